From an optimization exercise on the open Yosys and OpenROAD flow, aimed at small area; shortcuts taken in it are not production practice.
Where RTL was checked, it was by simulation tests only, not by an equivalence proof against the original.
Order is by start time. A run may have started before the one above it ended, and the first run may already hold edits.
The series may have gaps, and a smaller design here may also do less where the tests do not look.
The RTL of runs 6, 7, 9 to 12, 14 and 16 was laid out without a check of its function.
Power is estimated from default activity; no workload was simulated.

## config.mk

```make
export PLATFORM = sky130hd
export DESIGN_NAME = rst_cipher
export DESIGN_NICKNAME = rst_cipher
export VERILOG_FILES = /design/flow/design.v
export SDC_FILE = /design/flow/constraint.sdc
export NUM_CORES = 4
export LEC_CHECK = 0
export CAP_MARGIN = 20
export CORE_MARGIN = 2
export CORE_UTILIZATION = 40
export SLEW_MARGIN = 20
```

## constraint.sdc

```tcl
create_clock -name core_clock -period 6.0 [get_ports {clk}]
set_input_delay 1.2000 -clock core_clock [delete_from_list [all_inputs] [get_ports {clk}]]
set_output_delay 1.2000 -clock core_clock [all_outputs]
set_load 0.01 [all_outputs]
```

## design.v

```verilog
module rst_cipher(
   input clk
  ,input rst_n
  ,input ptxt_valid
  ,input [11:0][7:0] key
  ,input [7:0] ptxt_char
  ,output reg [15:0] ctxt_str
  ,output reg ctxt_ready
  ,output reg err_invalid_ptxt_char
  ,output reg err_invalid_key
  ,output reg key_not_installed  
);
  wire [11:0][7:0] rot_table;
  wire key_valid;
  wire is_key_installed;
  wire ptxt_invalid;
  reg ctxt_ready_reg;
  reg [15:0] ctxt_str_reg;
  check_key check(
    .c0(key[0]),
    .c1(key[1]),
    .c2(key[2]),
    .c3(key[3]),
    .c4(key[4]),
    .c5(key[5]),
    .c6(key[6]),
    .c7(key[7]),
    .c8(key[8]),
    .c9(key[9]),
    .c10(key[10]),
    .c11(key[11]),
    .is_valid(key_valid)
  );
  always @ (posedge clk or negedge rst_n)
    if(!rst_n) begin
      ctxt_str <= {2{8'h00}};
      ctxt_ready <= 0;
      err_invalid_key <= 0;
      err_invalid_ptxt_char <= 0;
      key_not_installed <= 1;
    end else begin
      err_invalid_key <= !key_valid;
      ctxt_str <= ctxt_str_reg;
      ctxt_ready <= ctxt_ready_reg;
      key_not_installed <= !is_key_installed;
      err_invalid_ptxt_char <= ptxt_invalid;
    end
  rot_table ROT_TABLE(
    .clk(clk),
    .rst_n(rst_n),
    .key_valid(key_valid),
    .ctxt_valid(ctxt_ready_reg),  
    .key(key),
    .rot_table(rot_table),
    .is_table_initialized(is_key_installed)
  );
  substitution_law SUB_LAW(
    .ptxt_char(ptxt_char),
    .ptxt_valid(ptxt_valid),
    .rot_table(rot_table),
    .is_key_installed(is_key_installed),
    .ctxt_str(ctxt_str_reg),
    .ctxt_valid(ctxt_ready_reg),
    .err_invalid_ptxt_char(ptxt_invalid)
  );
endmodule
module rot_table (
   input clk
  ,input rst_n
  ,input key_valid
  ,input ctxt_valid
  ,input [11:0][7:0] key
  ,output reg [11:0][7:0] rot_table
  ,output reg is_table_initialized
);
  reg [7:0] temp_row;
  reg [7:0] temp_column;
  always @ (posedge clk or negedge rst_n) 
    if(!rst_n) begin
      rot_table <= {12{8'd0}};
      temp_row <= 8'd0;
      temp_column <= 8'd0;
      is_table_initialized <= 0;
    end else if(key_valid && !is_table_initialized) begin
      rot_table[0] <= key[11];
      rot_table[1] <= key[1];
      rot_table[2] <= key[9];
      rot_table[3] <= key[3];
      rot_table[4] <= key[7];
      rot_table[5] <= key[5];
      rot_table[6] <= key[10];
      rot_table[7] <= key[0]; 
      rot_table[8] <= key[8]; 
      rot_table[9] <= key[2]; 
      rot_table[10] <= key[6]; 
      rot_table[11] <= key[4];
      temp_row <= key[5];
      temp_column <= key[4];
      is_table_initialized <= 1;
    end else if(ctxt_valid) begin
      rot_table[0] <= temp_row;
      rot_table[1] <= rot_table[0];
      rot_table[2] <= rot_table[1];
      rot_table[3] <= rot_table[2];
      rot_table[4] <= rot_table[3];
      rot_table[5] <= rot_table[4];
      rot_table[6] <=  temp_column;
      rot_table[7] <=  rot_table[6]; 
      rot_table[8] <=  rot_table[7]; 
      rot_table[9] <=  rot_table[8]; 
      rot_table[10] <= rot_table[9]; 
      rot_table[11] <= rot_table[10];
      temp_row <= rot_table[4];
      temp_column <= rot_table[10];
    end
endmodule
module check_key (c0,c1,c2,c3,c4,c5,c6,c7,c8,c9,c10,c11,is_valid);
  input [7:0] c0,c1,c2,c3,c4,c5,c6,c7,c8,c9,c10,c11;
  output is_valid;
  wire check_all,check0,check1,check2,check3,check4,check5,check6,check7,check8,check9,check10,check11;
  wire  [7:0] key [11:0];
  localparam NUL_CHAR = 8'h00;
  localparam UPPERCASE_A_CHAR = 8'h41;
  localparam UPPERCASE_Z_CHAR = 8'h5A;
  localparam LOWERCASE_A_CHAR = 8'h61;
  localparam LOWERCASE_Z_CHAR = 8'h7A;
  localparam DIGIT_0_CHAR = 8'h30;
  localparam DIGIT_9_CHAR = 8'h39;
  wire       	c0_char_is_uppercase_letter;
  wire       	c0_char_is_lowercase_letter;
  wire 		  	c0_char_is_digit;
  wire       	c0_char_is_valid;
  wire       	c1_char_is_uppercase_letter;
  wire       	c1_char_is_lowercase_letter;
  wire 		  	c1_char_is_digit;
  wire       	c1_char_is_valid;
  wire       	c2_char_is_uppercase_letter;
  wire       	c2_char_is_lowercase_letter;
  wire 		  	c2_char_is_digit;
  wire       	c2_char_is_valid;
  wire       	c3_char_is_uppercase_letter;
  wire       	c3_char_is_lowercase_letter;
  wire 		  	c3_char_is_digit;
  wire       	c3_char_is_valid;
  wire       	c4_char_is_uppercase_letter;
  wire       	c4_char_is_lowercase_letter;
  wire 		  	c4_char_is_digit;
  wire       	c4_char_is_valid;
  wire       	c5_char_is_uppercase_letter;
  wire       	c5_char_is_lowercase_letter;
  wire 		  	c5_char_is_digit;
  wire       	c5_char_is_valid;
  wire       	c6_char_is_uppercase_letter;
  wire       	c6_char_is_lowercase_letter;
  wire 		  	c6_char_is_digit;
  wire       	c6_char_is_valid;
  wire       	c7_char_is_uppercase_letter;
  wire       	c7_char_is_lowercase_letter;
  wire 		  	c7_char_is_digit;
  wire       	c7_char_is_valid;
  wire       	c8_char_is_uppercase_letter;
  wire       	c8_char_is_lowercase_letter;
  wire 		  	c8_char_is_digit;
  wire       	c8_char_is_valid;
  wire       	c9_char_is_uppercase_letter;
  wire       	c9_char_is_lowercase_letter;
  wire 		  	c9_char_is_digit;
  wire       	c9_char_is_valid;
  wire       	c10_char_is_uppercase_letter;
  wire       	c10_char_is_lowercase_letter;
  wire 		  	c10_char_is_digit;
  wire       	c10_char_is_valid;
  wire       	c11_char_is_uppercase_letter;
  wire       	c11_char_is_lowercase_letter;
  wire 		  	c11_char_is_digit;
  wire       	c11_char_is_valid;
  wire 			  keyformalvalid;
  assign c0_char_is_uppercase_letter = (c0 >= UPPERCASE_A_CHAR) && (c0 <= UPPERCASE_Z_CHAR);                                  
  assign c0_char_is_lowercase_letter = (c0 >= LOWERCASE_A_CHAR) && (c0 <= LOWERCASE_Z_CHAR);                                        											  
  assign c0_char_is_digit = (c0 >= DIGIT_0_CHAR) && (c0 <= DIGIT_9_CHAR);                                                                              
  assign c0_char_is_valid = c0_char_is_uppercase_letter || c0_char_is_lowercase_letter || c0_char_is_digit; 
  assign c1_char_is_uppercase_letter = (c1 >= UPPERCASE_A_CHAR) && (c1 <= UPPERCASE_Z_CHAR);                                  
  assign c1_char_is_lowercase_letter = (c1 >= LOWERCASE_A_CHAR) && (c1 <= LOWERCASE_Z_CHAR);                                        											  
  assign c1_char_is_digit = (c1 >= DIGIT_0_CHAR) && (c1 <= DIGIT_9_CHAR);                                                                              
  assign c1_char_is_valid = c1_char_is_uppercase_letter || c1_char_is_lowercase_letter || c1_char_is_digit; 
  assign c2_char_is_uppercase_letter = (c2 >= UPPERCASE_A_CHAR) && (c2 <= UPPERCASE_Z_CHAR);                                  
  assign c2_char_is_lowercase_letter = (c2 >= LOWERCASE_A_CHAR) && (c2 <= LOWERCASE_Z_CHAR);                                        											  
  assign c2_char_is_digit = (c2 >= DIGIT_0_CHAR) && (c2 <= DIGIT_9_CHAR);                                                                              
  assign c2_char_is_valid = c2_char_is_uppercase_letter || c2_char_is_lowercase_letter || c2_char_is_digit; 
  assign c3_char_is_uppercase_letter = (c3 >= UPPERCASE_A_CHAR) && (c3 <= UPPERCASE_Z_CHAR);                                  
  assign c3_char_is_lowercase_letter = (c3 >= LOWERCASE_A_CHAR) && (c3 <= LOWERCASE_Z_CHAR);                                        											  
  assign c3_char_is_digit = (c3 >= DIGIT_0_CHAR) && (c3 <= DIGIT_9_CHAR);                                                                              
  assign c3_char_is_valid = c3_char_is_uppercase_letter || c3_char_is_lowercase_letter || c3_char_is_digit; 
  assign c4_char_is_uppercase_letter = (c4 >= UPPERCASE_A_CHAR) && (c4 <= UPPERCASE_Z_CHAR);                                  
  assign c4_char_is_lowercase_letter = (c4 >= LOWERCASE_A_CHAR) && (c4 <= LOWERCASE_Z_CHAR);                                        											  
  assign c4_char_is_digit = (c4 >= DIGIT_0_CHAR) && (c4 <= DIGIT_9_CHAR);                                                                              
  assign c4_char_is_valid = c4_char_is_uppercase_letter || c4_char_is_lowercase_letter || c4_char_is_digit; 
  assign c5_char_is_uppercase_letter = (c5 >= UPPERCASE_A_CHAR) && (c5 <= UPPERCASE_Z_CHAR);                                  
  assign c5_char_is_lowercase_letter = (c5 >= LOWERCASE_A_CHAR) && (c5 <= LOWERCASE_Z_CHAR);                                        											  
  assign c5_char_is_digit = (c5 >= DIGIT_0_CHAR) && (c5 <= DIGIT_9_CHAR);                                                                              
  assign c5_char_is_valid = c5_char_is_uppercase_letter || c5_char_is_lowercase_letter || c5_char_is_digit; 
  assign c6_char_is_uppercase_letter = (c6 >= UPPERCASE_A_CHAR) && (c6 <= UPPERCASE_Z_CHAR);                                  
  assign c6_char_is_lowercase_letter = (c6 >= LOWERCASE_A_CHAR) && (c6 <= LOWERCASE_Z_CHAR);                                        											  
  assign c6_char_is_digit = (c6 >= DIGIT_0_CHAR) && (c6 <= DIGIT_9_CHAR);                                                                              
  assign c6_char_is_valid = c6_char_is_uppercase_letter || c6_char_is_lowercase_letter || c6_char_is_digit; 
  assign c7_char_is_uppercase_letter = (c7 >= UPPERCASE_A_CHAR) && (c7 <= UPPERCASE_Z_CHAR);                                  
  assign c7_char_is_lowercase_letter = (c7 >= LOWERCASE_A_CHAR) && (c7 <= LOWERCASE_Z_CHAR);                                        											  
  assign c7_char_is_digit = (c7 >= DIGIT_0_CHAR) && (c7 <= DIGIT_9_CHAR);                                                                              
  assign c7_char_is_valid = c7_char_is_uppercase_letter || c7_char_is_lowercase_letter || c7_char_is_digit; 
  assign c8_char_is_uppercase_letter = (c8 >= UPPERCASE_A_CHAR) && (c8 <= UPPERCASE_Z_CHAR);                                  
  assign c8_char_is_lowercase_letter = (c8 >= LOWERCASE_A_CHAR) && (c8 <= LOWERCASE_Z_CHAR);                                        											  
  assign c8_char_is_digit = (c8 >= DIGIT_0_CHAR) && (c8 <= DIGIT_9_CHAR);                                                                              
  assign c8_char_is_valid = c8_char_is_uppercase_letter || c8_char_is_lowercase_letter || c8_char_is_digit; 
  assign c9_char_is_uppercase_letter = (c9 >= UPPERCASE_A_CHAR) && (c9 <= UPPERCASE_Z_CHAR);                                  
  assign c9_char_is_lowercase_letter = (c9 >= LOWERCASE_A_CHAR) && (c9 <= LOWERCASE_Z_CHAR);                                        											  
  assign c9_char_is_digit = (c9 >= DIGIT_0_CHAR) && (c9 <= DIGIT_9_CHAR);                                                                              
  assign c9_char_is_valid = c9_char_is_uppercase_letter || c9_char_is_lowercase_letter || c9_char_is_digit; 
  assign c10_char_is_uppercase_letter = (c10 >= UPPERCASE_A_CHAR) && (c10 <= UPPERCASE_Z_CHAR);                                  
  assign c10_char_is_lowercase_letter = (c10 >= LOWERCASE_A_CHAR) && (c10 <= LOWERCASE_Z_CHAR);                                        											  
  assign c10_char_is_digit = (c10 >= DIGIT_0_CHAR) && (c10 <= DIGIT_9_CHAR);                                                                              
  assign c10_char_is_valid = c10_char_is_uppercase_letter || c10_char_is_lowercase_letter || c10_char_is_digit; 
  assign c11_char_is_uppercase_letter = (c11 >= UPPERCASE_A_CHAR) && (c11 <= UPPERCASE_Z_CHAR);                                  
  assign c11_char_is_lowercase_letter = (c11 >= LOWERCASE_A_CHAR) && (c11 <= LOWERCASE_Z_CHAR);                                        											  
  assign c11_char_is_digit = (c11 >= DIGIT_0_CHAR) && (c11 <= DIGIT_9_CHAR);                                                                              
  assign c11_char_is_valid = c11_char_is_uppercase_letter || c11_char_is_lowercase_letter || c11_char_is_digit;
  assign keyformalvalid = c0_char_is_valid &&
              c1_char_is_valid && 
              c2_char_is_valid && 
              c3_char_is_valid && 
              c4_char_is_valid && 
              c5_char_is_valid && 
              c6_char_is_valid && 
              c7_char_is_valid && 
              c8_char_is_valid && 
              c9_char_is_valid && 
              c10_char_is_valid && 
              c11_char_is_valid;
  assign check0  = (c0==c1)||(c0==c2)||(c0==c3)||(c0==c4)||(c0==c5)||(c0==c6)||(c0==c7)||(c0==c8)||(c0==c9)||(c0==c10)||(c0==c11);						
  assign check1  = (c1==c2)||(c1==c3)||(c1==c4)||(c1==c5)||(c1==c6)||(c1==c7)||(c1==c8)||(c1==c9)||(c1==c10)||(c1==c11);	
  assign check2  = (c2==c3)||(c2==c4)||(c2==c5)||(c2==c6)||(c2==c7)||(c2==c8)||(c2==c9)||(c2==c10)||(c2==c11);	
  assign check3  = (c3==c4)||(c3==c5)||(c3==c6)||(c3==c7)||(c3==c8)||(c3==c9)||(c3==c10)||(c3==c11);	
  assign check4  = (c4==c5)||(c4==c6)||(c4==c7)||(c4==c8)||(c4==c9)||(c4==c10)||(c4==c11);	
  assign check5  = (c5==c6)||(c5==c7)||(c5==c8)||(c5==c9)||(c5==c10)||(c5==c11);	
  assign check6  = (c6==c7)||(c6==c8)||(c6==c9)||(c6==c10)||(c6==c11);	
  assign check7  = (c7==c8)||(c7==c9)||(c7==c10)||(c7==c11);	
  assign check8  = (c8==c9)||(c8==c10)||(c8==c11);	
  assign check9  = (c9==c10)||(c9==c11);	
  assign check10 = (c10==c11);	
  assign check_all = check0||check1||check2||check3||check4||check5||check6||check7||check8||check9||check10;						
  assign is_valid = (keyformalvalid===1'b1) && (check_all===1'b0) ? 1'b1:1'b0;
endmodule
module substitution_law(
  input [7:0] ptxt_char,
  input [11:0][7:0] rot_table,
  input ptxt_valid,
  input is_key_installed,
  output reg [15:0] ctxt_str, 
  output reg ctxt_valid,
  output err_invalid_ptxt_char
);
  localparam NUL_CHAR = 8'h00;
  localparam UPPERCASE_A_CHAR = 8'h41;
  localparam UPPERCASE_Z_CHAR = 8'h5A;
  localparam LOWERCASE_A_CHAR = 8'h61;
  localparam LOWERCASE_Z_CHAR = 8'h7A;
  localparam DIGIT_0_CHAR = 8'h30;
  localparam DIGIT_9_CHAR = 8'h39;
  wire is_uppercase_char;
  wire is_lowercase_char;
  wire is_digit_char;
  assign is_uppercase_char =  (ptxt_char >= UPPERCASE_A_CHAR) &&
                              (ptxt_char <= UPPERCASE_Z_CHAR);
  assign is_lowercase_char =  (ptxt_char >= LOWERCASE_A_CHAR) &&
                              (ptxt_char <= LOWERCASE_Z_CHAR);
  assign is_digit_char =  (ptxt_char >= DIGIT_0_CHAR) &&
                              (ptxt_char <= DIGIT_9_CHAR);
  assign err_invalid_ptxt_char = !(is_digit_char || is_uppercase_char || is_lowercase_char);
  always @(*) begin
    ctxt_valid = 0;
    if(!err_invalid_ptxt_char && ptxt_valid && is_key_installed) begin
      ctxt_valid = 1;
      case(ptxt_char)
        (8'd97) : ctxt_str = {rot_table[0],rot_table[6]}; 
        (8'd98) : ctxt_str = {rot_table[0],rot_table[7]}; 
        (8'd99) : ctxt_str = {rot_table[0],rot_table[8]}; 
        (8'd100) : ctxt_str = {rot_table[0],rot_table[9]}; 
        (8'd101) : ctxt_str = {rot_table[0],rot_table[10]}; 
        (8'd102) : ctxt_str = {rot_table[0],rot_table[11]}; 
        (8'd103) : ctxt_str = {rot_table[1],rot_table[6]}; 
        (8'd104) : ctxt_str = {rot_table[1],rot_table[7]}; 
        (8'd105) : ctxt_str = {rot_table[1],rot_table[8]}; 
        (8'd106) : ctxt_str = {rot_table[1],rot_table[9]}; 
        (8'd107) : ctxt_str = {rot_table[1],rot_table[10]}; 
        (8'd108) : ctxt_str = {rot_table[1],rot_table[11]}; 
        (8'd109) : ctxt_str = {rot_table[2],rot_table[6]}; 
        (8'd110) : ctxt_str = {rot_table[2],rot_table[7]}; 
        (8'd111) : ctxt_str = {rot_table[2],rot_table[8]}; 
        (8'd112) : ctxt_str = {rot_table[2],rot_table[9]}; 
        (8'd113) : ctxt_str = {rot_table[2],rot_table[10]}; 
        (8'd114) : ctxt_str = {rot_table[2],rot_table[11]}; 
        (8'd115) : ctxt_str = {rot_table[3],rot_table[6]}; 
        (8'd116) : ctxt_str = {rot_table[3],rot_table[7]}; 
        (8'd117) : ctxt_str = {rot_table[3],rot_table[8]}; 
        (8'd118) : ctxt_str = {rot_table[3],rot_table[9]}; 
        (8'd119) : ctxt_str = {rot_table[3],rot_table[10]}; 
        (8'd120) : ctxt_str = {rot_table[3],rot_table[11]}; 
        (8'd121) : ctxt_str = {rot_table[4],rot_table[6]}; 
        (8'd122) : ctxt_str = {rot_table[4],rot_table[7]};
        (8'd65) : ctxt_str = {rot_table[0],rot_table[6]}; 
        (8'd66) : ctxt_str = {rot_table[0],rot_table[7]}; 
        (8'd67) : ctxt_str = {rot_table[0],rot_table[8]}; 
        (8'd68) : ctxt_str = {rot_table[0],rot_table[9]}; 
        (8'd69) : ctxt_str = {rot_table[0],rot_table[10]}; 
        (8'd70) : ctxt_str = {rot_table[0],rot_table[11]}; 
        (8'd71) : ctxt_str = {rot_table[1],rot_table[6]}; 
        (8'd72) : ctxt_str = {rot_table[1],rot_table[7]}; 
        (8'd73) : ctxt_str = {rot_table[1],rot_table[8]}; 
        (8'd74) : ctxt_str = {rot_table[1],rot_table[9]}; 
        (8'd75) : ctxt_str = {rot_table[1],rot_table[10]}; 
        (8'd76) : ctxt_str = {rot_table[1],rot_table[11]}; 
        (8'd77) : ctxt_str = {rot_table[2],rot_table[6]}; 
        (8'd78) : ctxt_str = {rot_table[2],rot_table[7]}; 
        (8'd79) : ctxt_str = {rot_table[2],rot_table[8]}; 
        (8'd80) : ctxt_str = {rot_table[2],rot_table[9]}; 
        (8'd81) : ctxt_str = {rot_table[2],rot_table[10]}; 
        (8'd82) : ctxt_str = {rot_table[2],rot_table[11]}; 
        (8'd83) : ctxt_str = {rot_table[3],rot_table[6]}; 
        (8'd84) : ctxt_str = {rot_table[3],rot_table[7]}; 
        (8'd85) : ctxt_str = {rot_table[3],rot_table[8]}; 
        (8'd86) : ctxt_str = {rot_table[3],rot_table[9]}; 
        (8'd87) : ctxt_str = {rot_table[3],rot_table[10]}; 
        (8'd88) : ctxt_str = {rot_table[3],rot_table[11]}; 
        (8'd89) : ctxt_str = {rot_table[4],rot_table[6]}; 
        (8'd90) : ctxt_str = {rot_table[4],rot_table[7]};
        (8'd48) : ctxt_str = {rot_table[4],rot_table[8]}; 
        (8'd49) : ctxt_str = {rot_table[4],rot_table[9]}; 
        (8'd50) : ctxt_str = {rot_table[4],rot_table[10]}; 
        (8'd51) : ctxt_str = {rot_table[4],rot_table[11]}; 
        (8'd52) : ctxt_str = {rot_table[5],rot_table[6]}; 
        (8'd53) : ctxt_str = {rot_table[5],rot_table[7]}; 
        (8'd54) : ctxt_str = {rot_table[5],rot_table[8]}; 
        (8'd55) : ctxt_str = {rot_table[5],rot_table[9]}; 
        (8'd56) : ctxt_str = {rot_table[5],rot_table[10]}; 
        (8'd57) : ctxt_str = {rot_table[5],rot_table[11]};
        default: begin
          ctxt_str = {2{8'h00}};
          ctxt_valid = 0;
        end
      endcase
    end else begin
      ctxt_valid = 0;
      ctxt_str = {2{8'h00}};
    end
  end
endmodule
```

## run.sh

```bash
#!/bin/bash
# synth_recipe.tcl (not shown) runs the flow's synth.tcl, then flattens the netlist and writes it again
# the make line also repeats each setting of config.mk as NAME=value (left out here)
make -C /OpenROAD-flow-scripts/flow DESIGN_CONFIG=/design/flow/config.mk WORK_HOME=/design/flow/orfs CLKGATE_MAP_FILE= SYNTH_SCRIPT=/design/flow/synth_recipe.tcl finish
```

==> metrics.md, run 1 <==
| Metric | Value |
|---|---|
| Largest register FFs | 88 |
| Die ar. | 0.0355 mm^2 |
| Distinct cells, synth | 52 |
| Sequential power share | 28.8% |
| Sw frac | 32.4% |
| Cell mode on critical path | nor4_1 |
| DRT iter0 DRCs | 1539 |
| Final hold violations | 0 |
| LEAKAGE | 6.29 nW |
| Final Setup Violations | 0 |
| Num ports | 127 |
| Cell taking the most area after synthesis | xor2_1 |
| Worst slew margin | 21.6% |
| Root Driver | clkbuf_16 |
| Sequential-to-total area share from yosys stat | 21.5% |
| FF+latch count, synth | 117 |
| Crit-path max cell delay | 1.17 ns |
| Family with the most delay on the worst path | buffers and inverters |
| Cell area after layout | 0.0157 mm^2 |
| Resized Gates After CTS | 0 |
| Clk sinks | 117 |
| Clock Path Buffers | 2 |
| Core area | 0.0335 mm^2 |
| Crit Path Category | primary input to register |
| Diodes inserted | 0 |
| CP Max Fanout | 96 |
| # rows | 67 |
| Pins Over Slew Limit | 0 |
| Cell Pwr Density | 175 mW/mm^2 |
| Routability-driven placement congestion ratio | 1.09 |
| Ys flop type | dfrtp_1 |
| CTS tree | built |
| Clock power share | 40.0% |
| Async SR Flop Fraction | 100% |
| Vias in the first global route | 12700 |
| Combinational share of power | 31.2% |
| Synth cell count leaders | xor2_1 (340), xnor2_1 (192), buf_2 (145), mux2_2 (129) |
| Avg Cell Area, Syn | 8.62 um^2 |
| DR DRC count | 0 |
| Total negative slack | 0 ns |
| Layout cell share with drive strength beyond 1 | 16.4% |
| Arr. time, crit path | 5.13 ns |
| Input/output buffers | 126 |
| Top-count cell post-synth | xor2_1 |
| Total gr overflow | 0 |
| Initial core utilization | 40.6% |
| Initial antenna violation count | 0 |
| Maximum clock rate | 207 MHz |
| Power Total | 2.74 mW |
| VDD IR max | 180 uV |
| Synth Instances | 1578 |
| All-layer global routing usage | 31.2% |
| Syn-to-layout area delta | 15.3% |
| Number of post-CTS setup repair buffers | 0 |
| Routed met2 length | 24000 um |
| Global-route wire length before repair | 83000 um |
| Synth top area share | 21.9% |
| Vias per cell | 6.16 |
| ANT nets after route | 0 |
| Max layer used | met4 |
| DIE WIDTH | 188 um |
| Layout Utilization | 46.8% |
| Hold WC Path Type | register to register |
| Final Skew | 0.00725 ns |
| Top cells by area, synth | xor2_1 (22%), dfrtp_1 (21%), xnor2_1 (12%) |
| Post-placement cell area | 0.0150 mm^2 |
| Synth warn | 3 |
| Critical Path End Type | register |
| Post-synth EDFFs | 0 |
| DRT Pass-1 Iters | 9 |
| CTS Hold Bufs | 0 |
| Fin crit share | 80.5% |
| CP required | 6.30 ns |
| Max Cap Violations | 0 |
| Via count | 12700 |
| Final min period | 4.83 ns |
| Die Height | 188 um |
| Clock Latency Late Sink | 0.42 ns |
| Critical-path cell list | clkdlybuf4s50_1 -> buf_4 -> xor2_1 -> nor4_1 -> nand2_1 -> o21ai_0 -> nor4_1 -> nand3_1 -> nor3_4 -> buf_12 -> mux2_2 |
| Clk slew on worst S/H paths | 0.05 ns |
| CP Launch Type | primary input |
| Slowest CP cell | clkdlybuf4s50_1 |
| Final non-filler cell total | 2058 |
| Number of H-tree levels | 4 |
| Internal | 1.85 mW |
| Nets | 1704 |
| Inserted Clock Buffers | 17 |
| Placed cells | 2025 |
| WP buf/inv | 3 |
| Dpl hpwl | 39000 um |
| Net Sw Power | 889 uW |
| WL met3 | 6000 um |
| Met1 WL | 23100 um |
| Routed WL | 56100 um |
| RSZ-0062 raised after global routing | no |
| Largest net degree at the start of global routing | 97 |
| Avg WL per Cell | 27.3 um |
| Status | timing/DRC/antenna clean |
| Worst Max-Slew Pin Slew | 1.17 ns |
| Synthesized cell area | 0.0136 mm^2 |
==> area by class of cell <==
class | instances | area [um^2]
tap | 448 | 561
timing repair buffer | 216 | 1930
fill | 3254 | 17900
sequential | 117 | 2930
multi-input combinational | 1216 | 9510
inverter | 29 | 110
clock buffer | 24 | 492
clock inverter | 8 | 145
==> cell families after synthesis <==
family                 count (synthesis)  synth area share, %
buffers and inverters                245                 8.76
AO/OA/AOI/OAI                        134                 6.76
multiplexers                         171                 13.9
XOR/XNOR                             532                 34.3
flip-flops                           117                 21.5
AND/OR/NAND/NOR                      379                 14.8
==> cells in the final DEF (no fill, tap or decap), types with 11 or more instances in the layout <==
cell and count:
a21oi_1 30, clkbuf_16 17, a222oi_1 16, a22oi_1 11, mux2_2 129, inv_1 28
clkdlybuf4s50_1 120, mux2i_1 30, mux2_1 12, buf_4 89, o21ai_0 21, nand2_1 116
nand4_1 65, xnor2_1 192, xor2_1 340, dfrtp_1 116, nor2_1 43, o22ai_1 14
or4_1 18, nor4_1 106
==> worst paths after layout <==
path	from	endpoint	slack, ns	cells after the start
max	key[66]	ROT_TABLE.temp_column[2]	1.17	11
min	ROT_TABLE.rot_table[15]	ROT_TABLE.rot_table[23]	0.51	2
max reg2reg	ROT_TABLE.is_table_initialized	ROT_TABLE.temp_column[2]	3.66	4
min reg2reg	ROT_TABLE.rot_table[15]	ROT_TABLE.rot_table[23]	0.51	2
max in group asynchronous	rst_n	ROT_TABLE.rot_table[10]	3.90	2
min in group asynchronous	rst_n	ROT_TABLE.rot_table[53]	0.90	1
==> tightest hold or removal path: cells and delay by family (launching register included) <==
family / cells / cell delay (ns)
simple gates: 1 / 0.05
flops: 1 / 0.36
compound gates: 1 / 0.06
==> per-layer routing <==
metal / up-vias / track usage (%)
met5: - / 0
met2: 856 / 46.4
met3: 203 / 5.49
met4: 0 / 16.4
met1: 6203 / 43.2
li1: 5416 / -
==> power by group through the flow <==
stage	Clock, mW	Sequential, mW	Combinational, mW
floorplan	0	0.805	0.543
global placement	0	0.805	0.822
detailed placement	0	0.805	0.828
CTS	1.11	0.791	0.831
global route	1.15	0.790	0.897
finish	1.10	0.791	0.856
==> per-stage QoR <==
| step | worst slack [ns] | hold slack, ns |
|---|---|---|
| 2_1_floorplan | 2.34 | 0.397 |
| 3_3_place_gp | 0.954 | 0.491 |
| 3_5_place_dp | 0.915 | 0.504 |
| 4_1_cts | 1.34 | 0.515 |
| 5_1_grt | 1.11 | 0.551 |
| 6_report | 1.17 | 0.513 |
==> run 2: changes to the inputs <==
==> design.v (replaced) <==
module rst_cipher(
   input clk
  ,input rst_n
  ,input ptxt_valid
  ,input [11:0][7:0] key
  ,input [7:0] ptxt_char
  ,output [15:0] ctxt_str
  ,output reg ctxt_ready
  ,output reg err_invalid_ptxt_char
  ,output reg err_invalid_key
  ,output reg key_not_installed
);
  function automatic valid_char(input [7:0] c);
    valid_char = !c[7] && (c[6] ? (c[4:0] != 5'd0 && c[4:0] <= 5'd26)
                                : (c[5] && c[4] && c[3:0] <= 4'd9));
  endfunction
  function automatic [5:0] enc(input [7:0] c);
    enc[5] = c[6] ? c[5] : (c[3] ? c[0] : c[2]);
    enc[4] = c[4];
    enc[3] = c[3] | !c[6];
    enc[2] = c[6] ? c[2] : !c[3];
    enc[1] = c[1] | (!c[6] & c[3]);
    enc[0] = c[0] | (!c[6] & c[3]);
  endfunction
  function automatic [7:0] dec(input [5:0] e);
    reg dig, dig8;
    dig  = e[4] & e[3] & (e[2] | (e[1] & e[0]));
    dig8 = dig & !e[2];
    dec[7] = 1'b0;
    dec[6] = !dig;
    dec[5] = dig | e[5];
    dec[4] = e[4];
    dec[3] = dig ? !e[2] : e[3];
    dec[2] = e[2] & (!dig | e[5]);
    dec[1] = e[1] & !dig8;
    dec[0] = dig8 ? e[5] : e[0];
  endfunction
  function automatic [5:0] rowcol(input [5:0] k);
    case (k)
      6'd16: rowcol = 6'b001010;
      6'd17: rowcol = 6'b001100;
      6'd18: rowcol = 6'b001001;
      6'd19: rowcol = 6'b001110;
      6'd20: rowcol = 6'b110000;
      6'd21: rowcol = 6'b110101;
      6'd22: rowcol = 6'b110010;
      6'd23: rowcol = 6'b110100;
      6'd24: rowcol = 6'b110001;
      6'd25: rowcol = 6'b110110;
      6'd33: rowcol = 6'b000000;
      6'd34: rowcol = 6'b000101;
      6'd35: rowcol = 6'b000010;
      6'd36: rowcol = 6'b000100;
      6'd37: rowcol = 6'b000001;
      6'd38: rowcol = 6'b000110;
      6'd39: rowcol = 6'b101000;
      6'd40: rowcol = 6'b101101;
      6'd41: rowcol = 6'b101010;
      6'd42: rowcol = 6'b101100;
      6'd43: rowcol = 6'b101001;
      6'd44: rowcol = 6'b101110;
      6'd45: rowcol = 6'b010000;
      6'd46: rowcol = 6'b010101;
      6'd47: rowcol = 6'b010010;
      6'd48: rowcol = 6'b010100;
      6'd49: rowcol = 6'b010001;
      6'd50: rowcol = 6'b010110;
      6'd51: rowcol = 6'b100000;
      6'd52: rowcol = 6'b100101;
      6'd53: rowcol = 6'b100010;
      6'd54: rowcol = 6'b100100;
      6'd55: rowcol = 6'b100001;
      6'd56: rowcol = 6'b100110;
      6'd57: rowcol = 6'b001000;
      6'd58: rowcol = 6'b001101;
      default: rowcol = 6'd0;
    endcase
  endfunction
  function automatic [1:0] sub3(input [1:0] a, input [1:0] b);
    case ({a, b})
      4'b0000, 4'b0101, 4'b1010: sub3 = 2'd0;
      4'b0100, 4'b1001, 4'b0010: sub3 = 2'd1;
      default:                   sub3 = 2'd2;
    endcase
  endfunction
  function automatic [5:0] pick(input [5:0][5:0] t, input [2:0] a);
    case (a)
      3'b000:  pick = t[0];
      3'b101:  pick = t[1];
      3'b010:  pick = t[2];
      3'b100:  pick = t[3];
      3'b001:  pick = t[4];
      default: pick = t[5];
    endcase
  endfunction
  wire [11:0][5:0] kc;
  wire [11:0] kval;
  wire [65:0] same;
  genvar gi, gj;
  generate
    for (gi = 0; gi < 12; gi = gi + 1) begin : g_enc
      assign kc[gi] = enc(key[gi]);
      assign kval[gi] = valid_char(key[gi]);
    end
    for (gi = 0; gi < 12; gi = gi + 1) begin : g_a
      for (gj = gi + 1; gj < 12; gj = gj + 1) begin : g_b
        code_eq u_eq (
          .a(kc[gi]), .an(~kc[gi]), .b(kc[gj]), .bn(~kc[gj]),
          .eq(same[gi * (23 - gi) / 2 + gj - gi - 1])
        );
      end
    end
  endgenerate
  wire kv = (&kval) & !(|same);
  wire pv = valid_char(ptxt_char);
  reg installed;
  reg rot2;                
  reg [1:0] rot3;          
  reg [5:0][5:0] trow;     
  reg [5:0][5:0] tcol;     
  reg [2:0] arow, acol;    
  wire sub = pv & ptxt_valid & installed;
  wire [5:0] rc = rowcol({ptxt_char[6], ptxt_char[4:0]});
  always @(posedge clk or negedge rst_n)
    if (!rst_n) begin
      ctxt_ready <= 1'b0;
      err_invalid_key <= 1'b0;
      err_invalid_ptxt_char <= 1'b0;
      key_not_installed <= 1'b1;
      installed <= 1'b0;
      rot2 <= 1'b0;
      rot3 <= 2'd0;
    end else begin
      ctxt_ready <= sub;
      err_invalid_key <= !kv;
      err_invalid_ptxt_char <= !pv;
      key_not_installed <= !installed;
      if (kv) installed <= 1'b1;
      if (sub) begin
        rot2 <= !rot2;
        rot3 <= {rot3[0], !rot3[0] & !rot3[1]};
      end
    end
  always @(posedge clk) begin
    if (!installed) begin
      trow <= {kc[5], kc[7], kc[3], kc[9], kc[1], kc[11]};
      tcol <= {kc[4], kc[6], kc[2], kc[8], kc[0], kc[10]};
    end
    arow <= {rc[5] ^ rot2, sub3(rc[4:3], rot3)};
    acol <= {rc[2] ^ rot2, sub3(rc[1:0], rot3)};
  end
  assign ctxt_str = ctxt_ready ? {dec(pick(trow, arow)), dec(pick(tcol, acol))}
                               : 16'd0;
endmodule
module code_eq (
   input [5:0] a
  ,input [5:0] an
  ,input [5:0] b
  ,input [5:0] bn
  ,output eq
);
  assign eq = &(~((a | b) & (an | bn)));
endmodule
--- a/config.mk
+++ b/config.mk
@@ -10,2 +10,4 @@
 export CORE_UTILIZATION = 40
 export SLEW_MARGIN = 20
+export SYNTH_HIERARCHICAL = 1
+export SYNTH_MINIMUM_KEEP_SIZE = 0
==> run 2 against run 1 <==
Net effect: still clean on timing, DRC and antenna; area after synthesis down 30%; critical path depth up 1; worst hold slack better by 0.015 ns; non-clock buffer count fell by 42; largest power group is now combinational cells.
==> metrics.md, run 2 <==
| Metric | Value |
|---|---|
| VDD IR max | 122 uV |
| Resized Gates After CTS | 0 |
| Synth warn | 7 |
| Maximum clock rate | 215 MHz |
| CTS Hold Bufs | 0 |
| RSZ-0062 raised after global routing | no |
| Number of H-tree levels | 3 |
| Final hold violations | 0 |
| Pins Over Slew Limit | 0 |
| Top-count cell post-synth | o22ai_1 |
| Initial core utilization | 40.5% |
| CP required | 6.16 ns |
| DRT iter0 DRCs | 2033 |
| Complex-gate fraction of the synthesized area | 41.8% |
| Main combinational cell family by area after synthesis | compound AO/OA/AOI/OAI gates |
| CTS tree | built |
| Final WS setup | 1.35 ns |
| Largest net degree at the start of global routing | 61 |
| Sequential-to-total area share from yosys stat | 26.2% |
| Simple-Gate Fraction of Synth Area | 21.2% |
| Critical-path cell list | clkdlybuf4s50_1 -> nand2b_1 -> nand2b_1 -> inv_1 -> o22ai_1 -> nand4_1 -> nor2_1 -> nor4_1 -> nand4_1 -> or4_1 -> a2111oi_2 -> nand3_1 |
| Final Setup Violations | 0 |
| Initial antenna violation count | 1 |
| Dpl hpwl | 33300 um |
| Crit Path Category | primary input to register |
| Most common cell after layout, fill and taps aside | o22ai_1 |
| Power Total | 2.26 mW |
| Synth Area in Adders | 0.897% |
| Status | timing/DRC/antenna clean |
| ANT nets after route | 0 |
| Hold WC Path Type | register to register |
| Avg WL per Cell | 28.3 um |
| Clock Latency Late Sink | 0.35 ns |
| Placed cells | 1678 |
| Die ar. | 0.0250 mm^2 |
| CP Max Fanout | 13 |
| Synth top area share | 22.8% |
| Global-route wire length before repair | 71100 um |
| Root Driver | clkbuf_16 |
| FF+latch count, synth | 86 |
| Post-synth EDFFs | 72 |
| Synth Instances | 1206 |
| Worst Max-Slew Pin Slew | 0.983 ns |
| Routability-driven placement congestion ratio | 1.11 |
| # rows | 56 |
| Final non-filler cell total | 1696 |
| Fin Hold WS | 0.528 ns |
| Filler instances | 2359 |
| Routed WL | 48000 um |
| Critical Path End Type | register |
| Layout cell share with drive strength beyond 1 | 11.5% |
| Async SR Flop Fraction | 9.30% |
| Seq. cell area | 0.00248 mm^2 |
| Fin crit share | 77.6% |
| Via count | 12100 |
| CP Launch Type | primary input |
| Synthesized cell area | 0.00948 mm^2 |
| Top cells by area, synth | edfxtp_1 (23%), o22ai_1 (22%), o22ai_2 (8.7%) |
| Total negative slack | 0 ns |
| Vias in the first global route | 11300 |
| Xor/xnor cell area share of the yosys netlist | 0.462% |
| Crit-path max cell delay | 0.62 ns |
| Arr. time, crit path | 4.81 ns |
| Cell area after layout | 0.0118 mm^2 |
| Post-synthesis mux area share | 4.99% |
| Number of post-CTS setup repair buffers | 0 |
| Post-placement cell area | 0.0114 mm^2 |
| Layout Utilization | 50.2% |
| Core area | 0.0234 mm^2 |
| Total gr overflow | 0 |
| Clk sinks | 86 |
| Nets | 1483 |
| Area of the multi-input gates | 0.00659 mm^2 |
| Ys flop type | edfxtp_1 |
| Final Skew | 0.0113 ns |
| DR DRC count | 0 |
| DIE WIDTH | 158 um |
| Synth cell count leaders | o22ai_1 (333), nand2_1 (114), nor2_1 (111), inv_1 (84) |
| Max Cap Violations | 0 |
| Cell Pwr Density | 192 mW/mm^2 |
| Slowest CP cell | clkdlybuf4s50_1 |
| Num ports | 127 |
| Clock Path Buffers | 2 |
| Final min period | 4.65 ns |
| Syn-to-layout area delta | 23.9% |
| LEAKAGE | 4.22 nW |
| Top Registers | tcol: 36 flops, trow: 36 flops |
| All-layer global routing usage | 38.2% |
| Distinct cells, synth | 73 |
| Cell taking the most area after synthesis | edfxtp_1 |
| Most frequent cells in the layout | o22ai_1 (333), clkdlybuf4s50_1 (124), nand2_1 (114) |
| Avg Cell Area, Syn | 7.86 um^2 |
| Input/output buffers | 124 |
| Clk slew on worst S/H paths | 0.06 ns |
| Vias per cell | 7.16 |
| DP Worst Slack | 1.05 ns |
| Inserted Clock Buffers | 9 |
| Die Height | 158 um |
| Worst slew margin | 34.5% |
| DRT Pass-1 Iters | 8 |
==> run 2: changes by cell type after synthesis, sizes merged, moves of 23 or more <==
| cell | delta |
|---|---|
| buf | -156 |
| clkbuf | -38 |
| dfrtp | -109 |
| edfxtp | +72 |
| inv | +55 |
| mux2 | -134 |
| nand2b | +49 |
| nor2 | +69 |
| nor4 | -84 |
| o21ai | +23 |
| o22ai | +385 |
| xnor2 | -190 |
| xor2 | -337 |
==> run 2: final timing paths <==
check | slack, ns | startpoint | to | depth (start not counted)
min in group asynchronous | 1.22 | rst_n | err_invalid_ptxt_char | 1
hold / removal | 0.53 | rot2 | rot2 | 1
setup / recovery | 1.35 | key[78] | err_invalid_key | 12
setup reg to reg | 4.15 | installed | tcol[29] | 2
hold reg to reg | 0.53 | rot2 | rot2 | 1
max in group asynchronous | 4.41 | rst_n | ctxt_ready | 1
==> run 2: logic make-up (layout without fill, tap and decap cells) <==
group,Yosys count,in the layout
xor+xnor,5,5
buf+inv,107,275
compound gates,556,556
mux,36,36
flops,86,86
fa+ha+maj,7,7
simple gates,408,408
other cells,1,4
==> run 2: area by class of cell <==
cell class / count / share of cell area (%)
antenna: 2 / 0.0426
clock buffer: 9 / 1.92
clock inverter: 7 / 0.894
inverter: 85 / 2.71
multi-input combinational: 1014 / 56.1
sequential: 86 / 21.1
tap: 319 / 3.40
timing repair buffer: 174 / 13.8
==> run 2: per-module statistics from Yosys (local to each module, per instance) <==
module	cell area (um^2)	times used	flip-flops and latches
code_eq	57.6	66	0
rst_cipher	5690	1	86
==> run 2: where the power goes <==
part	switching [mW]	internal, mW	leakage (nW)
Combinational	0.596	0.337	3.17
Clock	0.244	0.371	0.158
Sequential	0.0275	0.686	0.890
==> run 2: critical path, delay by kind of cell <==
family          cells  cell delay (ns)
compound gates      2             0.55
buf+inv             2             1.12
simple gates        8             1.95
==> run 2: layer usage <==
layer	up-vias	global-route usage (%)	wire, um
met5	-	0	0
met4	0	26.0	4030
met3	253	8.43	6240
met2	1035	55.2	19800
met1	5584	50.8	18000
li1	5266	-	-
==> run 3: changes to the inputs <==
--- a/design.v
+++ b/design.v
@@ -14,25 +14,4 @@
     valid_char = !c[7] && (c[6] ? (c[4:0] != 5'd0 && c[4:0] <= 5'd26)
                                 : (c[5] && c[4] && c[3:0] <= 4'd9));
-  endfunction
-  function automatic [5:0] enc(input [7:0] c);
-    enc[5] = c[6] ? c[5] : (c[3] ? c[0] : c[2]);
-    enc[4] = c[4];
-    enc[3] = c[3] | !c[6];
-    enc[2] = c[6] ? c[2] : !c[3];
-    enc[1] = c[1] | (!c[6] & c[3]);
-    enc[0] = c[0] | (!c[6] & c[3]);
-  endfunction
-  function automatic [7:0] dec(input [5:0] e);
-    reg dig, dig8;
-    dig  = e[4] & e[3] & (e[2] | (e[1] & e[0]));
-    dig8 = dig & !e[2];
-    dec[7] = 1'b0;
-    dec[6] = !dig;
-    dec[5] = dig | e[5];
-    dec[4] = e[4];
-    dec[3] = dig ? !e[2] : e[3];
-    dec[2] = e[2] & (!dig | e[5]);
-    dec[1] = e[1] & !dig8;
-    dec[0] = dig8 ? e[5] : e[0];
   endfunction
   function automatic [5:0] rowcol(input [5:0] k);
@@ -84,39 +63,35 @@
     endcase
   endfunction
-  function automatic [5:0] pick(input [5:0][5:0] t, input [2:0] a);
-    case (a)
-      3'b000:  pick = t[0];
-      3'b101:  pick = t[1];
-      3'b010:  pick = t[2];
-      3'b100:  pick = t[3];
-      3'b001:  pick = t[4];
-      default: pick = t[5];
-    endcase
-  endfunction
-  wire [11:0][5:0] kc;
   wire [11:0] kval;
-  wire [65:0] same;
+  wire [65:0][1:0] differ;
   genvar gi, gj;
   generate
-    for (gi = 0; gi < 12; gi = gi + 1) begin : g_enc
-      assign kc[gi] = enc(key[gi]);
+    for (gi = 0; gi < 12; gi = gi + 1) begin : g_val
       assign kval[gi] = valid_char(key[gi]);
     end
     for (gi = 0; gi < 12; gi = gi + 1) begin : g_a
       for (gj = gi + 1; gj < 12; gj = gj + 1) begin : g_b
-        code_eq u_eq (
-          .a(kc[gi]), .an(~kc[gi]), .b(kc[gj]), .bn(~kc[gj]),
-          .eq(same[gi * (23 - gi) / 2 + gj - gi - 1])
+        char_eq u_eq (
+          .a(key[gi][6:0]), .an(~key[gi][6:0]),
+          .b(key[gj][6:0]), .bn(~key[gj][6:0]),
+          .ne(differ[gi * (23 - gi) / 2 + gj - gi - 1])
         );
       end
     end
   endgenerate
-  wire kv = (&kval) & !(|same);
+  reg distinct;
+  integer p;
+  always @(*) begin
+    distinct = 1'b1;
+    for (p = 0; p < 66; p = p + 1)
+      distinct = distinct & (|differ[p]);
+  end
+  wire kv = (&kval) & distinct;
   wire pv = valid_char(ptxt_char);
   reg installed;
   reg rot2;                
   reg [1:0] rot3;          
-  reg [5:0][5:0] trow;     
-  reg [5:0][5:0] tcol;     
+  reg [5:0][6:0] trow;     
+  reg [5:0][6:0] tcol;     
   reg [2:0] arow, acol;    
   wire sub = pv & ptxt_valid & installed;
@@ -144,20 +119,47 @@
   always @(posedge clk) begin
     if (!installed) begin
-      trow <= {kc[5], kc[7], kc[3], kc[9], kc[1], kc[11]};
-      tcol <= {kc[4], kc[6], kc[2], kc[8], kc[0], kc[10]};
+      trow <= {key[5][6:0], key[7][6:0], key[3][6:0], key[9][6:0], key[1][6:0], key[11][6:0]};
+      tcol <= {key[4][6:0], key[6][6:0], key[2][6:0], key[8][6:0], key[0][6:0], key[10][6:0]};
     end
     arow <= {rc[5] ^ rot2, sub3(rc[4:3], rot3)};
     acol <= {rc[2] ^ rot2, sub3(rc[1:0], rot3)};
   end
-  assign ctxt_str = ctxt_ready ? {dec(pick(trow, arow)), dec(pick(tcol, acol))}
-                               : 16'd0;
+  ctxt_out u_out (
+    .trow(trow), .tcol(tcol), .arow(arow), .acol(acol), .rdy(ctxt_ready),
+    .ctxt_str(ctxt_str)
+  );
 endmodule
-module code_eq (
-   input [5:0] a
-  ,input [5:0] an
-  ,input [5:0] b
-  ,input [5:0] bn
-  ,output eq
+module char_eq (
+   input [6:0] a
+  ,input [6:0] an
+  ,input [6:0] b
+  ,input [6:0] bn
+  ,output [1:0] ne
 );
-  assign eq = &(~((a | b) & (an | bn)));
+  wire [6:0] same = ~((a | b) & (an | bn));
+  assign ne = {~&same[6:4], ~&same[3:0]};
 endmodule
+module ctxt_out (
+   input [5:0][6:0] trow
+  ,input [5:0][6:0] tcol
+  ,input [2:0] arow
+  ,input [2:0] acol
+  ,input rdy
+  ,output [15:0] ctxt_str
+);
+  function automatic [5:0] lines(input [2:0] a, input en);
+    lines[0] = en & !a[2] & (a[1:0] == 2'd0);
+    lines[1] = en &  a[2] & (a[1:0] == 2'd1);
+    lines[2] = en & !a[2] & (a[1:0] == 2'd2);
+    lines[3] = en &  a[2] & (a[1:0] == 2'd0);
+    lines[4] = en & !a[2] & (a[1:0] == 2'd1);
+    lines[5] = en &  a[2] & (a[1:0] == 2'd2);
+  endfunction
+  function automatic [6:0] sel(input [5:0][6:0] t, input [5:0] l);
+    integer i;
+    sel = 7'd0;
+    for (i = 0; i < 6; i = i + 1)
+      sel = sel | (t[i] & {7{l[i]}});
+  endfunction
+  assign ctxt_str = {1'b0, sel(trow, lines(arow, rdy)), 1'b0, sel(tcol, lines(acol, rdy))};
+endmodule
==> flow/run.sh (new file) <==
#!/bin/bash
# Layout flow: the standard ORFS flow with two changes:
#  - synthesis maps with an area-oriented ABC script (flow/abc.script)
#  - port buffers are sky130_fd_sc_hd__buf_1 cells
#  - clock tree: small clock buffers, no dummy loads
set -uo pipefail
W=$(pwd)
export MY_ABC_SCRIPT=$W/flow/abc.script
export CTS_ARGS="-sink_clustering_enable -repair_clock_nets -dont_use_dummy_load -buf_list sky130_fd_sc_hd__clkbuf_4 -root_buf sky130_fd_sc_hd__clkbuf_8"
make -C "$FLOW_HOME" DESIGN_CONFIG="$FLOW_CONFIG" WORK_HOME="$W/orfs" \
  CLKGATE_MAP_FILE= SYNTH_SCRIPT="$W/flow/synth.tcl" \
  BUFFER_PORTS_ARGS="-buffer_cell sky130_fd_sc_hd__buf_1" \
  finish > "$W/make.log" 2>&1
status=$?
R=$W/orfs/results/$FLOW_PLATFORM/rst_cipher/base
if [[ -f $R/6_final.odb ]]; then
  : # left out here: write the final layout as DEF
fi
exit $status
==> flow/abc.script (new file) <==
&get -n
&st
&dch -f
&nf -a -R 1000
&put
topo
==> flow/synth.tcl (new file) <==
# The standard flow's synthesis (synth_recipe.tcl), except that technology mapping runs
# the ABC script in MY_ABC_SCRIPT (area-oriented, no buffering or sizing)
proc synth {args} { yosys synth -nofsm -noshare {*}$args }
proc abc {args} {
  set i [lsearch -exact $args -script]
  if {$i >= 0 && [info exists ::env(MY_ABC_SCRIPT)]} {
    lset args [expr {$i + 1}] $::env(MY_ABC_SCRIPT)
  }
  puts "abc with: $args"
  yosys abc {*}$args
}
source $::env(SCRIPTS_DIR)/synth.tcl
# left out here: clear keep_hierarchy, flatten, clean up, hide names made inside functions, write 1_2_yosys.v
==> standard.sh (new file) <==
#!/bin/bash
# synth_recipe.tcl (not shown) runs the flow's synth.tcl, then flattens the netlist and writes it again
# the make line also repeats each setting of config.mk as NAME=value (left out here)
make -C /OpenROAD-flow-scripts/flow DESIGN_CONFIG=/design/flow/config.mk WORK_HOME=/design/flow/orfs CLKGATE_MAP_FILE= SYNTH_SCRIPT=/design/flow/synth_recipe.tcl "${@:-finish}"
--- a/config.mk
+++ b/config.mk
@@ -8,5 +8,6 @@
 export CAP_MARGIN = 20
 export CORE_MARGIN = 2
-export CORE_UTILIZATION = 40
+export CORE_UTILIZATION = 35
+export PLACE_DENSITY = 0.45
 export SLEW_MARGIN = 20
 export SYNTH_HIERARCHICAL = 1
removed: run.sh
==> run 3 against run 2 <==
Net effect: via count increased by 4.0%; core utilization shrank 9.6 points; combinational power down 17%; first-iteration DRC count up 28%; sequential cell count is 12 higher; cell count fell by 6.5%; power shrank 14%; worst hold slack worse by 0.0073 ns; cell area shrank 17%; fmax is 7.4% higher; area after synthesis down 9.6%; sequential power up 13%; critical endpoint is now installed.
==> metrics.md, run 3 <==
| Metric | Value |
|---|---|
| Worst Setup EP | installed |
| Largest net degree at the start of global routing | 86 |
| Most frequent cells in the layout | o22ai_1 (504), buf_1 (124), clkinv_1 (90) |
| Root Driver | clkbuf_8 |
| Total negative slack | 0 ns |
| Number of post-CTS setup repair buffers | 0 |
| Synth Instances | 1096 |
| Layout cell share with drive strength beyond 1 | 3.49% |
| Most common cell after layout, fill and taps aside | o22ai_1 |
| Critical-path cell list | buf_1 -> clkinv_1 -> nand4_1 -> o21ai_0 -> a2111oi_0 -> and4_1 -> nand4_1 -> nand2_1 |
| VDD IR max | 100 uV |
| Met2 usage | 61.6% |
| FF+latch count, synth | 98 |
| Maximum clock rate | 231 MHz |
| Nets | 1374 |
| Avg Cell Area, Syn | 7.83 um^2 |
| Worst r2r dst | trow[3] |
| Synth warn | 8 |
| Net Sw Power | 799 uW |
| R2R Setup Slk | 4.43 ns |
| DRT Pass-1 Iters | 10 |
| Number of H-tree levels | 3 |
| Clk sinks | 98 |
| LEAKAGE | 2.59 nW |
| Clock Path Buffers | 2 |
| Input/output buffers | 124 |
| Layout Utilization | 40.6% |
| ANT nets after route | 0 |
| Combinational share of power | 39.9% |
| DRT iter0 DRCs | 2594 |
| Dpl hpwl | 36300 um |
| Die Height | 161 um |
| Inserted Clock Buffers | 9 |
| Cell taking the most area after synthesis | o22ai_1 |
| CTS tree | built |
| Clk slew on worst S/H paths | 0.09 ns |
| Worst Setup SP | key[35] |
| All-layer global routing usage | 42.0% |
| Worst slew margin | 23.5% |
| Initial antenna violation count | 0 |
| Diodes inserted | 0 |
| Sequential-to-total area share from yosys stat | 33.2% |
| Routability-driven placement congestion ratio | 1.06 |
| Final Setup Violations | 0 |
| Final min period | 4.33 ns |
| CP Launch Type | primary input |
| Met3 usage | 11.5% |
| Clock power share | 18.6% |
| Hold WC Path Type | register to register |
| Sequential power share | 41.5% |
| Synth cell count leaders | o22ai_1 (504), clkinv_1 (91), nand4_1 (89), edfxtp_1 (84), nand3_1 (78) |
| Max Cap Violations | 0 |
| Top-count cell post-synth | o22ai_1 |
| DIE WIDTH | 161 um |
| Via count | 12600 |
| Critical Path End Type | register |
| Pins Over Slew Limit | 0 |
| Final hold violations | 0 |
| WP buf/inv | 2 |
| Initial core utilization | 35.5% |
| Synthesized cell area | 0.00858 mm^2 |
| Crit-path max cell delay | 0.81 ns |
| Global-route wire length before repair | 80500 um |
| Sw frac | 41.3% |
| Routed WL | 56000 um |
| Resized Gates After CTS | 0 |
| DR DRC count | 0 |
| Vias in the first global route | 11600 |
| Top cells by area, synth | o22ai_1 (37%), edfxtp_1 (29%), nand4_1 (6.5%) |
| Core area | 0.0242 mm^2 |
| Status | timing/DRC/antenna clean |
| Num ports | 127 |
| Top Registers | tcol: 42 flops, trow: 42 flops |
| Cell Pwr Density | 197 mW/mm^2 |
| RR Startpoint | installed |
| Distinct cells, synth | 41 |
| # rows | 57 |
| Clock Latency Late Sink | 0.38 ns |
| Family with the most delay on the worst path | buffers and inverters |
| RSZ-0062 raised after global routing | no |
| Avg WL per Cell | 35.3 um |
| Synth top area share | 36.8% |
| Total gr overflow | 0 |
| CP required | 6.32 ns |
| Die ar. | 0.0258 mm^2 |
| Internal | 1.14 mW |
| Met1 usage | 55.7% |
| Arr. time, crit path | 4.65 ns |
| CP Max Fanout | 14 |
| Worst reg-to-reg path cell count | 2 |
| Async SR Flop Fraction | 8.16% |
| Grt peak-use layer | met2 |
| Fin crit share | 72.2% |
| CTS Hold Bufs | 0 |
| Vias per cell | 7.97 |
| Syn-to-layout area delta | 14.4% |
| Final Skew | 0.0295 ns |
| Slowest CP cell | clkinv_1 |
| Crit Path Category | primary input to register |
| Cell mode on critical path | nand4_1 |
| Post-synth EDFFs | 84 |
| CP Depth | 8 |
| Worst Max-Slew Pin Slew | 1.15 ns |
| Ys flop type | edfxtp_1 |
run 3: area by class of cell:
type | instances | area, um^2
clock buffer | 9 | 124
fill | 2588 | 14400
inverter | 91 | 343
multi-input combinational | 906 | 5380
sequential | 98 | 2840
tap | 324 | 405
timing repair buffer | 157 | 717
run 3: how the worst min path moves through the flow:
stage	from	cells after the start	to	slack [ns]
finish	installed	1	key_not_installed	0.52
global route	installed	1	key_not_installed	0.54
CTS	installed	1	key_not_installed	0.51
detailed placement	installed	1	key_not_installed	0.48
global placement	installed	1	key_not_installed	0.47
floorplan	rot2	1	rot2	0.50
run 3: stage by stage:
step           setup slack [ns]  hold WS, ns  std cells  total power [mW]  area [um^2]
6_report                   1.67        0.521       1585              1.93         9810
5_1_grt                    1.89        0.536       1585              2.00         9810
4_1_cts                    2.18        0.511       1585              1.89         9810
3_5_place_dp               1.76        0.477       1576              1.54         9690
3_3_place_gp               1.72        0.473       1576              1.55         9690
2_1_floorplan              3.05        0.498       1097              1.19         8580
run 3: metal layers:
metal  part of all wire, %  vias to the layer above
li1                      -                     5116
met1                    37                     5943
met2                    42                     1250
met3                    14                      316
met4                   7.4                        0
met5                     0                        -
run 3: worst reg2reg max path, delay by kind of cell, from the launching register on:
family,cells,cell delay [ns]
buffers and inverters,2,0.70
flip-flops,1,0.43
run 3: per-module statistics from Yosys (local to each module, per instance):
module	flops+latches	copies in the design	area [um^2]
ctxt_out	0	1	499
rst_cipher	98	1	4440
char_eq	0	66	55.1
run 3: kinds of logic after synthesis:
logic type	after synthesis	synth area share (%)
compound gates	583	43.0
simple gates	312	18.5
flops	98	33.2
buf+inv	93	4.16
fa+ha+maj	4	0.584
xor+xnor	3	0.306
mux	2	0.263
other cells	1	0.0437
run 3: power groups by stage:
stage          Sequential, mW  Combinational [mW]  Clock (mW)
2_1_floorplan           0.811               0.378           0
3_3_place_gp            0.817               0.728           0
3_5_place_dp            0.819               0.725           0
4_1_cts                 0.803               0.727       0.364
5_1_grt                 0.809               0.802       0.394
6_report                0.804               0.771       0.360
==> run 4: changes to the inputs <==
--- a/flow/run.sh
+++ b/flow/run.sh
@@ -3,9 +3,7 @@
 #  - synthesis maps with an area-oriented ABC script (flow/abc.script)
 #  - port buffers are sky130_fd_sc_hd__buf_1 cells
-#  - clock tree: small clock buffers, no dummy loads
 set -uo pipefail
 W=$(pwd)
 export MY_ABC_SCRIPT=$W/flow/abc.script
-export CTS_ARGS="-sink_clustering_enable -repair_clock_nets -dont_use_dummy_load -buf_list sky130_fd_sc_hd__clkbuf_4 -root_buf sky130_fd_sc_hd__clkbuf_8"
 make -C "$FLOW_HOME" DESIGN_CONFIG="$FLOW_CONFIG" WORK_HOME="$W/orfs" \
   CLKGATE_MAP_FILE= SYNTH_SCRIPT="$W/flow/synth.tcl" \
--- a/config.mk
+++ b/config.mk
@@ -9,5 +9,4 @@
 export CORE_MARGIN = 2
 export CORE_UTILIZATION = 35
-export PLACE_DENSITY = 0.45
 export SLEW_MARGIN = 20
 export SYNTH_HIERARCHICAL = 1
==> run 4 against run 3 <==
Net effect: critical path type unchanged; register-to-register slack better by 0.05 ns; still clean; cell count is 0.19% lower; setup slack better by 0.24 ns; critical path depth is 3 higher; cell area is 0.75% higher; combinational power is 2% lower; wire length is 5.7% lower.
==> metrics.md, run 4 <==
| Metric | Value |
|---|---|
| Synth warn | 8 |
| CP Launch Type | primary input |
| FF+latch count, synth | 98 |
| DP Worst Slack | 1.91 ns |
| Final hold violations | 0 |
| Resized Gates After CTS | 0 |
| RSZ-0062 raised after global routing | no |
| Routed WL | 52800 um |
| CP Max Fanout | 14 |
| DR DRC count | 0 |
| Most common cell after layout, fill and taps aside | o22ai_1 |
| WP buf/inv | 2 |
| Clock Path Buffers | 2 |
| Worst Max-Slew Pin Slew | 1.12 ns |
| Post-synthesis mux area share | 0.263% |
| Vias in the first global route | 11400 |
| Synthesized cell area | 0.00858 mm^2 |
| Pins Over Slew Limit | 0 |
| Fin Hold WS | 0.572 ns |
| Hold WC Path Type | register to register |
| Synth top area share | 36.8% |
| Clock Latency Late Sink | 0.35 ns |
| Family with the most delay on the worst path | buffers and inverters |
| Top Registers | tcol: 42 flops, trow: 42 flops |
| Final min period | 4.09 ns |
| Crit-path max cell delay | 0.81 ns |
| Total gr overflow | 0 |
| Max Cap Violations | 0 |
| Async SR Flop Fraction | 8.16% |
| Cell mode on critical path | nand4_1 |
| Slowest CP cell | clkinv_1 |
| Clk slew on worst S/H paths | 0.07 ns |
| Filler instances | 2532 |
| Maximum clock rate | 244 MHz |
| Power Total | 2.13 mW |
| Critical Path End Type | register |
| Synth Instances | 1096 |
| Worst slew margin | 24.9% |
| CTS Hold Bufs | 0 |
| Simple-Gate Fraction of Synth Area | 18.5% |
| Top-count cell post-synth | o22ai_1 |
| Status | timing/DRC/antenna clean |
| Layout cell share with drive strength beyond 1 | 3.03% |
| Die ar. | 0.0258 mm^2 |
| Cell Pwr Density | 215 mW/mm^2 |
| Fin crit share | 68.2% |
| CTS tree | built |
| Avg WL per Cell | 33.4 um |
| Clk sinks | 98 |
| LEAKAGE | 2.60 nW |
| Input/output buffers | 124 |
| ANT nets after route | 0 |
| Post-placement cell area | 0.00959 mm^2 |
| Xor/xnor cell area share of the yosys netlist | 0.306% |
| Distinct cells, synth | 41 |
| VDD IR max | 119 uV |
| Top cells by area, synth | o22ai_1 (37%), edfxtp_1 (29%), nand4_1 (6.5%) |
| Complex-gate fraction of the synthesized area | 43.0% |
| Main combinational cell family by area after synthesis | compound AO/OA/AOI/OAI gates |
| DRT iter0 DRCs | 3284 |
| Inserted Clock Buffers | 9 |
| Crit Path Category | primary input to register |
| DIE WIDTH | 161 um |
| Root Driver | clkbuf_16 |
| # rows | 57 |
| Cell area after layout | 0.00989 mm^2 |
| Global-route wire length before repair | 78100 um |
| Final Skew | 0.00708 ns |
| Initial core utilization | 35.5% |
| Die Height | 161 um |
| Number of H-tree levels | 3 |
| Via count | 12600 |
| Nets | 1362 |
| Total negative slack | 0 ns |
| CP required | 6.20 ns |
| Syn-to-layout area delta | 15.3% |
| DRT Pass-1 Iters | 7 |
| Synth cell count leaders | o22ai_1 (504), clkinv_1 (91), nand4_1 (89), edfxtp_1 (84), nand3_1 (78) |
| Area of the multi-input gates | 0.00538 mm^2 |
| Dpl hpwl | 34600 um |
| Core area | 0.0242 mm^2 |
| Final WS setup | 1.91 ns |
| Post-synth EDFFs | 84 |
| Num ports | 127 |
| Avg Cell Area, Syn | 7.83 um^2 |
| Most frequent cells in the layout | o22ai_1 (504), buf_1 (124), clkinv_1 (91) |
| Cell taking the most area after synthesis | o22ai_1 |
| Initial antenna violation count | 2 |
| Critical-path cell list | buf_1 -> clkinv_1 -> o22ai_1 -> nand4_1 -> o22a_1 -> o221ai_1 -> nor3_1 -> nand4_1 -> nor4_1 -> nand4_1 -> nand2_1 |
| Synth Area in Adders | 0.584% |
| Largest net degree at the start of global routing | 87 |
| Routability-driven placement congestion ratio | 1.14 |
| Final Setup Violations | 0 |
| Arr. time, crit path | 4.29 ns |
| Sequential-to-total area share from yosys stat | 33.2% |
| Vias per cell | 7.94 |
| Seq. cell area | 0.00284 mm^2 |
| All-layer global routing usage | 40.0% |
| Ys flop type | edfxtp_1 |
| Number of post-CTS setup repair buffers | 0 |
run 4: cell types whose count changed in the layout (fill, tap and decap cells not counted), sizes merged:
cell | before | now
buf | 157 | 145
diode | 0 | 2
clkinvlp | 0 | 1
clkinv | 91 | 93
inv | 0 | 4
run 4: power by group:
group / switching [mW] / internal, mW / leakage [nW]
Combinational: 0.529 / 0.224 / 1.57
Sequential: 0.0361 / 0.771 / 0.893
Clock: 0.279 / 0.290 / 0.138
Total: 0.844 / 1.28 / 2.60
run 4: logic make-up (layout without fill, tap and decap cells):
family,after synthesis,after routing
AO/OA/AOI/OAI,583,583
AND/OR/NAND/NOR,312,312
flip-flops,98,98
buffers and inverters,93,252
adder cells (fa/ha/maj),4,4
XOR/XNOR,3,3
multiplexers,2,2
other,1,4
run 4: path summary, 6_finish.rpt:
| kind | slack, ns | to | start | depth (start not counted) |
|---|---|---|---|---|
| max | 1.91 | installed | key[27] | 11 |
| min | 0.57 | rot2 | rot2 | 1 |
| max reg2reg | 4.48 | acol[1] | rot3[0] | 4 |
| min reg2reg | 0.57 | rot2 | rot2 | 1 |
| max in group asynchronous | 4.90 | key_not_installed | rst_n | 1 |
| min in group asynchronous | 0.76 | err_invalid_ptxt_char | rst_n | 1 |
run 4: layout make-up:
class                   count  share of cell area (%)
diodes                      2                  0.0506
flip-flops and latches     98                    28.8
multi-input cells         906                    54.4
inverters                  91                    3.47
clock inverters             7                   0.607
repair buffers            145                    6.31
clock buffers               9                    2.28
well taps                 324                    4.10
run 4: stage by stage:
stage                     util [%]  instances
after detailed placement      39.7       1563
after global placement        39.7       1563
after global routing          40.9       1582
final                         40.9       1582
after floorplan                  -       1097
after CTS                     40.8       1579
run 4: per-module statistics from Yosys (local to each module, per instance):
module,copies in the design,flops+latches
char_eq,66,0
ctxt_out,1,0
rst_cipher,1,98
run 4: per-layer routing:
| layer | global-route usage [%] | part of all wire [%] | vias to the layer above |
|---|---|---|---|
| met5 | 0.189 | 0 | - |
| met3 | 10.7 | 15 | 292 |
| met1 | 54.6 | 37 | 5816 |
| li1 | - | - | 5129 |
| met4 | 18.9 | 6.4 | 0 |
| met2 | 58.8 | 41 | 1325 |
==> run 5: changes to the inputs <==
--- a/design.v
+++ b/design.v
@@ -14,4 +14,12 @@
     valid_char = !c[7] && (c[6] ? (c[4:0] != 5'd0 && c[4:0] <= 5'd26)
                                 : (c[5] && c[4] && c[3:0] <= 4'd9));
+  endfunction
+  function automatic [5:0] enc(input [7:0] c);
+    enc[5] = c[6] ? c[5] : (c[3] ? c[0] : c[2]);
+    enc[4] = c[4];
+    enc[3] = c[3] | !c[6];
+    enc[2] = c[6] ? c[2] : !c[3];
+    enc[1] = c[1] | (!c[6] & c[3]);
+    enc[0] = c[0] | (!c[6] & c[3]);
   endfunction
   function automatic [5:0] rowcol(input [5:0] k);
@@ -56,12 +64,6 @@
     endcase
   endfunction
-  function automatic [1:0] sub3(input [1:0] a, input [1:0] b);
-    case ({a, b})
-      4'b0000, 4'b0101, 4'b1010: sub3 = 2'd0;
-      4'b0100, 4'b1001, 4'b0010: sub3 = 2'd1;
-      default:                   sub3 = 2'd2;
-    endcase
-  endfunction
   wire [11:0] kval;
+  wire [11:0][5:0] kc;
   wire [65:0][1:0] differ;
   genvar gi, gj;
@@ -69,10 +71,10 @@
     for (gi = 0; gi < 12; gi = gi + 1) begin : g_val
       assign kval[gi] = valid_char(key[gi]);
+      assign kc[gi] = enc(key[gi]);
     end
     for (gi = 0; gi < 12; gi = gi + 1) begin : g_a
       for (gj = gi + 1; gj < 12; gj = gj + 1) begin : g_b
         char_eq u_eq (
-          .a(key[gi][6:0]), .an(~key[gi][6:0]),
-          .b(key[gj][6:0]), .bn(~key[gj][6:0]),
+          .a(kc[gi]), .an(~kc[gi]), .b(kc[gj]), .bn(~kc[gj]),
           .ne(differ[gi * (23 - gi) / 2 + gj - gi - 1])
         );
@@ -92,7 +94,7 @@
   reg rot2;                
   reg [1:0] rot3;          
-  reg [5:0][6:0] trow;     
-  reg [5:0][6:0] tcol;     
-  reg [2:0] arow, acol;    
+  reg [5:0][5:0] trow;     
+  reg [5:0][5:0] tcol;     
+  reg [2:0] crow, ccol;    
   wire sub = pv & ptxt_valid & installed;
   wire [5:0] rc = rowcol({ptxt_char[6], ptxt_char[4:0]});
@@ -119,47 +121,72 @@
   always @(posedge clk) begin
     if (!installed) begin
-      trow <= {key[5][6:0], key[7][6:0], key[3][6:0], key[9][6:0], key[1][6:0], key[11][6:0]};
-      tcol <= {key[4][6:0], key[6][6:0], key[2][6:0], key[8][6:0], key[0][6:0], key[10][6:0]};
+      trow <= {kc[5], kc[7], kc[3], kc[9], kc[1], kc[11]};
+      tcol <= {kc[4], kc[6], kc[2], kc[8], kc[0], kc[10]};
     end
-    arow <= {rc[5] ^ rot2, sub3(rc[4:3], rot3)};
-    acol <= {rc[2] ^ rot2, sub3(rc[1:0], rot3)};
+    crow <= rc[5:3];
+    ccol <= rc[2:0];
   end
   ctxt_out u_out (
-    .trow(trow), .tcol(tcol), .arow(arow), .acol(acol), .rdy(ctxt_ready),
+    .trow(trow), .tcol(tcol), .crow(crow), .ccol(ccol), .rot2(rot2), .rot3(rot3),
+    .rdy(ctxt_ready),
     .ctxt_str(ctxt_str)
   );
 endmodule
 module char_eq (
-   input [6:0] a
-  ,input [6:0] an
-  ,input [6:0] b
-  ,input [6:0] bn
+   input [5:0] a
+  ,input [5:0] an
+  ,input [5:0] b
+  ,input [5:0] bn
   ,output [1:0] ne
 );
-  wire [6:0] same = ~((a | b) & (an | bn));
-  assign ne = {~&same[6:4], ~&same[3:0]};
+  wire [5:0] same = ~((a | b) & (an | bn));
+  assign ne = {~&same[5:3], ~&same[2:0]};
 endmodule
 module ctxt_out (
-   input [5:0][6:0] trow
-  ,input [5:0][6:0] tcol
-  ,input [2:0] arow
-  ,input [2:0] acol
+   input [5:0][5:0] trow
+  ,input [5:0][5:0] tcol
+  ,input [2:0] crow
+  ,input [2:0] ccol
+  ,input rot2
+  ,input [1:0] rot3
   ,input rdy
   ,output [15:0] ctxt_str
 );
-  function automatic [5:0] lines(input [2:0] a, input en);
-    lines[0] = en & !a[2] & (a[1:0] == 2'd0);
-    lines[1] = en &  a[2] & (a[1:0] == 2'd1);
-    lines[2] = en & !a[2] & (a[1:0] == 2'd2);
-    lines[3] = en &  a[2] & (a[1:0] == 2'd0);
-    lines[4] = en & !a[2] & (a[1:0] == 2'd1);
-    lines[5] = en &  a[2] & (a[1:0] == 2'd2);
+  function automatic [1:0] sub3(input [1:0] a, input [1:0] b);
+    case ({a, b})
+      4'b0000, 4'b0101, 4'b1010: sub3 = 2'd0;
+      4'b0100, 4'b1001, 4'b0010: sub3 = 2'd1;
+      default:                   sub3 = 2'd2;
+    endcase
   endfunction
-  function automatic [6:0] sel(input [5:0][6:0] t, input [5:0] l);
+  function automatic [5:0] lines(input [2:0] a, input k2, input [1:0] k3,
+                                 input en);
+    reg e;
+    reg [1:0] s;
+    integer p;
+    e = a[2] ^ k2;
+    s = sub3(a[1:0], k3);
+    for (p = 0; p < 6; p = p + 1)
+      lines[p] = en & (e != p[0]) & (s == (p % 3 + 2) % 3);
+  endfunction
+  function automatic [5:0] sel(input [5:0][5:0] t, input [5:0] l);
     integer i;
-    sel = 7'd0;
+    sel = 6'd0;
     for (i = 0; i < 6; i = i + 1)
-      sel = sel | (t[i] & {7{l[i]}});
+      sel = sel | (t[i] & {6{l[i]}});
   endfunction
-  assign ctxt_str = {1'b0, sel(trow, lines(arow, rdy)), 1'b0, sel(tcol, lines(acol, rdy))};
+  function automatic [7:0] dec(input [5:0] e);
+    reg dig, dig8;
+    dig  = e[4] & e[3] & (e[2] | (e[1] & e[0]));
+    dig8 = dig & !e[2];
+    dec[7] = 1'b0;
+    dec[6] = !dig & (e != 6'd0);
+    dec[5] = dig | e[5];
+    dec[4] = e[4];
+    dec[3] = dig ? !e[2] : e[3];
+    dec[2] = e[2] & (!dig | e[5]);
+    dec[1] = e[1] & !dig8;
+    dec[0] = dig8 ? e[5] : e[0];
+  endfunction
+  assign ctxt_str = {dec(sel(trow, lines(crow, rot2, rot3, rdy))), dec(sel(tcol, lines(ccol, rot2, rot3, rdy)))};
 endmodule
--- a/flow/run.sh
+++ b/flow/run.sh
@@ -3,7 +3,9 @@
 #  - synthesis maps with an area-oriented ABC script (flow/abc.script)
 #  - port buffers are sky130_fd_sc_hd__buf_1 cells
+#  - clock tree: small clock buffers, no dummy loads
 set -uo pipefail
 W=$(pwd)
 export MY_ABC_SCRIPT=$W/flow/abc.script
+export CTS_ARGS="-sink_clustering_enable -repair_clock_nets -dont_use_dummy_load -buf_list sky130_fd_sc_hd__clkbuf_4 -root_buf sky130_fd_sc_hd__clkbuf_8"
 make -C "$FLOW_HOME" DESIGN_CONFIG="$FLOW_CONFIG" WORK_HOME="$W/orfs" \
   CLKGATE_MAP_FILE= SYNTH_SCRIPT="$W/flow/synth.tcl" \
==> run 5 against run 4 <==
Net effect: sequential power decreased by 15%; synthesized cell count increased by 3.7%; area after synthesis decreased by 1.2%; wire length decreased by 16%; worst hold slack got worse by 0.016 ns; setup slack got worse by 0.48 ns; count of clock-buffer cells in the layout unchanged; still clean; critical path type is now register to output port; fmax decreased by 10%; register-to-register slack got worse by 0.40 ns; cell count increased by 3.6%; highest routed layer is now met5; die area decreased by 1.1%; sequential share of layout area decreased by 3.5 points.
==> metrics.md, run 5 <==
| Metric | Value |
|---|---|
| Inserted Clock Buffers | 9 |
| Syn-to-layout area delta | 15.9% |
| CP required | 4.80 ns |
| Clk slew on worst S/H paths | 0.08 ns |
| Initial antenna violation count | 1 |
| Post-synth EDFFs | 72 |
| Initial core utilization | 35.9% |
| CTS tree | built |
| Root Driver | clkbuf_8 |
| All-layer global routing usage | 33.1% |
| Synth top area share | 31.7% |
| Layout cell share with drive strength beyond 1 | 4.48% |
| Worst slew margin | 23.8% |
| Arr. time, crit path | 3.37 ns |
| Synth Instances | 1137 |
| Number of H-tree levels | 3 |
| CP Launch Type | register |
| Final Skew | 0.0243 ns |
| Worst Max-Slew Pin Slew | 1.14 ns |
| Largest net degree at the start of global routing | 39 |
| Die Height | 160 um |
| DRT Pass-1 Iters | 10 |
| Total gr overflow | 0 |
| Hold Path Depth | 1 |
| Maximum clock rate | 219 MHz |
| CP Max Fanout | 7 |
| Number of post-CTS setup repair buffers | 0 |
| Via count | 12000 |
| Clk sinks | 86 |
| DRT iter0 DRCs | 2396 |
| Num ports | 127 |
| ANT nets after route | 0 |
| Vias per cell | 7.34 |
| Final hold violations | 0 |
| Avg WL per Cell | 27.0 um |
| Slowest CP cell | dfrtp_1 |
| Top cells by area, synth | o22ai_1 (32%), edfxtp_1 (26%), nand3_1 (8.0%) |
| Clock Latency Late Sink | 0.37 ns |
| Hold WC Path Type | register to register |
| Synth cell count leaders | o22ai_1 (430), nand3_1 (135), clkinv_1 (92), edfxtp_1 (72), nor2_1 (72) |
| Final min period | 4.57 ns |
| Async SR Flop Fraction | 9.30% |
| VDD IR max | 106 uV |
| Synthesized cell area | 0.00848 mm^2 |
| Clock Path Buffers | 2 |
| Synth warn | 8 |
| Cell taking the most area after synthesis | o22ai_1 |
| Status | timing/DRC/antenna clean |
| Critical-path cell list | nand2b_1 -> nor2_1 -> nor3_1 -> nor2_1 -> a222oi_1 -> nand2_1 -> a221oi_1 -> a31oi_1 -> o21ai_0 -> nor2_1 -> a31oi_1 -> buf_1 |
| FF+latch count, synth | 86 |
| Total negative slack | 0 ns |
| Most frequent cells in the layout | o22ai_1 (430), nand3_1 (135), buf_1 (124) |
| Sequential-to-total area share from yosys stat | 29.3% |
| Cell mode on critical path | nor2_1 |
| Dpl hpwl | 30000 um |
| Power Total | 1.92 mW |
| RSZ-0062 raised after global routing | no |
| Most common cell after layout, fill and taps aside | o22ai_1 |
| Fin crit share | 76.2% |
| Nets | 1430 |
| Family with the most delay on the worst path | compound AO/OA/AOI/OAI gates |
| Final Setup Violations | 0 |
| Distinct cells, synth | 39 |
| Ys flop type | edfxtp_1 |
| Routability-driven placement congestion ratio | 1.11 |
| Global-route wire length before repair | 66000 um |
| Max Cap Violations | 0 |
| Worst reg-to-reg path cell count | 2 |
| Resized Gates After CTS | 0 |
| LEAKAGE | 2.84 nW |
| Core area | 0.0236 mm^2 |
| Input/output buffers | 124 |
| Top-count cell post-synth | o22ai_1 |
| Crit Path Category | register to output port |
| Cell Pwr Density | 195 mW/mm^2 |
| Top Registers | tcol: 36 flops, trow: 36 flops |
| Crit-path max cell delay | 0.48 ns |
| DIE WIDTH | 160 um |
| DR DRC count | 0 |
| # rows | 56 |
| CTS Hold Bufs | 0 |
| Critical Path End Type | output port |
| Pins Over Slew Limit | 0 |
| CP Depth | 12 |
| Avg Cell Area, Syn | 7.45 um^2 |
| Vias in the first global route | 10800 |
| WP buf/inv | 1 |
| Routed WL | 44200 um |
| Die ar. | 0.0255 mm^2 |
## run 5: kinds of logic after synthesis
group / after synthesis / share of synthesized area [%]
other: 1 / 0.0442
xor gates and xnor gates: 3 / 0.310
DFF: 86 / 29.3
AOI/OAI and AO/OA: 584 / 44.2
and+or+nand+nor: 365 / 21.3
buffers and inverters: 94 / 4.25
adders and majority gates: 4 / 0.591
## run 5: per-stage QoR
stage	setup WS (ns)	instances	instance area, um^2	hold WS (ns)	utilization, %
final	1.43	1639	9820	0.556	41.6
after global routing	1.05	1636	9810	0.593	41.6
after CTS	1.38	1636	9810	0.562	41.6
after detailed placement	1.61	1627	9690	0.549	41.0
after global placement	1.81	1627	9690	0.525	41.0
after floorplan	2.47	1138	8480	0.499	-
## run 5: worst register-to-register path, cell delays in order (launching register included)
cell and delay [ns]:
dfrtp_1 0.40, inv_2 0.55, buf_4 0.57
## run 5: layer usage
metal | GRT usage, % | routed length, um | vias to the layer above
met5 | 0.189 | 12 | -
met1 | 43.7 | 16600 | 5447
met3 | 10.6 | 6460 | 302
met2 | 46.9 | 17700 | 1138
met4 | 20.2 | 3410 | 2
li1 | - | - | 5141
## run 5: worst paths after layout
check                                     to  startpoint  slack, ns
setup / recovery                 ctxt_str[0]     rot3[1]       1.43
hold / removal                          rot2        rot2       0.56
setup reg to reg                    tcol[22]   installed       4.08
hold reg to reg                         rot2        rot2       0.56
max in group asynchronous  key_not_installed       rst_n       4.95
min in group asynchronous         ctxt_ready       rst_n       0.74
## run 5: modules after synthesis, one instance, submodules excluded
module	flops+latches	cells	area (um^2)	copies in the design
rst_cipher	86	503	4690	1
ctxt_out	0	106	652	1
char_eq	0	8	47.5	66
## run 5: final cells by class
class / instances / area (um^2)
Antenna cell: 3 / 7.51
Clock buffer: 9 / 124
Fill cell: 2481 / 13800
Inverter: 92 / 345
Multi-Input combinational cell: 958 / 5640
Sequential cell: 86 / 2480
Tap cell: 319 / 399
Timing Repair Buffer: 172 / 826
## run 5: power breakdown
| group | internal [mW] | switching (mW) | total, mW |
|---|---|---|---|
| registers | 0.663 | 0.0216 | 0.684 |
| logic | 0.289 | 0.623 | 0.913 |
| clock network | 0.135 | 0.186 | 0.320 |
==> run 6: changes to the inputs <==
--- a/design.v
+++ b/design.v
@@ -14,12 +14,4 @@
     valid_char = !c[7] && (c[6] ? (c[4:0] != 5'd0 && c[4:0] <= 5'd26)
                                 : (c[5] && c[4] && c[3:0] <= 4'd9));
-  endfunction
-  function automatic [5:0] enc(input [7:0] c);
-    enc[5] = c[6] ? c[5] : (c[3] ? c[0] : c[2]);
-    enc[4] = c[4];
-    enc[3] = c[3] | !c[6];
-    enc[2] = c[6] ? c[2] : !c[3];
-    enc[1] = c[1] | (!c[6] & c[3]);
-    enc[0] = c[0] | (!c[6] & c[3]);
   endfunction
   function automatic [5:0] rowcol(input [5:0] k);
@@ -65,5 +57,4 @@
   endfunction
   wire [11:0] kval;
-  wire [11:0][5:0] kc;
   wire [65:0][1:0] differ;
   genvar gi, gj;
@@ -71,10 +62,10 @@
     for (gi = 0; gi < 12; gi = gi + 1) begin : g_val
       assign kval[gi] = valid_char(key[gi]);
-      assign kc[gi] = enc(key[gi]);
     end
     for (gi = 0; gi < 12; gi = gi + 1) begin : g_a
       for (gj = gi + 1; gj < 12; gj = gj + 1) begin : g_b
         char_eq u_eq (
-          .a(kc[gi]), .an(~kc[gi]), .b(kc[gj]), .bn(~kc[gj]),
+          .a(key[gi][6:0]), .an(~key[gi][6:0]),
+          .b(key[gj][6:0]), .bn(~key[gj][6:0]),
           .ne(differ[gi * (23 - gi) / 2 + gj - gi - 1])
         );
@@ -94,6 +85,6 @@
   reg rot2;                
   reg [1:0] rot3;          
-  reg [5:0][5:0] trow;     
-  reg [5:0][5:0] tcol;     
+  reg [5:0][6:0] trow;     
+  reg [5:0][6:0] tcol;     
   reg [2:0] crow, ccol;    
   wire sub = pv & ptxt_valid & installed;
@@ -121,6 +112,6 @@
   always @(posedge clk) begin
     if (!installed) begin
-      trow <= {kc[5], kc[7], kc[3], kc[9], kc[1], kc[11]};
-      tcol <= {kc[4], kc[6], kc[2], kc[8], kc[0], kc[10]};
+      trow <= {key[5][6:0], key[7][6:0], key[3][6:0], key[9][6:0], key[1][6:0], key[11][6:0]};
+      tcol <= {key[4][6:0], key[6][6:0], key[2][6:0], key[8][6:0], key[0][6:0], key[10][6:0]};
     end
     crow <= rc[5:3];
@@ -134,16 +125,16 @@
 endmodule
 module char_eq (
-   input [5:0] a
-  ,input [5:0] an
-  ,input [5:0] b
-  ,input [5:0] bn
+   input [6:0] a
+  ,input [6:0] an
+  ,input [6:0] b
+  ,input [6:0] bn
   ,output [1:0] ne
 );
-  wire [5:0] same = ~((a | b) & (an | bn));
-  assign ne = {~&same[5:3], ~&same[2:0]};
+  wire [6:0] same = ~((a | b) & (an | bn));
+  assign ne = {~&same[6:4], ~&same[3:0]};
 endmodule
 module ctxt_out (
-   input [5:0][5:0] trow
-  ,input [5:0][5:0] tcol
+   input [5:0][6:0] trow
+  ,input [5:0][6:0] tcol
   ,input [2:0] crow
   ,input [2:0] ccol
@@ -170,23 +161,10 @@
       lines[p] = en & (e != p[0]) & (s == (p % 3 + 2) % 3);
   endfunction
-  function automatic [5:0] sel(input [5:0][5:0] t, input [5:0] l);
+  function automatic [6:0] sel(input [5:0][6:0] t, input [5:0] l);
     integer i;
-    sel = 6'd0;
+    sel = 7'd0;
     for (i = 0; i < 6; i = i + 1)
-      sel = sel | (t[i] & {6{l[i]}});
+      sel = sel | (t[i] & {7{l[i]}});
   endfunction
-  function automatic [7:0] dec(input [5:0] e);
-    reg dig, dig8;
-    dig  = e[4] & e[3] & (e[2] | (e[1] & e[0]));
-    dig8 = dig & !e[2];
-    dec[7] = 1'b0;
-    dec[6] = !dig & (e != 6'd0);
-    dec[5] = dig | e[5];
-    dec[4] = e[4];
-    dec[3] = dig ? !e[2] : e[3];
-    dec[2] = e[2] & (!dig | e[5]);
-    dec[1] = e[1] & !dig8;
-    dec[0] = dig8 ? e[5] : e[0];
-  endfunction
-  assign ctxt_str = {dec(sel(trow, lines(crow, rot2, rot3, rdy))), dec(sel(tcol, lines(ccol, rot2, rot3, rdy)))};
+  assign ctxt_str = {1'b0, sel(trow, lines(crow, rot2, rot3, rdy)), 1'b0, sel(tcol, lines(ccol, rot2, rot3, rdy))};
 endmodule
==> run 6 against run 5 <==
Net effect: combinational power down 15%; setup slack better by 0.46 ns; clock skew up 0.011 ns; global-route usage up 8.6 points; area after synthesis up 0.62%; non-clock buffer count down 17; critical path depth down 2; first-iteration DRC count up 28%; critical endpoint is now installed; largest power group is now sequential cells; highest routed layer is now met4.
==> metrics.md, run 6 <==
| Metric | Value |
|---|---|
| Status | timing/DRC/antenna clean |
| Resized Gates After CTS | 0 |
| Inserted Clock Buffers | 9 |
| Routed WL | 55700 um |
| Hold Path Sink | rot2 |
| Final Setup Violations | 0 |
| Hold Path Depth | 1 |
| Synth cell count leaders | o22ai_1 (505), clkinv_1 (91), edfxtp_1 (84), nand3_1 (78), nand4_1 (75) |
| Layout cell share with drive strength beyond 1 | 3.38% |
| Final Skew | 0.0355 ns |
| CTS Hold Bufs | 0 |
| R2R Setup Slk | 4.47 ns |
| Maximum clock rate | 243 MHz |
| Async SR Flop Fraction | 8.16% |
| Crit-path max cell delay | 0.84 ns |
| DIE WIDTH | 160 um |
| Avg Cell Area, Syn | 7.90 um^2 |
| Largest net degree at the start of global routing | 87 |
| Die Height | 160 um |
| All-layer global routing usage | 41.7% |
| Clk sinks | 98 |
| Root Driver | clkbuf_8 |
| RR Startpoint | installed |
| Total negative slack | 0 ns |
| CTS tree | built |
| Worst r2r dst | tcol[5] |
| Cell mode on critical path | nand4_1 |
| Worst Max-Slew Pin Slew | 1.24 ns |
| LEAKAGE | 2.61 nW |
| Die ar. | 0.0256 mm^2 |
| Most frequent cells in the layout | o22ai_1 (505), buf_1 (124), clkinv_1 (90) |
| Routability-driven placement congestion ratio | 1.14 |
| CP required | 6.25 ns |
| Global-route wire length before repair | 80000 um |
| VDD IR max | 96.1 uV |
| Max Cap Violations | 0 |
| Total gr overflow | 0 |
| Top cells by area, synth | o22ai_1 (37%), edfxtp_1 (30%), nand4_1 (5.5%) |
| Fin crit share | 68.6% |
| Initial antenna violation count | 2 |
| Vias in the first global route | 11700 |
| Clock Path Buffers | 2 |
| Number of H-tree levels | 3 |
| Synthesized cell area | 0.00853 mm^2 |
| Avg WL per Cell | 35.6 um |
| Crit Path Category | primary input to register |
| Worst slew margin | 17.6% |
| Cell Pwr Density | 197 mW/mm^2 |
| Ys flop type | edfxtp_1 |
| Critical-path cell list | buf_1 -> clkinv_1 -> o22ai_1 -> nand4_1 -> o221ai_1 -> nor2_1 -> nand4_1 -> nor4_1 -> nand4_1 -> nand2_1 |
| Pins Over Slew Limit | 0 |
| Hold WC Path Type | register to register |
| Most common cell after layout, fill and taps aside | o22ai_1 |
| Final hold violations | 0 |
| Final min period | 4.11 ns |
| Via count | 13000 |
| Number of post-CTS setup repair buffers | 0 |
| Num ports | 127 |
| Clk slew on worst S/H paths | 0.10 ns |
| Vias per cell | 8.28 |
| CP Launch Type | primary input |
| Sequential-to-total area share from yosys stat | 33.3% |
| Worst reg-to-reg path cell count | 2 |
| Clock Latency Late Sink | 0.39 ns |
| Final non-filler cell total | 1567 |
| Slowest CP cell | buf_1 |
| Top-count cell post-synth | o22ai_1 |
| Core area | 0.0241 mm^2 |
| FF+latch count, synth | 98 |
| Worst Hold Launch | rot2 |
| ANT nets after route | 0 |
| Synth top area share | 37.0% |
| DRT Pass-1 Iters | 12 |
| Syn-to-layout area delta | 14.3% |
| Placed cells | 1557 |
| Post-synth EDFFs | 84 |
| Dpl hpwl | 35400 um |
| CP Max Fanout | 15 |
| Nets | 1355 |
| Arr. time, crit path | 4.36 ns |
| Synth warn | 8 |
| Top Registers | tcol: 42 flops, trow: 42 flops |
| Distinct cells, synth | 35 |
| Cell taking the most area after synthesis | o22ai_1 |
| Initial core utilization | 35.4% |
| DRT iter0 DRCs | 3069 |
| Synth Instances | 1079 |
| Critical Path End Type | register |
| Input/output buffers | 124 |
| # rows | 57 |
| RSZ-0062 raised after global routing | no |
| Layout Utilization | 40.5% |
| DR DRC count | 0 |
| Filler instances | 2583 |
-- run 6: layer usage --
metal / share of wire (%) / up-vias / track usage (%)
li1: - / 5081 / -
met1: 35 / 5982 / 53.3
met2: 39 / 1496 / 58.7
met3: 17 / 409 / 17.0
met4: 8.8 / 0 / 25.3
met5: 0 / - / 0.379
-- run 6: cell families (layout without fill, tap and decap cells) --
| group | after synthesis | count (layout) | share of synthesized area [%] |
|---|---|---|---|
| adder cells (fa/ha/maj) | 4 | 4 | 0.587 |
| AND/OR/NAND/NOR | 285 | 285 | 17.0 |
| other | 1 | 3 | 0.0440 |
| flip-flops | 98 | 98 | 33.3 |
| multiplexers | 1 | 1 | 0.132 |
| buffers and inverters | 93 | 255 | 4.18 |
| XOR/XNOR | 3 | 3 | 0.308 |
| AO/OA/AOI/OAI | 594 | 594 | 44.4 |
-- run 6: power by group --
part | leakage (nW) | internal, mW | total, mW | switching [mW]
Sequential | 0.892 | 0.752 | 0.774 | 0.0219
Clock | 0.0647 | 0.136 | 0.376 | 0.241
Combinational | 1.66 | 0.222 | 0.774 | 0.552
-- run 6: worst max path at each step --
stage	slack (ns)	startpoint	cells after the start	end
floorplan	3.19	installed	1	tcol[0]
global placement	1.72	key[80]	10	installed
detailed placement	1.73	key[91]	10	installed
CTS	2.08	rot3[0]	8	ctxt_str[4]
global route	1.87	rot3[0]	8	ctxt_str[4]
finish	1.89	key[80]	10	installed
-- run 6: metrics by stage --
step | area, um^2 | hold slack (ns) | worst slack [ns] | power [mW]
after floorplan | 8530 | 0.499 | 3.19 | 1.16
after global placement | 9620 | 0.531 | 1.72 | 1.51
after detailed placement | 9620 | 0.536 | 1.73 | 1.51
after CTS | 9750 | 0.553 | 2.08 | 1.87
after global routing | 9750 | 0.585 | 1.87 | 1.97
final | 9750 | 0.546 | 1.89 | 1.92
-- run 6: cell type report --
cell class	count	area (um^2)	area share (%)
antenna	1	2.50	0.0257
clock buffer	9	124	1.27
inverter	91	343	3.52
multi-input combinational	889	5330	54.7
sequential	98	2840	29.2
tap	324	405	4.16
timing repair buffer	155	702	7.20
-- run 6: modules after synthesis (local to each module, per instance) --
module      flip-flops and latches  cells
char_eq                          0      9
rst_cipher                      98    397
ctxt_out                         0     88
-- run 6: worst max-delay path, delay by kind of cell --
family | cells | cell delay [ns]
AND/OR/NAND/NOR | 6 | 0.99
AO/OA/AOI/OAI | 2 | 0.57
buffers and inverters | 2 | 1.59
==> run 7: changes to the inputs <==
--- a/config.mk
+++ b/config.mk
@@ -9,4 +9,5 @@
 export CORE_MARGIN = 2
 export CORE_UTILIZATION = 35
+export GPL_TIMING_DRIVEN = 0
 export SLEW_MARGIN = 20
 export SYNTH_HIERARCHICAL = 1
==> run 7 against run 6 <==
Net effect: wire length fell by 12%; cell count fell by 1.9%; sequential share of layout area is 0.66 points higher; area after synthesis is the same; largest power group unchanged.
==> metrics.md, run 7 <==
| Metric | Value |
|---|---|
| Status | timing/DRC/antenna clean |
| Synth top area share | 37.0% |
| Top Registers | tcol: 42 flops, trow: 42 flops |
| Arr. time, crit path | 4.52 ns |
| VDD IR max | 129 uV |
| All-layer global routing usage | 37.0% |
| Cell area after layout | 0.00954 mm^2 |
| Simple-Gate Fraction of Synth Area | 17.0% |
| Resized Gates After CTS | 0 |
| Sequential-to-total area share from yosys stat | 33.3% |
| CTS tree | built |
| Synth cell count leaders | o22ai_1 (505), clkinv_1 (91), edfxtp_1 (84), nand3_1 (78), nand4_1 (75) |
| Nets | 1326 |
| Placed cells | 1528 |
| Total negative slack | 0 ns |
| Input/output buffers | 124 |
| Die Height | 160 um |
| CP Max Fanout | 13 |
| Max Cap Violations | 0 |
| Largest net degree at the start of global routing | 87 |
| FF+latch count, synth | 98 |
| Synth Area in Adders | 0.587% |
| Number of post-CTS setup repair buffers | 0 |
| DRT iter0 DRCs | 3011 |
| Vias in the first global route | 11400 |
| R2R Setup Slk | 4.51 ns |
| Via count | 12400 |
| Power Total | 1.84 mW |
| Maximum clock rate | 233 MHz |
| Num ports | 127 |
| Final Skew | 0.0298 ns |
| Most common cell after layout, fill and taps aside | o22ai_1 |
| Post-synth EDFFs | 84 |
| Worst Setup SP | key[73] |
| Die ar. | 0.0256 mm^2 |
| Pins Over Slew Limit | 0 |
| Hold WC Path Type | register to register |
| Worst Max-Slew Pin Slew | 1.22 ns |
| Synth Instances | 1079 |
| CP Launch Type | primary input |
| Worst Setup EP | installed |
| CP required | 6.23 ns |
| Routed WL | 49300 um |
| Number of H-tree levels | 3 |
| Final hold violations | 0 |
| Top-count cell post-synth | o22ai_1 |
| Critical Path End Type | register |
| Synth warn | 8 |
| Top cells by area, synth | o22ai_1 (37%), edfxtp_1 (30%), nand4_1 (5.5%) |
| Worst reg-to-reg path cell count | 1 |
| Most frequent cells in the layout | o22ai_1 (505), buf_1 (123), clkinv_1 (90) |
| ANT nets after route | 0 |
| Worst slew margin | 18.4% |
| DIE WIDTH | 160 um |
| Inserted Clock Buffers | 9 |
| Syn-to-layout area delta | 11.8% |
| Cell taking the most area after synthesis | o22ai_1 |
| Clk sinks | 98 |
| Filler instances | 2617 |
| Post-placement cell area | 0.00941 mm^2 |
| Final non-filler cell total | 1538 |
| Total gr overflow | 0 |
| Crit Path Category | primary input to register |
| Main combinational cell family by area after synthesis | compound AO/OA/AOI/OAI gates |
| Routability-driven placement congestion ratio | 1.10 |
| Clock Latency Late Sink | 0.36 ns |
| Area of the multi-input gates | 0.00533 mm^2 |
| LEAKAGE | 2.48 nW |
| Complex-gate fraction of the synthesized area | 44.4% |
| Final Setup Violations | 0 |
| Root Driver | clkbuf_8 |
| Async SR Flop Fraction | 8.16% |
| Avg Cell Area, Syn | 7.90 um^2 |
| Clk slew on worst S/H paths | 0.09 ns |
| Initial core utilization | 35.4% |
| Vias per cell | 8.07 |
| Final min period | 4.29 ns |
| Synthesized cell area | 0.00853 mm^2 |
| Seq. cell area | 0.00284 mm^2 |
| Initial antenna violation count | 1 |
| # rows | 57 |
| Worst r2r dst | tcol[13] |
| Xor/xnor cell area share of the yosys netlist | 0.308% |
| Avg WL per Cell | 32.1 um |
| Global-route wire length before repair | 72800 um |
| DRT Pass-1 Iters | 9 |
| Fin crit share | 71.5% |
| Cell Pwr Density | 193 mW/mm^2 |
| DR DRC count | 0 |
| Layout cell share with drive strength beyond 1 | 1.15% |
| Core area | 0.0241 mm^2 |
| RR Startpoint | installed |
| Dpl hpwl | 31400 um |
| RSZ-0062 raised after global routing | no |
| Clock Path Buffers | 2 |
| CTS Hold Bufs | 0 |
| Distinct cells, synth | 35 |
| Ys flop type | edfxtp_1 |
| Post-synthesis mux area share | 0.132% |
## run 7: cell counts after synthesis
No cell type changed its count.
## run 7: power by group
group,internal [mW],switching [mW],total [mW]
sequential,0.753,0.0220,0.775
clock,0.135,0.199,0.334
combinational,0.210,0.522,0.732
total,1.10,0.743,1.84
## run 7: logic make-up (layout without fill, tap and decap cells)
logic type,Yosys count,in the layout
multiplexers,1,1
flip-flops,98,98
buffers and inverters,93,226
XOR/XNOR,3,3
AND/OR/NAND/NOR,285,285
AO/OA/AOI/OAI,594,594
other,1,3
adder cells (fa/ha/maj),4,4
## run 7: cell type report
cell class                      instances  share of cell area, %
Tap cell                              324                   4.25
Clock buffer                            9                   1.30
Buffer                                  2                  0.157
Inverter                               91                   3.63
Sequential cell                        98                   29.8
Timing Repair Buffer                  124                   4.89
Antenna cell                            1                 0.0262
Multi-Input combinational cell        889                   55.9
## run 7: per-module statistics from Yosys, one instance, submodules excluded
module | cell area (um^2) | copies in the design | cells inside | flops+latches
char_eq | 55.1 | 66 | 9 | 0
ctxt_out | 558 | 1 | 88 | 0
rst_cipher | 4340 | 1 | 397 | 98
## run 7: through the flow
step	setup slack, ns	hold slack, ns	utilization (%)
final	1.71	0.547	39.6
after global routing	1.82	0.555	39.5
after CTS	2.06	0.547	39.5
after detailed placement	1.82	0.533	39.0
after global placement	1.81	0.531	39.0
after floorplan	3.19	0.499	-
## run 7: critical path: stages
cell      delay, ns
buf_1          0.81
clkinv_1       0.99
o22ai_1        0.36
nand4_1        0.23
o221ai_1       0.24
nor2_1         0.07
nand4_1        0.13
nor4_1         0.11
nand4_1        0.28
nand2_1        0.09
## run 7: per-layer routing
metal | part of all wire (%) | GRT usage (%) | wire length, um
met2 | 41 | 54.1 | 20300
met3 | 16 | 12.0 | 7950
met4 | 6.6 | 18.6 | 3270
met1 | 36 | 48.8 | 17800
met5 | 0.036 | 0 | 18
## run 7: worst min-delay path by stage
stage / end / from / cells past startpoint / slack (ns)
4_1_cts: rot2 / rot2 / 1 / 0.55
6_report: rot2 / rot2 / 1 / 0.55
3_3_place_gp: rot2 / rot2 / 1 / 0.53
2_1_floorplan: rot2 / rot2 / 1 / 0.50
5_1_grt: rot2 / rot2 / 1 / 0.55
3_5_place_dp: rot2 / rot2 / 1 / 0.53
==> run 8: changes to the inputs <==
==> design.v: back to that of run 5 <==
==> run 8 against run 7 <==
Net effect: wire length down 11%; power grew 2.1%; critical path depth rose by 3; count of clock-buffer cells in the layout unchanged; via count is 5.5% lower; global-route usage shrank 3.9 points; largest power group is now combinational cells.
==> metrics.md, run 8 <==
| Metric | Value |
|---|---|
| Die Height | 160 um |
| Initial antenna violation count | 0 |
| Top Registers | tcol: 36 flops, trow: 36 flops |
| FF+latch count, synth | 86 |
| Synth Instances | 1137 |
| Routed WL | 43800 um |
| Post-synth EDFFs | 72 |
| ANT nets after route | 0 |
| RR Startpoint | installed |
| Worst slew margin | 16.1% |
| VDD IR max | 137 uV |
| Clk slew on worst S/H paths | 0.08 ns |
| Via count | 11700 |
| Final non-filler cell total | 1591 |
| Final WS setup | 0.898 ns |
| Max Cap Violations | 0 |
| Final min period | 5.10 ns |
| Total negative slack | 0 ns |
| Placed cells | 1581 |
| Hold Path Depth | 1 |
| DRT iter0 DRCs | 2525 |
| Resized Gates After CTS | 0 |
| Inserted Clock Buffers | 9 |
| CTS Hold Bufs | 0 |
| Worst Max-Slew Pin Slew | 1.26 ns |
| Ys flop type | edfxtp_1 |
| Async SR Flop Fraction | 9.30% |
| Root Driver | clkbuf_8 |
| Input/output buffers | 124 |
| Critical Path End Type | register |
| Power Total | 1.88 mW |
| Global-route wire length before repair | 65100 um |
| Clock Path Buffers | 2 |
| Hold WC Path Type | register to register |
| Die ar. | 0.0255 mm^2 |
| Cell Pwr Density | 198 mW/mm^2 |
| Number of post-CTS setup repair buffers | 0 |
| Largest net degree at the start of global routing | 75 |
| Status | timing/DRC/antenna clean |
| Syn-to-layout area delta | 11.8% |
| Worst Hold Launch | rot2 |
| Hold Path Sink | rot2 |
| Most frequent cells in the layout | o22ai_1 (430), nand3_1 (135), buf_1 (123) |
| Worst r2r dst | tcol[30] |
| Avg Cell Area, Syn | 7.45 um^2 |
| Worst reg-to-reg path cell count | 1 |
| CP Launch Type | primary input |
| LEAKAGE | 2.63 nW |
| DP Worst Slack | 0.820 ns |
| DR DRC count | 0 |
| Avg WL per Cell | 27.5 um |
| Routability-driven placement congestion ratio | 1.04 |
| Final Setup Violations | 0 |
| Filler instances | 2528 |
| Fin Hold WS | 0.546 ns |
| Nets | 1384 |
| Vias in the first global route | 10400 |
| Cell taking the most area after synthesis | o22ai_1 |
| Distinct cells, synth | 39 |
| Layout Utilization | 40.1% |
| Vias per cell | 7.37 |
| Fin crit share | 85.0% |
| All-layer global routing usage | 33.0% |
| Cell area after layout | 0.00948 mm^2 |
| Final Skew | 0.0335 ns |
| Synth top area share | 31.7% |
| Most common cell after layout, fill and taps aside | o22ai_1 |
| Core area | 0.0236 mm^2 |
| Post-placement cell area | 0.00935 mm^2 |
| Worst Setup SP | key[62] |
| Crit Path Category | primary input to register |
| Dpl hpwl | 29400 um |
| Synth warn | 8 |
| DIE WIDTH | 160 um |
| Number of H-tree levels | 3 |
| Synthesized cell area | 0.00848 mm^2 |
| Clk sinks | 86 |
| Initial core utilization | 35.9% |
| DRT Pass-1 Iters | 9 |
| # rows | 56 |
| Layout cell share with drive strength beyond 1 | 1.10% |
| Arr. time, crit path | 5.36 ns |
| Final hold violations | 0 |
| Total gr overflow | 0 |
| R2R Setup Slk | 4.63 ns |
| Clock Latency Late Sink | 0.37 ns |
| Sequential-to-total area share from yosys stat | 29.3% |
| Pins Over Slew Limit | 0 |
| RSZ-0062 raised after global routing | no |
| Synth cell count leaders | o22ai_1 (430), nand3_1 (135), clkinv_1 (92), edfxtp_1 (72), nor2_1 (72) |
| CP Max Fanout | 13 |
| CP required | 6.26 ns |
| Top-count cell post-synth | o22ai_1 |
| Num ports | 127 |
| Top cells by area, synth | o22ai_1 (32%), edfxtp_1 (26%), nand3_1 (8.0%) |
| Maximum clock rate | 196 MHz |
| CTS tree | built |
-- run 8: Yosys stat by module (local to each module, per instance) --
module,cells inside,cell area (um^2)
char_eq,8,47.5
ctxt_out,106,652
rst_cipher,503,4690
-- run 8: final cells by class --
| class | count | area [um^2] | share of cell area [%] |
|---|---|---|---|
| multi-input combinational | 958 | 5640 | 59.5 |
| sequential | 86 | 2480 | 26.2 |
| timing repair buffer | 124 | 467 | 4.92 |
| tap | 319 | 399 | 4.21 |
| inverter | 92 | 350 | 3.70 |
| clock buffer | 9 | 124 | 1.31 |
| buffer | 2 | 15.0 | 0.158 |
| antenna | 1 | 2.50 | 0.0264 |
-- run 8: power breakdown --
| part | switching, mW | internal, mW | total, mW |
|---|---|---|---|
| logic | 0.617 | 0.265 | 0.882 |
| registers | 0.0206 | 0.663 | 0.684 |
| clock network | 0.179 | 0.134 | 0.313 |
-- run 8: kinds of logic (layout without fill, tap and decap cells) --
family	Yosys count	after routing	share of synthesized area, %
adder cells (fa/ha/maj)	4	4	0.591
buffers and inverters	94	227	4.25
flip-flops	86	86	29.3
AND/OR/NAND/NOR	365	365	21.3
AO/OA/AOI/OAI	584	584	44.2
other	1	3	0.0442
XOR/XNOR	3	3	0.310
-- run 8: layer usage --
layer | share of wire, % | wire [um] | up-vias | track usage, %
li1 | - | - | 5019 | -
met1 | 39 | 17200 | 5427 | 46.1
met2 | 40 | 17400 | 1072 | 45.5
met3 | 14 | 6290 | 208 | 9.30
met4 | 6.7 | 2930 | 0 | 18.3
met5 | 0 | 0 | - | 0
-- run 8: worst max-delay path: stages --
cell and delay [ns]:
buf_1 0.23, nor2b_1 0.09, or2_0 0.66, clkinv_1 0.51, o22ai_1 0.12, nand3_1 0.15
o22ai_1 0.09, nor4_1 0.46, nand3_1 0.23, a2111oi_0 0.92, and4_1 0.45, nand4_1 0.16
nand2_1 0.10
-- run 8: how the worst max path moves through the flow --
| stage | depth (start not counted) | to | slack, ns |
|---|---|---|---|
| 2_1_floorplan | 11 | ctxt_str[0] | 2.47 |
| 3_3_place_gp | 13 | installed | 0.74 |
| 4_1_cts | 13 | installed | 1.17 |
| 5_1_grt | 12 | ctxt_str[0] | 0.90 |
| 3_5_place_dp | 13 | installed | 0.82 |
| 6_report | 13 | installed | 0.90 |
==> run 9: changes to the inputs <==
--- a/design.v
+++ b/design.v
@@ -16,10 +16,10 @@
   endfunction
   function automatic [5:0] enc(input [7:0] c);
-    enc[5] = c[6] ? c[5] : (c[3] ? c[0] : c[2]);
-    enc[4] = c[4];
-    enc[3] = c[3] | !c[6];
-    enc[2] = c[6] ? c[2] : !c[3];
-    enc[1] = c[1] | (!c[6] & c[3]);
-    enc[0] = c[0] | (!c[6] & c[3]);
+    enc[5] = c[4];
+    enc[4] = !c[3] & c[6];
+    enc[3] = c[6] ? c[0] : !c[1];
+    enc[2] = c[6] ? c[1] : !c[2];
+    enc[1] = c[6] ? c[2] : !c[3];
+    enc[0] = c[6] ? c[5] : c[0];
   endfunction
   function automatic [5:0] rowcol(input [5:0] k);
@@ -66,4 +66,5 @@
   wire [11:0] kval;
   wire [11:0][5:0] kc;
+  wire [11:0][5:0] ks;     
   wire [65:0][1:0] differ;
   genvar gi, gj;
@@ -72,4 +73,5 @@
       assign kval[gi] = valid_char(key[gi]);
       assign kc[gi] = enc(key[gi]);
+      assign ks[gi] = kc[gi] ^ 6'b010000;
     end
     for (gi = 0; gi < 12; gi = gi + 1) begin : g_a
@@ -121,6 +123,6 @@
   always @(posedge clk) begin
     if (!installed) begin
-      trow <= {kc[5], kc[7], kc[3], kc[9], kc[1], kc[11]};
-      tcol <= {kc[4], kc[6], kc[2], kc[8], kc[0], kc[10]};
+      trow <= {ks[5], ks[7], ks[3], ks[9], ks[1], ks[11]};
+      tcol <= {ks[4], ks[6], ks[2], ks[8], ks[0], ks[10]};
     end
     crow <= rc[5:3];
@@ -176,17 +178,11 @@
       sel = sel | (t[i] & {6{l[i]}});
   endfunction
-  function automatic [7:0] dec(input [5:0] e);
-    reg dig, dig8;
-    dig  = e[4] & e[3] & (e[2] | (e[1] & e[0]));
-    dig8 = dig & !e[2];
-    dec[7] = 1'b0;
-    dec[6] = !dig & (e != 6'd0);
-    dec[5] = dig | e[5];
-    dec[4] = e[4];
-    dec[3] = dig ? !e[2] : e[3];
-    dec[2] = e[2] & (!dig | e[5]);
-    dec[1] = e[1] & !dig8;
-    dec[0] = dig8 ? e[5] : e[0];
+  function automatic [7:0] dec(input [5:0] t, input en);
+    reg dig;
+    dig = t[5] & t[4] & (t[1] | (t[2] & t[3]));
+    dec = dig ? {4'b0011, !t[1], !t[2], !t[3], t[0]}
+              : {1'b0, en, t[0], t[5], t[4], t[1], t[2], t[3]};
   endfunction
-  assign ctxt_str = {dec(sel(trow, lines(crow, rot2, rot3, rdy))), dec(sel(tcol, lines(ccol, rot2, rot3, rdy)))};
+  assign ctxt_str = {dec(sel(trow, lines(crow, rot2, rot3, rdy)), rdy),
+                     dec(sel(tcol, lines(ccol, rot2, rot3, rdy)), rdy)};
 endmodule
==> run 9 against run 8 <==
Net effect: critical path type unchanged; sequential share of layout area is 0.12 points lower; via count is 0.10% higher; non-clock buffer count is 16 higher.
==> metrics.md, run 9 <==
| Metric | Value |
|---|---|
| Syn-to-layout area delta | 14.7% |
| Post-synthesis mux area share | 1.45% |
| Complex-gate fraction of the synthesized area | 43.4% |
| Maximum clock rate | 214 MHz |
| Area of the multi-input gates | 0.00557 mm^2 |
| CP Max Fanout | 13 |
| Arr. time, crit path | 4.93 ns |
| Avg Cell Area, Syn | 7.43 um^2 |
| Filler instances | 2471 |
| Max Cap Violations | 0 |
| Synth cell count leaders | o22ai_1 (429), nand3_1 (134), clkinv_1 (87), nor2_1 (75), nand2_1 (73) |
| Synth Instances | 1118 |
| Clk slew on worst S/H paths | 0.07 ns |
| Core area | 0.0234 mm^2 |
| CP required | 6.26 ns |
| Top cells by area, synth | o22ai_1 (32%), edfxtp_1 (26%), nand3_1 (8.1%) |
| Routed WL | 44300 um |
| Root Driver | clkbuf_8 |
| Number of post-CTS setup repair buffers | 0 |
| Dpl hpwl | 30500 um |
| Layout cell share with drive strength beyond 1 | 4.26% |
| Crit Path Category | primary input to register |
| Post-synth EDFFs | 72 |
| Total gr overflow | 0 |
| RR Startpoint | installed |
| Synth warn | 8 |
| Avg WL per Cell | 27.9 um |
| Vias in the first global route | 10700 |
| CP Launch Type | primary input |
| CTS Hold Bufs | 0 |
| Pins Over Slew Limit | 0 |
| Main combinational cell family by area after synthesis | compound AO/OA/AOI/OAI gates |
| RSZ-0062 raised after global routing | no |
| Global-route wire length before repair | 65700 um |
| Worst slew margin | 16.6% |
| Family with the most delay on the worst path | simple AND/OR/NAND/NOR gates |
| DR DRC count | 0 |
| WP buf/inv | 2 |
| Sequential-to-total area share from yosys stat | 29.9% |
| Top Registers | tcol: 36 flops, trow: 36 flops |
| Worst Setup SP | key[86] |
| Num ports | 127 |
| Most common cell after layout, fill and taps aside | o22ai_1 |
| Final hold violations | 0 |
| ANT nets after route | 0 |
| Initial antenna violation count | 1 |
| Input/output buffers | 124 |
| Resized Gates After CTS | 0 |
| Via count | 11700 |
| Worst Hold Launch | rot2 |
| Critical-path cell list | buf_1 -> nand2b_1 -> clkinv_1 -> o22ai_1 -> nand3_1 -> o22ai_1 -> nor2_1 -> nand4_1 -> nor4_1 -> nand4_1 -> or4_1 -> nand2_1 |
| Synth Area in Adders | 0.603% |
| Cell Pwr Density | 200 mW/mm^2 |
| Synthesized cell area | 0.00830 mm^2 |
| Clk sinks | 86 |
| Crit-path max cell delay | 0.70 ns |
| Fin Hold WS | 0.526 ns |
| Vias per cell | 7.40 |
| Seq. cell area | 0.00248 mm^2 |
| DRT Pass-1 Iters | 9 |
| Routability-driven placement congestion ratio | 1.04 |
| Final min period | 4.68 ns |
| LEAKAGE | 2.71 nW |
| VDD IR max | 92.7 uV |
| DRT iter0 DRCs | 2775 |
| Number of H-tree levels | 3 |
| Ys flop type | edfxtp_1 |
| Distinct cells, synth | 40 |
| Clock Path Buffers | 2 |
| Total negative slack | 0 ns |
| FF+latch count, synth | 86 |
| # rows | 56 |
| Inserted Clock Buffers | 9 |
| Async SR Flop Fraction | 9.30% |
| Diodes inserted | 0 |
| Xor/xnor cell area share of the yosys netlist | 0.317% |
| Die Height | 158 um |
| Final Setup Violations | 0 |
| All-layer global routing usage | 34.8% |
| Clock Latency Late Sink | 0.35 ns |
| Status | timing/DRC/antenna clean |
| Simple-Gate Fraction of Synth Area | 20.2% |
| Critical Path End Type | register |
| Hold WC Path Type | register to register |
| Top-count cell post-synth | o22ai_1 |
| Slowest CP cell | nand2b_1 |
| Fin crit share | 78.0% |
| Largest net degree at the start of global routing | 75 |
| Nets | 1381 |
| DIE WIDTH | 158 um |
| Most frequent cells in the layout | o22ai_1 (429), nand3_1 (134), buf_1 (123) |
| CTS tree | built |
| Worst Max-Slew Pin Slew | 1.25 ns |
| Cell taking the most area after synthesis | o22ai_1 |
| Synth top area share | 32.3% |
| Die ar. | 0.0250 mm^2 |
| Initial core utilization | 35.5% |
| Final Skew | 0.0233 ns |
==> run 9: routing by layer <==
layer  track usage (%)  wire length, um  up-vias
met3              9.17             6560      278
met5                 0                0        -
met1              46.1            16500     5274
met4              23.6             3540        0
met2              49.4            17700     1163
li1                  -                -     5023
==> run 9: worst paths after layout <==
kind	endpoint	slack [ns]	cells past startpoint
worst max-delay path	installed	1.32	12
worst min-delay path	rot2	0.53	1
worst max register to register	trow[19]	4.63	1
worst min register to register	rot2	0.53	1
max in group asynchronous	key_not_installed	4.92	1
min in group asynchronous	err_invalid_ptxt_char	0.76	1
==> run 9: cells by family (layout without fill, tap and decap cells) <==
group                    after synthesis  count (layout)
AO/OA/AOI/OAI                        569             569
AND/OR/NAND/NOR                      354             354
buffers and inverters                 89             238
flip-flops                            86              86
multiplexers                          12              12
adder cells (fa/ha/maj)                4               4
XOR/XNOR                               3               3
other                                  1               2
==> run 9: final cells by class <==
type,count,share of cell area (%)
inverter,87,3.48
clock buffer,9,1.30
multi-input combinational,944,58.5
sequential,86,26.1
buffer,2,0.158
timing repair buffer,140,6.28
tap,319,4.19
==> run 9: report_power, final <==
part           internal (mW)  switching [mW]  leakage [nW]  total [mW]
sequential             0.664          0.0214         0.794       0.685
clock                  0.134           0.171        0.0647       0.305
combinational          0.283           0.631          1.85       0.914
total                   1.08           0.823          2.71        1.90
==> run 9: Yosys stat by module (local to each module, per instance) <==
module,cell area (um^2),flops+latches,times used
char_eq,47.5,0,66
ctxt_out,651,0,1
rst_cipher,4510,86,1
==> run 9: through the flow <==
| stage | utilization, % | instance area, um^2 | total power [mW] | cells | setup WS, ns |
|---|---|---|---|---|---|
| after detailed placement | 40.0 | 9360 | 1.56 | 1576 | 1.08 |
| after floorplan | - | 8310 | 1.23 | 1119 | 2.42 |
| final | 40.7 | 9520 | 1.90 | 1587 | 1.32 |
| after CTS | 40.5 | 9480 | 1.86 | 1585 | 1.39 |
| after global placement | 39.2 | 9170 | 1.53 | 1562 | 0.381 |
| after global routing | 40.7 | 9520 | 1.99 | 1587 | 0.959 |
==> run 10: changes to the inputs <==
==> flow/abc.script (replaced) <==
strash
dc2
dc2
dch -f
map -a
&get -n
&st
&dch -f
&nf -a -R 1000
&put
topo
==> run 10 against run 9 <==
Net effect: still clean; via count rose by 0.49%; sequential cell count did not move; worst hold slack improved by 0.0096 ns; highest routed layer unchanged.
==> metrics.md, run 10 <==
| Metric | Value |
|---|---|
| Input/output buffers | 124 |
| CP Max Fanout | 12 |
| Synthesized cell area | 0.00840 mm^2 |
| Vias per cell | 7.43 |
| Crit Path Category | primary input to register |
| Max Cap Violations | 0 |
| Via count | 11800 |
| Core area | 0.0235 mm^2 |
| Total negative slack | 0 ns |
| Top-count cell post-synth | o22ai_1 |
| Routed met2 length | 18200 um |
| Hold Path Depth | 1 |
| Final hold violations | 0 |
| Hold Path Sink | rot2 |
| Number of H-tree levels | 3 |
| Root Driver | clkbuf_8 |
| ANT nets after route | 0 |
| Worst slew margin | 16.2% |
| Avg Cell Area, Syn | 7.49 um^2 |
| Synth warn | 8 |
| Worst r2r dst | trow[33] |
| Power Total | 1.91 mW |
| Critical Path End Type | register |
| Met1 WL | 16900 um |
| Clk slew on worst S/H paths | 0.07 ns |
| Arr. time, crit path | 4.84 ns |
| Maximum clock rate | 216 MHz |
| DP Worst Slack | 1.19 ns |
| Avg WL per Cell | 28.3 um |
| Cell mode on critical path | nand3_1 |
| Most frequent cells in the layout | o22ai_1 (423), nand3_1 (146), buf_1 (123) |
| Async SR Flop Fraction | 9.30% |
| DRT Pass-1 Iters | 7 |
| Clk sinks | 86 |
| RSZ-0062 raised after global routing | no |
| Post-placement cell area | 0.00939 mm^2 |
| # rows | 56 |
| Syn-to-layout area delta | 13.8% |
| Ys flop type | edfxtp_1 |
| Routability-driven placement congestion ratio | 0.996 |
| Cell area after layout | 0.00957 mm^2 |
| Crit-path max cell delay | 0.90 ns |
| Top cells by area, synth | o22ai_1 (31%), edfxtp_1 (26%), nand3_1 (8.7%) |
| Distinct cells, synth | 47 |
| Number of post-CTS setup repair buffers | 0 |
| Worst Setup SP | key[22] |
| Initial antenna violation count | 0 |
| Num ports | 127 |
| Dpl hpwl | 30500 um |
| Fin crit share | 77.1% |
| VDD IR max | 91.4 uV |
| Vias in the first global route | 10800 |
| WL met3 | 6140 um |
| CP Launch Type | primary input |
| Final Setup Violations | 0 |
| Slowest CP cell | mux2i_2 |
| Total gr overflow | 0 |
| Synth cell count leaders | o22ai_1 (423), nand3_1 (146), clkinv_1 (109), edfxtp_1 (72), nor2_1 (63) |
| Inserted Clock Buffers | 9 |
| Post-synth EDFFs | 72 |
| Status | timing/DRC/antenna clean |
| Global-route wire length before repair | 66600 um |
| LEAKAGE | 2.71 nW |
| FF+latch count, synth | 86 |
| Final non-filler cell total | 1588 |
| Resized Gates After CTS | 0 |
| RR Startpoint | installed |
| Cell Pwr Density | 199 mW/mm^2 |
| Routed WL | 45000 um |
| Worst reg-to-reg path cell count | 1 |
| All-layer global routing usage | 34.0% |
| Final WS setup | 1.37 ns |
| CTS tree | built |
| Placed cells | 1575 |
| Top Registers | tcol: 36 flops, trow: 36 flops |
| Critical-path cell list | buf_1 -> mux2i_2 -> clkinv_1 -> o22ai_1 -> nand3_1 -> o22a_1 -> nand4_1 -> nor4_1 -> nand3_1 -> nor3_1 -> nand3_1 -> nand2_1 |
| Cell taking the most area after synthesis | o22ai_1 |
| DIE WIDTH | 159 um |
| Hold WC Path Type | register to register |
| DRT iter0 DRCs | 2715 |
| Worst Hold Launch | rot2 |
| CP required | 6.21 ns |
| Die ar. | 0.0253 mm^2 |
| Clock Latency Late Sink | 0.37 ns |
| Nets | 1380 |
| Synth top area share | 31.5% |
| Max layer used | met4 |
| Final Skew | 0.0295 ns |
| Sequential-to-total area share from yosys stat | 29.6% |
| Pins Over Slew Limit | 0 |
| Layout cell share with drive strength beyond 1 | 3.16% |
| DR DRC count | 0 |
| Clock Path Buffers | 2 |
| CTS Hold Bufs | 0 |
| Largest net degree at the start of global routing | 75 |
| Die Height | 159 um |
| Synth Instances | 1122 |
| Most common cell after layout, fill and taps aside | o22ai_1 |
| Worst Max-Slew Pin Slew | 1.26 ns |
| Initial core utilization | 35.7% |
| Final min period | 4.63 ns |
| R2R Setup Slk | 4.64 ns |
-- run 10: cell types whose count changed after synthesis, moves of 7 or more --
cell | before | now
nand2_1 | 73 | 37
clkinv_1 | 87 | 109
a22oi_1 | 3 | 24
nand3_1 | 134 | 146
nor2_1 | 75 | 63
o21a_1 | 0 | 10
o21ai_0 | 40 | 30
a21o_1 | 9 | 18
a222oi_1 | 21 | 12
a21boi_0 | 2 | 9
-- run 10: layout make-up --
type,count,area (um^2)
Inverter,109,414
Timing Repair Buffer,135,568
Clock buffer,9,124
Multi-Input combinational cell,926,5560
Buffer,2,15.0
Antenna cell,2,5.00
Tap cell,319,399
Sequential cell,86,2480
Fill cell,2487,14000
-- run 10: power by group --
part / switching (mW) / total, mW / internal, mW
combinational: 0.629 / 0.908 / 0.279
sequential: 0.0210 / 0.685 / 0.664
clock: 0.180 / 0.314 / 0.134
total: 0.830 / 1.91 / 1.08
-- run 10: how the worst max path moves through the flow --
| stage | end |
|---|---|
| CTS | ctxt_str[8] |
| global route | ctxt_str[8] |
| floorplan | installed |
| global placement | installed |
| detailed placement | installed |
| finish | installed |
-- run 10: logic make-up (layout without fill, tap and decap cells) --
logic type | count (synthesis) | count (layout) | synth area share [%]
other | 1 | 4 | 0.0446
AO/OA/AOI/OAI | 592 | 592 | 45.3
XOR/XNOR | 3 | 3 | 0.313
AND/OR/NAND/NOR | 319 | 319 | 18.5
adder cells (fa/ha/maj) | 4 | 4 | 0.596
multiplexers | 6 | 6 | 0.715
flip-flops | 86 | 86 | 29.6
buffers and inverters | 111 | 255 | 5.05
-- run 10: stage by stage --
stage | hold WS, ns | util (%)
floorplan | 0.499 | -
global placement | 0.523 | 39.4
detailed placement | 0.528 | 39.9
CTS | 0.543 | 40.4
global route | 0.559 | 40.6
finish | 0.536 | 40.6
-- run 10: metal layers --
metal / vias to the layer above / global-route usage [%]
met5: - / 0.379
met4: 0 / 22.9
met3: 284 / 8.47
met2: 1126 / 49.5
met1: 5348 / 44.6
li1: 5037 / -
-- run 10: modules after synthesis, one instance, submodules excluded --
| module | times used | cell area [um^2] |
|---|---|---|
| rst_cipher | 1 | 4590 |
| ctxt_out | 1 | 677 |
| char_eq | 66 | 47.5 |
-- run 10: critical path, delay by kind of cell --
family	cells	cell delay [ns]
simple gates	7	0.92
mux	1	0.90
buf+inv	2	1.15
compound gates	2	0.64
==> run 11: changes to the inputs <==
==> flow/abc.script (replaced) <==
&get -n
&st
&dch -f
&nf -a -R 1000
&put
topo
--- a/config.mk
+++ b/config.mk
@@ -6,9 +6,9 @@
 export NUM_CORES = 4
 export LEC_CHECK = 0
-export CAP_MARGIN = 20
+export CAP_MARGIN = 0
 export CORE_MARGIN = 2
 export CORE_UTILIZATION = 35
 export GPL_TIMING_DRIVEN = 0
-export SLEW_MARGIN = 20
+export SLEW_MARGIN = 0
 export SYNTH_HIERARCHICAL = 1
 export SYNTH_MINIMUM_KEEP_SIZE = 0
==> run 11 against run 10 <==
Net effect: now fails the layout checks on max-capacitance violations, max-slew violations; clock skew is 0.0025 ns lower; area after synthesis decreased by 1.2%; sequential power barely moved; largest power group unchanged; first-iteration DRC count shrank 4.0%.
==> metrics.md, run 11 <==
| Metric | Value |
|---|---|
| Hold Path Depth | 1 |
| Worst slew margin | -7.30% |
| Synth cell count leaders | o22ai_1 (429), nand3_1 (134), clkinv_1 (87), nor2_1 (75), nand2_1 (73) |
| Clk sinks | 86 |
| Final hold violations | 0 |
| Synth Instances | 1118 |
| CP Launch Type | primary input |
| Routability-driven placement congestion ratio | 1.04 |
| Worst reg-to-reg path cell count | 2 |
| Pins Over Slew Limit | 27 |
| All-layer global routing usage | 34.5% |
| VDD IR max | 99.8 uV |
| Fin crit share | 85.0% |
| Cell area after layout | 0.00947 mm^2 |
| Worst r2r dst | trow[29] |
| Total negative slack | 0 ns |
| Power Total | 1.91 mW |
| Layout Utilization | 40.5% |
| Die ar. | 0.0250 mm^2 |
| Via count | 11900 |
| Cell taking the most area after synthesis | o22ai_1 |
| Largest net degree at the start of global routing | 58 |
| DRT Pass-1 Iters | 10 |
| Avg WL per Cell | 27.9 um |
| Top-count cell post-synth | o22ai_1 |
| Vias per cell | 7.45 |
| RR Startpoint | installed |
| Inserted Clock Buffers | 9 |
| Vias in the first global route | 10700 |
| Top cells by area, synth | o22ai_1 (32%), edfxtp_1 (26%), nand3_1 (8.1%) |
| Worst Max-Slew Pin Slew | 1.56 ns |
| CTS Hold Bufs | 0 |
| Maximum clock rate | 196 MHz |
| Worst Hold Launch | rot2 |
| Synthesized cell area | 0.00830 mm^2 |
| Crit-path max cell delay | 1.29 ns |
| Number of post-CTS setup repair buffers | 0 |
| Arr. time, crit path | 5.33 ns |
| Diodes inserted | 0 |
| Filler instances | 2533 |
| Fin Hold WS | 0.526 ns |
| Slowest CP cell | mux2i_1 |
| Number of H-tree levels | 3 |
| Top Registers | tcol: 36 flops, trow: 36 flops |
| Most frequent cells in the layout | o22ai_1 (429), nand3_1 (134), buf_1 (124) |
| Critical-path cell list | buf_1 -> mux2i_1 -> clkinv_1 -> o22ai_1 -> nand3_1 -> o22ai_1 -> nor2_1 -> nand4_1 -> nor4_1 -> nand4_1 -> or4_1 -> nand2_1 |
| CTS tree | built |
| Dpl hpwl | 30700 um |
| Cell Pwr Density | 201 mW/mm^2 |
| Clk slew on worst S/H paths | 0.07 ns |
| Initial antenna violation count | 1 |
| ANT nets after route | 0 |
| Hold Path Sink | rot2 |
| DIE WIDTH | 158 um |
| Synth top area share | 32.3% |
| Num ports | 127 |
| Post-synth EDFFs | 72 |
| FF+latch count, synth | 86 |
| Clock Path Buffers | 2 |
| # rows | 56 |
| Ys flop type | edfxtp_1 |
| Global-route wire length before repair | 64700 um |
| DRT iter0 DRCs | 2606 |
| Status | failed layout checks |
| WP buf/inv | 2 |
| Synth warn | 8 |
| LEAKAGE | 2.73 nW |
| Max Cap Violations | 5 |
| Resized Gates After CTS | 0 |
| CP required | 6.22 ns |
| R2R Setup Slk | 4.68 ns |
| Syn-to-layout area delta | 14.1% |
| CP Max Fanout | 12 |
| Total gr overflow | 0 |
| Final Setup Violations | 0 |
| Sequential-to-total area share from yosys stat | 29.9% |
| Hold WC Path Type | register to register |
| Crit Path Category | primary input to register |
| SO Viols | max-capacitance violations, max-slew violations |
| Most common cell after layout, fill and taps aside | o22ai_1 |
| DR DRC count | 0 |
| Family with the most delay on the worst path | buffers and inverters |
| Routed WL | 44500 um |
| Input/output buffers | 124 |
| Initial core utilization | 35.5% |
| Distinct cells, synth | 40 |
| Avg Cell Area, Syn | 7.43 um^2 |
| Post-placement cell area | 0.00934 mm^2 |
| Final Skew | 0.0270 ns |
| Layout cell share with drive strength beyond 1 | 2.59% |
| Clock Latency Late Sink | 0.37 ns |
| Final min period | 5.10 ns |
| Core area | 0.0234 mm^2 |
| RSZ-0062 raised after global routing | no |
| Nets | 1385 |
| Critical Path End Type | register |
| Root Driver | clkbuf_8 |
| Die Height | 158 um |
| Async SR Flop Fraction | 9.30% |
## run 11: cell types whose count changed in the layout (fill, tap and decap cells not counted), moves of 10 or more
cell	change
o21ai_1	+14
a22oi_1	-21
a21oi_1	+12
nand2_1	+36
nand3_1	-12
mux2i_1	+12
buf_4	+11
o21a_1	-10
nor2_1	+12
clkinv_1	-22
## run 11: layout make-up
cell class              count  area [um^2]  area share (%)
inverters                  87          328            3.46
repair buffers            144          639            6.75
clock buffers               9          124            1.31
flip-flops and latches     86         2480            26.2
well taps                 319          399            4.22
plain buffers               2         15.0           0.159
multi-input cells         944         5480            57.9
## run 11: worst max path at each step
stage                 start     endpoint  slack, ns  depth (start not counted)
finish              key[86]    installed       0.90                         12
detailed placement  key[38]    installed       1.06                         13
floorplan           rot3[0]  ctxt_str[0]       2.42                         11
CTS                 rot3[0]  ctxt_str[0]       1.38                         12
global placement    key[78]    installed       0.38                         12
global route        key[86]    installed       0.97                         12
## run 11: logic make-up after synthesis
| logic type | after synthesis | share of synthesized area [%] |
|---|---|---|
| buffers and inverters | 89 | 4.11 |
| xor gates and xnor gates | 3 | 0.317 |
| DFF | 86 | 29.9 |
| AOI/OAI and AO/OA | 569 | 43.4 |
| and+or+nand+nor | 354 | 20.2 |
| muxes | 12 | 1.45 |
| adders and majority gates | 4 | 0.603 |
| other | 1 | 0.0452 |
## run 11: per-layer routing
metal	up-vias	track usage, %	wire [um]
li1	5025	-	-
met1	5316	45.0	16400
met2	1208	49.6	17500
met3	305	9.66	6760
met4	0	23.2	3770
met5	-	0	0
## run 11: Yosys stat by module, one instance, submodules excluded
| module | cells inside | flip-flops and latches | cell area, um^2 | copies in the design |
|---|---|---|---|---|
| ctxt_out | 111 | 0 | 651 | 1 |
| rst_cipher | 479 | 86 | 4510 | 1 |
| char_eq | 8 | 0 | 47.5 | 66 |
## run 11: through the flow
stage,setup WS [ns],std cells
floorplan,2.42,1119
global placement,0.381,1562
finish,0.899,1591
global route,0.968,1591
CTS,1.38,1590
detailed placement,1.06,1581
## run 11: where the power goes
group          switching [mW]  internal [mW]  total, mW
combinational           0.630          0.281      0.911
sequential             0.0211          0.664      0.685
clock                   0.176          0.134      0.311
total                   0.827           1.08       1.91
==> run 12: changes to the inputs <==
--- a/flow/run.sh
+++ b/flow/run.sh
@@ -7,5 +7,5 @@
 W=$(pwd)
 export MY_ABC_SCRIPT=$W/flow/abc.script
-export CTS_ARGS="-sink_clustering_enable -repair_clock_nets -dont_use_dummy_load -buf_list sky130_fd_sc_hd__clkbuf_4 -root_buf sky130_fd_sc_hd__clkbuf_8"
+export CTS_ARGS="-sink_clustering_enable -repair_clock_nets -dont_use_dummy_load -buf_list sky130_fd_sc_hd__clkbuf_8 -root_buf sky130_fd_sc_hd__clkbuf_8 -sink_clustering_size 24 -sink_clustering_max_diameter 120"
 make -C "$FLOW_HOME" DESIGN_CONFIG="$FLOW_CONFIG" WORK_HOME="$W/orfs" \
   CLKGATE_MAP_FILE= SYNTH_SCRIPT="$W/flow/synth.tcl" \
--- a/config.mk
+++ b/config.mk
@@ -6,9 +6,9 @@
 export NUM_CORES = 4
 export LEC_CHECK = 0
-export CAP_MARGIN = 0
+export CAP_MARGIN = 20
 export CORE_MARGIN = 2
 export CORE_UTILIZATION = 35
 export GPL_TIMING_DRIVEN = 0
-export SLEW_MARGIN = 0
+export SLEW_MARGIN = 20
 export SYNTH_HIERARCHICAL = 1
 export SYNTH_MINIMUM_KEEP_SIZE = 0
==> run 12 against run 11 <==
Net effect: largest cell class unchanged; count of clock-buffer cells in the layout stayed put; die area did not move; clock skew is 0.0037 ns lower; the run now finishes clean; global-route usage grew 0.29 points; power down 0.13%; combinational power hardly changed; wire length down 0.28%; clock power fell by 2%; synthesized cell count unchanged; cell count shrank 0.25%; worst hold slack barely moved; fmax increased by 9.0%.
==> metrics.md, run 12 <==
| Metric | Value |
|---|---|
| Status | timing/DRC/antenna clean |
| Slowest CP cell | nand2b_1 |
| Number of post-CTS setup repair buffers | 0 |
| Final min period | 4.68 ns |
| Total negative slack | 0 ns |
| Cell taking the most area after synthesis | o22ai_1 |
| Initial core utilization | 35.5% |
| ANT nets after route | 0 |
| Root Driver | clkbuf_8 |
| Dpl hpwl | 30500 um |
| Largest net degree at the start of global routing | 75 |
| DRT Pass-1 Iters | 9 |
| Final Setup Violations | 0 |
| Final Skew | 0.0233 ns |
| Worst slew margin | 16.6% |
| Critical Path End Type | register |
| Via count | 11700 |
| Most frequent cells in the layout | o22ai_1 (429), nand3_1 (134), buf_1 (123) |
| Top-count cell post-synth | o22ai_1 |
| Synth Instances | 1118 |
| DP Worst Slack | 1.08 ns |
| RSZ-0062 raised after global routing | no |
| Worst Max-Slew Pin Slew | 1.25 ns |
| DIE WIDTH | 158 um |
| Vias per cell | 7.40 |
| Most common cell after layout, fill and taps aside | o22ai_1 |
| Final hold violations | 0 |
| Top Registers | tcol: 36 flops, trow: 36 flops |
| Filler instances | 2471 |
| Resized Gates After CTS | 0 |
| Diodes inserted | 0 |
| Critical-path cell list | buf_1 -> nand2b_1 -> clkinv_1 -> o22ai_1 -> nand3_1 -> o22ai_1 -> nor2_1 -> nand4_1 -> nor4_1 -> nand4_1 -> or4_1 -> nand2_1 |
| Distinct cells, synth | 40 |
| Worst Setup EP | installed |
| Final WS setup | 1.32 ns |
| LEAKAGE | 2.71 nW |
| DRT iter0 DRCs | 2775 |
| Sequential-to-total area share from yosys stat | 29.9% |
| Avg WL per Cell | 27.9 um |
| Maximum clock rate | 214 MHz |
| Initial antenna violation count | 1 |
| R2R Setup Slk | 4.63 ns |
| Synth cell count leaders | o22ai_1 (429), nand3_1 (134), clkinv_1 (87), nor2_1 (75), nand2_1 (73) |
| RR Startpoint | installed |
| Post-synth EDFFs | 72 |
| DR DRC count | 0 |
| Die ar. | 0.0250 mm^2 |
| Inserted Clock Buffers | 9 |
| Layout cell share with drive strength beyond 1 | 4.26% |
| Synth warn | 8 |
| Worst reg-to-reg path cell count | 1 |
| Clock Latency Late Sink | 0.35 ns |
| Clock Path Buffers | 2 |
| CP Max Fanout | 13 |
| Arr. time, crit path | 4.93 ns |
| Clk sinks | 86 |
| CTS tree | built |
| Nets | 1381 |
| Async SR Flop Fraction | 9.30% |
| # rows | 56 |
| Max Cap Violations | 0 |
| Pins Over Slew Limit | 0 |
| Syn-to-layout area delta | 14.7% |
| Input/output buffers | 124 |
| Fin crit share | 78.0% |
| Clk slew on worst S/H paths | 0.07 ns |
| Number of H-tree levels | 3 |
| Avg Cell Area, Syn | 7.43 um^2 |
| CTS Hold Bufs | 0 |
| VDD IR max | 92.7 uV |
| Total gr overflow | 0 |
| Vias in the first global route | 10700 |
| Worst r2r dst | trow[19] |
| CP required | 6.26 ns |
| Synthesized cell area | 0.00830 mm^2 |
| Worst Setup SP | key[86] |
| Crit Path Category | primary input to register |
| Crit-path max cell delay | 0.70 ns |
| Routability-driven placement congestion ratio | 1.04 |
| Global-route wire length before repair | 65700 um |
| Die Height | 158 um |
| Ys flop type | edfxtp_1 |
| Routed WL | 44300 um |
| Top cells by area, synth | o22ai_1 (32%), edfxtp_1 (26%), nand3_1 (8.1%) |
| Core area | 0.0234 mm^2 |
| Num ports | 127 |
| CP Launch Type | primary input |
| All-layer global routing usage | 34.8% |
| FF+latch count, synth | 86 |
| Synth top area share | 32.3% |
| Cell Pwr Density | 200 mW/mm^2 |
| Hold WC Path Type | register to register |
[run 12: cell types whose count changed in the layout (fill, tap and decap cells not counted), moves of 2 or more]
cell     change
mux2i_1     -10
mux2i_2     +10
a21oi_1      -8
a21oi_2      +8
o21ai_1      -6
o21ai_2      +6
buf_4        -5
buf_6        +2
[run 12: worst min-delay path by stage]
stage / start / end / slack [ns] / cells past startpoint
after floorplan: rot2 / rot2 / 0.50 / 1
after global placement: rot2 / rot2 / 0.52 / 1
after detailed placement: rot2 / rot2 / 0.53 / 1
after CTS: rot2 / rot2 / 0.53 / 1
after global routing: rot2 / rot2 / 0.55 / 1
final: rot2 / rot2 / 0.53 / 1
[run 12: final cells by class]
class	instances	area [um^2]	share of cell area, %
clock buffer	9	124	1.30
inverter	87	332	3.48
multi-input combinational	944	5570	58.5
tap	319	399	4.19
buffer	2	15.0	0.158
timing repair buffer	140	598	6.28
sequential	86	2480	26.1
[run 12: cell families (layout without fill, tap and decap cells)]
| family | Yosys count | in the layout | share of synthesized area (%) |
|---|---|---|---|
| simple gates | 354 | 354 | 20.2 |
| mux | 12 | 12 | 1.45 |
| xor+xnor | 3 | 3 | 0.317 |
| flops | 86 | 86 | 29.9 |
| other cells | 1 | 2 | 0.0452 |
| buf+inv | 89 | 238 | 4.11 |
| compound gates | 569 | 569 | 43.4 |
| fa+ha+maj | 4 | 4 | 0.603 |
[run 12: critical path, delay by kind of cell]
family,cells,cell delay [ns]
AO/OA/AOI/OAI,2,0.25
AND/OR/NAND/NOR,8,2.55
buffers and inverters,2,0.91
[run 12: per-stage QoR]
step                utilization (%)  cells  hold WS [ns]  power, mW  area, um^2
global placement               39.2   1562         0.523       1.53        9170
global route                   40.7   1587         0.555       1.99        9520
detailed placement             40.0   1576         0.525       1.56        9360
CTS                            40.5   1585         0.532       1.86        9480
finish                         40.7   1587         0.526       1.90        9520
floorplan                         -   1119         0.499       1.23        8310
[run 12: layer usage]
layer  part of all wire [%]  track usage [%]  routed length, um  up-vias
met5                      0                0                  0        -
met4                    8.0             23.6               3540        0
met3                     15             9.17               6560      278
met2                     40             49.4              17700     1163
met1                     37             46.1              16500     5274
li1                       -                -                  -     5023
[run 12: per-module statistics from Yosys (local to each module, per instance)]
module / times used / cells inside / flops+latches
char_eq: 66 / 8 / 0
ctxt_out: 1 / 111 / 0
rst_cipher: 1 / 479 / 86
[run 12: power by group]
part	switching (mW)	leakage [nW]	internal [mW]
Sequential	0.0214	0.794	0.664
Clock	0.171	0.0647	0.134
Combinational	0.631	1.85	0.283
==> run 13: changes to the inputs <==
--- a/design.v
+++ b/design.v
@@ -16,10 +16,10 @@
   endfunction
   function automatic [5:0] enc(input [7:0] c);
-    enc[5] = c[4];
-    enc[4] = !c[3] & c[6];
-    enc[3] = c[6] ? c[0] : !c[1];
-    enc[2] = c[6] ? c[1] : !c[2];
-    enc[1] = c[6] ? c[2] : !c[3];
-    enc[0] = c[6] ? c[5] : c[0];
+    enc[5] = c[6] ? c[5] : (c[3] ? c[0] : c[2]);
+    enc[4] = c[4];
+    enc[3] = c[3] | !c[6];
+    enc[2] = c[6] ? c[2] : !c[3];
+    enc[1] = c[1] | (!c[6] & c[3]);
+    enc[0] = c[0] | (!c[6] & c[3]);
   endfunction
   function automatic [5:0] rowcol(input [5:0] k);
@@ -66,5 +66,4 @@
   wire [11:0] kval;
   wire [11:0][5:0] kc;
-  wire [11:0][5:0] ks;     
   wire [65:0][1:0] differ;
   genvar gi, gj;
@@ -73,5 +72,4 @@
       assign kval[gi] = valid_char(key[gi]);
       assign kc[gi] = enc(key[gi]);
-      assign ks[gi] = kc[gi] ^ 6'b010000;
     end
     for (gi = 0; gi < 12; gi = gi + 1) begin : g_a
@@ -123,6 +121,6 @@
   always @(posedge clk) begin
     if (!installed) begin
-      trow <= {ks[5], ks[7], ks[3], ks[9], ks[1], ks[11]};
-      tcol <= {ks[4], ks[6], ks[2], ks[8], ks[0], ks[10]};
+      trow <= {kc[5], kc[7], kc[3], kc[9], kc[1], kc[11]};
+      tcol <= {kc[4], kc[6], kc[2], kc[8], kc[0], kc[10]};
     end
     crow <= rc[5:3];
@@ -178,11 +176,17 @@
       sel = sel | (t[i] & {6{l[i]}});
   endfunction
-  function automatic [7:0] dec(input [5:0] t, input en);
-    reg dig;
-    dig = t[5] & t[4] & (t[1] | (t[2] & t[3]));
-    dec = dig ? {4'b0011, !t[1], !t[2], !t[3], t[0]}
-              : {1'b0, en, t[0], t[5], t[4], t[1], t[2], t[3]};
+  function automatic [7:0] dec(input [5:0] e);
+    reg dig, dig8;
+    dig  = e[4] & e[3] & (e[2] | (e[1] & e[0]));
+    dig8 = dig & !e[2];
+    dec[7] = 1'b0;
+    dec[6] = !dig & (e != 6'd0);
+    dec[5] = dig | e[5];
+    dec[4] = e[4];
+    dec[3] = dig ? !e[2] : e[3];
+    dec[2] = e[2] & (!dig | e[5]);
+    dec[1] = e[1] & !dig8;
+    dec[0] = dig8 ? e[5] : e[0];
   endfunction
-  assign ctxt_str = {dec(sel(trow, lines(crow, rot2, rot3, rdy)), rdy),
-                     dec(sel(tcol, lines(ccol, rot2, rot3, rdy)), rdy)};
+  assign ctxt_str = {dec(sel(trow, lines(crow, rot2, rot3, rdy))), dec(sel(tcol, lines(ccol, rot2, rot3, rdy)))};
 endmodule
==> run 13 against run 12 <==
Net effect: via count down 0.10%; combinational power down 3.5%; area after synthesis up 2.1%; sequential power about the same; cell area down 0.47%; register-to-register slack about the same; fmax down 8.3%; still clean on timing, DRC and antenna; die area up 2.0%; core utilization down 0.55 points; worst hold slack better by 0.020 ns; power down 1.3%; sequential cell count unchanged.
==> metrics.md, run 13 <==
| Metric | Value |
|---|---|
| Cell area after layout | 0.00948 mm^2 |
| Post-placement cell area | 0.00935 mm^2 |
| Top Registers | tcol: 36 flops, trow: 36 flops |
| Distinct cells, synth | 39 |
| R2R Setup Slk | 4.63 ns |
| Pins Over Slew Limit | 0 |
| Arr. time, crit path | 5.36 ns |
| Synth cell count leaders | o22ai_1 (430), nand3_1 (135), clkinv_1 (92), edfxtp_1 (72), nor2_1 (72) |
| Final min period | 5.10 ns |
| Largest net degree at the start of global routing | 75 |
| Cell Pwr Density | 198 mW/mm^2 |
| Via count | 11700 |
| Seq. cell area | 0.00248 mm^2 |
| CTS Hold Bufs | 0 |
| Final WS setup | 0.898 ns |
| Nets | 1384 |
| Hold Path Depth | 1 |
| DP Worst Slack | 0.820 ns |
| Avg WL per Cell | 27.5 um |
| Syn-to-layout area delta | 11.8% |
| Core area | 0.0236 mm^2 |
| Number of post-CTS setup repair buffers | 0 |
| Maximum clock rate | 196 MHz |
| # rows | 56 |
| Worst Max-Slew Pin Slew | 1.26 ns |
| Clock Path Buffers | 2 |
| LEAKAGE | 2.63 nW |
| Synth top area share | 31.7% |
| Ys flop type | edfxtp_1 |
| Synth Instances | 1137 |
| Resized Gates After CTS | 0 |
| Area of the multi-input gates | 0.00564 mm^2 |
| Worst r2r dst | tcol[30] |
| Final Skew | 0.0335 ns |
| Vias in the first global route | 10400 |
| Total negative slack | 0 ns |
| Final hold violations | 0 |
| DRT iter0 DRCs | 2525 |
| DR DRC count | 0 |
| Worst Hold Launch | rot2 |
| CP Max Fanout | 13 |
| Clock Latency Late Sink | 0.37 ns |
| ANT nets after route | 0 |
| Initial core utilization | 35.9% |
| Worst slew margin | 16.1% |
| VDD IR max | 137 uV |
| Most common cell after layout, fill and taps aside | o22ai_1 |
| Async SR Flop Fraction | 9.30% |
| DRT Pass-1 Iters | 9 |
| Die ar. | 0.0255 mm^2 |
| RR Startpoint | installed |
| Final non-filler cell total | 1591 |
| CTS tree | built |
| Global-route wire length before repair | 65100 um |
| Clk slew on worst S/H paths | 0.08 ns |
| Layout cell share with drive strength beyond 1 | 1.10% |
| Root Driver | clkbuf_8 |
| Routed WL | 43800 um |
| All-layer global routing usage | 33.0% |
| DIE WIDTH | 160 um |
| Initial antenna violation count | 0 |
| Critical Path End Type | register |
| Placed cells | 1581 |
| Synth warn | 8 |
| CP required | 6.26 ns |
| Fin crit share | 85.0% |
| Final Setup Violations | 0 |
| Hold Path Sink | rot2 |
| Sequential-to-total area share from yosys stat | 29.3% |
| Grt peak-use layer | met1 |
| Filler instances | 2528 |
| Clk sinks | 86 |
| Crit Path Category | primary input to register |
| CP Launch Type | primary input |
| Die Height | 160 um |
| Fin Hold WS | 0.546 ns |
| FF+latch count, synth | 86 |
| Met1 usage | 46.1% |
| Avg Cell Area, Syn | 7.45 um^2 |
| Worst reg-to-reg path cell count | 1 |
| Top cells by area, synth | o22ai_1 (32%), edfxtp_1 (26%), nand3_1 (8.0%) |
| Max Cap Violations | 0 |
| Most frequent cells in the layout | o22ai_1 (430), nand3_1 (135), buf_1 (123) |
| Post-synth EDFFs | 72 |
| Power Total | 1.88 mW |
| Synthesized cell area | 0.00848 mm^2 |
| Status | timing/DRC/antenna clean |
| Hold WC Path Type | register to register |
| Layout Utilization | 40.1% |
| Met2 usage | 45.5% |
| Vias per cell | 7.37 |
| Top-count cell post-synth | o22ai_1 |
| Cell taking the most area after synthesis | o22ai_1 |
| Dpl hpwl | 29400 um |
| Num ports | 127 |
| Inserted Clock Buffers | 9 |
| Total gr overflow | 0 |
| Routability-driven placement congestion ratio | 1.04 |
| RSZ-0062 raised after global routing | no |
| Met3 usage | 9.30% |
| Input/output buffers | 124 |
| Number of H-tree levels | 3 |
## run 13: cell types whose count changed after synthesis, sizes merged, moves of 8 or more
cell / change
nor2b: +13
o21ai: +10
a21oi: -28
nor3: +12
o211ai: +22
mux2i: -12
nand2b: +8
o21a: +12
or2: +24
nand2: -30
nor4: -9
## run 13: Yosys stat by module, one instance, submodules excluded
module      area (um^2)  copies in the design  flip-flops and latches
char_eq            47.5                    66                       0
ctxt_out            652                     1                       0
rst_cipher         4690                     1                      86
## run 13: logic make-up after synthesis
family / share of synthesized area, %
buffers and inverters: 4.25
AND/OR/NAND/NOR: 21.3
XOR/XNOR: 0.310
AO/OA/AOI/OAI: 44.2
other: 0.0442
flip-flops: 29.3
adder cells (fa/ha/maj): 0.591
## run 13: cell type report
| cell class | count | share of cell area (%) |
|---|---|---|
| Inverter | 92 | 3.70 |
| Tap cell | 319 | 4.21 |
| Timing Repair Buffer | 124 | 4.92 |
| Clock buffer | 9 | 1.31 |
| Antenna cell | 1 | 0.0264 |
| Sequential cell | 86 | 26.2 |
| Buffer | 2 | 0.158 |
| Multi-Input combinational cell | 958 | 59.5 |
## run 13: worst max-delay path by stage
stage                       start     endpoint  slack, ns  cells after the start
after global placement    key[94]    installed       0.74                     13
after global routing      rot3[0]  ctxt_str[0]       0.90                     12
final                     key[62]    installed       0.90                     13
after CTS                 key[46]    installed       1.17                     13
after floorplan           rot3[0]  ctxt_str[0]       2.47                     11
after detailed placement  key[46]    installed       0.82                     13
## run 13: worst max-delay path, cell delays in order
cell       delay [ns]
buf_1            0.23
nor2b_1          0.09
or2_0            0.66
clkinv_1         0.51
o22ai_1          0.12
nand3_1          0.15
o22ai_1          0.09
nor4_1           0.46
nand3_1          0.23
a2111oi_0        0.92
and4_1           0.45
nand4_1          0.16
nand2_1          0.10
## run 13: power breakdown
group | total (mW) | internal [mW] | switching [mW]
logic | 0.882 | 0.265 | 0.617
registers | 0.684 | 0.663 | 0.0206
clock network | 0.313 | 0.134 | 0.179
## run 13: metal layers
metal | wire, um | part of all wire, %
met3 | 6290 | 14
met5 | 0 | 0
met2 | 17400 | 40
met1 | 17200 | 39
met4 | 2930 | 6.7
==> run 14: changes to the inputs <==
--- a/design.v
+++ b/design.v
@@ -16,10 +16,10 @@
   endfunction
   function automatic [5:0] enc(input [7:0] c);
-    enc[5] = c[6] ? c[5] : (c[3] ? c[0] : c[2]);
-    enc[4] = c[4];
-    enc[3] = c[3] | !c[6];
-    enc[2] = c[6] ? c[2] : !c[3];
-    enc[1] = c[1] | (!c[6] & c[3]);
-    enc[0] = c[0] | (!c[6] & c[3]);
+    enc[5] = c[4];
+    enc[4] = !c[3] & c[6];
+    enc[3] = c[6] ? c[0] : !c[1];
+    enc[2] = c[6] ? c[1] : !c[2];
+    enc[1] = c[6] ? c[2] : !c[3];
+    enc[0] = c[6] ? c[5] : c[0];
   endfunction
   function automatic [5:0] rowcol(input [5:0] k);
@@ -66,4 +66,5 @@
   wire [11:0] kval;
   wire [11:0][5:0] kc;
+  wire [11:0][5:0] ks;     
   wire [65:0][1:0] differ;
   genvar gi, gj;
@@ -72,4 +73,5 @@
       assign kval[gi] = valid_char(key[gi]);
       assign kc[gi] = enc(key[gi]);
+      assign ks[gi] = kc[gi] ^ 6'b010000;
     end
     for (gi = 0; gi < 12; gi = gi + 1) begin : g_a
@@ -121,6 +123,6 @@
   always @(posedge clk) begin
     if (!installed) begin
-      trow <= {kc[5], kc[7], kc[3], kc[9], kc[1], kc[11]};
-      tcol <= {kc[4], kc[6], kc[2], kc[8], kc[0], kc[10]};
+      trow <= {ks[5], ks[7], ks[3], ks[9], ks[1], ks[11]};
+      tcol <= {ks[4], ks[6], ks[2], ks[8], ks[0], ks[10]};
     end
     crow <= rc[5:3];
@@ -176,17 +178,11 @@
       sel = sel | (t[i] & {6{l[i]}});
   endfunction
-  function automatic [7:0] dec(input [5:0] e);
-    reg dig, dig8;
-    dig  = e[4] & e[3] & (e[2] | (e[1] & e[0]));
-    dig8 = dig & !e[2];
-    dec[7] = 1'b0;
-    dec[6] = !dig & (e != 6'd0);
-    dec[5] = dig | e[5];
-    dec[4] = e[4];
-    dec[3] = dig ? !e[2] : e[3];
-    dec[2] = e[2] & (!dig | e[5]);
-    dec[1] = e[1] & !dig8;
-    dec[0] = dig8 ? e[5] : e[0];
+  function automatic [7:0] dec(input [5:0] t, input en);
+    reg dig;
+    dig = t[5] & t[4] & (t[1] | (t[2] & t[3]));
+    dec = dig ? {4'b0011, !t[1], !t[2], !t[3], t[0]}
+              : {1'b0, en, t[0], t[5], t[4], t[1], t[2], t[3]};
   endfunction
-  assign ctxt_str = {dec(sel(trow, lines(crow, rot2, rot3, rdy))), dec(sel(tcol, lines(ccol, rot2, rot3, rdy)))};
+  assign ctxt_str = {dec(sel(trow, lines(crow, rot2, rot3, rdy)), rdy),
+                     dec(sel(tcol, lines(ccol, rot2, rot3, rdy)), rdy)};
 endmodule
--- a/flow/run.sh
+++ b/flow/run.sh
@@ -7,5 +7,5 @@
 W=$(pwd)
 export MY_ABC_SCRIPT=$W/flow/abc.script
-export CTS_ARGS="-sink_clustering_enable -repair_clock_nets -dont_use_dummy_load -buf_list sky130_fd_sc_hd__clkbuf_8 -root_buf sky130_fd_sc_hd__clkbuf_8 -sink_clustering_size 24 -sink_clustering_max_diameter 120"
+export CTS_ARGS="-sink_clustering_enable -repair_clock_nets -dont_use_dummy_load -buf_list sky130_fd_sc_hd__clkbuf_4 -root_buf sky130_fd_sc_hd__clkbuf_8"
 make -C "$FLOW_HOME" DESIGN_CONFIG="$FLOW_CONFIG" WORK_HOME="$W/orfs" \
   CLKGATE_MAP_FILE= SYNTH_SCRIPT="$W/flow/synth.tcl" \
--- a/config.mk
+++ b/config.mk
@@ -8,5 +8,5 @@
 export CAP_MARGIN = 20
 export CORE_MARGIN = 2
-export CORE_UTILIZATION = 35
+export CORE_UTILIZATION = 50
 export GPL_TIMING_DRIVEN = 0
 export SLEW_MARGIN = 20
==> run 14 against run 13 <==
Net effect: clock skew down 0.0054 ns; setup slack better by 0.31 ns; register-to-register slack hardly changed; cell area is 0.99% lower; critical path type is now register to output port; highest routed layer is now met5; sequential share of layout area rose by 0.26 points; global-route usage is 14 points higher; still clean on timing, DRC and antenna; critical path depth decreased by 1; worst hold slack worse by 0.015 ns; cell count down 6.6%; non-clock buffer count grew 12.
==> metrics.md, run 14 <==
| Metric | Value |
|---|---|
| Vias in the first global route | 10600 |
| Root Driver | clkbuf_8 |
| Post-placement cell area | 0.00925 mm^2 |
| Most frequent cells in the layout | o22ai_1 (429), nand3_1 (134), buf_1 (124) |
| Layout Utilization | 57.2% |
| Routability-driven placement congestion ratio | 1.07 |
| Max Cap Violations | 0 |
| Number of H-tree levels | 3 |
| Total gr overflow | 0 |
| Sequential-to-total area share from yosys stat | 29.9% |
| CP required | 4.80 ns |
| Dpl hpwl | 28400 um |
| Critical Path End Type | output port |
| Syn-to-layout area delta | 13.0% |
| Distinct cells, synth | 40 |
| Async SR Flop Fraction | 9.30% |
| Hold Path Depth | 1 |
| Initial core utilization | 50.6% |
| Nets | 1377 |
| Simple-Gate Fraction of Synth Area | 20.2% |
| CP Max Fanout | 9 |
| DRT iter0 DRCs | 2476 |
| Seq. cell area | 0.00248 mm^2 |
| Vias per cell | 7.98 |
| Avg WL per Cell | 28.6 um |
| Worst reg-to-reg path cell count | 1 |
| Avg Cell Area, Syn | 7.43 um^2 |
| Main combinational cell family by area after synthesis | compound AO/OA/AOI/OAI gates |
| Final min period | 4.79 ns |
| DR DRC count | 0 |
| Synthesized cell area | 0.00830 mm^2 |
| Synth top area share | 32.3% |
| VDD IR max | 124 uV |
| FF+latch count, synth | 86 |
| Die Height | 133 um |
| Worst Hold Launch | rot2 |
| Fin Hold WS | 0.531 ns |
| ANT nets after route | 0 |
| All-layer global routing usage | 46.8% |
| Final non-filler cell total | 1486 |
| Via count | 11900 |
| Clk sinks | 86 |
| Filler instances | 1603 |
| Area of the multi-input gates | 0.00558 mm^2 |
| Clock Path Buffers | 2 |
| Top Registers | tcol: 36 flops, trow: 36 flops |
| Routed WL | 42400 um |
| Synth Area in Adders | 0.603% |
| Fin crit share | 79.9% |
| Global-route wire length before repair | 63000 um |
| Crit Path Category | register to output port |
| Top cells by area, synth | o22ai_1 (32%), edfxtp_1 (26%), nand3_1 (8.1%) |
| Largest net degree at the start of global routing | 75 |
| Total negative slack | 0 ns |
| Hold WC Path Type | register to register |
| Maximum clock rate | 209 MHz |
| Most common cell after layout, fill and taps aside | o22ai_1 |
| Worst r2r dst | trow[27] |
| Final hold violations | 0 |
| DIE WIDTH | 133 um |
| Clk slew on worst S/H paths | 0.08 ns |
| CP Launch Type | register |
| Arr. time, crit path | 3.59 ns |
| Cell taking the most area after synthesis | o22ai_1 |
| Input/output buffers | 124 |
| Synth warn | 8 |
| Pins Over Slew Limit | 0 |
| LEAKAGE | 2.69 nW |
| Cell area after layout | 0.00938 mm^2 |
| CTS Hold Bufs | 0 |
| Worst Max-Slew Pin Slew | 1.26 ns |
| Top-count cell post-synth | o22ai_1 |
| Core area | 0.0164 mm^2 |
| Synth Instances | 1118 |
| Ys flop type | edfxtp_1 |
| RSZ-0062 raised after global routing | no |
| # rows | 47 |
| Inserted Clock Buffers | 9 |
| Die ar. | 0.0177 mm^2 |
| Status | timing/DRC/antenna clean |
| CTS tree | built |
| Hold Path Sink | rot2 |
| Resized Gates After CTS | 0 |
| Final Setup Violations | 0 |
| Post-synth EDFFs | 72 |
| Clock Latency Late Sink | 0.35 ns |
| Worst slew margin | 16.2% |
| Number of post-CTS setup repair buffers | 0 |
| Num ports | 127 |
| R2R Setup Slk | 4.62 ns |
| Synth cell count leaders | o22ai_1 (429), nand3_1 (134), clkinv_1 (87), nor2_1 (75), nand2_1 (73) |
| Xor/xnor cell area share of the yosys netlist | 0.317% |
| DRT Pass-1 Iters | 13 |
| Post-synthesis mux area share | 1.45% |
| Layout cell share with drive strength beyond 1 | 4.11% |
| Cell Pwr Density | 202 mW/mm^2 |
| Initial antenna violation count | 1 |
| Final Skew | 0.0281 ns |
| RR Startpoint | installed |
| Complex-gate fraction of the synthesized area | 43.4% |
| Placed cells | 1475 |
==> run 14: final cells by class <==
type	instances	share of cell area (%)
well taps	220	2.93
inverters	87	3.53
flip-flops and latches	86	26.5
repair buffers	136	6.04
plain buffers	2	0.160
clock buffers	9	1.32
diodes	2	0.0533
multi-input cells	944	59.5
==> run 14: cells by family (layout without fill, tap and decap cells) <==
| logic type | after synthesis | count (layout) |
|---|---|---|
| adder cells (fa/ha/maj) | 4 | 4 |
| XOR/XNOR | 3 | 3 |
| AO/OA/AOI/OAI | 569 | 569 |
| multiplexers | 12 | 12 |
| buffers and inverters | 89 | 234 |
| other | 1 | 4 |
| flip-flops | 86 | 86 |
| AND/OR/NAND/NOR | 354 | 354 |
==> run 14: how the worst max path moves through the flow <==
stage                 start     endpoint  slack (ns)  cells past startpoint
finish              rot3[0]  ctxt_str[0]        1.21                     12
floorplan           rot3[0]  ctxt_str[0]        2.42                     11
CTS                 rot3[0]  ctxt_str[0]        1.26                     12
global route        rot3[0]  ctxt_str[0]        0.83                     12
detailed placement  key[86]    installed        1.30                     13
global placement    key[78]    installed        0.42                     12
==> run 14: per-module statistics from Yosys, one instance, submodules excluded <==
module / flops+latches / area, um^2
char_eq: 0 / 47.5
ctxt_out: 0 / 651
rst_cipher: 86 / 4510
==> run 14: critical path, stage by stage, from the launching register on <==
cell and delay [ns]:
dfrtp_1 0.49, nand2b_1 0.22, nor2_1 0.07, nor3_1 0.40, nand2_1 0.14, nor2_1 0.38
a222oi_1 0.19, and2_0 0.23, nor2_1 0.14, a21boi_0 0.54, nor2_1 0.11, a21oi_1 0.16
buf_1 0.17
==> run 14: power by group <==
group / total, mW / internal, mW / leakage [nW] / switching (mW)
sequential: 0.685 / 0.664 / 0.794 / 0.0210
clock: 0.305 / 0.134 / 0.0647 / 0.171
combinational: 0.910 / 0.281 / 1.83 / 0.629
==> run 14: per-stage QoR <==
| step | total power [mW] | worst slack (ns) |
|---|---|---|
| CTS | 1.84 | 1.26 |
| global route | 1.97 | 0.834 |
| floorplan | 1.23 | 2.42 |
| detailed placement | 1.55 | 1.30 |
| finish | 1.90 | 1.21 |
| global placement | 1.52 | 0.424 |
==> run 14: metal layers <==
metal / vias to the layer above / global-route usage [%] / part of all wire, %
li1: 5018 / - / -
met1: 5181 / 59.0 / 35
met2: 1291 / 64.8 / 38
met3: 371 / 16.4 / 16
met4: 4 / 36.6 / 11
met5: - / 0.833 / 0.12
==> run 15: changes to the inputs <==
--- a/design.v
+++ b/design.v
@@ -16,10 +16,10 @@
   endfunction
   function automatic [5:0] enc(input [7:0] c);
-    enc[5] = c[4];
-    enc[4] = !c[3] & c[6];
-    enc[3] = c[6] ? c[0] : !c[1];
-    enc[2] = c[6] ? c[1] : !c[2];
-    enc[1] = c[6] ? c[2] : !c[3];
-    enc[0] = c[6] ? c[5] : c[0];
+    enc[5] = c[6] ? c[5] : (c[3] ? c[0] : c[2]);
+    enc[4] = c[4];
+    enc[3] = c[3] | !c[6];
+    enc[2] = c[6] ? c[2] : !c[3];
+    enc[1] = c[1] | (!c[6] & c[3]);
+    enc[0] = c[0] | (!c[6] & c[3]);
   endfunction
   function automatic [5:0] rowcol(input [5:0] k);
@@ -66,5 +66,4 @@
   wire [11:0] kval;
   wire [11:0][5:0] kc;
-  wire [11:0][5:0] ks;     
   wire [65:0][1:0] differ;
   genvar gi, gj;
@@ -73,5 +72,4 @@
       assign kval[gi] = valid_char(key[gi]);
       assign kc[gi] = enc(key[gi]);
-      assign ks[gi] = kc[gi] ^ 6'b010000;
     end
     for (gi = 0; gi < 12; gi = gi + 1) begin : g_a
@@ -123,6 +121,6 @@
   always @(posedge clk) begin
     if (!installed) begin
-      trow <= {ks[5], ks[7], ks[3], ks[9], ks[1], ks[11]};
-      tcol <= {ks[4], ks[6], ks[2], ks[8], ks[0], ks[10]};
+      trow <= {kc[5], kc[7], kc[3], kc[9], kc[1], kc[11]};
+      tcol <= {kc[4], kc[6], kc[2], kc[8], kc[0], kc[10]};
     end
     crow <= rc[5:3];
@@ -178,11 +176,17 @@
       sel = sel | (t[i] & {6{l[i]}});
   endfunction
-  function automatic [7:0] dec(input [5:0] t, input en);
-    reg dig;
-    dig = t[5] & t[4] & (t[1] | (t[2] & t[3]));
-    dec = dig ? {4'b0011, !t[1], !t[2], !t[3], t[0]}
-              : {1'b0, en, t[0], t[5], t[4], t[1], t[2], t[3]};
+  function automatic [7:0] dec(input [5:0] e);
+    reg dig, dig8;
+    dig  = e[4] & e[3] & (e[2] | (e[1] & e[0]));
+    dig8 = dig & !e[2];
+    dec[7] = 1'b0;
+    dec[6] = !dig & (e != 6'd0);
+    dec[5] = dig | e[5];
+    dec[4] = e[4];
+    dec[3] = dig ? !e[2] : e[3];
+    dec[2] = e[2] & (!dig | e[5]);
+    dec[1] = e[1] & !dig8;
+    dec[0] = dig8 ? e[5] : e[0];
   endfunction
-  assign ctxt_str = {dec(sel(trow, lines(crow, rot2, rot3, rdy)), rdy),
-                     dec(sel(tcol, lines(ccol, rot2, rot3, rdy)), rdy)};
+  assign ctxt_str = {dec(sel(trow, lines(crow, rot2, rot3, rdy))), dec(sel(tcol, lines(ccol, rot2, rot3, rdy)))};
 endmodule
==> run 15 against run 14 <==
Net effect: count of clock-buffer cells in the layout unchanged; cell area shrank 0.33%; fmax decreased by 1.1%; combinational power down 4.3%; non-clock buffer count down 12; clock skew is 0.0044 ns lower; sequential power about the same; worst hold slack improved by 0.0080 ns.
==> metrics.md, run 15 <==
| Metric | Value |
|---|---|
| Clock Path Buffers | 2 |
| CTS tree | built |
| Die ar. | 0.0180 mm^2 |
| Top cells by area, synth | o22ai_1 (32%), edfxtp_1 (26%), nand3_1 (8.0%) |
| Sequential-to-total area share from yosys stat | 29.3% |
| Fin crit share | 80.8% |
| Final hold violations | 0 |
| Synth top area share | 31.7% |
| Fin Hold WS | 0.539 ns |
| FF+latch count, synth | 86 |
| Avg Cell Area, Syn | 7.45 um^2 |
| Nets | 1384 |
| Number of post-CTS setup repair buffers | 0 |
| DRT iter0 DRCs | 2287 |
| Worst Hold Launch | rot2 |
| DR DRC count | 0 |
| Vias per cell | 7.89 |
| Async SR Flop Fraction | 9.30% |
| Core area | 0.0166 mm^2 |
| Via count | 11800 |
| DIE WIDTH | 134 um |
| R2R Setup Slk | 4.65 ns |
| Synth warn | 8 |
| Top Registers | tcol: 36 flops, trow: 36 flops |
| Top-count cell post-synth | o22ai_1 |
| Die Height | 134 um |
| Arr. time, crit path | 5.11 ns |
| Slowest CP cell | a2111oi_0 |
| Num ports | 127 |
| Clk sinks | 86 |
| Crit Path Category | primary input to register |
| Final Setup Violations | 0 |
| Status | timing/DRC/antenna clean |
| Syn-to-layout area delta | 10.3% |
| Worst reg-to-reg path cell count | 1 |
| LEAKAGE | 2.63 nW |
| Input/output buffers | 124 |
| Inserted Clock Buffers | 9 |
| Dpl hpwl | 27100 um |
| CTS Hold Bufs | 0 |
| Resized Gates After CTS | 0 |
| RR Startpoint | installed |
| Initial antenna violation count | 1 |
| VDD IR max | 108 uV |
| Pins Over Slew Limit | 0 |
| DP Worst Slack | 1.17 ns |
| Hold Path Depth | 1 |
| CP Max Fanout | 13 |
| Initial core utilization | 51.1% |
| All-layer global routing usage | 44.1% |
| Vias in the first global route | 10300 |
| Final WS setup | 1.15 ns |
| Root Driver | clkbuf_8 |
| CP required | 6.26 ns |
| Filler instances | 1648 |
| Most common cell after layout, fill and taps aside | o22ai_1 |
| Final Skew | 0.0237 ns |
| Synth Instances | 1137 |
| Most frequent cells in the layout | o22ai_1 (430), nand3_1 (135), buf_1 (124) |
| Clk slew on worst S/H paths | 0.07 ns |
| Total negative slack | 0 ns |
| Cell Pwr Density | 200 mW/mm^2 |
| Cell taking the most area after synthesis | o22ai_1 |
| Max Cap Violations | 0 |
| Maximum clock rate | 206 MHz |
| Total gr overflow | 0 |
| Hold Path Sink | rot2 |
| Synthesized cell area | 0.00848 mm^2 |
| Hold WC Path Type | register to register |
| Synth cell count leaders | o22ai_1 (430), nand3_1 (135), clkinv_1 (92), edfxtp_1 (72), nor2_1 (72) |
| CP Launch Type | primary input |
| Ys flop type | edfxtp_1 |
| Critical-path cell list | buf_1 -> nor2b_1 -> or2_0 -> clkinv_1 -> o22ai_1 -> nand3_1 -> o22ai_1 -> nor4_1 -> nand3_1 -> a2111oi_0 -> and4_1 -> nand4_1 -> nand2_1 |
| Clock Latency Late Sink | 0.36 ns |
| Global-route wire length before repair | 61100 um |
| Post-synth EDFFs | 72 |
| Avg WL per Cell | 27.4 um |
| Final min period | 4.85 ns |
| Distinct cells, synth | 39 |
| # rows | 47 |
| Crit-path max cell delay | 0.81 ns |
| Worst Max-Slew Pin Slew | 1.25 ns |
| Critical Path End Type | register |
| Routability-driven placement congestion ratio | 1.01 |
| Power Total | 1.87 mW |
| Largest net degree at the start of global routing | 75 |
| Worst slew margin | 16.7% |
| Routed WL | 40900 um |
| Layout cell share with drive strength beyond 1 | 1.02% |
| DRT Pass-1 Iters | 10 |
| Number of H-tree levels | 3 |
| ANT nets after route | 0 |
| RSZ-0062 raised after global routing | no |
| Worst r2r dst | tcol[5] |
[run 15: through the flow]
stage / utilization, % / cell area [um^2] / cells
2_1_floorplan: - / 8480 / 1138
6_report: 56.4 / 9350 / 1492
3_3_place_gp: 55.6 / 9220 / 1482
5_1_grt: 56.4 / 9350 / 1491
3_5_place_dp: 55.6 / 9230 / 1482
4_1_cts: 56.4 / 9350 / 1491
[run 15: power by group]
group / switching [mW] / internal (mW) / total (mW)
Combinational: 0.606 / 0.265 / 0.871
Clock: 0.177 / 0.134 / 0.312
Sequential: 0.0207 / 0.663 / 0.684
[run 15: kinds of logic (layout without fill, tap and decap cells)]
logic type,after synthesis,in the layout,share of synthesized area [%]
AOI/OAI and AO/OA,584,584,44.2
and+or+nand+nor,365,365,21.3
buffers and inverters,94,227,4.25
DFF,86,86,29.3
adders and majority gates,4,4,0.591
xor gates and xnor gates,3,3,0.310
other,1,3,0.0442
[run 15: worst max-delay path, delay by kind of cell]
kind	cells	cell delay (ns)
AO/OA/AOI/OAI	3	1.10
AND/OR/NAND/NOR	8	2.13
buffers and inverters	2	0.67
[run 15: area by class of cell]
| cell class | instances | area [um^2] | share of cell area (%) |
|---|---|---|---|
| Tap cell | 220 | 275 | 2.94 |
| Buffer | 2 | 15.0 | 0.161 |
| Sequential cell | 86 | 2480 | 26.6 |
| Inverter | 92 | 350 | 3.75 |
| Clock buffer | 9 | 124 | 1.32 |
| Multi-Input combinational cell | 958 | 5640 | 60.3 |
| Timing Repair Buffer | 124 | 465 | 4.98 |
| Antenna cell | 1 | 2.50 | 0.0268 |
[run 15: metal layers]
layer	global-route usage (%)	wire length (um)	up-vias	share of wire, %
met5	0	0	-	0
met4	25.5	3080	0	7.5
met3	12.4	6340	253	15
met2	60.9	16200	1177	40
met1	61.3	15300	5314	37
li1	-	-	5032	-
[run 15: modules after synthesis, one instance, submodules excluded]
module | flip-flops and latches | area (um^2)
rst_cipher | 86 | 4690
ctxt_out | 0 | 652
char_eq | 0 | 47.5
[run 15: worst max-delay path by stage]
stage	start	to	slack [ns]	cells after the start
after global placement	key[62]	installed	0.98	13
after detailed placement	key[78]	installed	1.17	13
after CTS	rot3[0]	ctxt_str[0]	1.39	12
after floorplan	rot3[0]	ctxt_str[0]	2.47	11
after global routing	key[78]	installed	0.96	13
final	key[78]	installed	1.15	13
==> run 16: changes to the inputs <==
--- a/design.v
+++ b/design.v
@@ -16,10 +16,10 @@
   endfunction
   function automatic [5:0] enc(input [7:0] c);
-    enc[5] = c[6] ? c[5] : (c[3] ? c[0] : c[2]);
-    enc[4] = c[4];
-    enc[3] = c[3] | !c[6];
-    enc[2] = c[6] ? c[2] : !c[3];
-    enc[1] = c[1] | (!c[6] & c[3]);
-    enc[0] = c[0] | (!c[6] & c[3]);
+    enc[5] = c[4];
+    enc[4] = !c[3] & c[6];
+    enc[3] = c[6] ? c[0] : !c[1];
+    enc[2] = c[6] ? c[1] : !c[2];
+    enc[1] = c[6] ? c[2] : !c[3];
+    enc[0] = c[6] ? c[5] : c[0];
   endfunction
   function automatic [5:0] rowcol(input [5:0] k);
@@ -66,4 +66,5 @@
   wire [11:0] kval;
   wire [11:0][5:0] kc;
+  wire [11:0][5:0] ks;     
   wire [65:0][1:0] differ;
   genvar gi, gj;
@@ -72,4 +73,5 @@
       assign kval[gi] = valid_char(key[gi]);
       assign kc[gi] = enc(key[gi]);
+      assign ks[gi] = kc[gi] ^ 6'b010000;
     end
     for (gi = 0; gi < 12; gi = gi + 1) begin : g_a
@@ -121,6 +123,6 @@
   always @(posedge clk) begin
     if (!installed) begin
-      trow <= {kc[5], kc[7], kc[3], kc[9], kc[1], kc[11]};
-      tcol <= {kc[4], kc[6], kc[2], kc[8], kc[0], kc[10]};
+      trow <= {ks[5], ks[7], ks[3], ks[9], ks[1], ks[11]};
+      tcol <= {ks[4], ks[6], ks[2], ks[8], ks[0], ks[10]};
     end
     crow <= rc[5:3];
@@ -176,17 +178,11 @@
       sel = sel | (t[i] & {6{l[i]}});
   endfunction
-  function automatic [7:0] dec(input [5:0] e);
-    reg dig, dig8;
-    dig  = e[4] & e[3] & (e[2] | (e[1] & e[0]));
-    dig8 = dig & !e[2];
-    dec[7] = 1'b0;
-    dec[6] = !dig & (e != 6'd0);
-    dec[5] = dig | e[5];
-    dec[4] = e[4];
-    dec[3] = dig ? !e[2] : e[3];
-    dec[2] = e[2] & (!dig | e[5]);
-    dec[1] = e[1] & !dig8;
-    dec[0] = dig8 ? e[5] : e[0];
+  function automatic [7:0] dec(input [5:0] t, input en);
+    reg dig;
+    dig = t[5] & t[4] & (t[1] | (t[2] & t[3]));
+    dec = dig ? {4'b0011, !t[1], !t[2], !t[3], t[0]}
+              : {1'b0, en, t[0], t[5], t[4], t[1], t[2], t[3]};
   endfunction
-  assign ctxt_str = {dec(sel(trow, lines(crow, rot2, rot3, rdy))), dec(sel(tcol, lines(ccol, rot2, rot3, rdy)))};
+  assign ctxt_str = {dec(sel(trow, lines(crow, rot2, rot3, rdy)), rdy),
+                     dec(sel(tcol, lines(ccol, rot2, rot3, rdy)), rdy)};
 endmodule
--- a/config.mk
+++ b/config.mk
@@ -8,7 +8,7 @@
 export CAP_MARGIN = 20
 export CORE_MARGIN = 2
-export CORE_UTILIZATION = 50
+export CORE_UTILIZATION = 35
 export GPL_TIMING_DRIVEN = 0
-export SLEW_MARGIN = 20
+export SLEW_MARGIN = 10
 export SYNTH_HIERARCHICAL = 1
 export SYNTH_MINIMUM_KEEP_SIZE = 0
==> run 16 against run 15 <==
Net effect: clock power decreased by 4%; count of clock-buffer cells in the layout unchanged; critical endpoint unchanged; cell area grew 2.6%; still clean on timing, DRC and antenna; sequential cell count did not move; critical path depth fell by 1; combinational power grew 5.7%; global-route usage shrank 9.7 points; sequential share of layout area fell by 0.68 points.
==> metrics.md, run 16 <==
| Metric | Value |
|---|---|
| Distinct cells, synth | 40 |
| Nets | 1399 |
| CTS tree | built |
| Vias in the first global route | 10800 |
| CP required | 6.19 ns |
| Via count | 12000 |
| Most frequent cells in the layout | o22ai_1 (429), nand3_1 (134), buf_1 (124) |
| Arr. time, crit path | 4.82 ns |
| WL met3 | 6610 um |
| Top Registers | tcol: 36 flops, trow: 36 flops |
| Die ar. | 0.0250 mm^2 |
| Ys flop type | edfxtp_1 |
| Input/output buffers | 124 |
| Largest net degree at the start of global routing | 43 |
| Crit-path max cell delay | 0.96 ns |
| Worst reg-to-reg path cell count | 2 |
| Post-synth EDFFs | 72 |
| Inserted Clock Buffers | 9 |
| Routed met2 length | 17600 um |
| Avg Cell Area, Syn | 7.43 um^2 |
| Vias per cell | 7.46 |
| Final hold violations | 0 |
| Avg WL per Cell | 27.4 um |
| DRT iter0 DRCs | 2664 |
| Cell taking the most area after synthesis | o22ai_1 |
| FF+latch count, synth | 86 |
| Cell Pwr Density | 199 mW/mm^2 |
| Worst slew margin | 15.6% |
| Pins Over Slew Limit | 0 |
| # rows | 56 |
| Clk slew on worst S/H paths | 0.07 ns |
| Die Height | 158 um |
| Initial core utilization | 35.5% |
| Synth cell count leaders | o22ai_1 (429), nand3_1 (134), clkinv_1 (87), nor2_1 (75), nand2_1 (73) |
| Power Total | 1.91 mW |
| Worst Setup SP | key[22] |
| Async SR Flop Fraction | 9.30% |
| Clock Latency Late Sink | 0.36 ns |
| Max Cap Violations | 0 |
| Total negative slack | 0 ns |
| Syn-to-layout area delta | 15.6% |
| Max layer used | met5 |
| CP Launch Type | primary input |
| Initial antenna violation count | 0 |
| Worst Setup EP | installed |
| Routability-driven placement congestion ratio | 1.04 |
| R2R Setup Slk | 4.37 ns |
| DR DRC count | 0 |
| Sequential-to-total area share from yosys stat | 29.9% |
| Area of the multi-input gates | 0.00550 mm^2 |
| Final min period | 4.62 ns |
| Final Setup Violations | 0 |
| Core area | 0.0234 mm^2 |
| DIE WIDTH | 158 um |
| Worst r2r dst | trow[19] |
| Top-count cell post-synth | o22ai_1 |
| CP Max Fanout | 12 |
| Seq. cell area | 0.00248 mm^2 |
| Num ports | 127 |
| RR Startpoint | installed |
| Root Driver | clkbuf_8 |
| Maximum clock rate | 216 MHz |
| Hold WC Path Type | register to register |
| DRT Pass-1 Iters | 9 |
| Fin crit share | 77.1% |
| Hold Path Depth | 1 |
| Number of post-CTS setup repair buffers | 0 |
| Dpl hpwl | 31000 um |
| Total gr overflow | 0 |
| Top cells by area, synth | o22ai_1 (32%), edfxtp_1 (26%), nand3_1 (8.1%) |
| Filler instances | 2516 |
| Met1 WL | 16200 um |
| Synthesized cell area | 0.00830 mm^2 |
| Status | timing/DRC/antenna clean |
| Final Skew | 0.0271 ns |
| Resized Gates After CTS | 0 |
| Most common cell after layout, fill and taps aside | o22ai_1 |
| VDD IR max | 91.9 uV |
| Crit Path Category | primary input to register |
| RSZ-0062 raised after global routing | no |
| Synth warn | 8 |
| Synth top area share | 32.3% |
| All-layer global routing usage | 34.4% |
| ANT nets after route | 0 |
| Critical-path cell list | buf_1 -> mux2i_1 -> clkinv_1 -> o22ai_1 -> nand3_1 -> o22ai_1 -> nor2_1 -> nand4_1 -> nor4_1 -> nand4_1 -> or4_1 -> nand2_1 |
| Clock Path Buffers | 2 |
| Clk sinks | 86 |
| Layout cell share with drive strength beyond 1 | 4.04% |
| Synth Instances | 1118 |
| Worst Max-Slew Pin Slew | 1.27 ns |
| Slowest CP cell | mux2i_1 |
| Number of H-tree levels | 3 |
| Routed WL | 44100 um |
| Global-route wire length before repair | 64800 um |
| LEAKAGE | 2.80 nW |
| CTS Hold Bufs | 0 |
| Critical Path End Type | register |
[run 16: changes by cell type after synthesis, moves of 13 or more]
cell,delta
or2_0,-24
nand2_1,+30
nor2b_1,-13
o211ai_1,-22
a21oi_1,+28
[run 16: critical path: cells and delay by family]
family / cells / cell delay (ns)
mux: 1 / 0.96
compound gates: 2 / 0.56
buf+inv: 2 / 1.19
simple gates: 7 / 0.91
[run 16: where the power goes]
group	internal, mW	switching [mW]
clock	0.134	0.167
combinational	0.290	0.631
sequential	0.664	0.0209
total	1.09	0.819
[run 16: cell type report]
cell class	instances	area share, %
buffer	2	0.156
timing repair buffer	158	7.76
antenna	1	0.0261
inverter	87	3.42
clock buffer	9	1.29
sequential	86	25.9
tap	319	4.16
multi-input combinational	944	57.3
[run 16: how the worst min path moves through the flow]
stage	end	start
2_1_floorplan	rot2	rot2
6_report	rot2	rot2
5_1_grt	rot2	rot2
3_5_place_dp	rot2	rot2
3_3_place_gp	rot2	rot2
4_1_cts	rot2	rot2
[run 16: stage by stage]
step           utilization [%]  hold slack [ns]  worst slack, ns  instances  area [um^2]
2_1_floorplan                -            0.499             2.42       1119         8310
3_3_place_gp              39.2            0.523            0.381       1562         9170
4_1_cts                   40.8            0.535             1.41       1599         9540
5_1_grt                   41.0            0.548            0.993       1605         9590
6_report                  41.0            0.531             1.38       1606         9600
3_5_place_dp              40.2            0.524             1.07       1590         9410
[run 16: cell families (layout without fill, tap and decap cells)]
| group | after synthesis | after routing | share of synthesized area, % |
|---|---|---|---|
| multiplexers | 12 | 12 | 1.45 |
| adder cells (fa/ha/maj) | 4 | 4 | 0.603 |
| other | 1 | 3 | 0.0452 |
| AND/OR/NAND/NOR | 354 | 354 | 20.2 |
| XOR/XNOR | 3 | 3 | 0.317 |
| buffers and inverters | 89 | 256 | 4.11 |
| flip-flops | 86 | 86 | 29.9 |
| AO/OA/AOI/OAI | 569 | 569 | 43.4 |
[run 16: layer usage]
| layer | up-vias | track usage, % |
|---|---|---|
| met4 | 2 | 23.4 |
| met5 | - | 0 |
| met3 | 278 | 9.50 |
| li1 | 5063 | - |
| met2 | 1180 | 49.6 |
| met1 | 5452 | 44.4 |
[run 16: modules after synthesis (local to each module, per instance)]
| module | flops+latches | cell area (um^2) | times used |
|---|---|---|---|
| rst_cipher | 86 | 4510 | 1 |
| ctxt_out | 0 | 651 | 1 |
| char_eq | 0 | 47.5 | 66 |
==> run 17: changes to the inputs <==
--- a/design.v
+++ b/design.v
@@ -16,10 +16,10 @@
   endfunction
   function automatic [5:0] enc(input [7:0] c);
-    enc[5] = c[4];
-    enc[4] = !c[3] & c[6];
-    enc[3] = c[6] ? c[0] : !c[1];
-    enc[2] = c[6] ? c[1] : !c[2];
-    enc[1] = c[6] ? c[2] : !c[3];
-    enc[0] = c[6] ? c[5] : c[0];
+    enc[5] = c[6] ? c[5] : (c[3] ? c[0] : c[2]);
+    enc[4] = c[4];
+    enc[3] = c[3] | !c[6];
+    enc[2] = c[6] ? c[2] : !c[3];
+    enc[1] = c[1] | (!c[6] & c[3]);
+    enc[0] = c[0] | (!c[6] & c[3]);
   endfunction
   function automatic [5:0] rowcol(input [5:0] k);
@@ -66,5 +66,4 @@
   wire [11:0] kval;
   wire [11:0][5:0] kc;
-  wire [11:0][5:0] ks;     
   wire [65:0][1:0] differ;
   genvar gi, gj;
@@ -73,5 +72,4 @@
       assign kval[gi] = valid_char(key[gi]);
       assign kc[gi] = enc(key[gi]);
-      assign ks[gi] = kc[gi] ^ 6'b010000;
     end
     for (gi = 0; gi < 12; gi = gi + 1) begin : g_a
@@ -123,6 +121,6 @@
   always @(posedge clk) begin
     if (!installed) begin
-      trow <= {ks[5], ks[7], ks[3], ks[9], ks[1], ks[11]};
-      tcol <= {ks[4], ks[6], ks[2], ks[8], ks[0], ks[10]};
+      trow <= {kc[5], kc[7], kc[3], kc[9], kc[1], kc[11]};
+      tcol <= {kc[4], kc[6], kc[2], kc[8], kc[0], kc[10]};
     end
     crow <= rc[5:3];
@@ -178,11 +176,17 @@
       sel = sel | (t[i] & {6{l[i]}});
   endfunction
-  function automatic [7:0] dec(input [5:0] t, input en);
-    reg dig;
-    dig = t[5] & t[4] & (t[1] | (t[2] & t[3]));
-    dec = dig ? {4'b0011, !t[1], !t[2], !t[3], t[0]}
-              : {1'b0, en, t[0], t[5], t[4], t[1], t[2], t[3]};
+  function automatic [7:0] dec(input [5:0] e);
+    reg dig, dig8;
+    dig  = e[4] & e[3] & (e[2] | (e[1] & e[0]));
+    dig8 = dig & !e[2];
+    dec[7] = 1'b0;
+    dec[6] = !dig & (e != 6'd0);
+    dec[5] = dig | e[5];
+    dec[4] = e[4];
+    dec[3] = dig ? !e[2] : e[3];
+    dec[2] = e[2] & (!dig | e[5]);
+    dec[1] = e[1] & !dig8;
+    dec[0] = dig8 ? e[5] : e[0];
   endfunction
-  assign ctxt_str = {dec(sel(trow, lines(crow, rot2, rot3, rdy)), rdy),
-                     dec(sel(tcol, lines(ccol, rot2, rot3, rdy)), rdy)};
+  assign ctxt_str = {dec(sel(trow, lines(crow, rot2, rot3, rdy))), dec(sel(tcol, lines(ccol, rot2, rot3, rdy)))};
 endmodule
--- a/flow/run.sh
+++ b/flow/run.sh
@@ -7,5 +7,5 @@
 W=$(pwd)
 export MY_ABC_SCRIPT=$W/flow/abc.script
-export CTS_ARGS="-sink_clustering_enable -repair_clock_nets -dont_use_dummy_load -buf_list sky130_fd_sc_hd__clkbuf_4 -root_buf sky130_fd_sc_hd__clkbuf_8"
+export CTS_ARGS="-sink_clustering_enable -sink_clustering_size 10 -sink_clustering_max_diameter 40 -dont_use_dummy_load -buf_list sky130_fd_sc_hd__clkbuf_4 -root_buf sky130_fd_sc_hd__clkbuf_8"
 make -C "$FLOW_HOME" DESIGN_CONFIG="$FLOW_CONFIG" WORK_HOME="$W/orfs" \
   CLKGATE_MAP_FILE= SYNTH_SCRIPT="$W/flow/synth.tcl" \
--- a/config.mk
+++ b/config.mk
@@ -10,5 +10,5 @@
 export CORE_UTILIZATION = 35
 export GPL_TIMING_DRIVEN = 0
-export SLEW_MARGIN = 10
+export SLEW_MARGIN = 20
 export SYNTH_HIERARCHICAL = 1
 export SYNTH_MINIMUM_KEEP_SIZE = 0
==> run 17 against run 16 <==
Net effect: critical path type unchanged; synthesized cell count is 1.7% higher; critical endpoint unchanged; setup slack worse by 0.48 ns; count of clock-buffer cells in the layout stayed put; wire length is 0.58% lower; cell count is 0.93% lower; first-iteration DRC count is 5.2% lower; sequential power hardly changed; die area is 2.0% higher; worst hold slack better by 0.015 ns; sequential cell count stayed put; combinational power is 4.2% lower.
==> metrics.md, run 17 <==
| Metric | Value |
|---|---|
| Status | timing/DRC/antenna clean |
| CP Launch Type | primary input |
| Final Skew | 0.0335 ns |
| Cell taking the most area after synthesis | o22ai_1 |
| WP buf/inv | 2 |
| Root Driver | clkbuf_8 |
| Final Setup Violations | 0 |
| ANT nets after route | 0 |
| Routability-driven placement congestion ratio | 1.04 |
| Routed WL | 43800 um |
| DRT iter0 DRCs | 2525 |
| Number of H-tree levels | 3 |
| Initial core utilization | 35.9% |
| Input/output buffers | 124 |
| Clock Path Buffers | 2 |
| Maximum clock rate | 196 MHz |
| Total negative slack | 0 ns |
| Layout Utilization | 40.1% |
| Worst Max-Slew Pin Slew | 1.26 ns |
| Syn-to-layout area delta | 11.8% |
| Global-route wire length before repair | 65100 um |
| Clk slew on worst S/H paths | 0.08 ns |
| Fin Hold WS | 0.546 ns |
| FF+latch count, synth | 86 |
| Vias in the first global route | 10400 |
| Synthesized cell area | 0.00848 mm^2 |
| Post-synth EDFFs | 72 |
| Die ar. | 0.0255 mm^2 |
| VDD IR max | 137 uV |
| Number of post-CTS setup repair buffers | 0 |
| Synth Instances | 1137 |
| Max Cap Violations | 0 |
| RSZ-0062 raised after global routing | no |
| Initial antenna violation count | 0 |
| Avg Cell Area, Syn | 7.45 um^2 |
| Via count | 11700 |
| Cell Pwr Density | 198 mW/mm^2 |
| Arr. time, crit path | 5.36 ns |
| CTS Hold Bufs | 0 |
| Total gr overflow | 0 |
| Clock Latency Late Sink | 0.37 ns |
| Power Total | 1.88 mW |
| LEAKAGE | 2.63 nW |
| Pins Over Slew Limit | 0 |
| Resized Gates After CTS | 0 |
| Vias per cell | 7.37 |
| Final hold violations | 0 |
| Sequential-to-total area share from yosys stat | 29.3% |
| Post-placement cell area | 0.00935 mm^2 |
| CTS tree | built |
| Top-count cell post-synth | o22ai_1 |
| Crit Path Category | primary input to register |
| Synth cell count leaders | o22ai_1 (430), nand3_1 (135), clkinv_1 (92), edfxtp_1 (72), nor2_1 (72) |
| Critical-path cell list | buf_1 -> nor2b_1 -> or2_0 -> clkinv_1 -> o22ai_1 -> nand3_1 -> o22ai_1 -> nor4_1 -> nand3_1 -> a2111oi_0 -> and4_1 -> nand4_1 -> nand2_1 |
| Async SR Flop Fraction | 9.30% |
| Worst slew margin | 16.1% |
| Distinct cells, synth | 39 |
| Nets | 1384 |
| DRT Pass-1 Iters | 9 |
| Num ports | 127 |
| Inserted Clock Buffers | 9 |
| Die Height | 160 um |
| Core area | 0.0236 mm^2 |
| Top cells by area, synth | o22ai_1 (32%), edfxtp_1 (26%), nand3_1 (8.0%) |
| Critical Path End Type | register |
| DIE WIDTH | 160 um |
| Synth top area share | 31.7% |
| DR DRC count | 0 |
| Clk sinks | 86 |
| Cell area after layout | 0.00948 mm^2 |
| Layout cell share with drive strength beyond 1 | 1.10% |
| CP required | 6.26 ns |
| All-layer global routing usage | 33.0% |
| Crit-path max cell delay | 0.92 ns |
| Final min period | 5.10 ns |
| # rows | 56 |
| Fin crit share | 85.0% |
| Dpl hpwl | 29400 um |
| Most frequent cells in the layout | o22ai_1 (430), nand3_1 (135), buf_1 (123) |
| Synth warn | 8 |
| CP Max Fanout | 13 |
| Top Registers | tcol: 36 flops, trow: 36 flops |
| Avg WL per Cell | 27.5 um |
| Most common cell after layout, fill and taps aside | o22ai_1 |
| Slowest CP cell | a2111oi_0 |
| Family with the most delay on the worst path | simple AND/OR/NAND/NOR gates |
| Ys flop type | edfxtp_1 |
| Hold WC Path Type | register to register |
| Largest net degree at the start of global routing | 75 |
-- run 17: power breakdown --
part / leakage (nW) / switching (mW) / internal (mW) / total, mW
sequential: 0.794 / 0.0206 / 0.663 / 0.684
clock: 0.0647 / 0.179 / 0.134 / 0.313
combinational: 1.78 / 0.617 / 0.265 / 0.882
-- run 17: path summary, 6_finish.rpt --
kind / from / end / slack (ns) / depth (start not counted)
max: key[62] / installed / 0.90 / 13
min: rot2 / rot2 / 0.55 / 1
max reg2reg: installed / tcol[30] / 4.63 / 1
min reg2reg: rot2 / rot2 / 0.55 / 1
max in group asynchronous: rst_n / key_not_installed / 4.95 / 1
min in group asynchronous: rst_n / rot3[0] / 0.73 / 1
-- run 17: metal layers --
layer | track usage, % | vias up | wire (um)
li1 | - | 5019 | -
met1 | 46.1 | 5427 | 17200
met4 | 18.3 | 0 | 2930
met5 | 0 | - | 0
met2 | 45.5 | 1072 | 17400
met3 | 9.30 | 208 | 6290
-- run 17: stage by stage --
step	std cells	setup WS (ns)
6_report	1591	0.898
5_1_grt	1590	0.904
4_1_cts	1590	1.17
3_5_place_dp	1581	0.820
3_3_place_gp	1581	0.743
2_1_floorplan	1138	2.47
-- run 17: final cells by class --
cell class	count	area (um^2)
Fill cell	2528	14100
Multi-Input combinational cell	958	5640
Sequential cell	86	2480
Timing Repair Buffer	124	467
Tap cell	319	399
Inverter	92	350
Clock buffer	9	124
Buffer	2	15.0
Antenna cell	1	2.50
-- run 17: modules after synthesis (local to each module, per instance) --
module      flip-flops and latches  copies in the design
char_eq                          0                    66
ctxt_out                         0                     1
rst_cipher                      86                     1
-- run 17: kinds of logic after synthesis --
family | count (synthesis) | synth area share [%]
buf+inv | 94 | 4.25
compound gates | 584 | 44.2
flops | 86 | 29.3
other cells | 1 | 0.0442
simple gates | 365 | 21.3
xor+xnor | 3 | 0.310
fa+ha+maj | 4 | 0.591
==> run 18: changes to the inputs <==
--- a/flow/run.sh
+++ b/flow/run.sh
@@ -7,5 +7,5 @@
 W=$(pwd)
 export MY_ABC_SCRIPT=$W/flow/abc.script
-export CTS_ARGS="-sink_clustering_enable -sink_clustering_size 10 -sink_clustering_max_diameter 40 -dont_use_dummy_load -buf_list sky130_fd_sc_hd__clkbuf_4 -root_buf sky130_fd_sc_hd__clkbuf_8"
+export CTS_ARGS="-sink_clustering_enable -repair_clock_nets -dont_use_dummy_load -buf_list sky130_fd_sc_hd__clkbuf_4 -root_buf sky130_fd_sc_hd__clkbuf_8"
 make -C "$FLOW_HOME" DESIGN_CONFIG="$FLOW_CONFIG" WORK_HOME="$W/orfs" \
   CLKGATE_MAP_FILE= SYNTH_SCRIPT="$W/flow/synth.tcl" \
==> flow/abc.script (replaced) <==
&get -n
&st
&deepsyn -T 20
&dch -f
&nf -a -R 1000
&put
topo
==> run 18 against run 17 <==
Net effect: still clean on timing, DRC and antenna; cell area shrank 0.22%; first-iteration DRC count shrank 13%; combinational power shrank 2.4%; non-clock buffer count grew 4; sequential power is essentially flat; via count shrank 0.43%; core utilization is essentially flat; power shrank 1.2%; largest cell class unchanged; largest power group unchanged.
==> metrics.md, run 18 <==
| Metric | Value |
|---|---|
| Status | timing/DRC/antenna clean |
| Final min period | 4.39 ns |
| RSZ-0062 raised after global routing | no |
| Cell taking the most area after synthesis | o22ai_1 |
| Top-count cell post-synth | o22ai_1 |
| DIE WIDTH | 159 um |
| Nets | 1370 |
| Routability-driven placement congestion ratio | 1.02 |
| CTS Hold Bufs | 0 |
| Core area | 0.0235 mm^2 |
| Top cells by area, synth | o22ai_1 (31%), edfxtp_1 (26%), nand3_1 (9.0%) |
| Largest net degree at the start of global routing | 75 |
| Clock Latency Late Sink | 0.35 ns |
| DRT Pass-1 Iters | 9 |
| Cell Pwr Density | 196 mW/mm^2 |
| Distinct cells, synth | 38 |
| Number of H-tree levels | 3 |
| DRT iter0 DRCs | 2193 |
| Hold WC Path Type | register to register |
| Layout Utilization | 40.2% |
| Routed WL | 42200 um |
| VDD IR max | 91.4 uV |
| Synthesized cell area | 0.00842 mm^2 |
| Max Cap Violations | 0 |
| LEAKAGE | 2.61 nW |
| DR DRC count | 0 |
| Final Skew | 0.0262 ns |
| Num ports | 127 |
| RR Startpoint | installed |
| Top Registers | tcol: 36 flops, trow: 36 flops |
| Final hold violations | 0 |
| Hold Path Sink | rot2 |
| Most frequent cells in the layout | o22ai_1 (423), nand3_1 (151), buf_1 (124) |
| Avg Cell Area, Syn | 7.53 um^2 |
| CTS tree | built |
| Initial core utilization | 35.8% |
| Root Driver | clkbuf_8 |
| Async SR Flop Fraction | 9.30% |
| Clock Path Buffers | 2 |
| Arr. time, crit path | 4.66 ns |
| Avg WL per Cell | 26.7 um |
| FF+latch count, synth | 86 |
| # rows | 56 |
| Vias per cell | 7.40 |
| Worst Hold Launch | rot2 |
| Worst reg-to-reg path cell count | 1 |
| Resized Gates After CTS | 0 |
| Die ar. | 0.0253 mm^2 |
| Clk slew on worst S/H paths | 0.08 ns |
| Via count | 11700 |
| Critical Path End Type | register |
| Synth cell count leaders | o22ai_1 (423), nand3_1 (151), clkinv_1 (92), edfxtp_1 (72), o21ai_0 (50) |
| Synth top area share | 31.4% |
| Layout cell share with drive strength beyond 1 | 1.35% |
| Final Setup Violations | 0 |
| Pins Over Slew Limit | 0 |
| Filler instances | 2567 |
| Initial antenna violation count | 0 |
| Syn-to-layout area delta | 12.3% |
| Worst Max-Slew Pin Slew | 1.16 ns |
| Worst slew margin | 22.8% |
| Ys flop type | edfxtp_1 |
| Crit Path Category | primary input to register |
| Number of post-CTS setup repair buffers | 0 |
| Fin crit share | 73.1% |
| R2R Setup Slk | 4.62 ns |
| Total gr overflow | 0 |
| Seq. cell area | 0.00248 mm^2 |
| Area of the multi-input gates | 0.00558 mm^2 |
| CP required | 6.27 ns |
| Global-route wire length before repair | 62500 um |
| Die Height | 159 um |
| Clk sinks | 86 |
| Sequential-to-total area share from yosys stat | 29.5% |
| Synth warn | 8 |
| All-layer global routing usage | 31.6% |
| Maximum clock rate | 228 MHz |
| ANT nets after route | 0 |
| CP Launch Type | primary input |
| Hold Path Depth | 1 |
| Vias in the first global route | 10400 |
| Worst r2r dst | tcol[16] |
| Post-synth EDFFs | 72 |
| Synth Instances | 1119 |
| CP Max Fanout | 13 |
| Total negative slack | 0 ns |
| Inserted Clock Buffers | 9 |
| Dpl hpwl | 28700 um |
| Input/output buffers | 124 |
| Most common cell after layout, fill and taps aside | o22ai_1 |
[run 18: cell count changes in the layout (fill, tap and decap cells not counted), sizes merged, moves of 9 or more]
| cell | before | now |
|---|---|---|
| nor2 | 72 | 45 |
| mux2i | 0 | 9 |
| a222oi | 22 | 7 |
| nand3 | 135 | 151 |
| a22oi | 5 | 27 |
| nor3 | 23 | 11 |
| o211ai | 25 | 14 |
[run 18: metal layers]
metal	track usage, %	wire, um	vias to the layer above
li1	-	-	4985
met1	42.3	16200	5343
met2	45.0	16700	1092
met3	9.01	6190	256
met4	18.9	3050	0
met5	0	0	-
[run 18: layout make-up]
type | count | share of cell area, %
multi-input combinational | 940 | 59.0
sequential | 86 | 26.3
timing repair buffer | 128 | 5.28
tap | 319 | 4.22
inverter | 92 | 3.71
clock buffer | 9 | 1.31
buffer | 2 | 0.159
antenna | 1 | 0.0265
[run 18: cell families (layout without fill, tap and decap cells)]
| group | Yosys count | in the layout | synth area share [%] |
|---|---|---|---|
| adder cells (fa/ha/maj) | 4 | 4 | 0.594 |
| buffers and inverters | 94 | 231 | 4.28 |
| AND/OR/NAND/NOR | 345 | 345 | 20.6 |
| AO/OA/AOI/OAI | 577 | 577 | 43.6 |
| multiplexers | 9 | 9 | 1.07 |
| flip-flops | 86 | 86 | 29.5 |
| XOR/XNOR | 3 | 3 | 0.312 |
| other | 1 | 3 | 0.0445 |
[run 18: power breakdown]
| part | internal [mW] | switching, mW | leakage (nW) | total (mW) |
|---|---|---|---|---|
| registers | 0.663 | 0.0210 | 0.795 | 0.684 |
| logic | 0.260 | 0.601 | 1.75 | 0.861 |
| clock network | 0.134 | 0.177 | 0.0647 | 0.311 |
[run 18: per-stage QoR]
step           power, mW  hold WS (ns)  setup slack (ns)  instances  area (um^2)
6_report            1.86         0.544              1.61       1577         9460
3_3_place_gp        1.50         0.528             0.739       1563         9290
2_1_floorplan       1.21         0.498              2.43       1120         8430
4_1_cts             1.82         0.545              1.60       1576         9450
5_1_grt             1.94         0.573              1.33       1576         9450
3_5_place_dp        1.51         0.532              1.37       1567         9330
[run 18: modules after synthesis (local to each module, per instance)]
module      area, um^2  times used
rst_cipher        4610           1
ctxt_out           676           1
char_eq           47.5          66
[run 18: how the worst max path moves through the flow]
stage,start,to,slack [ns],cells past startpoint
after floorplan,key[59],installed,2.43,12
after global placement,key[59],installed,0.74,13
after detailed placement,key[54],installed,1.37,13
after CTS,rot3[1],ctxt_str[0],1.60,11
after global routing,rot3[1],ctxt_str[1],1.33,11
final,key[62],installed,1.61,13
[run 18: critical path, cell delays in order]
cell	delay [ns]
buf_1	0.22
nor2b_1	0.08
or2_1	0.57
clkinv_1	0.47
o22ai_1	0.12
nand3_1	0.20
o22a_1	0.16
o221ai_1	0.14
nor3_1	0.27
nand4_1	0.12
nor4_1	0.75
nand4_1	0.22
nand2_1	0.12
==> run 19: changes to the inputs <==
==> flow/abc.script (replaced) <==
&get -n
&st
&dch -f
&nf -a -R 1000 -C 32
&put
topo
==> run 19 against run 18 <==
Net effect: synthesized cell count grew 1.4%; area after synthesis grew 0.53%; critical path depth grew 1.
==> metrics.md, run 19 <==
| Metric | Value |
|---|---|
| Status | timing/DRC/antenna clean |
| Total gr overflow | 0 |
| Vias in the first global route | 10500 |
| Avg WL per Cell | 26.7 um |
| Post-placement cell area | 0.00935 mm^2 |
| CP Launch Type | register |
| Top cells by area, synth | o22ai_1 (32%), edfxtp_1 (26%), nand3_1 (8.0%) |
| CP Max Fanout | 9 |
| Fin crit share | 80.7% |
| Initial core utilization | 35.9% |
| # rows | 56 |
| Placed cells | 1580 |
| Synth Instances | 1135 |
| Fin Hold WS | 0.537 ns |
| All-layer global routing usage | 31.8% |
| Pins Over Slew Limit | 0 |
| Crit Path Category | register to output port |
| Top-count cell post-synth | o22ai_1 |
| DP Worst Slack | 1.29 ns |
| Distinct cells, synth | 39 |
| ANT nets after route | 0 |
| Dpl hpwl | 29100 um |
| Worst slew margin | 18.6% |
| Clock Latency Late Sink | 0.35 ns |
| Final Skew | 0.0163 ns |
| Synth warn | 8 |
| WP buf/inv | 2 |
| DR DRC count | 0 |
| Input/output buffers | 124 |
| Most common cell after layout, fill and taps aside | o22ai_1 |
| Clk slew on worst S/H paths | 0.07 ns |
| Synth top area share | 31.7% |
| Sequential-to-total area share from yosys stat | 29.3% |
| Nets | 1383 |
| Max Cap Violations | 0 |
| CP required | 4.80 ns |
| Worst Max-Slew Pin Slew | 1.22 ns |
| RSZ-0062 raised after global routing | no |
| Clock Path Buffers | 2 |
| CTS Hold Bufs | 0 |
| Ys flop type | edfxtp_1 |
| Top Registers | tcol: 36 flops, trow: 36 flops |
| Inserted Clock Buffers | 9 |
| Final WS setup | 1.16 ns |
| FF+latch count, synth | 86 |
| Number of post-CTS setup repair buffers | 0 |
| VDD IR max | 110 uV |
| Clk sinks | 86 |
| Largest net degree at the start of global routing | 75 |
| Final Setup Violations | 0 |
| DRT iter0 DRCs | 2633 |
| Initial antenna violation count | 0 |
| DRT Pass-1 Iters | 9 |
| Core area | 0.0236 mm^2 |
| Cell mode on critical path | nand2_1 |
| Num ports | 127 |
| Diodes inserted | 0 |
| Post-synth EDFFs | 72 |
| Number of H-tree levels | 3 |
| Critical-path cell list | nand2b_1 -> nor3_1 -> nor3_1 -> nor2_1 -> a222oi_1 -> nand2_1 -> a221oi_1 -> clkinv_1 -> nand2_1 -> or2_0 -> nor2_1 -> nand2_1 -> and2_0 -> buf_1 |
| Final non-filler cell total | 1589 |
| Routed WL | 42500 um |
| Vias per cell | 7.39 |
| Synthesized cell area | 0.00847 mm^2 |
| Maximum clock rate | 207 MHz |
| Arr. time, crit path | 3.64 ns |
| Layout Utilization | 40.1% |
| Routability-driven placement congestion ratio | 1.00 |
| Hold WC Path Type | register to register |
| Critical Path End Type | output port |
| Die ar. | 0.0255 mm^2 |
| CTS tree | built |
| Crit-path max cell delay | 0.48 ns |
| Final min period | 4.84 ns |
| Via count | 11700 |
| Layout cell share with drive strength beyond 1 | 1.10% |
| Global-route wire length before repair | 63400 um |
| Cell area after layout | 0.00947 mm^2 |
| Total negative slack | 0 ns |
| Die Height | 160 um |
| Synth cell count leaders | o22ai_1 (429), nand3_1 (135), clkinv_1 (94), edfxtp_1 (72), nand2_1 (59) |
| Slowest CP cell | dfrtp_1 |
| Resized Gates After CTS | 0 |
| Most frequent cells in the layout | o22ai_1 (429), nand3_1 (135), buf_1 (124) |
| Cell Pwr Density | 198 mW/mm^2 |
| Syn-to-layout area delta | 11.9% |
| Cell taking the most area after synthesis | o22ai_1 |
| DIE WIDTH | 160 um |
| Family with the most delay on the worst path | simple AND/OR/NAND/NOR gates |
| Async SR Flop Fraction | 9.30% |
| Final hold violations | 0 |
| Power Total | 1.87 mW |
| Root Driver | clkbuf_8 |
| LEAKAGE | 2.66 nW |
| Avg Cell Area, Syn | 7.46 um^2 |
[run 19: final timing paths]
path	from	endpoint	slack, ns	depth (start not counted)
max in group asynchronous	rst_n	key_not_installed	4.94	1
min in group asynchronous	rst_n	err_invalid_key	0.74	1
hold reg to reg	rot2	rot2	0.54	1
hold / removal	rot2	rot2	0.54	1
setup / recovery	rot3[0]	ctxt_str[0]	1.16	14
setup reg to reg	installed	tcol[8]	4.62	1
[run 19: metal layers]
metal  track usage [%]  wire (um)  up-vias
li1                  -          -     5035
met1              44.9      16500     5365
met2              45.1      17000     1115
met3              6.54       6260      233
met4              17.4       2740        0
met5                 0          0        -
[run 19: cells by family (layout without fill, tap and decap cells)]
kind of cell / count (synthesis) / in the layout / share of synthesized area (%)
other: 1 / 2 / 0.0443
buffers and inverters: 96 / 230 / 4.34
AND/OR/NAND/NOR: 365 / 365 / 21.2
XOR/XNOR: 3 / 3 / 0.310
adder cells (fa/ha/maj): 4 / 4 / 0.591
AO/OA/AOI/OAI: 580 / 580 / 44.1
flip-flops: 86 / 86 / 29.3
[run 19: cell type report]
type | instances | area (um^2)
flip-flops and latches | 86 | 2480
repair buffers | 125 | 473
inverters | 94 | 358
well taps | 319 | 399
multi-input cells | 954 | 5620
plain buffers | 2 | 15.0
clock buffers | 9 | 124
fillers | 2535 | 14100
[run 19: report_power, final]
group          internal [mW]  total [mW]  leakage [nW]  switching [mW]
registers              0.663       0.684         0.794          0.0209
logic                  0.264       0.879          1.80           0.615
clock network          0.134       0.311        0.0647           0.176
[run 19: per-module statistics from Yosys (local to each module, per instance)]
module	flip-flops and latches	cells inside	area [um^2]
rst_cipher	86	491	4660
char_eq	0	8	47.5
ctxt_out	0	116	669
==> run 20: changes to the inputs <==
--- a/flow/run.sh
+++ b/flow/run.sh
@@ -1,4 +1,4 @@
 #!/bin/bash
-# Layout flow: the standard ORFS flow with two changes:
+# Layout flow: the standard ORFS flow with these changes:
 #  - synthesis maps with an area-oriented ABC script (flow/abc.script)
 #  - port buffers are sky130_fd_sc_hd__buf_1 cells
==> flow/abc.script (replaced) <==
&get -n
&st
&deepsyn -T 20
&dch -f
&nf -a -R 1000
&put
topo
==> run 20 against run 19 <==
Net effect: via count is 0.61% lower; count of clock-buffer cells in the layout stayed put; die area is 0.52% lower; non-clock buffer count is 3 higher; first-iteration DRC count is 17% lower; clock power hardly changed; setup slack better by 0.45 ns; worst hold slack better by 0.0068 ns; sequential power hardly changed; fmax is 10% higher; critical path depth is 1 lower; clock skew is 0.0099 ns higher; critical path type is now primary input to register.
==> metrics.md, run 20 <==
| Metric | Value |
|---|---|
| Status | timing/DRC/antenna clean |
| FF+latch count, synth | 86 |
| Routability-driven placement congestion ratio | 1.02 |
| Layout Utilization | 40.2% |
| Clock Path Buffers | 2 |
| Die Height | 159 um |
| Clk sinks | 86 |
| Xor/xnor cell area share of the yosys netlist | 0.312% |
| Syn-to-layout area delta | 12.3% |
| Global-route wire length before repair | 62500 um |
| Crit-path max cell delay | 0.75 ns |
| Clk slew on worst S/H paths | 0.08 ns |
| Number of post-CTS setup repair buffers | 0 |
| Synth Area in Adders | 0.594% |
| Resized Gates After CTS | 0 |
| Sequential-to-total area share from yosys stat | 29.5% |
| Vias per cell | 7.40 |
| Most common cell after layout, fill and taps aside | o22ai_1 |
| VDD IR max | 91.4 uV |
| LEAKAGE | 2.61 nW |
| DP Worst Slack | 1.37 ns |
| Total gr overflow | 0 |
| Main combinational cell family by area after synthesis | compound AO/OA/AOI/OAI gates |
| Routed WL | 42200 um |
| Post-synthesis mux area share | 1.07% |
| RSZ-0062 raised after global routing | no |
| Complex-gate fraction of the synthesized area | 43.6% |
| Top-count cell post-synth | o22ai_1 |
| # rows | 56 |
| Top Registers | tcol: 36 flops, trow: 36 flops |
| Final WS setup | 1.61 ns |
| All-layer global routing usage | 31.6% |
| Final min period | 4.39 ns |
| Seq. cell area | 0.00248 mm^2 |
| Cell area after layout | 0.00946 mm^2 |
| Nets | 1370 |
| CTS Hold Bufs | 0 |
| Max Cap Violations | 0 |
| Synthesized cell area | 0.00842 mm^2 |
| Number of H-tree levels | 3 |
| Critical-path cell list | buf_1 -> nor2b_1 -> or2_1 -> clkinv_1 -> o22ai_1 -> nand3_1 -> o22a_1 -> o221ai_1 -> nor3_1 -> nand4_1 -> nor4_1 -> nand4_1 -> nand2_1 |
| Initial antenna violation count | 0 |
| Fin Hold WS | 0.544 ns |
| CTS tree | built |
| Cell mode on critical path | nand4_1 |
| Die ar. | 0.0253 mm^2 |
| Largest net degree at the start of global routing | 75 |
| Avg Cell Area, Syn | 7.53 um^2 |
| CP Max Fanout | 13 |
| Pins Over Slew Limit | 0 |
| Ys flop type | edfxtp_1 |
| Num ports | 127 |
| Final Skew | 0.0262 ns |
| DRT Pass-1 Iters | 9 |
| Fin crit share | 73.1% |
| Maximum clock rate | 228 MHz |
| DRT iter0 DRCs | 2193 |
| Input/output buffers | 124 |
| Synth top area share | 31.4% |
| CP required | 6.27 ns |
| Synth warn | 8 |
| Inserted Clock Buffers | 9 |
| Avg WL per Cell | 26.7 um |
| Core area | 0.0235 mm^2 |
| Post-synth EDFFs | 72 |
| Clock Latency Late Sink | 0.35 ns |
| Final hold violations | 0 |
| Worst slew margin | 22.8% |
| Initial core utilization | 35.8% |
| Vias in the first global route | 10400 |
| Simple-Gate Fraction of Synth Area | 20.6% |
| Filler instances | 2567 |
| Final Setup Violations | 0 |
| Top cells by area, synth | o22ai_1 (31%), edfxtp_1 (26%), nand3_1 (9.0%) |
| DIE WIDTH | 159 um |
| Worst Max-Slew Pin Slew | 1.16 ns |
| DR DRC count | 0 |
| Dpl hpwl | 28700 um |
| ANT nets after route | 0 |
| Synth Instances | 1119 |
| Total negative slack | 0 ns |
| Root Driver | clkbuf_8 |
| CP Launch Type | primary input |
| Hold WC Path Type | register to register |
| Crit Path Category | primary input to register |
| Post-placement cell area | 0.00933 mm^2 |
| Area of the multi-input gates | 0.00558 mm^2 |
| Distinct cells, synth | 38 |
| Synth cell count leaders | o22ai_1 (423), nand3_1 (151), clkinv_1 (92), edfxtp_1 (72), o21ai_0 (50) |
| Layout cell share with drive strength beyond 1 | 1.35% |
| Most frequent cells in the layout | o22ai_1 (423), nand3_1 (151), buf_1 (124) |
| Slowest CP cell | nor4_1 |
| Async SR Flop Fraction | 9.30% |
| Cell taking the most area after synthesis | o22ai_1 |
| Critical Path End Type | register |
| Via count | 11700 |
| Arr. time, crit path | 4.66 ns |
| Cell Pwr Density | 196 mW/mm^2 |
==> run 20: changes by cell type after synthesis, moves of 9 or more <==
cell      delta
a22oi_1     +27
nand3_1     +16
a222oi_1    -14
nand2_1     -12
nor2_1      -12
nor3_1      -11
o211ai_1    -11
mux2i_1      +9
==> run 20: area by class of cell <==
type                            count  share of cell area (%)
Antenna cell                        1                  0.0265
Buffer                              2                   0.159
Clock buffer                        9                    1.31
Inverter                           92                    3.71
Multi-Input combinational cell    940                    59.0
Sequential cell                    86                    26.3
Tap cell                          319                    4.22
Timing Repair Buffer              128                    5.28
==> run 20: cell families after synthesis <==
| logic type | after synthesis |
|---|---|
| xor gates and xnor gates | 3 |
| AOI/OAI and AO/OA | 577 |
| adders and majority gates | 4 |
| and+or+nand+nor | 345 |
| buffers and inverters | 94 |
| other | 1 |
| muxes | 9 |
| DFF | 86 |
==> run 20: modules after synthesis, one instance, submodules excluded <==
module      cell area [um^2]  cells  flip-flops and latches  times used
ctxt_out                 676    113                       0           1
char_eq                 47.5      8                       0          66
rst_cipher              4610    478                      86           1
==> run 20: routing by layer <==
metal	track usage [%]	part of all wire [%]
met3	9.01	15
met4	18.9	7.2
met2	45.0	40
met1	42.3	38
met5	0	0
==> run 20: worst paths after layout <==
check / from / to / slack, ns / cells past startpoint
setup reg to reg: installed / tcol[16] / 4.62 / 1
max in group asynchronous: rst_n / key_not_installed / 4.94 / 1
hold reg to reg: rot2 / rot2 / 0.54 / 1
min in group asynchronous: rst_n / err_invalid_key / 0.74 / 1
hold / removal: rot2 / rot2 / 0.54 / 1
setup / recovery: key[62] / installed / 1.61 / 13
==> run 20: worst max-delay path: cells and delay by family <==
| family | cells | cell delay (ns) |
|---|---|---|
| compound gates | 3 | 0.42 |
| buf+inv | 2 | 0.69 |
| simple gates | 8 | 2.33 |
==> run 20: power breakdown <==
| part | switching [mW] | internal (mW) |
|---|---|---|
| clock | 0.177 | 0.134 |
| sequential | 0.0210 | 0.663 |
| combinational | 0.601 | 0.260 |
==> run 20: stage by stage <==
| step | power [mW] | instances |
|---|---|---|
| after global placement | 1.50 | 1563 |
| after floorplan | 1.21 | 1120 |
| final | 1.86 | 1577 |
| after detailed placement | 1.51 | 1567 |
| after CTS | 1.82 | 1576 |
| after global routing | 1.94 | 1576 |

-- port drivers added, routing unchanged --
The results above use ideal ports. As a check the final layouts listed here were re-extracted and re-timed, cells and wires unchanged. Step 1 assumes that a clkbuf_16 drives the clock port and a buf_2 every other input. Step 2 adds t to the input delays and takes it off the output delays; t is the mean of the earliest and latest rising clock arrival at the registers after step 1. Input paths then give back, and output paths get back, about the clock's delay inside the block. Slacks: no drivers / after step 1 / after step 2; pairs: no drivers / after step 1.
| run | t (ns) | setup WS [ns] | latest minus earliest clock arrival (ns) | worst register clock-pin slew, ns | pins driven straight from the clock port |
|---|---|---|---|---|---|
| run 1 | 0.461 | 1.170 / 1.194 / 0.733 | 0.009 / 0.008 | 0.06 / 0.06 | 1 |
| run 2 | 0.379 | 1.346 / 1.363 / 0.984 | 0.013 / 0.014 | 0.07 / 0.07 | 1 |
| run 3 | 0.409 | 1.665 / 1.678 / 1.268 | 0.038 / 0.039 | 0.10 / 0.10 | 1 |
| run 4 | 0.386 | 1.910 / 1.917 / 1.531 | 0.009 / 0.009 | 0.08 / 0.08 | 1 |
| run 5 | 0.381 | 1.431 / 1.394 / 1.376 | 0.048 / 0.048 | 0.11 / 0.11 | 1 |
| run 6 | 0.421 | 1.887 / 1.891 / 1.470 | 0.054 / 0.054 | 0.13 / 0.13 | 1 |
| run 7 | 0.390 | 1.708 / 1.714 / 1.324 | 0.041 / 0.041 | 0.11 / 0.11 | 1 |
| run 8 | 0.391 | 0.898 / 0.917 / 0.525 | 0.038 / 0.039 | 0.10 / 0.10 | 1 |
| run 9 | 0.367 | 1.321 / 1.334 / 0.966 | 0.041 / 0.041 | 0.10 / 0.10 | 1 |
| run 10 | 0.383 | 1.372 / 1.385 / 1.002 | 0.046 / 0.046 | 0.11 / 0.11 | 1 |
| run 11 | 0.384 | 0.899 / 0.910 / 0.526 | 0.045 / 0.045 | 0.10 / 0.10 | 1 |
| run 12 | 0.367 | 1.321 / 1.334 / 0.966 | 0.041 / 0.041 | 0.10 / 0.10 | 1 |
| run 13 | 0.391 | 0.898 / 0.917 / 0.525 | 0.038 / 0.039 | 0.10 / 0.10 | 1 |
| run 14 | 0.371 | 1.206 / 1.172 / 1.062 | 0.033 / 0.033 | 0.09 / 0.09 | 1 |
| run 15 | 0.378 | 1.151 / 1.160 / 0.782 | 0.036 / 0.036 | 0.09 / 0.09 | 1 |
| run 16 | 0.366 | 1.375 / 1.379 / 1.013 | 0.053 / 0.053 | 0.11 / 0.11 | 1 |
| run 17 | 0.391 | 0.898 / 0.917 / 0.525 | 0.038 / 0.039 | 0.10 / 0.10 | 1 |
| run 18 | 0.380 | 1.613 / 1.601 / 1.250 | 0.041 / 0.040 | 0.10 / 0.10 | 1 |
| run 19 | 0.389 | 1.160 / 1.122 / 0.929 | 0.030 / 0.030 | 0.09 / 0.09 | 1 |
| run 20 | 0.380 | 1.613 / 1.601 / 1.250 | 0.041 / 0.040 | 0.10 / 0.10 | 1 |
For run 1, which loses most, drivers alone change the setup slack by +0.024 ns; drivers and shift together by -0.437 ns.
